Background: an optimization exercise with open tools, aiming at a short achievable clock period and few clock cycles. Do not read the settings as production practice. The RTL was checked by simulation tests, not by an equivalence proof against the original design. The runs stand in the order in which they began. Some may have run side by side, so a run need not build on the results above it, and the first need not be the original design. Some runs may be left out. An edit can pass the tests and still lose a function that they never use. Power and IR drop assume default switching activity.

==> design.v <==
`timescale 1ns / 1ps
module SignZeroExtend(
        input wire [15:0] immediate,     
        input ExtSel,                    
        output [31:0] extendImmediate
    );
    assign extendImmediate[15:0] = immediate;
    assign extendImmediate[31:16] = ExtSel ? (immediate[15] ? 16'hffff : 16'h0000) : 16'h0000;
endmodule
`timescale 1ns / 1ps
module RegisterFile(
       input CLK,                
       input RegWre,
       input [4:0] rs,
       input [4:0] rt,
       input [4:0] rd,
       input [1:0] RegDst,
       input [31:0] WriteData, 
       output reg[31:0] ReadData1,
       output reg[31:0] ReadData2
    );
    reg [31:0] regFile[0:31];
    always@(*)  begin
        ReadData1 = (rs == 0) ? 32'h0 : regFile[rs];
        ReadData2 = (rt == 0) ? 32'h0 : regFile[rt];
    end
    reg [4:0] WriteReg; 
    always@(RegDst or rt or rd) begin
        case (RegDst)
            2'b00: WriteReg = 31;
            2'b01: WriteReg = rt;
            default: WriteReg = rd;
        endcase
    end
    always@(posedge CLK) begin
        if(RegWre && WriteReg)begin
                regFile[WriteReg] <= WriteData;
            end
    end
endmodule
`timescale 1ns / 1ps
module PC(
       input CLK,                
       input Reset,             
       input PCWre,             
       input [1:0] PCSrc,            
       input [31:0] immediate,  
       input [25:0] addr,
       input [31:0] rs_val,
       output reg [31:0] curPC,  
       output reg [31:0] PC4,
       output reg [31:0] nextPC
    );
    always@(Reset or curPC or PCSrc or immediate or addr or rs_val)
    begin
        PC4 = curPC + 4;
        if(!Reset) begin
            nextPC = 0;
        end
        else begin
            case(PCSrc)
                2'b00: nextPC = curPC + 4;
                2'b01: nextPC = curPC + 4 + immediate * 4;
                2'b10: nextPC = rs_val;
                2'b11: nextPC = {PC4[31:28],addr,2'b00};
            endcase
        end
    end
    always@(posedge CLK or negedge Reset)
    begin
        if(!Reset)  
            begin
                curPC <= 0;
            end
        else 
            begin
                if(PCWre)  
                    begin 
                        curPC <= nextPC;
                    end
                else     
                    begin
                        curPC <= curPC;
                    end
            end
    end
endmodule
`timescale 1ns / 1ps
module IR(
        input CLK,
        input RST,
        input IRWre,
        input [31:0] instruction,
        output reg[31:0] out
    );
    always@(posedge CLK or negedge RST) begin
        if (RST == 0) begin
            out <= 0;
        end
        else if (IRWre) begin
            out <= instruction;
        end
        else begin
            out <= out;
        end
    end
endmodule
`timescale 1ns / 1ps
module DR(
    input CLK,
    input [31:0] data,
    output reg[31:0] out
    );
    always@(negedge CLK) begin
        out <= data;
    end
endmodule
`timescale 1ns / 1ps
module ALU(
    input [2:0] ALUOp,
    input [31:0] A,
    input [31:0] B,
    output reg [31:0] result,
    output zero,
    output sign
    );
    assign zero = (result==0)?1:0;
    assign sign = result[31] == 0 ? 0 : 1;
    always @( ALUOp or A or B ) begin
        case (ALUOp)
          3'b000 : result = A + B;
          3'b001 : result = A - B;
          3'b101 : result = (A < B) ? 1 : 0; 
          3'b110 : result = (A < B && A[31] == B[31] || 
                                          A[31] == 1 && B[31] == 0) ? 1:0;
          3'b010 : result = B << A;
          3'b011 : result = A | B;
          3'b100 : result = A & B; 
          3'b111 : result = A ^ B;
         default : result = 32'h00000000;
         endcase
     end
endmodule
`timescale 1ns / 1ps
module ControlUnit(
        input zero,
        input sign,
        input CLK,
        input RST,         
        input [5:0] op,     
        output reg PCWre, 
        output reg ALUSrcA,     
        output reg ALUSrcB,      
        output reg DBDataSrc, 
        output reg RegWre, 
        output reg WrRegDSrc,  
        output reg InsMemRW, 
        output reg mRD,         
        output reg mWR, 
        output reg IRWre,   
        output reg ExtSel,   
        output reg [1:0] PCSrc,  
        output reg [1:0] RegDst,   
        output reg [2:0] ALUOp,     
        output reg [2:0] status  
    );
	parameter ADD  = 6'b000000;  
	parameter ADDIU  = 6'b000010;  
	parameter SUB  = 6'b000001; 
	parameter ORI  = 6'b010010; 
	parameter XORI  = 6'b010011; 
	parameter AND  = 6'b010000; 
	parameter ANDI  = 6'b010001; 
	parameter SLL  = 6'b011000; 
	parameter SLT  = 6'b100111; 
	parameter SLTI  = 6'b100110; 
	parameter BEQ  = 6'b110100; 
	parameter BNE  = 6'b110101; 
	parameter BLTZ  = 6'b110110; 
	parameter JAL  = 6'b111010; 
	parameter J  = 6'b111000; 
	parameter JR  = 6'b111001; 
	parameter SW  = 6'b110000; 
	parameter LW  = 6'b110001; 
	parameter HALT  = 6'b111111; 
    parameter sIF = 3'b000;
    parameter sID = 3'b001;
    parameter sEXE= 3'b010;
    parameter sMEM= 3'b100;
    parameter sWB = 3'b011;
    always@(negedge CLK or negedge RST) begin
        if (RST == 0) begin
            status <= 3'b000;
        end
        else begin
            case (status) 
                sIF: status <= sID;
                sID: begin
                        case (op)
                            J, JR, HALT: status <= sIF;
                            JAL: status <= sWB;
                            default: status <= sEXE;
                        endcase
                end
                sEXE: begin
                        case (op)
                            BEQ, BLTZ: status <= sIF;
                            SW, LW: status <= sMEM;
                            default: status <= sWB;
                        endcase
                end
                sMEM: begin
                        case (op)
                            SW: status <= sIF;
                            default: status <= sWB;
                        endcase
                end
                sWB: status <= sIF;
                default: status <= sIF;           
            endcase
        end
    end
    always@(op or zero or sign or status) 
    begin
        InsMemRW = 1;  
        PCWre = (op != HALT && status == sIF) ? 1 : 0;    
        ALUSrcA = (op == SLL) ? 1 : 0;
        ALUSrcB = (op == ADDIU || op == ANDI || op == ORI || op == XORI || op == SLTI || op == LW || op == SW) ? 1 : 0;
        DBDataSrc = (op == LW) ? 1 : 0;
        RegWre = (status != sWB || op == BEQ || op == BNE || op == BLTZ || op == J || op == SW || op == JR || op == HALT) ? 0 : 1;
        WrRegDSrc = (op == JAL) ? 0 : 1;
        mRD = (status == sMEM && op == LW) ? 1 : 0;
        mWR = (status == sMEM && op == SW) ? 1 : 0;      
        IRWre = (status == sID) ? 1 : 0;
        ExtSel = (op == ORI || op == XORI || op == ANDI) ? 0 : 1;
        case (op) 
            J, JAL: PCSrc = 2'b11;
            JR: PCSrc = 2'b10;
            BEQ: PCSrc = (zero == 1) ? 2'b01 : 2'b00;
			BNE: PCSrc = (zero == 0) ? 2'b01 : 2'b00;
            BLTZ: PCSrc = (sign == 1 && zero == 0) ? 2'b01: 2'b00;
            default: PCSrc = 2'b00;
        endcase
        case (op)
            JAL: RegDst = 2'b00;
            ADDIU, ANDI, ORI, XORI, SLTI, LW: RegDst = 2'b01;
            default: RegDst = 2'b10;
        endcase
        case (op) 
            ADD, ADDIU, SW, LW: 
                    ALUOp = 3'b000;
            SUB, BEQ, BNE, BLTZ: 
                    ALUOp = 3'b001;
            SLT, SLTI:
                    ALUOp = 3'b110;
            SLL:
                    ALUOp = 3'b010;
            ORI:
                    ALUOp = 3'b011;
            AND, ANDI:
                    ALUOp = 3'b100;
			XORI:
					ALUOp = 3'b111;
            default:
                    ALUOp = 3'b000;         
        endcase
    end
endmodule
`timescale 1ns / 1ps
module MultipleCycleCPU(
        input CLK,
        input RST,
        output [31:0] imem_addr,
        input  [31:0] imem_rdata,
        output [31:0] dmem_addr,
        output [31:0] dmem_wdata,
        output dmem_we,
        input  [31:0] dmem_rdata,
        output halted
    );
    wire [31:0] curPC, nextPC, instruction, DB, ALUResult, ADR_out, BDR_out;
    wire zero, sign, PCWre, ALUSrcA, ALUSrcB, DBDataSrc, RegWre, WrRegDSrc;
    wire InsMemRW, mRD, mWR, IRWre, ExtSel;
    wire [1:0] PCSrc;
    wire [1:0] RegDst;
    wire [2:0] ALUOp;
    wire [2:0] status;
    wire [5:0] op;
    wire [4:0] rs, rt, rd, sa;
    wire [15:0] immediate;
    wire [31:0] extendImmediate;
    wire [25:0] addr;
    assign op = instruction[31:26];
    assign rs = instruction[25:21];
    assign rt = instruction[20:16];
    assign rd = instruction[15:11];
    assign sa = instruction[5:0];
    assign immediate = instruction[15:0];
    assign addr = instruction[25:0];
    SignZeroExtend SignZeroExtend(.immediate(immediate),
                                  .ExtSel(ExtSel),
                                  .extendImmediate(extendImmediate));
    wire [31:0] ReadData1, ReadData2, PC4, IDataOut,ALUoutDR_out, DataOut;
    RegisterFile RegisterFile(.CLK(CLK),
                        .RegWre(RegWre),
                        .rs(rs),
                        .rt(rt),
                        .rd(rd),
                        .RegDst(RegDst),
                        .WriteData(WrRegDSrc ? DB : PC4),
                        .ReadData1(ReadData1),
                        .ReadData2(ReadData2));
    PC PC(.CLK(CLK),
          .Reset(RST),
          .PCWre(PCWre),
          .PCSrc(PCSrc),
          .immediate(extendImmediate),
          .addr(addr),
          .curPC(curPC),
          .PC4(PC4),
          .nextPC(nextPC),
          .rs_val(ReadData1));     
    assign imem_addr = curPC;
    assign IDataOut = imem_rdata;
    IR IR(.CLK(CLK),
          .RST(RST),
          .IRWre(IRWre),
          .instruction(IDataOut),
          .out(instruction));
    DR ADR(.CLK(CLK), 
           .data(ReadData1),
           .out(ADR_out));
    DR BDR(.CLK(CLK), 
                  .data(ReadData2),
                  .out(BDR_out));
    ALU ALU(.ALUOp(ALUOp),
            .A(ALUSrcA ? {27'b0, sa} : ADR_out),
            .B(ALUSrcB ? extendImmediate: BDR_out),
            .result(ALUResult),
            .zero(zero),
            .sign(sign));
    DR ALUoutDR(.CLK(CLK),
        .data(ALUResult),
        .out(ALUoutDR_out));
    ControlUnit ControlUnit(.zero(zero),
                            .sign(sign),
                            .CLK(CLK),
                            .RST(RST),
                            .op(op),
                            .PCWre(PCWre),
                            .ALUSrcA(ALUSrcA),
                            .ALUSrcB(ALUSrcB),   
                            .DBDataSrc(DBDataSrc),
                            .RegWre(RegWre),
                            .WrRegDSrc(WrRegDSrc),
                            .InsMemRW(InsMemRW),        
                            .mRD(mRD),
                            .mWR(mWR),
                            .IRWre(IRWre),
                            .ExtSel(ExtSel),
                            .PCSrc(PCSrc),
                            .RegDst(RegDst),
                            .ALUOp(ALUOp),
                            .status(status)
                            );
    assign dmem_addr = ALUoutDR_out;
    assign dmem_wdata = BDR_out;
    assign dmem_we = mWR;
    assign DataOut = dmem_rdata;
    DR DBDR(.CLK(CLK),
            .data(DBDataSrc ? DataOut : ALUResult),
            .out(DB));
    assign halted = (op == 6'b111111);
endmodule
==> run.sh <==
#!/bin/bash
# synth_recipe.tcl (not shown) runs the flow's synth.tcl, then flattens the netlist and writes it again
# the make line also repeats each setting of config.mk as NAME=value (left out here)
make -C /OpenROAD-flow-scripts/flow DESIGN_CONFIG=/design/flow/config.mk WORK_HOME=/design/flow/orfs CLKGATE_MAP_FILE= SYNTH_SCRIPT=/design/flow/synth_recipe.tcl finish
==> config.mk <==
export PLATFORM = sky130hd
export DESIGN_NAME = MultipleCycleCPU
export DESIGN_NICKNAME = MultipleCycleCPU
export VERILOG_FILES = /design/flow/design.v
export SDC_FILE = /design/flow/constraint.sdc
export NUM_CORES = 4
export LEC_CHECK = 0
export CAP_MARGIN = 20
export CORE_MARGIN = 2
export CORE_UTILIZATION = 40
export SETUP_SLACK_MARGIN = 0.5
export SLEW_MARGIN = 20
==> constraint.sdc <==
create_clock -name core_clock -period 12.5 [get_ports {CLK}]
set_input_delay 2.5000 -clock core_clock [delete_from_list [all_inputs] [get_ports {CLK}]]
set_output_delay 2.5000 -clock core_clock [all_outputs]
set_load 0.01 [all_outputs]
==> flow_metrics.py, run 1 <==
metrics = {
    "clock_network": {
        "clkSinkCount": 1219,
        "htree_levels": 3,
        "clkTransAtPathRegs_ns": 0.06,
        "cts-root-buf": "clkbuf_16",
        "clock_path_buffers": 3,
        "clk_latency_ns": 0.77,
        "cts_made_buffers": 121,
        "hold_buffers": 0,
        "cts_tree": "done",
    },
    "placed_design": {
        "place_ws_ns": 0.253,
        "gp_congestion": 1.07,
        "port_buffers": 163,
        "dp_hpwl_um": 153000,
    },
    "synthesis": {
        "syn_area_per_cell_um2": 14.9,
        "syn-cell-area_um2": 64400,
        "synth_cell_type_count": 109,
        "yosysSeqAreaShare_pct": 54.3,
        "synthCells": 4327,
        "synth_top_family_by_area": "multiplexers",
        "synth-xor-area-share_pct": 1.01,
        "synth_mux_area_share_pct": 24.9,
        "ys_warn_count": 6,
        "synth.most_common_cell": "edfxtp_1",
        "synth_edf_count": 1024,
        "ys_seq_elements": 1219,
        "yosysTopAreaCell": "edfxtp_1",
        "synth-simple-area-share_pct": 6.68,
        "ys_top_cells_by_area": "edfxtp_1 48%, mux4_2 22%, dfxtp_1 4.0%",
        "yosysTopAreaCellShare_pct": 47.7,
        "synth-compound-area-share_pct": 7.87,
        "ys_top_cells_by_count": "1,024 x edfxtp_1, 642 x mux4_2, 307 x nand2_1, 296 x nor2_1, 197 x clkbuf_1",
        "ys.flop_type": "edfxtp_1",
        "async_reset_ff_share_pct": 5.50,
        "synth-adder-area-share_pct": 2.50,
    },
    "global_route": {
        "grt_util_all_layers_pct": 27.7,
        "grt_pass1_vias": 43700,
        "antenna_found_initial": 7,
        "grt_max_degree": 122,
        "grt-ovfl-total": 0,
        "grt_pass1_wl_um": 323000,
    },
    "final_layout": {
        "fill_cells": 13800,
        "syn_to_final_growth_pct": 15.6,
        "nets": 4856,
        "seq_area_um2": 35000,
        "finalCoreUtilization_pct": 46.5,
        "multi_input_area_um2": 28500,
        "layout-drive-gt1-share_pct": 25.8,
    },
    "worst_setup_path": {
        "reg2regPathDepth": 24,
        "r2r-end": "PC.curPC[8]",
        "worstSetupEndpoint": "PC.curPC[8]",
        "cp-end-kind": "flip-flop",
        "worstSetupStartpoint": "ADR.out[0]",
        "critPathMaxFanout": 5,
        "cp-start-kind": "flip-flop",
        "r2r_start": "ADR.out[0]",
        "r2r_slack_ns": 0.64,
        "critical_path_class": "flip-flop to flip-flop",
        "crit_arrival_ns": 12.50,
        "crit_required_ns": 13.14,
    },
    "die": {
        "start_util_pct": 40.2,
        "rows": 147,
        "die_area_um2": 164000,
        "coreArea_um2": 160000,
        "fp.dieH_um": 405,
        "io_pins": 164,
        "chipWidth_um": 405,
    },
    "worst_hold_path": {
        "min_path_cells": 1,
        "hp-class": "flip-flop to flip-flop",
    },
    "status": {
        "outcome": "timing/DRC/antenna clean",
    },
    "detailed_routing": {
        "drtIter0Drc": 5751,
        "drc": 0,
        "viasPerCell": 6.39,
        "ant_nets": 0,
        "first_pass_iters": 9,
        "wire_per_inst_um": 33.0,
        "num_vias": 44300,
        "wirelength_um": 229000,
    },
    "run": {
        "cap_violations": 0,
    },
    "sta": {
        "slew_headroom_pct": 10.8,
        "rsz0062_at_grt": "no",
        "fin_worst_hold_slack_ns": 0.530,
        "fin_worst_skew_ns": 0.0887,
        "finalHoldViolCount": 0,
        "setup_ws_ns": 0.640,
        "slew_viol_final": 0,
        "finalSetupTns_ns": 0,
        "finalSetupViolCount": 0,
        "worst_pin_slew_ns": 1.32,
    },
}
[through the flow]
stage / area [um2] / cells
2_1_floorplan: 64600 / 4358
3_3_place_gp: 69400 / 6547
3_5_place_dp: 69600 / 6553
4_1_cts: 74100 / 6912
5_1_grt: 74500 / 6927
6_report: 74500 / 6929
[kinds of logic (layout without fill, tap and decap cells)]
| family | count (synthesis) | count (layout) |
|---|---|---|
| mux | 792 | 792 |
| xor+xnor | 74 | 74 |
| flops | 1219 | 1219 |
| buf+inv | 438 | 847 |
| fa+ha+maj | 127 | 127 |
| simple gates | 930 | 930 |
| other cells | 1 | 34 |
| compound gates | 746 | 746 |
[routing by layer]
metal	routed length, um	vias to the layer above	GRT usage, %
met5	18	-	0
met4	12800	2	13.6
met3	21500	580	5.15
met2	109000	2557	45.0
met1	85400	23000	35.7
li1	-	18100	-
[critical path, cell delays in order, from the launching register on]
cell and delay (ns):
dfxtp_1 0.31, a21boi_4 0.15, nor2_4 0.20, inv_1 0.09, ha_2 0.23, fa_2 0.45, a211oi_4 0.29, o21bai_2 0.12
a2111oi_2 0.40, buf_4 0.19, o41ai_1 0.12, a221oi_1 0.34, xnor2_1 0.11, nand2_1 0.08, nand4b_1 0.16, nor4_2 0.30
nand4_1 0.29, and4b_4 0.52, buf_4 0.15, a21oi_2 0.08, a221oi_4 0.32, buf_4 0.18, o21a_1 0.11, a2111oi_0 0.05
a221oi_1 0.28
[registers in the layout (all words and copies together) (netlist names)]
signal	count
PC.curPC	32
IR.out	32
DBDR.out	32
ADR.out	32
BDR.out	32
ControlUnit.status	3
RegisterFile.regFile	1024
ALUoutDR.out	32
[cell type report]
cell class / count / area share (%)
Clock buffer: 152 / 4.40
Sequential cell: 1219 / 47.0
Multi-Input combinational cell: 2701 / 38.2
Timing Repair Buffer: 352 / 4.47
Tap cell: 2160 / 3.63
Clock inverter: 203 / 1.59
Inverter: 140 / 0.705
Antenna cell: 2 / 0.00672
[how the worst min path moves through the flow]
| stage | from | endpoint | slack (ns) |
|---|---|---|---|
| 2_1_floorplan | ControlUnit.status[1] | ControlUnit.status[0] | 0.47 |
| 3_3_place_gp | ControlUnit.status[1] | ControlUnit.status[0] | 0.52 |
| 3_5_place_dp | ControlUnit.status[1] | ControlUnit.status[0] | 0.53 |
| 4_1_cts | ControlUnit.status[1] | ControlUnit.status[0] | 0.53 |
| 5_1_grt | ControlUnit.status[1] | ControlUnit.status[0] | 0.56 |
| 6_report | ControlUnit.status[1] | ControlUnit.status[0] | 0.53 |
[cells in the final DEF (no fill, tap or decap), drive strengths merged, types with 19 or more instances in the layout]
| cell type | Yosys | final |
|---|---|---|
| dfrtp | 64 | 64 |
| o21ai | 192 | 192 |
| clkbuf | 197 | 153 |
| conb | 1 | 32 |
| and2 | 39 | 39 |
| mux2 | 41 | 41 |
| a21oi | 144 | 144 |
| nand2b | 20 | 20 |
| o21a | 22 | 22 |
| clkdlybuf4s50 | 0 | 162 |
| nand3 | 78 | 78 |
| inv | 140 | 278 |
| nor2 | 299 | 299 |
| and3 | 25 | 25 |
| mux4 | 642 | 642 |
| clkinv | 1 | 45 |
| nor4 | 20 | 20 |
| o22ai | 24 | 24 |
| xnor2 | 55 | 55 |
| buf | 100 | 189 |
| ha | 124 | 124 |
| xor2 | 19 | 19 |
| a211oi | 27 | 27 |
| a221oi | 23 | 23 |
| o211ai | 42 | 42 |
| edfxtp | 1024 | 1024 |
| a31oi | 29 | 29 |
| nand2 | 309 | 309 |
| nor3 | 45 | 45 |
| o21bai | 19 | 19 |
| mux2i | 109 | 109 |
| dfxtp | 128 | 128 |
| a21o | 30 | 30 |
[repair_timing]
action | 4_1_cts | 5_1_grt
setup buffers | 5 | 12
gates resized for setup | 8 | 47
pin swaps | 4 | 14
gates cloned | 0 | 1
endpoints found under the setup margin | 29 | 35
Testbench counts, summed over its fixed seeds: cycles 583,124.
Power of run 1 is not shown: the default activity estimate is doubtful for this run.
==> run 2, diff against run 1 <==
==> design.v (replaced) <==
module RegisterFile(
    input         CLK,
    input         we,
    input  [4:0]  wa,
    input  [31:0] wd,
    input  [4:0]  ra1,
    input  [4:0]  ra2,
    output [31:0] rd1,
    output [31:0] rd2
    );
    reg [31:0] regs [1:31];
    always @(posedge CLK) begin
        if (we && wa != 5'd0)
            regs[wa] <= wd;
    end
    assign rd1 = (ra1 == 5'd0) ? 32'h0 : regs[ra1];
    assign rd2 = (ra2 == 5'd0) ? 32'h0 : regs[ra2];
endmodule
module MultipleCycleCPU(
        input CLK,
        input RST,
        output [31:0] imem_addr,
        input  [31:0] imem_rdata,
        output [31:0] dmem_addr,
        output [31:0] dmem_wdata,
        output dmem_we,
        input  [31:0] dmem_rdata,
        output halted
    );
    localparam [5:0] OP_ADD = 6'b000000, OP_SUB = 6'b000001, OP_ADDIU = 6'b000010,
                     OP_AND = 6'b010000, OP_ANDI = 6'b010001, OP_ORI = 6'b010010,
                     OP_XORI = 6'b010011, OP_SLL = 6'b011000, OP_SLTI = 6'b100110,
                     OP_SLT = 6'b100111, OP_SW = 6'b110000, OP_LW = 6'b110001,
                     OP_BEQ = 6'b110100, OP_BNE = 6'b110101, OP_BLTZ = 6'b110110,
                     OP_J = 6'b111000, OP_JR = 6'b111001, OP_JAL = 6'b111010,
                     OP_HALT = 6'b111111;
    reg [31:0] eA;         
    reg [31:0] eT;         
    reg [31:0] eB;         
    reg [4:0]  eSa;        
    reg [31:0] ePc4;       
    reg [31:0] eTarget;    
    reg [4:0]  eDst;       
    reg        eWe;        
    reg eSelAdd, eSelSub, eSelAnd, eSelOr, eSelXor, eSelSlt, eSelSll, eSelPc4, eSelLoad;
    reg eJmp, eJr, eBeq, eBne, eBltz, eSw, eHalt;
    wire [31:0] sum  = eA + eB;
    wire [31:0] diff = eA - eB;
    wire        lt   = (eA[31] != eB[31]) ? eA[31] : diff[31];
    wire [31:0] sll  = eT << eSa;
    wire        eq   = (eA == eT);
    wire [31:0] result =
          ({32{eSelAdd}}  & sum)
        | ({32{eSelSub}}  & diff)
        | ({32{eSelAnd}}  & (eA & eB))
        | ({32{eSelOr}}   & (eA | eB))
        | ({32{eSelXor}}  & (eA ^ eB))
        | ({32{eSelSlt}}  & {31'b0, lt})
        | ({32{eSelSll}}  & sll)
        | ({32{eSelPc4}}  & ePc4)
        | ({32{eSelLoad}} & dmem_rdata);
    wire take = eJmp | (eBeq & eq) | (eBne & ~eq) | (eBltz & diff[31]);
    wire [31:0] nextPC = eJr ? eA : (take ? eTarget : ePc4);
    assign imem_addr  = nextPC;
    assign dmem_addr  = sum;
    assign dmem_wdata = eT;
    assign dmem_we    = eSw;
    assign halted     = eHalt;
    wire [31:0] ins = imem_rdata;
    wire [5:0]  op  = ins[31:26];
    wire [4:0]  rs  = ins[25:21];
    wire [4:0]  rt  = ins[20:16];
    wire [4:0]  rd  = ins[15:11];
    wire [15:0] imm = ins[15:0];
    wire [31:0] rf1, rf2;
    RegisterFile RegisterFile(.CLK(CLK), .we(eWe), .wa(eDst), .wd(result),
                              .ra1(rs), .ra2(rt), .rd1(rf1), .rd2(rf2));
    wire [31:0] rsVal = (eWe && eDst == rs) ? result : rf1;
    wire [31:0] rtVal = (eWe && eDst == rt) ? result : rf2;
    wire dAdd  = op == OP_ADD,  dSub  = op == OP_SUB,  dAddiu = op == OP_ADDIU;
    wire dAnd  = op == OP_AND,  dAndi = op == OP_ANDI, dOri   = op == OP_ORI;
    wire dXori = op == OP_XORI, dSll  = op == OP_SLL,  dSlti  = op == OP_SLTI;
    wire dSlt  = op == OP_SLT,  dSw   = op == OP_SW,   dLw    = op == OP_LW;
    wire dBeq  = op == OP_BEQ,  dBne  = op == OP_BNE,  dBltz  = op == OP_BLTZ;
    wire dJ    = op == OP_J,    dJr   = op == OP_JR,   dJal   = op == OP_JAL;
    wire dHalt = op == OP_HALT;
    wire zext   = dAndi | dOri | dXori;
    wire useImm = dAddiu | dAndi | dOri | dXori | dSlti | dLw | dSw;
    wire [31:0] extImm = {{16{imm[15] & ~zext}}, imm};
    wire wrRd = dAdd | dSub | dAnd | dSll | dSlt;
    wire wrRt = dAddiu | dAndi | dOri | dXori | dSlti | dLw;
    wire [4:0] dst = dJal ? 5'd31 : (wrRt ? rt : rd);
    wire writes = (wrRd | wrRt | dJal) && dst != 5'd0;
    wire [31:0] fPc4 = {nextPC[31:2] + 30'd1, nextPC[1:0]};
    wire [31:0] fBr  = {nextPC[31:2] + {{14{imm[15]}}, imm} + 30'd1, nextPC[1:0]};
    wire [31:0] fTarget = dHalt ? nextPC :
                          (dJ | dJal) ? {fPc4[31:28], ins[25:0], 2'b00} : fBr;
    always @(posedge CLK or negedge RST) begin
        if (!RST) begin
            eA <= 32'h0; eT <= 32'h0; eB <= 32'h0; eSa <= 5'h0;
            ePc4 <= 32'h0; eTarget <= 32'h0; eDst <= 5'h0; eWe <= 1'b0;
            eSelAdd <= 1'b0; eSelSub <= 1'b0; eSelAnd <= 1'b0; eSelOr <= 1'b0;
            eSelXor <= 1'b0; eSelSlt <= 1'b0; eSelSll <= 1'b0; eSelPc4 <= 1'b0;
            eSelLoad <= 1'b0;
            eJmp <= 1'b0; eJr <= 1'b0; eBeq <= 1'b0; eBne <= 1'b0; eBltz <= 1'b0;
            eSw <= 1'b0; eHalt <= 1'b0;
        end else begin
            eA <= rsVal;
            eT <= rtVal;
            eB <= useImm ? extImm : rtVal;
            eSa <= ins[4:0];
            ePc4 <= fPc4;
            eTarget <= fTarget;
            eDst <= dst;
            eWe <= writes;
            eSelAdd <= dAdd | dAddiu;
            eSelSub <= dSub;
            eSelAnd <= dAnd | dAndi;
            eSelOr <= dOri;
            eSelXor <= dXori;
            eSelSlt <= dSlt | dSlti;
            eSelSll <= dSll;
            eSelPc4 <= dJal;
            eSelLoad <= dLw;
            eJmp <= dJ | dJal | dHalt;
            eJr <= dJr;
            eBeq <= dBeq;
            eBne <= dBne;
            eBltz <= dBltz;
            eSw <= dSw;
            eHalt <= dHalt;
        end
    end
endmodule
--- a/config.mk
+++ b/config.mk
@@ -6,7 +6,8 @@
 export NUM_CORES = 4
 export LEC_CHECK = 0
+export ABC_CLOCK_PERIOD_IN_PS = 4000
 export CAP_MARGIN = 20
 export CORE_MARGIN = 2
 export CORE_UTILIZATION = 40
-export SETUP_SLACK_MARGIN = 0.5
+export SETUP_SLACK_MARGIN = 5
 export SLEW_MARGIN = 20
==> flow_metrics.py, run 2 <==
metrics = {
    "synthesis": {
        "synth_edf_count": 992,
        "ys_seq_elements": 1179,
        "async_reset_ff_share_pct": 15.9,
        "yosysTopAreaCellShare_pct": 47.7,
        "ys_warn_count": 2,
        "yosysTopAreaCell": "edfxtp_1",
        "syn_area_per_cell_um2": 14.7,
        "syn-cell-area_um2": 62400,
        "synth_cell_type_count": 90,
        "yosysSeqAreaShare_pct": 55.2,
        "synth.most_common_cell": "edfxtp_1",
        "synthCells": 4258,
        "ys.flop_type": "edfxtp_1",
        "ys_top_cells_by_count": "992 x edfxtp_1, 515 x mux4_2, 251 x mux2i_1, 249 x nand2_1, 240 x nor2_1",
        "ys_top_cells_by_area": "edfxtp_1 48%, mux4_2 19%, dfrtp_1 7.5%",
    },
    "detailed_routing": {
        "viasPerCell": 6.46,
        "ant_nets": 0,
        "wire_per_inst_um": 34.3,
        "drc": 0,
        "drtIter0Drc": 5417,
        "num_vias": 43300,
        "first_pass_iters": 9,
        "wirelength_um": 230000,
    },
    "die": {
        "coreArea_um2": 155000,
        "fp.dieH_um": 399,
        "rows": 144,
        "io_pins": 164,
        "start_util_pct": 40.4,
        "chipWidth_um": 399,
        "die_area_um2": 159000,
    },
    "sta": {
        "slew_headroom_pct": 21.5,
        "fin_crit_sh_pct": 64.8,
        "finalSetupTns_ns": 0,
        "worst_pin_slew_ns": 1.18,
        "slew_viol_final": 0,
        "fmax_mhz": 123,
        "finalSetupViolCount": 0,
        "finalCriticalPeriod_ns": 8.11,
        "fin_worst_skew_ns": 0.0238,
        "finalHoldViolCount": 0,
        "rsz0062_at_grt": "yes",
    },
    "final_layout": {
        "nets": 4752,
        "layout.cells.non_filler": 6706,
        "layout-drive-gt1-share_pct": 28.3,
        "largest-register": "RegisterFile.regs",
        "layout_common_cells": "992 x edfxtp_1, 515 x mux4_2, 246 x nand2_1, 240 x buf_4, 234 x mux2i_1",
        "syn_to_final_growth_pct": 17.6,
        "layout_commonest_cell": "edfxtp_1",
        "largest_reg_flops": 992,
    },
    "worst_setup_path": {
        "critPathMaxFanout": 11,
        "crit_family": "simple AND/OR/NAND/NOR gates",
        "crit_path_max_incr_delay_ns": 0.67,
        "critPathBufInv": 4,
        "path_cells": "inv_1 > ha_2 > nor3_4 > nand3_2 > o211a_4 > a21oi_4 > a311oi_4 > nor2b_2 > o21ai_1 > a211oi_2 > nor3_2 > fa_1 > inv_4 > a21o_4 > or4_4 > nand2_8 > buf_8 > mux2i_4 > o21ai_2 > buf_2",
        "crit_required_ns": 10.00,
        "crit_arrival_ns": 5.61,
        "cp-end-kind": "primary output",
        "critical_path_class": "flip-flop to primary output",
        "cp-start-kind": "flip-flop",
        "slowest_stage": "or4_4",
    },
    "global_route": {
        "grt_pass1_wl_um": 321000,
        "grt_util_all_layers_pct": 28.6,
        "grt-ovfl-total": 0,
        "grt_pass1_vias": 42200,
        "antenna_found_initial": 6,
        "grt_max_degree": 99,
    },
    "clock_network": {
        "cts_made_buffers": 130,
        "cts_tree": "done",
        "clock_path_buffers": 3,
        "hold_buffers": 0,
        "cts-root-buf": "clkbuf_16",
        "clkSinkCount": 1179,
        "clk_latency_ns": 0.79,
        "clkTransAtPathRegs_ns": 0.06,
        "htree_levels": 4,
    },
    "placed_design": {
        "gp_congestion": 1.00,
        "port_buffers": 163,
        "dpl.cell_count": 6282,
        "dp_hpwl_um": 144000,
    },
    "pwr": {
        "p_leak_nw": 25.8,
        "ir_drop_mv": 0.142,
        "p_per_area_nw_per_um2": 163,
    },
    "worst_hold_path": {
        "hp-class": "flip-flop to flip-flop",
    },
    "run": {
        "cap_violations": 0,
    },
    "status": {
        "outcome": "timing/DRC/antenna clean",
    },
}
-- run 2: timing repair --
action,CTS,global route
buffers inserted,142,38
setup endpoints to repair,77,121
gates resized for setup,304,117
cloned,3,2
pin swaps,58,45
-- run 2: final timing paths --
kind	startpoint	end	slack (ns)	cells past startpoint
max	eA[10]	imem_addr[29]	4.39	20
min	eTarget[1]	ePc4[1]	0.62	2
max reg2reg	eA[1]	eB[27]	5.03	50
min reg2reg	eTarget[1]	ePc4[1]	0.62	2
max in group asynchronous	RST	eA[24]	9.36	2
min in group asynchronous	RST	ePc4[23]	1.71	1
-- run 2: through the flow --
stage	util (%)	area (um2)	worst slack [ns]	hold slack [ns]	total power, mW
floorplan	-	62400	5.14	0.572	6.54
global route	47.5	73400	4.26	0.662	12.3
detailed placement	43.2	66700	3.14	0.677	7.76
finish	47.5	73400	4.39	0.622	11.9
CTS	47.0	72600	4.34	0.615	11.7
global placement	43.1	66700	3.37	0.631	7.74
-- run 2: cell families (layout without fill, tap and decap cells) --
group | count (synthesis) | in the layout | share of synthesized area (%)
muxes | 804 | 804 | 23.3
adders and majority gates | 131 | 131 | 2.67
buffers and inverters | 447 | 843 | 2.75
xor gates and xnor gates | 124 | 124 | 1.74
and+or+nand+nor | 737 | 740 | 5.40
DFF | 1179 | 1179 | 55.2
AOI/OAI and AO/OA | 836 | 837 | 8.93
other | 0 | 4 | 0
-- run 2: layout make-up --
class / instances / area, um2
fill: 13200 / 81200
sequential: 1179 / 34500
multi-input combinational: 2636 / 27600
timing repair buffer: 460 / 4110
clock buffer: 160 / 3450
tap: 2044 / 2560
clock inverter: 75 / 628
inverter: 147 / 566
antenna: 4 / 10.0
timing repair inverter: 1 / 7.51
-- run 2: worst reg2reg max path, delay by kind of cell, from the launching register on --
family	cells	cell delay, ns
simple gates	1	0.10
flops	1	0.42
buf+inv	38	4.29
fa+ha+maj	1	0.14
compound gates	10	2.38
-- run 2: metal layers --
| metal | vias to the layer above | global-route usage, % | share of wire [%] |
|---|---|---|---|
| met1 | 22700 | 38.5 | 39 |
| met3 | 468 | 5.64 | 9.7 |
| met5 | - | 0 | 0.030 |
| li1 | 17700 | - | - |
| met2 | 2457 | 44.7 | 46 |
| met4 | 10 | 13.4 | 5.2 |
-- run 2: power breakdown --
part / internal (mW) / switching, mW / leakage (nW) / total [mW]
sequential: 4.62 / 0.251 / 11.3 / 4.87
clock: 2.07 / 1.66 / 1.98 / 3.73
combinational: 1.39 / 1.95 / 12.5 / 3.35
Testbench counts for the RTL of run 2, summed over its fixed seeds: cycles 150,538.
==> run 3, diff against run 2 <==
--- a/design.v
+++ b/design.v
@@ -35,4 +35,5 @@
                      OP_J = 6'b111000, OP_JR = 6'b111001, OP_JAL = 6'b111010,
                      OP_HALT = 6'b111111;
+    reg [31:0] fPC;        
     reg [31:0] eA;         
     reg [31:0] eT;         
@@ -43,6 +44,15 @@
     reg [4:0]  eDst;       
     reg        eWe;        
-    reg eSelAdd, eSelSub, eSelAnd, eSelOr, eSelXor, eSelSlt, eSelSll, eSelPc4, eSelLoad;
-    reg eJmp, eJr, eBeq, eBne, eBltz, eSw, eHalt;
+    reg eSelAdd, eSelSub, eSelAnd, eSelOr, eSelXor, eSelSlt, eSelSll, eSelPc4;
+    reg eLw, eSw, eHalt;
+    reg eBeq, eBne, eBltz, ePred;
+    reg [31:0] mAddr, mData, mResult;
+    reg [4:0]  mDst;
+    reg        mWe, mLw, mSw, mHalt;
+    assign dmem_addr  = mAddr;
+    assign dmem_wdata = mData;
+    assign dmem_we    = mSw;
+    assign halted     = mHalt;
+    wire [31:0] mRes = mLw ? dmem_rdata : mResult;
     wire [31:0] sum  = eA + eB;
     wire [31:0] diff = eA - eB;
@@ -50,5 +60,5 @@
     wire [31:0] sll  = eT << eSa;
     wire        eq   = (eA == eT);
-    wire [31:0] result =
+    wire [31:0] eResult =
           ({32{eSelAdd}}  & sum)
         | ({32{eSelSub}}  & diff)
@@ -58,13 +68,9 @@
         | ({32{eSelSlt}}  & {31'b0, lt})
         | ({32{eSelSll}}  & sll)
-        | ({32{eSelPc4}}  & ePc4)
-        | ({32{eSelLoad}} & dmem_rdata);
-    wire take = eJmp | (eBeq & eq) | (eBne & ~eq) | (eBltz & diff[31]);
-    wire [31:0] nextPC = eJr ? eA : (take ? eTarget : ePc4);
-    assign imem_addr  = nextPC;
-    assign dmem_addr  = sum;
-    assign dmem_wdata = eT;
-    assign dmem_we    = eSw;
-    assign halted     = eHalt;
+        | ({32{eSelPc4}}  & ePc4);
+    wire taken   = (eBeq & eq) | (eBne & ~eq) | (eBltz & diff[31]);
+    wire mispred = (eBeq | eBne | eBltz) & (taken != ePred);
+    wire [31:0] fixPC = ePred ? ePc4 : eTarget;
+    assign imem_addr = fPC;
     wire [31:0] ins = imem_rdata;
     wire [5:0]  op  = ins[31:26];
@@ -74,8 +80,10 @@
     wire [15:0] imm = ins[15:0];
     wire [31:0] rf1, rf2;
-    RegisterFile RegisterFile(.CLK(CLK), .we(eWe), .wa(eDst), .wd(result),
+    RegisterFile RegisterFile(.CLK(CLK), .we(mWe), .wa(mDst), .wd(mRes),
                               .ra1(rs), .ra2(rt), .rd1(rf1), .rd2(rf2));
-    wire [31:0] rsVal = (eWe && eDst == rs) ? result : rf1;
-    wire [31:0] rtVal = (eWe && eDst == rt) ? result : rf2;
+    wire [31:0] rsVal = (eWe && eDst == rs) ? eResult :
+                        (mWe && mDst == rs) ? mRes : rf1;
+    wire [31:0] rtVal = (eWe && eDst == rt) ? eResult :
+                        (mWe && mDst == rt) ? mRes : rf2;
     wire dAdd  = op == OP_ADD,  dSub  = op == OP_SUB,  dAddiu = op == OP_ADDIU;
     wire dAnd  = op == OP_AND,  dAndi = op == OP_ANDI, dOri   = op == OP_ORI;
@@ -92,18 +100,32 @@
     wire [4:0] dst = dJal ? 5'd31 : (wrRt ? rt : rd);
     wire writes = (wrRd | wrRt | dJal) && dst != 5'd0;
-    wire [31:0] fPc4 = {nextPC[31:2] + 30'd1, nextPC[1:0]};
-    wire [31:0] fBr  = {nextPC[31:2] + {{14{imm[15]}}, imm} + 30'd1, nextPC[1:0]};
-    wire [31:0] fTarget = dHalt ? nextPC :
-                          (dJ | dJal) ? {fPc4[31:28], ins[25:0], 2'b00} : fBr;
+    wire readsRs = ~(dSll | dJ | dJal | dHalt);
+    wire readsRt = dAdd | dSub | dAnd | dSll | dSlt | dSw | dBeq | dBne | dBltz;
+    wire loadUse = eLw & eWe & ((readsRs & (eDst == rs)) | (readsRt & (eDst == rt)));
+    wire sameReg = (rs == rt);
+    wire pred = dBeq ? (sameReg | imm[15]) :
+                dBne ? (~sameReg) :
+                       (~sameReg & imm[15]);
+    wire [31:0] fPc4 = {fPC[31:2] + 30'd1, fPC[1:0]};
+    wire [31:0] fBr  = {fPC[31:2] + {{14{imm[15]}}, imm} + 30'd1, fPC[1:0]};
+    wire [31:0] fJmp = {fPc4[31:28], ins[25:0], 2'b00};
+    wire [31:0] fNext = dHalt ? fPC :
+                        (dJ | dJal) ? fJmp :
+                        dJr ? rsVal :
+                        ((dBeq | dBne | dBltz) & pred) ? fBr : fPc4;
+    wire bubble = mispred | loadUse;
     always @(posedge CLK or negedge RST) begin
         if (!RST) begin
+            fPC <= 32'h0;
             eA <= 32'h0; eT <= 32'h0; eB <= 32'h0; eSa <= 5'h0;
             ePc4 <= 32'h0; eTarget <= 32'h0; eDst <= 5'h0; eWe <= 1'b0;
             eSelAdd <= 1'b0; eSelSub <= 1'b0; eSelAnd <= 1'b0; eSelOr <= 1'b0;
             eSelXor <= 1'b0; eSelSlt <= 1'b0; eSelSll <= 1'b0; eSelPc4 <= 1'b0;
-            eSelLoad <= 1'b0;
-            eJmp <= 1'b0; eJr <= 1'b0; eBeq <= 1'b0; eBne <= 1'b0; eBltz <= 1'b0;
-            eSw <= 1'b0; eHalt <= 1'b0;
+            eLw <= 1'b0; eSw <= 1'b0; eHalt <= 1'b0;
+            eBeq <= 1'b0; eBne <= 1'b0; eBltz <= 1'b0; ePred <= 1'b0;
+            mAddr <= 32'h0; mData <= 32'h0; mResult <= 32'h0; mDst <= 5'h0;
+            mWe <= 1'b0; mLw <= 1'b0; mSw <= 1'b0; mHalt <= 1'b0;
         end else begin
+            fPC <= mispred ? fixPC : (loadUse ? fPC : fNext);
             eA <= rsVal;
             eT <= rtVal;
@@ -111,8 +133,8 @@
             eSa <= ins[4:0];
             ePc4 <= fPc4;
-            eTarget <= fTarget;
+            eTarget <= fBr;
             eDst <= dst;
-            eWe <= writes;
-            eSelAdd <= dAdd | dAddiu;
+            eWe <= writes & ~bubble;
+            eSelAdd <= dAdd | dAddiu | dLw | dSw;
             eSelSub <= dSub;
             eSelAnd <= dAnd | dAndi;
@@ -122,12 +144,19 @@
             eSelSll <= dSll;
             eSelPc4 <= dJal;
-            eSelLoad <= dLw;
-            eJmp <= dJ | dJal | dHalt;
-            eJr <= dJr;
-            eBeq <= dBeq;
-            eBne <= dBne;
-            eBltz <= dBltz;
-            eSw <= dSw;
-            eHalt <= dHalt;
+            eLw <= dLw & ~bubble;
+            eSw <= dSw & ~bubble;
+            eHalt <= dHalt & ~bubble;
+            eBeq <= dBeq & ~bubble;
+            eBne <= dBne & ~bubble;
+            eBltz <= dBltz & ~bubble;
+            ePred <= pred;
+            mAddr <= sum;
+            mData <= eT;
+            mResult <= eResult;
+            mDst <= eDst;
+            mWe <= eWe;
+            mLw <= eLw;
+            mSw <= eSw;
+            mHalt <= eHalt;
         end
     end
==> flow/run.sh (new file) <==
#!/bin/bash
set -o pipefail
MARGIN=${MARGIN:-8.5}
cp standard.sh standard_sh.log
cp config.mk config_mk_orig.log
sed -i '/SETUP_SLACK_MARGIN/d' config.mk
echo "export SETUP_SLACK_MARGIN = $MARGIN" >> config.mk
bash standard.sh > standard.log 2>&1
==> standard.sh (new file) <==
#!/bin/bash
# synth_recipe.tcl (not shown) runs the flow's synth.tcl, then flattens the netlist and writes it again
# the make line also repeats each setting of config.mk as NAME=value (left out here)
make -C /OpenROAD-flow-scripts/flow DESIGN_CONFIG=/design/flow/config.mk WORK_HOME=/design/flow/orfs CLKGATE_MAP_FILE= SYNTH_SCRIPT=/design/flow/synth_recipe.tcl "${@:-finish}"
--- a/config.mk
+++ b/config.mk
@@ -6,8 +6,7 @@
 export NUM_CORES = 4
 export LEC_CHECK = 0
-export ABC_CLOCK_PERIOD_IN_PS = 4000
 export CAP_MARGIN = 20
 export CORE_MARGIN = 2
 export CORE_UTILIZATION = 40
-export SETUP_SLACK_MARGIN = 5
 export SLEW_MARGIN = 20
+export SETUP_SLACK_MARGIN = 8.5
removed: run.sh
==> flow_metrics.py, run 3 <==
metrics = {
    "sta": {
        "finalHoldViolCount": 0,
        "fmax_mhz": 216,
        "finalCriticalPeriod_ns": 4.64,
        "fin_worst_skew_ns": 0.0284,
        "finalSetupViolCount": 0,
        "fin_worst_hold_slack_ns": 0.350,
        "finalSetupTns_ns": 0,
        "rsz0062_at_grt": "yes",
        "fin_crit_sh_pct": 37.1,
        "slew_headroom_pct": 19.5,
        "worst_pin_slew_ns": 1.20,
        "slew_viol_final": 0,
    },
    "detailed_routing": {
        "wirelength_um": 284000,
        "wire_per_inst_um": 36.8,
        "viasPerCell": 6.67,
        "first_pass_iters": 6,
        "drc": 0,
        "num_vias": 51500,
        "ant_nets": 0,
        "drtIter0Drc": 6952,
    },
    "worst_setup_path": {
        "cp-start-kind": "flip-flop",
        "crit_required_ns": 13.19,
        "cp-end-kind": "flip-flop",
        "worstSetupStartpoint": "eA[17]",
        "r2r_start": "eA[17]",
        "crit_arrival_ns": 5.33,
        "critPathMaxFanout": 14,
        "critical_path_class": "flip-flop to flip-flop",
    },
    "final_layout": {
        "fill_cells": 14100,
        "layout_common_cells": "992 x edfxtp_1, 420 x mux4_2, 328 x mux2i_1, 289 x buf_4, 273 x dfrtp_1",
        "syn_to_final_growth_pct": 26.6,
        "largest-register": "RegisterFile.regs",
        "layout-drive-gt1-share_pct": 35.1,
        "nets": 5567,
        "layout_commonest_cell": "edfxtp_1",
        "largest_reg_flops": 992,
    },
    "die": {
        "fp.dieH_um": 419,
        "start_util_pct": 40.2,
        "chipWidth_um": 419,
        "rows": 152,
        "coreArea_um2": 171000,
        "die_area_um2": 175000,
        "io_pins": 164,
    },
    "clock_network": {
        "clkTransAtPathRegs_ns": 0.06,
        "clock_path_buffers": 3,
        "htree_levels": 4,
        "clkSinkCount": 1313,
        "clk_latency_ns": 0.82,
        "cts_tree": "done",
        "cts_made_buffers": 145,
        "cts-root-buf": "clkbuf_16",
    },
    "synthesis": {
        "async_reset_ff_share_pct": 24.4,
        "syn_area_per_cell_um2": 14.0,
        "syn-cell-area_um2": 68800,
        "synth.most_common_cell": "edfxtp_1",
        "ys.flop_type": "edfxtp_1",
        "ys_top_cells_by_area": "edfxtp_1 43%, mux4_2 14%, dfrtp_1 12%",
        "yosysSeqAreaShare_pct": 55.0,
        "synth_cell_type_count": 103,
        "synth_edf_count": 992,
        "yosysTopAreaCellShare_pct": 43.3,
        "ys_seq_elements": 1313,
        "synthCells": 4903,
        "ys_warn_count": 2,
        "ys_top_cells_by_count": "992 x edfxtp_1, 420 x mux4_2, 356 x mux2i_1, 321 x dfrtp_1",
        "yosysTopAreaCell": "edfxtp_1",
    },
    "worst_hold_path": {
        "hp-class": "flip-flop to flip-flop",
        "hp-start": "eSw",
    },
    "pwr": {
        "p_leak_nw": 31.6,
        "p_per_area_nw_per_um2": 157,
        "total_power_mw": 13.7,
        "ir_drop_mv": 0.164,
    },
    "run": {
        "cap_violations": 0,
    },
    "global_route": {
        "grt_pass1_vias": 49500,
        "grt_pass1_wl_um": 389000,
        "grt_max_degree": 80,
        "antenna_found_initial": 7,
        "grt_util_all_layers_pct": 31.7,
        "grt-ovfl-total": 0,
    },
    "status": {
        "outcome": "timing/DRC/antenna clean",
    },
    "placed_design": {
        "dp_hpwl_um": 160000,
        "port_buffers": 163,
        "gp_congestion": 0.979,
    },
}
run 3: cell types whose count changed after synthesis, moves of 31 or more:
cell	change
a221oi_1	+108
buf_4	+43
buf_2	+54
dfrtp_1	+134
buf_1	-35
a211oi_1	+54
nor3_1	+31
mux2i_1	+105
a21oi_1	+36
mux2_2	+51
mux4_2	-95
run 3: cells by family (layout without fill, tap and decap cells):
group	Yosys count	count (layout)	synth area share, %
and+or+nand+nor	830	832	5.64
muxes	872	872	20.5
buffers and inverters	510	1087	3.42
DFF	1313	1313	55.0
AOI/OAI and AO/OA	1096	1096	11.1
adders and majority gates	129	129	2.39
other	0	4	0
xor gates and xnor gates	153	153	1.95
run 3: layout make-up:
type                            instances  area, um2  share of cell area [%]
Antenna cell                            4       10.0                  0.0115
Clock buffer                          183       3960                    4.55
Clock inverter                         74        703                   0.808
Inverter                              144        604                   0.694
Multi-Input combinational cell       3082      32400                    37.2
Sequential cell                      1313      37900                    43.5
Tap cell                             2233       2790                    3.21
Timing Repair Buffer                  684       8690                    9.98
Timing Repair inverter                  2       12.5                  0.0144
run 3: layer usage:
metal	vias to the layer above	wire [um]	global-route usage [%]
met5	-	41	0
met4	6	25400	22.9
met3	997	28400	6.80
met2	3491	131000	50.1
met1	26500	99600	38.6
li1	20500	-	-
run 3: path summary, 6_finish.rpt:
kind,to,slack [ns],depth (start not counted)
worst max-delay path,fPC[11],7.86,22
worst min-delay path,mSw,0.35,0
worst max register to register,fPC[11],7.86,22
worst min register to register,mSw,0.35,0
max in group asynchronous,fPC[13],8.87,3
min in group asynchronous,mAddr[31],1.62,1
run 3: power by group:
part | total [mW] | internal [mW] | leakage (nW) | switching, mW
sequential | 5.47 | 5.17 | 12.9 | 0.302
combinational | 3.93 | 1.60 | 16.4 | 2.33
clock | 4.30 | 2.44 | 2.26 | 1.86
run 3: timing repair:
action                     4_1_cts  5_1_grt
pin swaps                      116      149
setup endpoints to repair      328      201
gates resized for setup        864      321
cloned                          70        8
hold buffers                     0        0
buffers inserted               218      103
run 3: per-stage QoR:
stage	std cells	setup WS (ns)	utilization [%]	cell area [um2]
floorplan	4903	7.69	-	70400
global placement	7058	5.43	42.9	73300
detailed placement	7059	5.47	42.9	73400
CTS	7604	7.92	49.5	84700
global route	7715	7.78	50.8	87000
finish	7719	7.86	50.9	87000
run 3: critical path, stage by stage (launching register included):
cell	delay, ns
dfrtp_2	0.45
inv_1	0.06
ha_1	0.29
buf_4	0.21
nor2b_1	0.14
o21ai_0	0.20
nand3_1	0.19
a31oi_4	0.20
nand2b_4	0.17
nand2_4	0.05
a21oi_4	0.18
o21ai_2	0.07
nor2b_4	0.14
fa_2	0.56
buf_12	0.14
nor2b_4	0.05
o31a_1	0.27
nor3_4	0.26
buf_12	0.17
nand2b_4	0.24
buf_4	0.16
a221oi_2	0.03
a221oi_1	0.28
Testbench counts for the RTL of run 3, summed over its fixed seeds: cycles 154,628.
==> run 4, diff against run 3 <==
--- a/design.v
+++ b/design.v
@@ -16,4 +16,24 @@
     assign rd1 = (ra1 == 5'd0) ? 32'h0 : regs[ra1];
     assign rd2 = (ra2 == 5'd0) ? 32'h0 : regs[ra2];
+endmodule
+module CmpTree #(parameter W = 32) (
+    input  [W-1:0] a,
+    input  [W-1:0] b,
+    output         lt,
+    output         eq
+    );
+    generate
+        if (W == 1) begin : leaf
+            assign lt = ~a[0] & b[0];
+            assign eq = ~(a[0] ^ b[0]);
+        end else begin : node
+            localparam H = W / 2;
+            wire ltH, eqH, ltL, eqL;
+            CmpTree #(W - H) hi (.a(a[W-1:H]), .b(b[W-1:H]), .lt(ltH), .eq(eqH));
+            CmpTree #(H)     lo (.a(a[H-1:0]), .b(b[H-1:0]), .lt(ltL), .eq(eqL));
+            assign lt = ltH | (eqH & ltL);
+            assign eq = eqH & eqL;
+        end
+    endgenerate
 endmodule
 module MultipleCycleCPU(
@@ -59,5 +79,4 @@
     wire        lt   = (eA[31] != eB[31]) ? eA[31] : diff[31];
     wire [31:0] sll  = eT << eSa;
-    wire        eq   = (eA == eT);
     wire [31:0] eResult =
           ({32{eSelAdd}}  & sum)
@@ -69,5 +88,9 @@
         | ({32{eSelSll}}  & sll)
         | ({32{eSelPc4}}  & ePc4);
-    wire taken   = (eBeq & eq) | (eBne & ~eq) | (eBltz & diff[31]);
+    wire ltLow, eqLow;
+    CmpTree #(31) cmpE (.a(eA[30:0]), .b(eT[30:0]), .lt(ltLow), .eq(eqLow));
+    wire brEq   = eqLow & (eA[31] == eT[31]);
+    wire brSign = eA[31] ^ eT[31] ^ ltLow;
+    wire taken   = (eBeq & brEq) | (eBne & ~brEq) | (eBltz & brSign);
     wire mispred = (eBeq | eBne | eBltz) & (taken != ePred);
     wire [31:0] fixPC = ePred ? ePc4 : eTarget;
--- a/flow/run.sh
+++ b/flow/run.sh
@@ -6,3 +6,4 @@
 sed -i '/SETUP_SLACK_MARGIN/d' config.mk
 echo "export SETUP_SLACK_MARGIN = $MARGIN" >> config.mk
+echo "export BUFFER_PORTS_ARGS = -buffer_cell sky130_fd_sc_hd__buf_4" >> config.mk
 bash standard.sh > standard.log 2>&1
--- a/config.mk
+++ b/config.mk
@@ -11,2 +11,3 @@
 export SLEW_MARGIN = 20
 export SETUP_SLACK_MARGIN = 8.5
+export BUFFER_PORTS_ARGS = -buffer_cell sky130_fd_sc_hd__buf_4
==> flow_metrics.py, run 4 <==
metrics = {
    "status": {
        "outcome": "timing/DRC/antenna clean",
    },
    "detailed_routing": {
        "wirelength_um": 282000,
        "drc": 0,
        "wire_per_inst_um": 36.1,
        "first_pass_iters": 9,
        "ant_nets": 0,
        "viasPerCell": 6.61,
        "drtIter0Drc": 7192,
        "num_vias": 51600,
    },
    "sta": {
        "finalSetupTns_ns": 0,
        "finalSetupViolCount": 0,
        "fin_worst_skew_ns": 0.0478,
        "fin_crit_sh_pct": 40.2,
        "finalHoldViolCount": 0,
        "fmax_mhz": 199,
        "rsz0062_at_grt": "yes",
        "setup_ws_ns": 7.48,
        "slew_headroom_pct": 15.3,
        "fin_worst_hold_slack_ns": 0.352,
        "slew_viol_final": 0,
        "worst_pin_slew_ns": 1.24,
        "finalCriticalPeriod_ns": 5.02,
    },
    "final_layout": {
        "syn_to_final_growth_pct": 25.7,
        "fill_cells": 14200,
        "nets": 5609,
        "largest-register": "RegisterFile.regs",
        "finalCoreUtilization_pct": 50.6,
        "largest_reg_flops": 992,
        "layout_common_cells": "992 x edfxtp_1, 454 x mux4_2, 383 x buf_4, 306 x mux2i_1, 285 x dfrtp_1",
        "layout-drive-gt1-share_pct": 34.9,
        "layout_commonest_cell": "edfxtp_1",
    },
    "worst_setup_path": {
        "cp-end-kind": "flip-flop",
        "slowest_stage": "fa_1",
        "path_cells": "inv_2 > ha_4 > o21ba_1 > or4_4 > a21oi_4 > nand2_2 > a211oi_4 > a2111oi_4 > nor3_1 > nor2_1 > o21bai_1 > a221oi_2 > fa_1 > a22oi_1 > o2111ai_2 > a21oi_4 > mux2i_4 > a221oi_1 > nor2_1",
        "r2r_slack_ns": 7.48,
        "critical_path_class": "flip-flop to flip-flop",
        "crit_arrival_ns": 5.70,
        "r2r_start": "eB[1]",
        "reg2regPathDepth": 19,
        "worstSetupEndpoint": "fPC[0]",
        "cp-start-kind": "flip-flop",
        "r2r-end": "fPC[0]",
        "worstSetupStartpoint": "eB[1]",
        "critPathMaxFanout": 5,
        "crit_required_ns": 13.18,
        "crit_path_max_incr_delay_ns": 0.57,
    },
    "synthesis": {
        "synthCells": 4927,
        "yosysTopAreaCellShare_pct": 43.1,
        "async_reset_ff_share_pct": 24.4,
        "synth-simple-area-share_pct": 5.90,
        "synth-adder-area-share_pct": 2.94,
        "ys.flop_type": "edfxtp_1",
        "yosysSeqAreaShare_pct": 54.8,
        "ys_warn_count": 2,
        "ys_top_cells_by_count": "992 x edfxtp_1, 454 x mux4_2, 348 x mux2i_1, 321 x dfrtp_1, 293 x nor2_1",
        "ys_top_cells_by_area": "edfxtp_1 43%, mux4_2 15%, dfrtp_1 12%",
        "ys_seq_elements": 1313,
        "synth_top_family_by_area": "multiplexers",
        "synth_edf_count": 992,
        "synth-xor-area-share_pct": 1.54,
        "syn-cell-area_um2": 69000,
        "synth-compound-area-share_pct": 10.6,
        "yosysTopAreaCell": "edfxtp_1",
        "synth_mux_area_share_pct": 20.9,
        "synth_cell_type_count": 96,
        "synth.most_common_cell": "edfxtp_1",
        "syn_area_per_cell_um2": 14.0,
    },
    "pwr": {
        "p_per_area_nw_per_um2": 157,
        "ir_drop_mv": 0.138,
        "total_power_mw": 13.7,
        "p_leak_nw": 31.8,
    },
    "clock_network": {
        "cts-root-buf": "clkbuf_16",
        "hold_buffers": 0,
        "clkTransAtPathRegs_ns": 0.06,
        "cts_made_buffers": 144,
        "clock_path_buffers": 3,
        "clkSinkCount": 1313,
        "htree_levels": 4,
        "cts_tree": "done",
        "clk_latency_ns": 0.81,
    },
    "worst_hold_path": {
        "hp-class": "flip-flop to flip-flop",
    },
    "die": {
        "io_pins": 164,
        "rows": 152,
        "fp.dieH_um": 419,
        "chipWidth_um": 419,
        "start_util_pct": 40.2,
        "die_area_um2": 176000,
        "coreArea_um2": 172000,
    },
    "global_route": {
        "grt_util_all_layers_pct": 31.4,
        "grt_pass1_wl_um": 386000,
        "grt_pass1_vias": 49700,
        "antenna_found_initial": 6,
        "grt_util_met3_pct": 6.37,
        "grt_max_degree": 83,
        "grt.busiest_layer": "met2",
        "grt-ovfl-total": 0,
        "met2_usage_pct": 49.6,
        "grtUsageMet1_pct": 38.5,
    },
    "placed_design": {
        "place_ws_ns": 5.42,
        "dp_hpwl_um": 162000,
        "gp_congestion": 0.961,
        "port_buffers": 163,
    },
    "run": {
        "cap_violations": 0,
    },
}
[run 4: timing repair]
| item | in CTS | in global routing |
|---|---|---|
| setup endpoints to repair | 189 | 140 |
| setup buffers | 206 | 94 |
| cloned | 74 | 16 |
| pin swaps | 118 | 167 |
| resized for setup | 578 | 293 |
[run 4: worst min path at each step]
stage	start	endpoint	slack, ns	cells past startpoint
2_1_floorplan	eHalt	mHalt	0.33	0
3_3_place_gp	eSw	mSw	0.33	0
3_5_place_dp	eHalt	mHalt	0.34	0
4_1_cts	eHalt	mHalt	0.36	0
5_1_grt	eHalt	mHalt	0.36	0
6_report	eHalt	mHalt	0.35	0
[run 4: cells by family after synthesis]
logic type / count (synthesis)
AOI/OAI and AO/OA: 1071
xor gates and xnor gates: 121
adders and majority gates: 160
buffers and inverters: 499
DFF: 1313
muxes: 868
and+or+nand+nor: 895
[run 4: per-stage QoR]
step / instances / cell area, um2
2_1_floorplan: 4927 / 70200
3_3_place_gp: 7155 / 72900
3_5_place_dp: 7156 / 73000
4_1_cts: 7689 / 84300
5_1_grt: 7800 / 86800
6_report: 7803 / 86800
[run 4: metal layers]
layer,vias to the layer above,wire (um)
met5,-,23
met2,3522,131000
met4,4,24100
li1,20600,-
met1,26600,99500
met3,944,27700
[run 4: area by class of cell]
class | count | area [um2] | area share [%]
Antenna cell | 3 | 7.51 | 0.00865
Timing Repair Buffer | 664 | 8620 | 9.93
Inverter | 144 | 572 | 0.659
Sequential cell | 1313 | 37900 | 43.6
Clock buffer | 183 | 3830 | 4.42
Tap cell | 2310 | 2890 | 3.33
Clock inverter | 70 | 843 | 0.972
Multi-Input combinational cell | 3116 | 32200 | 37.1
[run 4: critical path: cells and delay by family (launching register included)]
family                     cells  cell delay, ns
adders and majority gates      2            0.79
DFF                            1            0.41
AOI/OAI and AO/OA             10            2.44
buffers and inverters          1            0.12
muxes                          1            0.17
and+or+nand+nor                5            0.93
[run 4: power by group]
group          internal (mW)  switching, mW
combinational           1.60           2.25
clock                   2.46           1.85
sequential              5.13          0.361
Testbench counts for the RTL of run 4, summed over its fixed seeds: cycles 154,628.
==> run 5, diff against run 4 <==
--- a/design.v
+++ b/design.v
@@ -66,5 +66,6 @@
     reg eSelAdd, eSelSub, eSelAnd, eSelOr, eSelXor, eSelSlt, eSelSll, eSelPc4;
     reg eLw, eSw, eHalt;
-    reg eBeq, eBne, eBltz, ePred;
+    reg eBeq, eBne, eBltz, ePred, eJr;
+    reg [31:0] ras;        
     reg [31:0] mAddr, mData, mResult;
     reg [4:0]  mDst;
@@ -77,5 +78,7 @@
     wire [31:0] sum  = eA + eB;
     wire [31:0] diff = eA - eB;
-    wire        lt   = (eA[31] != eB[31]) ? eA[31] : diff[31];
+    wire ltuLow, equLow;
+    CmpTree #(31) cmpSlt (.a(eA[30:0]), .b(eB[30:0]), .lt(ltuLow), .eq(equLow));
+    wire        lt   = (eA[31] != eB[31]) ? eA[31] : ltuLow;
     wire [31:0] sll  = eT << eSa;
     wire [31:0] eResult =
@@ -93,6 +96,7 @@
     wire brSign = eA[31] ^ eT[31] ^ ltLow;
     wire taken   = (eBeq & brEq) | (eBne & ~brEq) | (eBltz & brSign);
-    wire mispred = (eBeq | eBne | eBltz) & (taken != ePred);
-    wire [31:0] fixPC = ePred ? ePc4 : eTarget;
+    wire jrOk    = (eA == eTarget);
+    wire mispred = ((eBeq | eBne | eBltz) & (taken != ePred)) | (eJr & ~jrOk);
+    wire [31:0] fixPC = eJr ? eA : (ePred ? ePc4 : eTarget);
     assign imem_addr = fPC;
     wire [31:0] ins = imem_rdata;
@@ -131,10 +135,33 @@
                        (~sameReg & imm[15]);
     wire [31:0] fPc4 = {fPC[31:2] + 30'd1, fPC[1:0]};
-    wire [31:0] fBr  = {fPC[31:2] + {{14{imm[15]}}, imm} + 30'd1, fPC[1:0]};
+    wire [16:0] brLo = {1'b0, fPC[17:2]} + {1'b0, imm} + 17'd1;
+    wire [13:0] hi0  = fPC[31:18];
+    wire [13:0] hiP, hiM;
+    genvar k;
+    generate
+        for (k = 0; k < 14; k = k + 1) begin : incdec
+            if (k == 0) begin : b0
+                assign hiP[k] = ~hi0[k];
+                assign hiM[k] = ~hi0[k];
+            end else begin : bk
+                assign hiP[k] = hi0[k] ^ (&hi0[k-1:0]);
+                assign hiM[k] = hi0[k] ^ ~(|hi0[k-1:0]);
+            end
+        end
+    endgenerate
+    wire [13:0] brHi = (brLo[16] == imm[15]) ? hi0 : (brLo[16] ? hiP : hiM);
+    wire [31:0] fBr  = {brHi, brLo[15:0], fPC[1:0]};
     wire [31:0] fJmp = {fPc4[31:28], ins[25:0], 2'b00};
-    wire [31:0] fNext = dHalt ? fPC :
-                        (dJ | dJal) ? fJmp :
-                        dJr ? rsVal :
-                        ((dBeq | dBne | dBltz) & pred) ? fBr : fPc4;
+    wire isBr  = dBeq | dBne | dBltz;
+    wire sSelf = dHalt;
+    wire sJmp  = dJ | dJal;
+    wire sJr   = dJr;
+    wire sBr   = isBr & pred;
+    wire sSeq  = ~(sSelf | sJmp | sJr | sBr);
+    wire [31:0] fNext = ({32{sSelf}} & fPC)
+                      | ({32{sJmp}}  & fJmp)
+                      | ({32{sJr}}   & ras)
+                      | ({32{sBr}}   & fBr)
+                      | ({32{sSeq}}  & fPc4);
     wire bubble = mispred | loadUse;
     always @(posedge CLK or negedge RST) begin
@@ -147,4 +174,5 @@
             eLw <= 1'b0; eSw <= 1'b0; eHalt <= 1'b0;
             eBeq <= 1'b0; eBne <= 1'b0; eBltz <= 1'b0; ePred <= 1'b0;
+            eJr <= 1'b0; ras <= 32'h0;
             mAddr <= 32'h0; mData <= 32'h0; mResult <= 32'h0; mDst <= 5'h0;
             mWe <= 1'b0; mLw <= 1'b0; mSw <= 1'b0; mHalt <= 1'b0;
@@ -156,5 +184,7 @@
             eSa <= ins[4:0];
             ePc4 <= fPc4;
-            eTarget <= fBr;
+            eTarget <= dJr ? ras : fBr;
+            eJr <= dJr & ~bubble;
+            if (dJal) ras <= fPc4;
             eDst <= dst;
             eWe <= writes & ~bubble;
==> flow_metrics.py, run 5 <==
metrics = {
    "detailed_routing": {
        "wirelength_um": 297000,
        "drtIter0Drc": 8357,
        "ant_nets": 0,
        "wire_per_inst_um": 36.8,
        "viasPerCell": 6.70,
        "first_pass_iters": 7,
        "num_vias": 54200,
        "drc": 0,
    },
    "worst_setup_path": {
        "crit_arrival_ns": 4.95,
        "cp-start-kind": "primary input",
        "critPathMaxFanout": 16,
        "crit_path_max_incr_delay_ns": 0.28,
        "slowest_stage": "ha_4",
        "cpMostUsedCell": "buf_6",
        "path_cells": "buf_12 > ha_4 > nor2_1 > a211o_1 > nand3b_1 > o22a_4 > buf_6 > buf_6 > or2_4 > o22a_1 > o31ai_2 > a22oi_1 > mux2i_1",
        "critPathBufInv": 3,
        "cp-end-kind": "flip-flop",
        "critical_path_class": "primary input to flip-flop",
        "crit_required_ns": 13.23,
        "crit_family": "compound AO/OA/AOI/OAI gates",
    },
    "pwr": {
        "p_per_area_nw_per_um2": 160,
        "p_leak_nw": 32.6,
        "total_power_mw": 14.0,
        "ir_drop_mv": 0.154,
    },
    "sta": {
        "fin_worst_skew_ns": 0.0542,
        "slew_viol_final": 0,
        "worst_pin_slew_ns": 1.10,
        "fin_crit_sh_pct": 33.8,
        "finalSetupTns_ns": 0,
        "finalSetupViolCount": 0,
        "finalHoldViolCount": 0,
        "fmax_mhz": 237,
        "finalCriticalPeriod_ns": 4.22,
        "rsz0062_at_grt": "yes",
        "slew_headroom_pct": 26.8,
    },
    "final_layout": {
        "syn_to_final_growth_pct": 22.4,
        "layout_commonest_cell": "edfxtp_1",
        "nets": 5845,
        "layout_common_cells": "992 x edfxtp_1, 439 x mux4_2, 365 x buf_4, 327 x mux2i_1, 317 x nand2_1",
        "largest_reg_flops": 992,
        "layout-drive-gt1-share_pct": 31.1,
        "largest-register": "RegisterFile.regs",
    },
    "synthesis": {
        "synthCells": 5273,
        "syn_area_per_cell_um2": 13.6,
        "synth_cell_type_count": 95,
        "async_reset_ff_share_pct": 26.4,
        "synth.most_common_cell": "edfxtp_1",
        "syn-cell-area_um2": 71600,
        "synth_edf_count": 992,
        "ys_top_cells_by_count": "992 x edfxtp_1, 439 x mux4_2, 356 x dfrtp_1, 340 x mux2i_1, 337 x a21oi_1",
        "ys_warn_count": 2,
        "ys_seq_elements": 1348,
        "yosysTopAreaCell": "edfxtp_1",
        "ys.flop_type": "edfxtp_1",
        "yosysSeqAreaShare_pct": 54.1,
        "yosysTopAreaCellShare_pct": 41.6,
        "ys_top_cells_by_area": "edfxtp_1 42%, mux4_2 14%, dfrtp_1 12%",
    },
    "global_route": {
        "grt_util_all_layers_pct": 31.7,
        "grt_pass1_vias": 51200,
        "grt_pass1_wl_um": 405000,
        "met2_usage_pct": 48.5,
        "antenna_found_initial": 15,
        "grt.busiest_layer": "met2",
        "grt-ovfl-total": 0,
        "grtUsageMet1_pct": 40.8,
        "grt_max_degree": 134,
        "grt_util_met3_pct": 6.83,
    },
    "run": {
        "cap_violations": 0,
    },
    "die": {
        "rows": 155,
        "start_util_pct": 40.2,
        "fp.dieH_um": 427,
        "io_pins": 164,
        "die_area_um2": 182000,
        "chipWidth_um": 427,
        "coreArea_um2": 178000,
    },
    "placed_design": {
        "gp_congestion": 0.981,
        "port_buffers": 163,
        "dp_hpwl_um": 173000,
    },
    "clock_network": {
        "clkSinkCount": 1348,
        "cts_made_buffers": 147,
        "cts-root-buf": "clkbuf_16",
        "htree_levels": 4,
        "clk_latency_ns": 0.82,
        "clkTransAtPathRegs_ns": 0.06,
        "hold_buffers": 0,
        "cts_tree": "done",
        "clock_path_buffers": 3,
    },
    "status": {
        "outcome": "timing/DRC/antenna clean",
    },
    "worst_hold_path": {
        "hp-class": "flip-flop to flip-flop",
    },
}
-- run 5: cell count changes in the layout (fill, tap and decap cells not counted), sizes merged, moves of 35 or more --
cell   change
nand2     +48
o21ai     +41
a21oi     +64
buf      -123
mux2      +41
dfrtp     +35
xor2      +40
-- run 5: metrics by stage --
| stage | instances | setup WS (ns) | instance area, um2 | hold WS, ns | utilization [%] |
|---|---|---|---|---|---|
| 2_1_floorplan | 5273 | 7.84 | 73200 | 0.331 | - |
| 3_3_place_gp | 7525 | 5.32 | 76100 | 0.337 | 42.7 |
| 3_5_place_dp | 7526 | 5.53 | 76100 | 0.346 | 42.8 |
| 4_1_cts | 7973 | 8.29 | 85600 | 0.358 | 48.1 |
| 5_1_grt | 8081 | 8.19 | 87600 | 0.361 | 49.2 |
| 6_report | 8089 | 8.28 | 87600 | 0.347 | 49.2 |
-- run 5: area by class of cell --
| class | instances | area [um2] |
|---|---|---|
| fillers | 15000 | 90400 |
| flip-flops and latches | 1348 | 38800 |
| multi-input cells | 3383 | 33100 |
| repair buffers | 559 | 7190 |
| clock buffers | 199 | 4080 |
| well taps | 2355 | 2950 |
| clock inverters | 68 | 848 |
| inverters | 157 | 617 |
| diodes | 20 | 50.0 |
-- run 5: kinds of logic after synthesis --
family,after synthesis,share of synthesized area (%)
flops,1348,54.1
compound gates,1189,11.2
simple gates,977,6.23
mux,886,20.3
buf+inv,543,3.18
fa+ha+maj,183,3.23
xor+xnor,147,1.80
-- run 5: repair_timing --
action | 4_1_cts | 5_1_grt
buffers inserted | 124 | 83
pin swaps | 64 | 96
setup endpoints to repair | 191 | 129
resized for setup | 387 | 205
cloned | 56 | 13
-- run 5: worst paths after layout --
path,startpoint,endpoint,slack [ns],depth (start not counted)
setup / recovery,imem_rdata[15],fPC[20],8.28,13
hold / removal,eSw,mSw,0.35,0
setup reg to reg,eA[30],eSw,8.51,14
hold reg to reg,eSw,mSw,0.35,0
max in group asynchronous,RST,fPC[26],8.83,3
min in group asynchronous,RST,mAddr[22],1.72,1
-- run 5: report_power, final --
group / internal [mW] / leakage, nW / switching (mW) / total [mW]
Combinational: 1.51 / 16.7 / 2.25 / 3.76
Clock: 2.55 / 2.42 / 1.93 / 4.48
Sequential: 5.34 / 13.4 / 0.444 / 5.79
-- run 5: routing by layer --
layer  vias up  wire length, um
met5         -              126
met4         4            24200
met3       943            33900
met2      4056           133000
met1     27700           106000
li1      21500                -
Testbench counts for the RTL of run 5, summed over its fixed seeds: cycles 154,628.
==> run 6, diff against run 5 <==
--- a/design.v
+++ b/design.v
@@ -56,4 +56,10 @@
                      OP_HALT = 6'b111111;
     reg [31:0] fPC;        
+    reg [31:0] ras;        
+    reg        dValid;     
+    reg [31:0] dIR;        
+    reg [31:0] dPc4;       
+    reg [31:0] dTarget;    
+    reg        dPred;      
     reg [31:0] eA;         
     reg [31:0] eT;         
@@ -67,5 +73,4 @@
     reg eLw, eSw, eHalt;
     reg eBeq, eBne, eBltz, ePred, eJr;
-    reg [31:0] ras;        
     reg [31:0] mAddr, mData, mResult;
     reg [4:0]  mDst;
@@ -99,11 +104,9 @@
     wire mispred = ((eBeq | eBne | eBltz) & (taken != ePred)) | (eJr & ~jrOk);
     wire [31:0] fixPC = eJr ? eA : (ePred ? ePc4 : eTarget);
-    assign imem_addr = fPC;
-    wire [31:0] ins = imem_rdata;
-    wire [5:0]  op  = ins[31:26];
-    wire [4:0]  rs  = ins[25:21];
-    wire [4:0]  rt  = ins[20:16];
-    wire [4:0]  rd  = ins[15:11];
-    wire [15:0] imm = ins[15:0];
+    wire [5:0]  op  = dIR[31:26];
+    wire [4:0]  rs  = dIR[25:21];
+    wire [4:0]  rt  = dIR[20:16];
+    wire [4:0]  rd  = dIR[15:11];
+    wire [15:0] imm = dIR[15:0];
     wire [31:0] rf1, rf2;
     RegisterFile RegisterFile(.CLK(CLK), .we(mWe), .wa(mDst), .wd(mRes),
@@ -118,5 +121,5 @@
     wire dSlt  = op == OP_SLT,  dSw   = op == OP_SW,   dLw    = op == OP_LW;
     wire dBeq  = op == OP_BEQ,  dBne  = op == OP_BNE,  dBltz  = op == OP_BLTZ;
-    wire dJ    = op == OP_J,    dJr   = op == OP_JR,   dJal   = op == OP_JAL;
+    wire dJr   = op == OP_JR,   dJal  = op == OP_JAL,  dJ     = op == OP_J;
     wire dHalt = op == OP_HALT;
     wire zext   = dAndi | dOri | dXori;
@@ -129,11 +132,19 @@
     wire readsRs = ~(dSll | dJ | dJal | dHalt);
     wire readsRt = dAdd | dSub | dAnd | dSll | dSlt | dSw | dBeq | dBne | dBltz;
-    wire loadUse = eLw & eWe & ((readsRs & (eDst == rs)) | (readsRt & (eDst == rt)));
-    wire sameReg = (rs == rt);
-    wire pred = dBeq ? (sameReg | imm[15]) :
-                dBne ? (~sameReg) :
-                       (~sameReg & imm[15]);
+    wire loadUse = dValid & eLw & eWe &
+                   ((readsRs & (eDst == rs)) | (readsRt & (eDst == rt)));
+    assign imem_addr = fPC;
+    wire [31:0] ins  = imem_rdata;
+    wire [5:0]  fOp  = ins[31:26];
+    wire [15:0] fImm = ins[15:0];
+    wire fBeq  = fOp == OP_BEQ,  fBne = fOp == OP_BNE, fBltz = fOp == OP_BLTZ;
+    wire fJ    = fOp == OP_J,    fJr  = fOp == OP_JR,  fJal  = fOp == OP_JAL;
+    wire fHalt = fOp == OP_HALT;
+    wire sameReg = (ins[25:21] == ins[20:16]);
+    wire pred = fBeq ? (sameReg | fImm[15]) :
+                fBne ? (~sameReg) :
+                       (~sameReg & fImm[15]);
     wire [31:0] fPc4 = {fPC[31:2] + 30'd1, fPC[1:0]};
-    wire [16:0] brLo = {1'b0, fPC[17:2]} + {1'b0, imm} + 17'd1;
+    wire [16:0] brLo = {1'b0, fPC[17:2]} + {1'b0, fImm} + 17'd1;
     wire [13:0] hi0  = fPC[31:18];
     wire [13:0] hiP, hiM;
@@ -150,12 +161,11 @@
         end
     endgenerate
-    wire [13:0] brHi = (brLo[16] == imm[15]) ? hi0 : (brLo[16] ? hiP : hiM);
+    wire [13:0] brHi = (brLo[16] == fImm[15]) ? hi0 : (brLo[16] ? hiP : hiM);
     wire [31:0] fBr  = {brHi, brLo[15:0], fPC[1:0]};
     wire [31:0] fJmp = {fPc4[31:28], ins[25:0], 2'b00};
-    wire isBr  = dBeq | dBne | dBltz;
-    wire sSelf = dHalt;
-    wire sJmp  = dJ | dJal;
-    wire sJr   = dJr;
-    wire sBr   = isBr & pred;
+    wire sSelf = fHalt;
+    wire sJmp  = fJ | fJal;
+    wire sJr   = fJr;
+    wire sBr   = (fBeq | fBne | fBltz) & pred;
     wire sSeq  = ~(sSelf | sJmp | sJr | sBr);
     wire [31:0] fNext = ({32{sSelf}} & fPC)
@@ -164,8 +174,9 @@
                       | ({32{sBr}}   & fBr)
                       | ({32{sSeq}}  & fPc4);
-    wire bubble = mispred | loadUse;
+    wire eBubble = mispred | loadUse | ~dValid;
     always @(posedge CLK or negedge RST) begin
         if (!RST) begin
-            fPC <= 32'h0;
+            fPC <= 32'h0; ras <= 32'h0;
+            dValid <= 1'b0; dIR <= 32'h0; dPc4 <= 32'h0; dTarget <= 32'h0; dPred <= 1'b0;
             eA <= 32'h0; eT <= 32'h0; eB <= 32'h0; eSa <= 5'h0;
             ePc4 <= 32'h0; eTarget <= 32'h0; eDst <= 5'h0; eWe <= 1'b0;
@@ -173,20 +184,29 @@
             eSelXor <= 1'b0; eSelSlt <= 1'b0; eSelSll <= 1'b0; eSelPc4 <= 1'b0;
             eLw <= 1'b0; eSw <= 1'b0; eHalt <= 1'b0;
-            eBeq <= 1'b0; eBne <= 1'b0; eBltz <= 1'b0; ePred <= 1'b0;
-            eJr <= 1'b0; ras <= 32'h0;
+            eBeq <= 1'b0; eBne <= 1'b0; eBltz <= 1'b0; ePred <= 1'b0; eJr <= 1'b0;
             mAddr <= 32'h0; mData <= 32'h0; mResult <= 32'h0; mDst <= 5'h0;
             mWe <= 1'b0; mLw <= 1'b0; mSw <= 1'b0; mHalt <= 1'b0;
         end else begin
-            fPC <= mispred ? fixPC : (loadUse ? fPC : fNext);
+            if (mispred) begin
+                fPC <= fixPC;
+                dValid <= 1'b0;
+            end else if (!loadUse) begin
+                fPC <= fNext;
+                dValid <= 1'b1;
+                dIR <= ins;
+                dPc4 <= fPc4;
+                dTarget <= fJr ? ras : fBr;
+                dPred <= pred;
+                if (fJal) ras <= fPc4;
+            end
             eA <= rsVal;
             eT <= rtVal;
             eB <= useImm ? extImm : rtVal;
-            eSa <= ins[4:0];
-            ePc4 <= fPc4;
-            eTarget <= dJr ? ras : fBr;
-            eJr <= dJr & ~bubble;
-            if (dJal) ras <= fPc4;
+            eSa <= dIR[4:0];
+            ePc4 <= dPc4;
+            eTarget <= dTarget;
+            ePred <= dPred;
             eDst <= dst;
-            eWe <= writes & ~bubble;
+            eWe <= writes & ~eBubble;
             eSelAdd <= dAdd | dAddiu | dLw | dSw;
             eSelSub <= dSub;
@@ -197,11 +217,11 @@
             eSelSll <= dSll;
             eSelPc4 <= dJal;
-            eLw <= dLw & ~bubble;
-            eSw <= dSw & ~bubble;
-            eHalt <= dHalt & ~bubble;
-            eBeq <= dBeq & ~bubble;
-            eBne <= dBne & ~bubble;
-            eBltz <= dBltz & ~bubble;
-            ePred <= pred;
+            eLw <= dLw & ~eBubble;
+            eSw <= dSw & ~eBubble;
+            eHalt <= dHalt & ~eBubble;
+            eBeq <= dBeq & ~eBubble;
+            eBne <= dBne & ~eBubble;
+            eBltz <= dBltz & ~eBubble;
+            eJr <= dJr & ~eBubble;
             mAddr <= sum;
             mData <= eT;
==> flow_metrics.py, run 6 <==
metrics = {
    "die": {
        "die_area_um2": 192000,
        "coreArea_um2": 187000,
        "start_util_pct": 40.1,
        "io_pins": 164,
        "chipWidth_um": 438,
        "fp.dieH_um": 438,
        "rows": 159,
    },
    "sta": {
        "finalSetupViolCount": 0,
        "worst_pin_slew_ns": 1.19,
        "fin_worst_hold_slack_ns": 0.361,
        "fin_crit_sh_pct": 36.0,
        "slew_headroom_pct": 20.6,
        "slew_viol_final": 0,
        "finalHoldViolCount": 0,
        "finalSetupTns_ns": 0,
        "fin_worst_skew_ns": 0.0531,
        "fmax_mhz": 222,
        "finalCriticalPeriod_ns": 4.51,
        "rsz0062_at_grt": "yes",
    },
    "global_route": {
        "grt_pass1_vias": 50800,
        "grt_util_all_layers_pct": 28.3,
        "grt_max_degree": 172,
        "grt_pass1_wl_um": 387000,
        "grt-ovfl-total": 0,
        "antenna_found_initial": 13,
    },
    "final_layout": {
        "nets": 5782,
        "fill_cells": 16300,
        "layout_common_cells": "992 x edfxtp_1, 496 x mux4_2, 390 x dfrtp_1, 338 x buf_4, 293 x mux2i_1",
        "layout_commonest_cell": "edfxtp_1",
        "syn_to_final_growth_pct": 15.4,
        "layout-drive-gt1-share_pct": 27.5,
        "largest-register": "RegisterFile.regs",
        "largest_reg_flops": 992,
    },
    "clock_network": {
        "cts_made_buffers": 156,
        "clock_path_buffers": 3,
        "htree_levels": 4,
        "clk_latency_ns": 0.83,
        "cts-root-buf": "clkbuf_16",
        "hold_buffers": 0,
        "cts_tree": "done",
        "clkTransAtPathRegs_ns": 0.06,
        "clkSinkCount": 1446,
    },
    "synthesis": {
        "syn-cell-area_um2": 75200,
        "ys.flop_type": "edfxtp_1",
        "ys_top_cells_by_count": "992 x edfxtp_1, 496 x mux4_2, 454 x dfrtp_1, 306 x nor2_1, 301 x a21oi_1",
        "synth_edf_count": 992,
        "yosysTopAreaCell": "edfxtp_1",
        "ys_top_cells_by_area": "edfxtp_1 40%, dfrtp_1 15%, mux4_2 15%",
        "synth.most_common_cell": "edfxtp_1",
        "yosysSeqAreaShare_pct": 54.7,
        "synth_cell_type_count": 90,
        "yosysTopAreaCellShare_pct": 39.6,
        "ys_warn_count": 2,
        "ys_seq_elements": 1446,
        "syn_area_per_cell_um2": 14.0,
        "async_reset_ff_share_pct": 31.4,
        "synthCells": 5362,
    },
    "pwr": {
        "total_power_mw": 16.3,
        "p_per_area_nw_per_um2": 187,
        "ir_drop_mv": 0.151,
        "p_leak_nw": 31.4,
    },
    "worst_hold_path": {
        "hp-class": "flip-flop to flip-flop",
        "holdPathEnd": "ePc4[27]",
        "hp-start": "dPc4[27]",
        "min_path_cells": 0,
    },
    "detailed_routing": {
        "viasPerCell": 6.46,
        "drtIter0Drc": 6572,
        "ant_nets": 0,
        "first_pass_iters": 8,
        "num_vias": 52700,
        "drc": 0,
        "wirelength_um": 276000,
        "wire_per_inst_um": 33.8,
    },
    "worst_setup_path": {
        "crit_required_ns": 13.14,
        "r2r_start": "eA[12]",
        "cp-start-kind": "primary input",
        "cp-end-kind": "flip-flop",
        "critical_path_class": "primary input to flip-flop",
        "reg2regPathDepth": 13,
        "critPathMaxFanout": 5,
        "crit_arrival_ns": 5.15,
        "r2r_slack_ns": 8.44,
        "r2r-end": "eJr",
    },
    "run": {
        "cap_violations": 0,
    },
    "placed_design": {
        "port_buffers": 163,
        "dp_hpwl_um": 174000,
        "gp_congestion": 0.999,
    },
    "status": {
        "outcome": "timing/DRC/antenna clean",
    },
}
==> run 6: changes by cell type after synthesis, moves of 26 or more <==
cell | before | now
a211oi_1 | 69 | 142
a21oi_1 | 337 | 301
buf_2 | 77 | 51
dfrtp_1 | 356 | 454
mux2_2 | 107 | 168
mux2i_1 | 340 | 299
mux4_2 | 439 | 496
nand2_1 | 325 | 274
nor3_1 | 71 | 43
xnor2_1 | 69 | 109
xor2_1 | 78 | 39
==> run 6: metal layers <==
metal	vias to the layer above	global-route usage (%)	part of all wire (%)	wire, um
met3	657	4.41	8.6	23700
li1	21500	-	-	-
met1	27600	37.1	38	105000
met4	4	16.5	6.9	19000
met5	-	0	0.0087	24
met2	2980	44.7	46	128000
==> run 6: cells by family after synthesis <==
kind of cell,share of synthesized area [%]
adders and majority gates,3.07
muxes,21.5
and+or+nand+nor,5.63
DFF,54.7
buffers and inverters,3.15
xor gates and xnor gates,1.72
AOI/OAI and AO/OA,10.2
==> run 6: area by class of cell <==
class	instances	area [um2]	share of cell area [%]
clock buffer	204	4220	4.86
sequential	1446	41200	47.5
timing repair buffer	403	3680	4.24
antenna	5	12.5	0.0144
multi-input combinational	3365	33100	38.1
inverter	161	629	0.725
clock inverter	79	816	0.940
tap	2495	3120	3.60
==> run 6: power by group <==
group          switching, mW  total (mW)  leakage, nW  internal [mW]
Clock                   2.03        4.62         2.43           2.59
Sequential             0.667        6.59         14.5           5.93
Combinational           3.08        5.05         14.5           1.96
Total                   5.78        16.3         31.4           10.5
==> run 6: worst max path at each step <==
| stage | cells after the start | slack (ns) | from | to |
|---|---|---|---|---|
| after floorplan | 12 | 7.53 | imem_rdata[0] | fPC[30] |
| after global placement | 13 | 6.81 | imem_rdata[0] | fPC[30] |
| after detailed placement | 13 | 6.77 | imem_rdata[0] | fPC[30] |
| after CTS | 14 | 8.00 | imem_rdata[0] | fPC[30] |
| after global routing | 14 | 7.92 | imem_rdata[0] | fPC[30] |
| final | 12 | 7.99 | imem_rdata[8] | fPC[30] |
==> run 6: critical path, stage by stage <==
cell and delay, ns:
buf_4 0.14, ha_4 0.24, a21oi_1 0.19, o21ai_2 0.13, a2111oi_4 0.41, a21oi_4 0.10
buf_12 0.14, or4_4 0.45, o21ba_4 0.22, mux2_4 0.30, a221oi_2 0.22, a21oi_1 0.09
==> run 6: what timing repair did <==
action / 4_1_cts / 5_1_grt
setup buffers: 62 / 35
pin swaps: 34 / 26
cloned: 9 / 3
resized for setup: 177 / 110
setup endpoints to repair: 313 / 317
==> run 6: metrics by stage <==
step	setup WS, ns	cell area, um2	utilization (%)	std cells
global route	7.92	86800	46.3	8153
CTS	8.00	86000	45.9	8114
global placement	6.81	79500	42.4	7760
finish	7.99	86800	46.3	8158
detailed placement	6.77	79500	42.4	7760
floorplan	7.53	75500	-	5362
Testbench counts for the RTL of run 6, summed over its fixed seeds: cycles 158,421.
==> run 7, diff against run 6 <==
--- a/design.v
+++ b/design.v
@@ -56,10 +56,4 @@
                      OP_HALT = 6'b111111;
     reg [31:0] fPC;        
-    reg [31:0] ras;        
-    reg        dValid;     
-    reg [31:0] dIR;        
-    reg [31:0] dPc4;       
-    reg [31:0] dTarget;    
-    reg        dPred;      
     reg [31:0] eA;         
     reg [31:0] eT;         
@@ -73,4 +67,5 @@
     reg eLw, eSw, eHalt;
     reg eBeq, eBne, eBltz, ePred, eJr;
+    reg [31:0] ras;        
     reg [31:0] mAddr, mData, mResult;
     reg [4:0]  mDst;
@@ -104,9 +99,11 @@
     wire mispred = ((eBeq | eBne | eBltz) & (taken != ePred)) | (eJr & ~jrOk);
     wire [31:0] fixPC = eJr ? eA : (ePred ? ePc4 : eTarget);
-    wire [5:0]  op  = dIR[31:26];
-    wire [4:0]  rs  = dIR[25:21];
-    wire [4:0]  rt  = dIR[20:16];
-    wire [4:0]  rd  = dIR[15:11];
-    wire [15:0] imm = dIR[15:0];
+    assign imem_addr = fPC;
+    wire [31:0] ins = imem_rdata;
+    wire [5:0]  op  = ins[31:26];
+    wire [4:0]  rs  = ins[25:21];
+    wire [4:0]  rt  = ins[20:16];
+    wire [4:0]  rd  = ins[15:11];
+    wire [15:0] imm = ins[15:0];
     wire [31:0] rf1, rf2;
     RegisterFile RegisterFile(.CLK(CLK), .we(mWe), .wa(mDst), .wd(mRes),
@@ -121,5 +118,5 @@
     wire dSlt  = op == OP_SLT,  dSw   = op == OP_SW,   dLw    = op == OP_LW;
     wire dBeq  = op == OP_BEQ,  dBne  = op == OP_BNE,  dBltz  = op == OP_BLTZ;
-    wire dJr   = op == OP_JR,   dJal  = op == OP_JAL,  dJ     = op == OP_J;
+    wire dJ    = op == OP_J,    dJr   = op == OP_JR,   dJal   = op == OP_JAL;
     wire dHalt = op == OP_HALT;
     wire zext   = dAndi | dOri | dXori;
@@ -132,19 +129,11 @@
     wire readsRs = ~(dSll | dJ | dJal | dHalt);
     wire readsRt = dAdd | dSub | dAnd | dSll | dSlt | dSw | dBeq | dBne | dBltz;
-    wire loadUse = dValid & eLw & eWe &
-                   ((readsRs & (eDst == rs)) | (readsRt & (eDst == rt)));
-    assign imem_addr = fPC;
-    wire [31:0] ins  = imem_rdata;
-    wire [5:0]  fOp  = ins[31:26];
-    wire [15:0] fImm = ins[15:0];
-    wire fBeq  = fOp == OP_BEQ,  fBne = fOp == OP_BNE, fBltz = fOp == OP_BLTZ;
-    wire fJ    = fOp == OP_J,    fJr  = fOp == OP_JR,  fJal  = fOp == OP_JAL;
-    wire fHalt = fOp == OP_HALT;
-    wire sameReg = (ins[25:21] == ins[20:16]);
-    wire pred = fBeq ? (sameReg | fImm[15]) :
-                fBne ? (~sameReg) :
-                       (~sameReg & fImm[15]);
+    wire loadUse = eLw & eWe & ((readsRs & (eDst == rs)) | (readsRt & (eDst == rt)));
+    wire sameReg = (rs == rt);
+    wire pred = dBeq ? (sameReg | imm[15]) :
+                dBne ? (~sameReg) :
+                       (~sameReg & imm[15]);
     wire [31:0] fPc4 = {fPC[31:2] + 30'd1, fPC[1:0]};
-    wire [16:0] brLo = {1'b0, fPC[17:2]} + {1'b0, fImm} + 17'd1;
+    wire [16:0] brLo = {1'b0, fPC[17:2]} + {1'b0, imm} + 17'd1;
     wire [13:0] hi0  = fPC[31:18];
     wire [13:0] hiP, hiM;
@@ -161,22 +150,26 @@
         end
     endgenerate
-    wire [13:0] brHi = (brLo[16] == fImm[15]) ? hi0 : (brLo[16] ? hiP : hiM);
+    wire [13:0] hiC0 = imm[15] ? hiM : hi0;
+    wire [13:0] hiC1 = imm[15] ? hi0 : hiP;
+    wire [13:0] brHi = brLo[16] ? hiC1 : hiC0;
     wire [31:0] fBr  = {brHi, brLo[15:0], fPC[1:0]};
     wire [31:0] fJmp = {fPc4[31:28], ins[25:0], 2'b00};
-    wire sSelf = fHalt;
-    wire sJmp  = fJ | fJal;
-    wire sJr   = fJr;
-    wire sBr   = (fBeq | fBne | fBltz) & pred;
+    wire isBr  = dBeq | dBne | dBltz;
+    wire sSelf = dHalt;
+    wire sJmp  = dJ | dJal;
+    wire sJr   = dJr;
+    wire sBr   = isBr & pred;
     wire sSeq  = ~(sSelf | sJmp | sJr | sBr);
-    wire [31:0] fNext = ({32{sSelf}} & fPC)
-                      | ({32{sJmp}}  & fJmp)
-                      | ({32{sJr}}   & ras)
-                      | ({32{sBr}}   & fBr)
-                      | ({32{sSeq}}  & fPc4);
-    wire eBubble = mispred | loadUse | ~dValid;
+    wire [31:0] fNextNoBr = ({32{sSelf}} & fPC)
+                          | ({32{sJmp}}  & fJmp)
+                          | ({32{sJr}}   & ras)
+                          | ({32{sSeq}}  & fPc4);
+    wire [31:0] fOther = mispred ? fixPC : (loadUse ? fPC : fNextNoBr);
+    wire        fTakeBr = sBr & ~mispred & ~loadUse;
+    wire [31:0] fPCnext = fTakeBr ? fBr : fOther;
+    wire bubble = mispred | loadUse;
     always @(posedge CLK or negedge RST) begin
         if (!RST) begin
-            fPC <= 32'h0; ras <= 32'h0;
-            dValid <= 1'b0; dIR <= 32'h0; dPc4 <= 32'h0; dTarget <= 32'h0; dPred <= 1'b0;
+            fPC <= 32'h0;
             eA <= 32'h0; eT <= 32'h0; eB <= 32'h0; eSa <= 5'h0;
             ePc4 <= 32'h0; eTarget <= 32'h0; eDst <= 5'h0; eWe <= 1'b0;
@@ -184,29 +177,20 @@
             eSelXor <= 1'b0; eSelSlt <= 1'b0; eSelSll <= 1'b0; eSelPc4 <= 1'b0;
             eLw <= 1'b0; eSw <= 1'b0; eHalt <= 1'b0;
-            eBeq <= 1'b0; eBne <= 1'b0; eBltz <= 1'b0; ePred <= 1'b0; eJr <= 1'b0;
+            eBeq <= 1'b0; eBne <= 1'b0; eBltz <= 1'b0; ePred <= 1'b0;
+            eJr <= 1'b0; ras <= 32'h0;
             mAddr <= 32'h0; mData <= 32'h0; mResult <= 32'h0; mDst <= 5'h0;
             mWe <= 1'b0; mLw <= 1'b0; mSw <= 1'b0; mHalt <= 1'b0;
         end else begin
-            if (mispred) begin
-                fPC <= fixPC;
-                dValid <= 1'b0;
-            end else if (!loadUse) begin
-                fPC <= fNext;
-                dValid <= 1'b1;
-                dIR <= ins;
-                dPc4 <= fPc4;
-                dTarget <= fJr ? ras : fBr;
-                dPred <= pred;
-                if (fJal) ras <= fPc4;
-            end
+            fPC <= fPCnext;
             eA <= rsVal;
             eT <= rtVal;
             eB <= useImm ? extImm : rtVal;
-            eSa <= dIR[4:0];
-            ePc4 <= dPc4;
-            eTarget <= dTarget;
-            ePred <= dPred;
+            eSa <= ins[4:0];
+            ePc4 <= fPc4;
+            eTarget <= dJr ? ras : fBr;
+            eJr <= dJr & ~bubble;
+            if (dJal) ras <= fPc4;
             eDst <= dst;
-            eWe <= writes & ~eBubble;
+            eWe <= writes & ~bubble;
             eSelAdd <= dAdd | dAddiu | dLw | dSw;
             eSelSub <= dSub;
@@ -217,11 +201,11 @@
             eSelSll <= dSll;
             eSelPc4 <= dJal;
-            eLw <= dLw & ~eBubble;
-            eSw <= dSw & ~eBubble;
-            eHalt <= dHalt & ~eBubble;
-            eBeq <= dBeq & ~eBubble;
-            eBne <= dBne & ~eBubble;
-            eBltz <= dBltz & ~eBubble;
-            eJr <= dJr & ~eBubble;
+            eLw <= dLw & ~bubble;
+            eSw <= dSw & ~bubble;
+            eHalt <= dHalt & ~bubble;
+            eBeq <= dBeq & ~bubble;
+            eBne <= dBne & ~bubble;
+            eBltz <= dBltz & ~bubble;
+            ePred <= pred;
             mAddr <= sum;
             mData <= eT;
--- a/flow/run.sh
+++ b/flow/run.sh
@@ -1,5 +1,5 @@
 #!/bin/bash
 set -o pipefail
-MARGIN=${MARGIN:-8.5}
+MARGIN=${MARGIN:-9}
 cp standard.sh standard_sh.log
 cp config.mk config_mk_orig.log
--- a/config.mk
+++ b/config.mk
@@ -10,4 +10,4 @@
 export CORE_UTILIZATION = 40
 export SLEW_MARGIN = 20
-export SETUP_SLACK_MARGIN = 8.5
+export SETUP_SLACK_MARGIN = 9
 export BUFFER_PORTS_ARGS = -buffer_cell sky130_fd_sc_hd__buf_4
==> flow_metrics.py, run 7 <==
metrics = {
    "status": {
        "outcome": "timing/DRC/antenna clean",
    },
    "synthesis": {
        "ys_top_cells_by_count": "992 x edfxtp_1, 426 x mux4_2, 386 x nand2_1, 356 x dfrtp_1, 318 x a21oi_1",
        "yosysSeqAreaShare_pct": 53.7,
        "ys_top_cells_by_area": "edfxtp_1 41%, mux4_2 13%, dfrtp_1 12%",
        "ys.flop_type": "edfxtp_1",
        "syn-cell-area_um2": 72100,
        "syn_area_per_cell_um2": 13.4,
        "yosysTopAreaCellShare_pct": 41.3,
        "synth_cell_type_count": 98,
        "yosysTopAreaCell": "edfxtp_1",
        "synth_edf_count": 992,
        "synthCells": 5378,
        "async_reset_ff_share_pct": 26.4,
        "ys_seq_elements": 1348,
        "ys_warn_count": 2,
        "synth.most_common_cell": "edfxtp_1",
    },
    "pwr": {
        "comb_power_share_pct": 29.6,
        "total_power_mw": 14.5,
        "p_seq_share_pct": 39.7,
        "ir_drop_mv": 0.137,
        "p_leak_nw": 34.4,
        "p_per_area_nw_per_um2": 156,
        "p_sw_share_pct": 33.7,
        "p_clk_share_pct": 30.7,
        "power.internal_mw": 9.61,
        "p_sw_mw": 4.89,
    },
    "worst_setup_path": {
        "cp-start-kind": "primary input",
        "cp-end-kind": "flip-flop",
        "crit_arrival_ns": 5.06,
        "crit_required_ns": 13.22,
        "critical_path_class": "primary input to flip-flop",
        "critPathMaxFanout": 5,
        "reg2regPathDepth": 11,
    },
    "detailed_routing": {
        "drc": 0,
        "drtIter0Drc": 8646,
        "wire_per_inst_um": 37.9,
        "wirelength_um": 318000,
        "num_vias": 56700,
        "viasPerCell": 6.76,
        "ant_nets": 0,
        "first_pass_iters": 7,
    },
    "global_route": {
        "grt-ovfl-total": 0,
        "antenna_found_initial": 17,
        "grt_pass1_vias": 54600,
        "grt_util_all_layers_pct": 33.7,
        "grt_pass1_wl_um": 434000,
        "grt_max_degree": 86,
    },
    "final_layout": {
        "layout_commonest_cell": "edfxtp_1",
        "layout_common_cells": "992 x edfxtp_1, 426 x mux4_2, 370 x nand2_1, 347 x buf_4, 293 x dfrtp_1",
        "largest-register": "RegisterFile.regs",
        "finalCoreUtilization_pct": 52.0,
        "layout.cells.non_filler": 8385,
        "layout-drive-gt1-share_pct": 36.6,
        "nets": 6155,
        "syn_to_final_growth_pct": 29.0,
        "fill_cells": 14600,
        "largest_reg_flops": 992,
    },
    "die": {
        "fp.dieH_um": 428,
        "coreArea_um2": 179000,
        "rows": 155,
        "io_pins": 164,
        "chipWidth_um": 428,
        "start_util_pct": 40.3,
        "die_area_um2": 184000,
    },
    "sta": {
        "rsz0062_at_grt": "yes",
        "finalCriticalPeriod_ns": 4.35,
        "fin_worst_skew_ns": 0.0297,
        "finalSetupViolCount": 0,
        "fmax_mhz": 230,
        "slew_headroom_pct": 27.4,
        "slew_viol_final": 0,
        "finalSetupTns_ns": 0,
        "finalHoldViolCount": 0,
        "worst_pin_slew_ns": 1.08,
        "fin_crit_sh_pct": 34.8,
    },
    "clock_network": {
        "clock_path_buffers": 3,
        "htree_levels": 4,
        "clkSinkCount": 1348,
        "clkTransAtPathRegs_ns": 0.06,
        "clk_latency_ns": 0.82,
        "hold_buffers": 0,
        "cts_made_buffers": 147,
        "cts_tree": "done",
        "cts-root-buf": "clkbuf_16",
    },
    "placed_design": {
        "dp_hpwl_um": 176000,
        "port_buffers": 163,
        "gp_congestion": 0.983,
        "dpl.cell_count": 7618,
    },
    "worst_hold_path": {
        "hp-class": "flip-flop to flip-flop",
        "min_path_cells": 0,
    },
    "run": {
        "cap_violations": 0,
    },
}
==> run 7: changes by cell type in the layout (fill, tap and decap cells not counted), sizes merged, moves of 62 or more <==
cell	change
buf	+329
nand2	+113
dfrtp	-98
mux2	-82
o21ai	+75
mux4	-62
==> run 7: logic make-up after synthesis <==
logic type,share of synthesized area (%)
buf+inv,3.55
fa+ha+maj,3.35
simple gates,6.60
compound gates,11.6
flops,53.7
mux,19.5
xor+xnor,1.69
==> run 7: repair_timing <==
action                                  CTS  global route
hold endpoints to repair                  0             0
setup buffers                           254           126
gates cloned                             99             7
resized for setup                       893           343
endpoints found under the setup margin  439           310
pin swaps                               202           207
==> run 7: critical path, cell delays in order <==
cell,delay [ns]
buf_12,0.11
inv_12,0.04
ha_4,0.12
inv_2,0.03
fa_2,0.35
a211oi_2,0.28
o21ai_2,0.13
a41oi_4,0.18
buf_12,0.15
o21ai_4,0.08
a31o_4,0.26
buf_6,0.13
mux2i_4,0.18
xnor2_2,0.21
o21ai_1,0.12
o21a_1,0.17
==> run 7: area by class of cell <==
cell class / count / area (um2) / area share, %
clock inverter: 65 / 693 / 0.746
clock buffer: 207 / 4180 / 4.50
timing repair buffer: 761 / 10400 / 11.2
tap: 2355 / 2950 / 3.17
inverter: 168 / 679 / 0.731
sequential: 1348 / 38800 / 41.7
antenna: 9 / 22.5 / 0.0242
multi-input combinational: 3471 / 35200 / 37.9
timing repair inverter: 1 / 7.51 / 0.00808
==> run 7: worst paths after layout <==
check,to,from,slack [ns]
min in group asynchronous,mData[26],RST,1.68
min reg2reg,mLw,eLw,0.39
max reg2reg,eB[10],eA[0],8.59
min,mLw,eLw,0.39
max in group asynchronous,eB[1],RST,9.31
max,fPC[21],imem_rdata[0],8.15
==> run 7: per-layer routing <==
metal	vias to the layer above	global-route usage [%]	wire, um
met5	-	0	39
met4	4	25.5	30500
met2	4352	50.9	140000
met1	28900	41.1	108000
met3	1218	9.30	39400
li1	22200	-	-
==> run 7: power by group through the flow <==
| stage | clock, mW | sequential, mW | combinational, mW |
|---|---|---|---|
| 2_1_floorplan | 0 | 5.60 | 2.00 |
| 5_1_grt | 4.63 | 5.76 | 4.51 |
| 4_1_cts | 4.46 | 5.73 | 3.85 |
| 6_report | 4.45 | 5.75 | 4.30 |
| 3_3_place_gp | 0 | 5.87 | 2.99 |
| 3_5_place_dp | 0 | 5.88 | 3.02 |
==> run 7: per-stage QoR <==
stage | area [um2] | hold WS [ns] | setup WS, ns
6_report | 92900 | 0.390 | 8.15
5_1_grt | 92900 | 0.405 | 8.07
4_1_cts | 89900 | 0.392 | 8.12
3_5_place_dp | 76300 | 0.377 | 5.50
3_3_place_gp | 76300 | 0.396 | 5.61
2_1_floorplan | 73700 | 0.331 | 7.65
Testbench counts for the RTL of run 7, summed over its fixed seeds: cycles 154,628.
==> run 8, diff against run 7 <==
--- a/design.v
+++ b/design.v
@@ -56,4 +56,10 @@
                      OP_HALT = 6'b111111;
     reg [31:0] fPC;        
+    reg [31:0] ras;        
+    reg        dValid;     
+    reg [31:0] dIR;        
+    reg [31:0] dPc4;       
+    reg [31:0] dTarget;    
+    reg        dPred;      
     reg [31:0] eA;         
     reg [31:0] eT;         
@@ -67,5 +73,4 @@
     reg eLw, eSw, eHalt;
     reg eBeq, eBne, eBltz, ePred, eJr;
-    reg [31:0] ras;        
     reg [31:0] mAddr, mData, mResult;
     reg [4:0]  mDst;
@@ -99,11 +104,9 @@
     wire mispred = ((eBeq | eBne | eBltz) & (taken != ePred)) | (eJr & ~jrOk);
     wire [31:0] fixPC = eJr ? eA : (ePred ? ePc4 : eTarget);
-    assign imem_addr = fPC;
-    wire [31:0] ins = imem_rdata;
-    wire [5:0]  op  = ins[31:26];
-    wire [4:0]  rs  = ins[25:21];
-    wire [4:0]  rt  = ins[20:16];
-    wire [4:0]  rd  = ins[15:11];
-    wire [15:0] imm = ins[15:0];
+    wire [5:0]  op  = dIR[31:26];
+    wire [4:0]  rs  = dIR[25:21];
+    wire [4:0]  rt  = dIR[20:16];
+    wire [4:0]  rd  = dIR[15:11];
+    wire [15:0] imm = dIR[15:0];
     wire [31:0] rf1, rf2;
     RegisterFile RegisterFile(.CLK(CLK), .we(mWe), .wa(mDst), .wd(mRes),
@@ -118,5 +121,5 @@
     wire dSlt  = op == OP_SLT,  dSw   = op == OP_SW,   dLw    = op == OP_LW;
     wire dBeq  = op == OP_BEQ,  dBne  = op == OP_BNE,  dBltz  = op == OP_BLTZ;
-    wire dJ    = op == OP_J,    dJr   = op == OP_JR,   dJal   = op == OP_JAL;
+    wire dJr   = op == OP_JR,   dJal  = op == OP_JAL,  dJ     = op == OP_J;
     wire dHalt = op == OP_HALT;
     wire zext   = dAndi | dOri | dXori;
@@ -129,11 +132,19 @@
     wire readsRs = ~(dSll | dJ | dJal | dHalt);
     wire readsRt = dAdd | dSub | dAnd | dSll | dSlt | dSw | dBeq | dBne | dBltz;
-    wire loadUse = eLw & eWe & ((readsRs & (eDst == rs)) | (readsRt & (eDst == rt)));
-    wire sameReg = (rs == rt);
-    wire pred = dBeq ? (sameReg | imm[15]) :
-                dBne ? (~sameReg) :
-                       (~sameReg & imm[15]);
+    wire loadUse = dValid & eLw & eWe &
+                   ((readsRs & (eDst == rs)) | (readsRt & (eDst == rt)));
+    assign imem_addr = fPC;
+    wire [31:0] ins  = imem_rdata;
+    wire [5:0]  fOp  = ins[31:26];
+    wire [15:0] fImm = ins[15:0];
+    wire fBeq  = fOp == OP_BEQ,  fBne = fOp == OP_BNE, fBltz = fOp == OP_BLTZ;
+    wire fJ    = fOp == OP_J,    fJr  = fOp == OP_JR,  fJal  = fOp == OP_JAL;
+    wire fHalt = fOp == OP_HALT;
+    wire sameReg = (ins[25:21] == ins[20:16]);
+    wire pred = fBeq ? (sameReg | fImm[15]) :
+                fBne ? (~sameReg) :
+                       (~sameReg & fImm[15]);
     wire [31:0] fPc4 = {fPC[31:2] + 30'd1, fPC[1:0]};
-    wire [16:0] brLo = {1'b0, fPC[17:2]} + {1'b0, imm} + 17'd1;
+    wire [16:0] brLo = {1'b0, fPC[17:2]} + {1'b0, fImm} + 17'd1;
     wire [13:0] hi0  = fPC[31:18];
     wire [13:0] hiP, hiM;
@@ -150,14 +161,13 @@
         end
     endgenerate
-    wire [13:0] hiC0 = imm[15] ? hiM : hi0;
-    wire [13:0] hiC1 = imm[15] ? hi0 : hiP;
+    wire [13:0] hiC0 = fImm[15] ? hiM : hi0;
+    wire [13:0] hiC1 = fImm[15] ? hi0 : hiP;
     wire [13:0] brHi = brLo[16] ? hiC1 : hiC0;
     wire [31:0] fBr  = {brHi, brLo[15:0], fPC[1:0]};
     wire [31:0] fJmp = {fPc4[31:28], ins[25:0], 2'b00};
-    wire isBr  = dBeq | dBne | dBltz;
-    wire sSelf = dHalt;
-    wire sJmp  = dJ | dJal;
-    wire sJr   = dJr;
-    wire sBr   = isBr & pred;
+    wire sSelf = fHalt;
+    wire sJmp  = fJ | fJal;
+    wire sJr   = fJr;
+    wire sBr   = (fBeq | fBne | fBltz) & pred;
     wire sSeq  = ~(sSelf | sJmp | sJr | sBr);
     wire [31:0] fNextNoBr = ({32{sSelf}} & fPC)
@@ -168,8 +178,9 @@
     wire        fTakeBr = sBr & ~mispred & ~loadUse;
     wire [31:0] fPCnext = fTakeBr ? fBr : fOther;
-    wire bubble = mispred | loadUse;
+    wire eBubble = mispred | loadUse | ~dValid;
     always @(posedge CLK or negedge RST) begin
         if (!RST) begin
-            fPC <= 32'h0;
+            fPC <= 32'h0; ras <= 32'h0;
+            dValid <= 1'b0; dIR <= 32'h0; dPc4 <= 32'h0; dTarget <= 32'h0; dPred <= 1'b0;
             eA <= 32'h0; eT <= 32'h0; eB <= 32'h0; eSa <= 5'h0;
             ePc4 <= 32'h0; eTarget <= 32'h0; eDst <= 5'h0; eWe <= 1'b0;
@@ -177,20 +188,28 @@
             eSelXor <= 1'b0; eSelSlt <= 1'b0; eSelSll <= 1'b0; eSelPc4 <= 1'b0;
             eLw <= 1'b0; eSw <= 1'b0; eHalt <= 1'b0;
-            eBeq <= 1'b0; eBne <= 1'b0; eBltz <= 1'b0; ePred <= 1'b0;
-            eJr <= 1'b0; ras <= 32'h0;
+            eBeq <= 1'b0; eBne <= 1'b0; eBltz <= 1'b0; ePred <= 1'b0; eJr <= 1'b0;
             mAddr <= 32'h0; mData <= 32'h0; mResult <= 32'h0; mDst <= 5'h0;
             mWe <= 1'b0; mLw <= 1'b0; mSw <= 1'b0; mHalt <= 1'b0;
         end else begin
             fPC <= fPCnext;
+            if (mispred) begin
+                dValid <= 1'b0;
+            end else if (!loadUse) begin
+                dValid <= 1'b1;
+                dIR <= ins;
+                dPc4 <= fPc4;
+                dTarget <= fJr ? ras : fBr;
+                dPred <= pred;
+                if (fJal) ras <= fPc4;
+            end
             eA <= rsVal;
             eT <= rtVal;
             eB <= useImm ? extImm : rtVal;
-            eSa <= ins[4:0];
-            ePc4 <= fPc4;
-            eTarget <= dJr ? ras : fBr;
-            eJr <= dJr & ~bubble;
-            if (dJal) ras <= fPc4;
+            eSa <= dIR[4:0];
+            ePc4 <= dPc4;
+            eTarget <= dTarget;
+            ePred <= dPred;
             eDst <= dst;
-            eWe <= writes & ~bubble;
+            eWe <= writes & ~eBubble;
             eSelAdd <= dAdd | dAddiu | dLw | dSw;
             eSelSub <= dSub;
@@ -201,11 +220,11 @@
             eSelSll <= dSll;
             eSelPc4 <= dJal;
-            eLw <= dLw & ~bubble;
-            eSw <= dSw & ~bubble;
-            eHalt <= dHalt & ~bubble;
-            eBeq <= dBeq & ~bubble;
-            eBne <= dBne & ~bubble;
-            eBltz <= dBltz & ~bubble;
-            ePred <= pred;
+            eLw <= dLw & ~eBubble;
+            eSw <= dSw & ~eBubble;
+            eHalt <= dHalt & ~eBubble;
+            eBeq <= dBeq & ~eBubble;
+            eBne <= dBne & ~eBubble;
+            eBltz <= dBltz & ~eBubble;
+            eJr <= dJr & ~eBubble;
             mAddr <= sum;
             mData <= eT;
==> flow_metrics.py, run 8 <==
metrics = {
    "final_layout": {
        "largest-register": "RegisterFile.regs",
        "nets": 6081,
        "largest_reg_flops": 992,
        "fill_cells": 15700,
        "layout_common_cells": "992 x edfxtp_1, 459 x mux4_2, 382 x dfrtp_1, 328 x buf_4, 308 x nand2_1",
        "layout-drive-gt1-share_pct": 34.9,
        "layout_commonest_cell": "edfxtp_1",
        "syn_to_final_growth_pct": 22.9,
        "finalCoreUtilization_pct": 49.4,
    },
    "clock_network": {
        "clk_latency_ns": 0.83,
        "cts_tree": "done",
        "hold_buffers": 0,
        "cts-root-buf": "clkbuf_16",
        "htree_levels": 4,
        "clkSinkCount": 1446,
        "clkTransAtPathRegs_ns": 0.07,
        "cts_made_buffers": 156,
        "clock_path_buffers": 3,
    },
    "sta": {
        "slew_viol_final": 0,
        "slew_headroom_pct": 29.0,
        "finalSetupTns_ns": 0,
        "finalSetupViolCount": 0,
        "worst_pin_slew_ns": 1.06,
        "finalCriticalPeriod_ns": 4.51,
        "fin_crit_sh_pct": 36.1,
        "rsz0062_at_grt": "yes",
        "fmax_mhz": 222,
        "fin_worst_skew_ns": 0.0393,
        "finalHoldViolCount": 0,
    },
    "synthesis": {
        "synth-simple-area-share_pct": 6.20,
        "ys_warn_count": 2,
        "syn-cell-area_um2": 74400,
        "syn_area_per_cell_um2": 13.7,
        "synth_mux_area_share_pct": 19.8,
        "synth_edf_count": 992,
        "yosysSeqAreaShare_pct": 55.3,
        "ys_top_cells_by_count": "992 x edfxtp_1, 459 x mux4_2, 454 x dfrtp_1, 429 x nand2_1, 330 x a21oi_1",
        "async_reset_ff_share_pct": 31.4,
        "ys_seq_elements": 1446,
        "synth_cell_type_count": 96,
        "synth-adder-area-share_pct": 3.24,
        "yosysTopAreaCellShare_pct": 40.1,
        "synth-xor-area-share_pct": 1.71,
        "ys_top_cells_by_area": "edfxtp_1 40%, dfrtp_1 15%, mux4_2 14%",
        "synth_top_family_by_area": "multiplexers",
        "synth.most_common_cell": "edfxtp_1",
        "synthCells": 5437,
        "synth-compound-area-share_pct": 10.6,
        "yosysTopAreaCell": "edfxtp_1",
        "ys.flop_type": "edfxtp_1",
    },
    "worst_setup_path": {
        "cp-end-kind": "flip-flop",
        "cp-start-kind": "primary input",
        "crit_required_ns": 13.26,
        "critical_path_class": "primary input to flip-flop",
        "critPathMaxFanout": 4,
        "crit_path_max_incr_delay_ns": 0.38,
        "path_cells": "buf_12 > inv_12 > ha_4 > inv_2 > fa_2 > a211oi_4 > o21ai_2 > nand3_4 > o21ai_4 > a221oi_4 > buf_6 > buf_8 > buf_4 > nor3_1 > a31oi_1 > o21ai_1 > o211ai_1 > o21a_1",
        "crit_arrival_ns": 5.27,
        "slowest_stage": "fa_2",
    },
    "detailed_routing": {
        "wire_per_inst_um": 34.7,
        "wirelength_um": 293000,
        "num_vias": 55000,
        "first_pass_iters": 12,
        "drtIter0Drc": 7174,
        "drc": 0,
        "viasPerCell": 6.53,
        "ant_nets": 0,
    },
    "global_route": {
        "grt_pass1_wl_um": 408000,
        "antenna_found_initial": 7,
        "grt_max_degree": 83,
        "grt_util_all_layers_pct": 30.1,
        "grt_pass1_vias": 53600,
        "grt-ovfl-total": 0,
    },
    "die": {
        "fp.dieH_um": 435,
        "coreArea_um2": 185000,
        "start_util_pct": 40.2,
        "chipWidth_um": 435,
        "die_area_um2": 189000,
        "rows": 158,
        "io_pins": 164,
    },
    "worst_hold_path": {
        "hp-class": "flip-flop to flip-flop",
    },
    "status": {
        "outcome": "timing/DRC/antenna clean",
    },
    "run": {
        "cap_violations": 0,
    },
    "placed_design": {
        "port_buffers": 163,
        "dp_hpwl_um": 176000,
        "gp_congestion": 0.983,
    },
}
==> run 8: changes by cell type after synthesis, sizes merged, moves of 25 or more <==
cell,before,now
xnor2,61,114
mux2i,312,281
a211oi,94,40
mux4,434,459
dfrtp,356,454
xor2,78,31
nand2,386,429
mux2,98,138
o221ai,35,61
a22oi,61,31
==> run 8: cell type report <==
class | instances | area [um2] | share of cell area, %
well taps | 2480 | 3100 | 3.40
repair buffers | 622 | 7150 | 7.83
clock buffers | 209 | 4290 | 4.70
clock inverters | 72 | 563 | 0.616
repair inverters | 3 | 15.0 | 0.0164
multi-input cells | 3423 | 34300 | 37.5
flip-flops and latches | 1446 | 41300 | 45.2
diodes | 2 | 5.00 | 0.00548
inverters | 172 | 704 | 0.771
==> run 8: final timing paths <==
path / startpoint / end / slack [ns] / depth (start not counted)
max in group asynchronous: RST / fPC[30] / 9.21 / 3
hold reg to reg: dTarget[29] / eTarget[29] / 0.38 / 0
min in group asynchronous: RST / mAddr[29] / 1.61 / 1
hold / removal: dTarget[29] / eTarget[29] / 0.38 / 0
setup / recovery: imem_rdata[0] / dTarget[26] / 7.99 / 18
setup reg to reg: eA[28] / ras[18] / 8.59 / 17
==> run 8: kinds of logic (layout without fill, tap and decap cells) <==
kind of cell	count (synthesis)	count (layout)
buffers and inverters	569	1078
DFF	1446	1446
xor gates and xnor gates	145	145
adders and majority gates	191	191
AOI/OAI and AO/OA	1195	1195
other	0	2
and+or+nand+nor	1013	1014
muxes	878	878
==> run 8: through the flow <==
step / area (um2) / hold slack [ns] / std cells / setup slack (ns)
2_1_floorplan: 74900 / 0.331 / 5437 / 7.55
3_3_place_gp: 78900 / 0.356 / 7818 / 6.75
3_5_place_dp: 78900 / 0.359 / 7819 / 6.81
4_1_cts: 89300 / 0.370 / 8349 / 8.13
5_1_grt: 91400 / 0.384 / 8427 / 7.85
6_report: 91400 / 0.380 / 8429 / 7.99
==> run 8: worst max-delay path, delay by kind of cell <==
family / cells / cell delay (ns)
fa+ha+maj: 2 / 0.50
buf+inv: 6 / 0.60
simple gates: 2 / 0.19
compound gates: 8 / 1.46
==> run 8: what timing repair did <==
item | 4_1_cts | 5_1_grt
setup endpoints to repair | 459 | 355
pin swaps | 130 | 150
gates cloned | 41 | 9
buffers inserted | 208 | 69
hold endpoints to repair | 0 | 0
gates resized for setup | 665 | 325
==> run 8: layer usage <==
| metal | GRT usage (%) | vias to the layer above | part of all wire [%] |
|---|---|---|---|
| met3 | 6.24 | 938 | 10 |
| met4 | 18.1 | 6 | 7.4 |
| met5 | 0 | - | 0.014 |
| met2 | 46.5 | 3702 | 45 |
| li1 | - | 22100 | - |
| met1 | 39.1 | 28300 | 37 |
Testbench counts for the RTL of run 8, summed over its fixed seeds: cycles 158,421.
Power of run 8 is not shown: the default activity estimate is doubtful for this run.
==> run 9, diff against run 8 <==
==> design.v: back to that of run 5 <==
--- a/config.mk
+++ b/config.mk
@@ -8,5 +8,5 @@
 export CAP_MARGIN = 20
 export CORE_MARGIN = 2
-export CORE_UTILIZATION = 40
+export CORE_UTILIZATION = 60
 export SLEW_MARGIN = 20
 export SETUP_SLACK_MARGIN = 9
==> flow_metrics.py, run 9 <==
metrics = {
    "clock_network": {
        "clock_path_buffers": 3,
        "hold_buffers": 0,
        "clkTransAtPathRegs_ns": 0.06,
        "clkSinkCount": 1348,
        "cts_made_buffers": 144,
        "htree_levels": 4,
        "clk_latency_ns": 0.81,
        "cts_tree": "done",
        "cts-root-buf": "clkbuf_16",
    },
    "pwr": {
        "p_clk_share_pct": 29.5,
        "p_leak_nw": 34.5,
        "ir_drop_mv": 0.136,
        "comb_power_share_pct": 30.6,
        "p_sw_share_pct": 33.9,
        "power.internal_mw": 9.57,
        "p_sw_mw": 4.90,
        "p_seq_share_pct": 39.9,
        "p_per_area_nw_per_um2": 158,
    },
    "synthesis": {
        "ys_warn_count": 2,
        "yosysTopAreaCell": "edfxtp_1",
        "synth_top_family_by_area": "multiplexers",
        "synth-compound-area-share_pct": 11.2,
        "async_reset_ff_share_pct": 26.4,
        "syn-cell-area_um2": 71600,
        "synth_cell_type_count": 95,
        "synth-adder-area-share_pct": 3.23,
        "ys_top_cells_by_count": "992 x edfxtp_1, 439 x mux4_2, 356 x dfrtp_1, 340 x mux2i_1, 337 x a21oi_1",
        "synth-xor-area-share_pct": 1.80,
        "synth_edf_count": 992,
        "ys_top_cells_by_area": "edfxtp_1 42%, mux4_2 14%, dfrtp_1 12%",
        "ys_seq_elements": 1348,
        "synth-simple-area-share_pct": 6.23,
        "ys.flop_type": "edfxtp_1",
        "synth.most_common_cell": "edfxtp_1",
        "yosysSeqAreaShare_pct": 54.1,
        "syn_area_per_cell_um2": 13.6,
        "yosysTopAreaCellShare_pct": 41.6,
        "synthCells": 5273,
        "synth_mux_area_share_pct": 20.3,
    },
    "sta": {
        "finalCriticalPeriod_ns": 4.49,
        "worst_pin_slew_ns": 1.32,
        "fin_crit_sh_pct": 35.9,
        "rsz0062_at_grt": "yes",
        "fmax_mhz": 223,
        "slew_headroom_pct": 11.8,
        "finalHoldViolCount": 0,
        "slew_viol_final": 0,
        "finalSetupViolCount": 0,
        "fin_worst_skew_ns": 0.0524,
        "finalSetupTns_ns": 0,
    },
    "die": {
        "fp.dieH_um": 349,
        "start_util_pct": 60.5,
        "coreArea_um2": 118000,
        "chipWidth_um": 349,
        "die_area_um2": 122000,
        "io_pins": 164,
        "rows": 126,
    },
    "placed_design": {
        "gp_congestion": 1.03,
        "dp_hpwl_um": 167000,
        "port_buffers": 163,
        "post_dp_cell_area_um2": 75100,
    },
    "worst_setup_path": {
        "cp-end-kind": "flip-flop",
        "cp-start-kind": "primary input",
        "critical_path_class": "primary input to flip-flop",
        "critPathMaxFanout": 5,
        "crit_arrival_ns": 5.15,
        "crit_required_ns": 13.16,
    },
    "status": {
        "outcome": "timing/DRC/antenna clean",
    },
    "detailed_routing": {
        "route.top_layer_used": "met5",
        "wire_per_inst_um": 41.3,
        "viasPerCell": 7.72,
        "wirelength_um": 308000,
        "ant_nets": 0,
        "met2_length_um": 130000,
        "drc": 0,
        "first_pass_iters": 7,
        "wl_met1_um": 98800,
        "drtIter0Drc": 9566,
        "dr_wl_met3_um": 47600,
        "num_vias": 57600,
    },
    "run": {
        "cap_violations": 0,
    },
    "global_route": {
        "grt_max_degree": 83,
        "antenna_found_initial": 13,
        "grt_pass1_wl_um": 417000,
        "grt_util_all_layers_pct": 49.1,
        "grt-ovfl-total": 0,
        "grt_pass1_vias": 55300,
    },
    "final_layout": {
        "largest_reg_flops": 992,
        "nets": 6063,
        "layout_common_cells": "992 x edfxtp_1, 439 x mux4_2, 356 x buf_4, 318 x mux2i_1, 310 x nand2_1",
        "fill_cells": 6659,
        "largest-register": "RegisterFile.regs",
        "final_area_um2": 91700,
        "layout_commonest_cell": "edfxtp_1",
        "syn_to_final_growth_pct": 28.2,
        "layout-drive-gt1-share_pct": 37.3,
    },
    "worst_hold_path": {
        "hp-class": "flip-flop to flip-flop",
    },
}
run 9: cell count changes after synthesis, sizes merged, moves of 21 or more:
cell | before | now
a211oi | 40 | 74
a221oi | 119 | 98
a22oi | 31 | 70
dfrtp | 454 | 356
mux2 | 138 | 107
mux2i | 281 | 340
nand2 | 429 | 325
nor2 | 240 | 308
o21ai | 297 | 226
o221ai | 61 | 27
xnor2 | 114 | 69
xor2 | 31 | 78
run 9: area by class of cell:
class	count	area, um2	area share [%]
sequential	1348	38800	42.3
clock inverter	69	598	0.652
clock buffer	195	3960	4.32
timing repair buffer	772	10400	11.4
inverter	157	649	0.708
tap	1536	1920	2.10
timing repair inverter	3	22.5	0.0246
antenna	2	5.00	0.00546
multi-input combinational	3388	35400	38.6
run 9: critical path, stage by stage:
cell and delay, ns:
buf_16 0.12, buf_16 0.13, mux4_2 0.53, mux4_2 0.52, o211ai_1 0.64, o21ai_1 0.22, nand2_1 0.13, o21ai_2 0.06
mux2_4 0.28
run 9: cells by family after synthesis:
family                   after synthesis
flip-flops                          1348
AND/OR/NAND/NOR                      977
adder cells (fa/ha/maj)              183
buffers and inverters                543
AO/OA/AOI/OAI                       1189
XOR/XNOR                             147
multiplexers                         886
run 9: timing repair:
| action | in CTS | in global routing |
|---|---|---|
| pin swaps | 173 | 179 |
| resized for setup | 939 | 363 |
| setup endpoints to repair | 438 | 474 |
| hold endpoints to repair | 0 | 0 |
| gates cloned | 93 | 17 |
| setup buffers | 276 | 112 |
run 9: metal layers:
metal	global-route usage, %	vias up
met5	0.549	-
met4	39.2	16
met3	16.5	1634
met2	69.8	5580
met1	61.7	28500
li1	-	22000
run 9: power by group through the flow:
stage	registers [mW]	logic [mW]	clock network, mW
global placement	5.87	3.07	0
CTS	5.74	3.95	4.20
finish	5.78	4.43	4.26
floorplan	5.67	2.04	0
global route	5.77	4.61	4.41
detailed placement	5.88	3.10	0
run 9: metrics by stage:
step / power [mW] / hold WS [ns] / utilization (%) / cells / setup WS, ns
after CTS: 13.9 / 0.354 / 75.1 / 7339 / 8.25
after global routing: 14.8 / 0.364 / 77.6 / 7468 / 8.10
after floorplan: 7.72 / 0.331 / - / 5273 / 7.84
final: 14.5 / 0.349 / 77.6 / 7470 / 8.01
after detailed placement: 8.98 / 0.341 / 63.5 / 6706 / 5.79
after global placement: 8.94 / 0.334 / 63.5 / 6705 / 5.37
run 9: final timing paths:
check                                from         to  slack, ns  depth (start not counted)
min                                   eSw        mSw       0.35                          0
max                        imem_rdata[16]      eB[7]       8.01                          9
max reg2reg                        eSa[0]      eB[6]       8.60                          7
min reg2reg                           eSw        mSw       0.35                          0
max in group asynchronous             RST      eT[4]       9.23                          2
min in group asynchronous             RST  mData[11]       1.65                          1
Testbench counts for the RTL of run 9, summed over its fixed seeds: cycles 154,628.
==> run 10, diff against run 9 <==
--- a/flow/run.sh
+++ b/flow/run.sh
@@ -7,3 +7,4 @@
 echo "export SETUP_SLACK_MARGIN = $MARGIN" >> config.mk
 echo "export BUFFER_PORTS_ARGS = -buffer_cell sky130_fd_sc_hd__buf_4" >> config.mk
+echo "export ADDER_MAP_FILE =" >> config.mk
 bash standard.sh > standard.log 2>&1
--- a/config.mk
+++ b/config.mk
@@ -12,2 +12,3 @@
 export SETUP_SLACK_MARGIN = 9
 export BUFFER_PORTS_ARGS = -buffer_cell sky130_fd_sc_hd__buf_4
+export ADDER_MAP_FILE =
==> flow_metrics.py, run 10 <==
metrics = {
    "status": {
        "outcome": "timing/DRC/antenna clean",
    },
    "sta": {
        "slew_headroom_pct": 22.7,
        "slew_viol_final": 0,
        "worst_pin_slew_ns": 1.16,
        "finalHoldViolCount": 0,
        "rsz0062_at_grt": "yes",
        "finalSetupViolCount": 0,
        "finalSetupTns_ns": 0,
        "setup_ws_ns": 8.22,
        "fin_worst_skew_ns": 0.0703,
        "fin_crit_sh_pct": 34.2,
        "finalCriticalPeriod_ns": 4.28,
        "fmax_mhz": 234,
    },
    "clock_network": {
        "clock_path_buffers": 3,
        "clk_latency_ns": 0.83,
        "clkTransAtPathRegs_ns": 0.06,
        "htree_levels": 4,
        "cts-root-buf": "clkbuf_16",
        "cts_tree": "done",
        "cts_made_buffers": 141,
        "clkSinkCount": 1348,
    },
    "pwr": {
        "comb_power_share_pct": 28.4,
        "ir_drop_mv": 0.160,
        "total_power_mw": 14.3,
        "p_sw_share_pct": 33.1,
        "p_sw_mw": 4.72,
        "p_seq_share_pct": 40.8,
        "power.internal_mw": 9.55,
        "p_per_area_nw_per_um2": 159,
        "p_leak_nw": 32.7,
        "p_clk_share_pct": 30.8,
    },
    "final_layout": {
        "largest_reg_flops": 992,
        "largest-register": "RegisterFile.regs",
        "layout-drive-gt1-share_pct": 36.3,
        "fill_cells": 6608,
        "layout_common_cells": "992 x edfxtp_1, 456 x mux4_2, 363 x nand2_1, 340 x buf_4, 297 x dfrtp_1",
        "layout_commonest_cell": "edfxtp_1",
        "layout.cells.non_filler": 7374,
        "nets": 5796,
        "finalCoreUtilization_pct": 77.0,
        "syn_to_final_growth_pct": 27.0,
    },
    "placed_design": {
        "gp_congestion": 1.03,
        "port_buffers": 163,
        "dpl.cell_count": 6657,
        "dp_hpwl_um": 161000,
        "place_ws_ns": 5.71,
    },
    "die": {
        "start_util_pct": 60.6,
        "coreArea_um2": 117000,
        "chipWidth_um": 347,
        "io_pins": 164,
        "rows": 125,
        "fp.dieH_um": 347,
        "die_area_um2": 121000,
    },
    "worst_hold_path": {
        "hp-class": "flip-flop to flip-flop",
        "min_path_cells": 0,
    },
    "worst_setup_path": {
        "critPathBufInv": 2,
        "crit_family": "compound AO/OA/AOI/OAI gates",
        "cpMostUsedCell": "o21ai_2",
        "critical_path_class": "primary input to flip-flop",
        "crit_cells": 11,
        "cp-start-kind": "primary input",
        "crit_path_max_incr_delay_ns": 0.73,
        "crit_required_ns": 13.25,
        "crit_arrival_ns": 5.02,
        "slowest_stage": "o211ai_1",
        "cp-end-kind": "flip-flop",
        "path_cells": "buf_16 > nor2b_4 > buf_12 > a221oi_4 > nor2_2 > o211ai_1 > nand3_1 > o21ai_2 > nand2_2 > o21ai_2 > mux2_4",
        "critPathMaxFanout": 37,
        "reg2regPathDepth": 11,
    },
    "run": {
        "cap_violations": 0,
    },
    "synthesis": {
        "syn-cell-area_um2": 70700,
        "synth_edf_count": 992,
        "ys_top_cells_by_area": "edfxtp_1 42%, mux4_2 15%, dfrtp_1 13%",
        "ys_seq_elements": 1348,
        "synth.most_common_cell": "edfxtp_1",
        "syn_area_per_cell_um2": 13.4,
        "ys_warn_count": 2,
        "ys_top_cells_by_count": "992 x edfxtp_1, 456 x mux4_2, 381 x nand2_1, 356 x dfrtp_1, 344 x a21oi_1",
        "yosysSeqAreaShare_pct": 54.8,
        "yosysTopAreaCellShare_pct": 42.2,
        "yosysTopAreaCell": "edfxtp_1",
        "ys.flop_type": "edfxtp_1",
        "async_reset_ff_share_pct": 26.4,
        "synth_cell_type_count": 97,
        "synthCells": 5280,
    },
    "detailed_routing": {
        "wire_per_inst_um": 41.4,
        "first_pass_iters": 7,
        "drc": 0,
        "viasPerCell": 7.70,
        "drtIter0Drc": 9716,
        "ant_nets": 0,
        "num_vias": 56800,
        "wirelength_um": 305000,
    },
    "global_route": {
        "grt_pass1_vias": 54100,
        "grt_max_degree": 106,
        "grt_util_all_layers_pct": 48.9,
        "grt_pass1_wl_um": 411000,
        "antenna_found_initial": 21,
        "grt-ovfl-total": 0,
    },
}
run 10: changes by cell type in the layout (fill, tap and decap cells not counted), sizes merged, moves of 46 or more:
cell / before / now
ha: 180 / 0
nand2: 325 / 382
maj3: 0 / 59
xnor2: 69 / 186
nor2: 308 / 262
mux2i: 340 / 287
run 10: cells by family after synthesis:
group	Yosys count	share of synthesized area [%]
muxes	828	20.0
AOI/OAI and AO/OA	1179	11.0
DFF	1348	54.8
and+or+nand+nor	1043	6.87
xor gates and xnor gates	260	3.24
adders and majority gates	59	0.841
buffers and inverters	563	3.30
run 10: timing repair:
| item | in CTS | in global routing |
|---|---|---|
| resized for setup | 849 | 304 |
| hold buffers | 0 | 0 |
| cloned | 87 | 6 |
| endpoints found under the setup margin | 474 | 532 |
| pin swaps | 192 | 172 |
| setup buffers | 240 | 121 |
run 10: routing by layer:
metal | wire, um | vias up | global-route usage (%) | part of all wire (%)
li1 | - | 21600 | - | -
met1 | 96000 | 27800 | 61.6 | 31
met2 | 129000 | 5674 | 70.1 | 42
met3 | 49000 | 1605 | 17.1 | 16
met4 | 30800 | 22 | 36.8 | 10
met5 | 363 | - | 0 | 0.12
run 10: area by class of cell:
cell class	count	area, um2	share of cell area (%)
sequential	1348	38800	43.2
clock buffer	177	3790	4.22
clock inverter	77	892	0.994
antenna	9	22.5	0.0251
tap	1524	1910	2.13
timing repair buffer	758	10400	11.5
timing repair inverter	2	12.5	0.0139
inverter	109	453	0.505
multi-input combinational	3370	33500	37.4
run 10: worst paths after layout:
kind	startpoint	to	slack [ns]
worst min register to register	eSw	mSw	0.36
worst min-delay path	eSw	mSw	0.36
max in group asynchronous	RST	eB[6]	9.22
worst max-delay path	imem_rdata[17]	eB[0]	8.22
min in group asynchronous	RST	mData[29]	1.62
worst max register to register	eA[15]	eB[0]	8.73
run 10: worst register-to-register path, cell delays in order, from the launching register on:
cell,delay [ns]
dfrtp_1,0.37
buf_4,0.38
nor2b_1,0.11
maj3_1,0.39
o2111ai_1,0.31
a2111oi_1,0.18
nor4_2,0.48
o211ai_1,0.28
buf_4,0.23
a311oi_4,0.51
o21ai_2,0.13
mux2_4,0.27
run 10: per-stage QoR:
step | hold slack (ns) | cell area, um2
5_1_grt | 0.373 | 89700
3_5_place_dp | 0.340 | 74000
3_3_place_gp | 0.335 | 74000
2_1_floorplan | 0.331 | 72600
4_1_cts | 0.365 | 87000
6_report | 0.365 | 89700
run 10: power groups by stage:
stage          Combinational (mW)  Clock, mW  Sequential, mW
6_report                     4.05       4.40            5.82
5_1_grt                      4.21       4.54            5.83
4_1_cts                      3.65       4.33            5.79
3_5_place_dp                 2.92          0            5.95
3_3_place_gp                 2.89          0            5.95
2_1_floorplan                2.06          0            5.63
==> run 11, diff against run 10 <==
--- a/design.v
+++ b/design.v
@@ -61,5 +61,7 @@
     reg [4:0]  eSa;        
     reg [31:0] ePc4;       
-    reg [31:0] eTarget;    
+    reg [15:0] eImm;       
+    reg [31:0] eJrPred;    
+    reg        eReplay;    
     reg [4:0]  eDst;       
     reg        eWe;        
@@ -96,7 +98,9 @@
     wire brSign = eA[31] ^ eT[31] ^ ltLow;
     wire taken   = (eBeq & brEq) | (eBne & ~brEq) | (eBltz & brSign);
-    wire jrOk    = (eA == eTarget);
-    wire mispred = ((eBeq | eBne | eBltz) & (taken != ePred)) | (eJr & ~jrOk);
-    wire [31:0] fixPC = eJr ? eA : (ePred ? ePc4 : eTarget);
+    wire [31:0] brTarget = {ePc4[31:2] + {{14{eImm[15]}}, eImm}, ePc4[1:0]};
+    wire jrOk    = (eA == eJrPred);
+    wire mispred = eReplay | ((eBeq | eBne | eBltz) & (taken != ePred)) | (eJr & ~jrOk);
+    wire [31:0] ePc  = {ePc4[31:2] - 30'd1, ePc4[1:0]};
+    wire [31:0] fixPC = eReplay ? ePc : (eJr ? eA : (ePred ? ePc4 : brTarget));
     assign imem_addr = fPC;
     wire [31:0] ins = imem_rdata;
@@ -164,10 +168,10 @@
                       | ({32{sBr}}   & fBr)
                       | ({32{sSeq}}  & fPc4);
-    wire bubble = mispred | loadUse;
+    wire bubble = mispred;
     always @(posedge CLK or negedge RST) begin
         if (!RST) begin
             fPC <= 32'h0;
             eA <= 32'h0; eT <= 32'h0; eB <= 32'h0; eSa <= 5'h0;
-            ePc4 <= 32'h0; eTarget <= 32'h0; eDst <= 5'h0; eWe <= 1'b0;
+            ePc4 <= 32'h0; eImm <= 16'h0; eJrPred <= 32'h0; eReplay <= 1'b0; eDst <= 5'h0; eWe <= 1'b0;
             eSelAdd <= 1'b0; eSelSub <= 1'b0; eSelAnd <= 1'b0; eSelOr <= 1'b0;
             eSelXor <= 1'b0; eSelSlt <= 1'b0; eSelSll <= 1'b0; eSelPc4 <= 1'b0;
@@ -178,5 +182,5 @@
             mWe <= 1'b0; mLw <= 1'b0; mSw <= 1'b0; mHalt <= 1'b0;
         end else begin
-            fPC <= mispred ? fixPC : (loadUse ? fPC : fNext);
+            fPC <= mispred ? fixPC : fNext;
             eA <= rsVal;
             eT <= rtVal;
@@ -184,5 +188,7 @@
             eSa <= ins[4:0];
             ePc4 <= fPc4;
-            eTarget <= dJr ? ras : fBr;
+            eImm <= imm;
+            eJrPred <= ras;
+            eReplay <= loadUse & ~bubble;
             eJr <= dJr & ~bubble;
             if (dJal) ras <= fPc4;
@@ -208,8 +214,8 @@
             mResult <= eResult;
             mDst <= eDst;
-            mWe <= eWe;
-            mLw <= eLw;
-            mSw <= eSw;
-            mHalt <= eHalt;
+            mWe <= eWe & ~eReplay;
+            mLw <= eLw & ~eReplay;
+            mSw <= eSw & ~eReplay;
+            mHalt <= eHalt & ~eReplay;
         end
     end
==> flow/run.sh (replaced) <==
#!/bin/bash
set -o pipefail
MARGIN=${MARGIN:-8.5}
cp standard.sh standard_sh.log
cp config.mk config_mk_orig.log
sed -i '/SETUP_SLACK_MARGIN/d' config.mk
echo "export SETUP_SLACK_MARGIN = $MARGIN" >> config.mk
echo "export BUFFER_PORTS_ARGS = -buffer_cell sky130_fd_sc_hd__buf_4" >> config.mk
bash standard.sh > standard.log 2>&1
--- a/config.mk
+++ b/config.mk
@@ -8,7 +8,6 @@
 export CAP_MARGIN = 20
 export CORE_MARGIN = 2
-export CORE_UTILIZATION = 60
+export CORE_UTILIZATION = 40
 export SLEW_MARGIN = 20
-export SETUP_SLACK_MARGIN = 9
+export SETUP_SLACK_MARGIN = 8.5
 export BUFFER_PORTS_ARGS = -buffer_cell sky130_fd_sc_hd__buf_4
-export ADDER_MAP_FILE =
==> flow_metrics.py, run 11 <==
metrics = {
    "status": {
        "outcome": "timing/DRC/antenna clean",
    },
    "sta": {
        "finalSetupTns_ns": 0,
        "slew_headroom_pct": 19.7,
        "finalHoldViolCount": 0,
        "worst_pin_slew_ns": 1.20,
        "finalCriticalPeriod_ns": 4.33,
        "rsz0062_at_grt": "yes",
        "fin_worst_skew_ns": 0.0656,
        "fmax_mhz": 231,
        "fin_crit_sh_pct": 34.6,
        "finalSetupViolCount": 0,
        "slew_viol_final": 0,
    },
    "pwr": {
        "ir_drop_mv": 0.128,
        "p_per_area_nw_per_um2": 159,
        "p_leak_nw": 32.7,
    },
    "final_layout": {
        "multi_input_area_um2": 34100,
        "fill_cells": 15300,
        "largest_reg_flops": 992,
        "layout_commonest_cell": "edfxtp_1",
        "layout_common_cells": "992 x edfxtp_1, 458 x mux4_2, 364 x buf_4, 325 x nand2_1, 313 x dfrtp_1",
        "nets": 5982,
        "layout-drive-gt1-share_pct": 31.1,
        "largest-register": "RegisterFile.regs",
        "seq_area_um2": 39100,
        "syn_to_final_growth_pct": 21.9,
        "final_area_um2": 88600,
    },
    "synthesis": {
        "synth_cell_type_count": 94,
        "ys_top_cells_by_count": "992 x edfxtp_1, 458 x mux4_2, 368 x dfrtp_1, 340 x a21oi_1, 340 x nand2_1",
        "async_reset_ff_share_pct": 27.1,
        "ys_warn_count": 2,
        "ys_seq_elements": 1360,
        "syn-cell-area_um2": 72700,
        "syn_area_per_cell_um2": 13.5,
        "synth_edf_count": 992,
        "yosysSeqAreaShare_pct": 53.6,
        "yosysTopAreaCellShare_pct": 41.0,
        "ys_top_cells_by_area": "edfxtp_1 41%, mux4_2 14%, dfrtp_1 13%",
        "ys.flop_type": "edfxtp_1",
        "synth.most_common_cell": "edfxtp_1",
        "synthCells": 5376,
        "yosysTopAreaCell": "edfxtp_1",
    },
    "clock_network": {
        "clk_latency_ns": 0.85,
        "cts_tree": "done",
        "cts-root-buf": "clkbuf_16",
        "cts_made_buffers": 145,
        "clkTransAtPathRegs_ns": 0.06,
        "clkSinkCount": 1360,
        "htree_levels": 4,
        "clock_path_buffers": 3,
    },
    "worst_setup_path": {
        "critPathBufInv": 2,
        "slowest_stage": "ha_1",
        "crit_family": "compound AO/OA/AOI/OAI gates",
        "critical_path_class": "primary input to flip-flop",
        "reg2regPathDepth": 8,
        "crit_path_max_incr_delay_ns": 0.36,
        "crit_cells": 12,
        "crit_arrival_ns": 5.06,
        "path_cells": "buf_4 > ha_1 > a21oi_1 > nand2_1 > a31oi_2 > a31oi_4 > buf_6 > o21ai_4 > nor3_2 > o21a_1 > o311a_1 > a31oi_1",
        "cp-end-kind": "flip-flop",
        "crit_required_ns": 13.23,
        "critPathMaxFanout": 5,
        "cp-start-kind": "primary input",
    },
    "placed_design": {
        "gp_congestion": 0.998,
        "dp_hpwl_um": 185000,
        "port_buffers": 163,
        "post_dp_cell_area_um2": 77500,
    },
    "global_route": {
        "grt_pass1_vias": 53000,
        "grt_max_degree": 168,
        "antenna_found_initial": 20,
        "grt_util_all_layers_pct": 32.5,
        "grt_pass1_wl_um": 422000,
        "grt-ovfl-total": 0,
    },
    "run": {
        "cap_violations": 0,
    },
    "die": {
        "coreArea_um2": 181000,
        "rows": 156,
        "chipWidth_um": 430,
        "die_area_um2": 185000,
        "fp.dieH_um": 430,
        "start_util_pct": 40.2,
        "io_pins": 164,
    },
    "detailed_routing": {
        "ant_nets": 0,
        "drtIter0Drc": 8783,
        "num_vias": 55500,
        "first_pass_iters": 8,
        "viasPerCell": 6.76,
        "wire_per_inst_um": 38.0,
        "wirelength_um": 312000,
        "drc": 0,
    },
    "worst_hold_path": {
        "hp-class": "flip-flop to flip-flop",
        "min_path_cells": 0,
    },
}
run 11: cell types whose count changed after synthesis, sizes merged, moves of 29 or more:
cell,previous run,this run
a31oi,51,22
clkbuf,288,259
maj3,59,0
o22ai,43,13
o21ai,237,274
mux2i,287,233
ha,0,210
buf,166,118
inv,106,199
xnor2,186,105
nand2,381,340
mux2,85,140
run 11: metal layers:
metal  vias to the layer above  wire [um]  global-route usage, %
li1                      21900          -                      -
met1                     28400     109000                   39.8
met2                      4175     140000                   49.7
met3                       973      37600                   9.03
met4                         4      26000                   23.2
met5                         -         22                      0
run 11: final timing paths:
path | end | slack (ns) | from
max in group asynchronous | eA[0] | 8.97 | RST
min in group asynchronous | mData[23] | 1.71 | RST
setup / recovery | fPC[31] | 8.17 | imem_rdata[9]
setup reg to reg | eB[0] | 8.43 | eA[26]
hold / removal | eJrPred[20] | 0.39 | ras[20]
hold reg to reg | eJrPred[20] | 0.39 | ras[20]
run 11: repair_timing:
| item | in CTS | in global routing |
|---|---|---|
| pin swaps | 47 | 71 |
| setup buffers | 99 | 110 |
| hold buffers | 0 | 0 |
| cloned | 46 | 19 |
| gates resized for setup | 327 | 242 |
| endpoints found under the setup margin | 212 | 283 |
run 11: cell families (layout without fill, tap and decap cells):
logic type	after synthesis	in the layout	share of synthesized area, %
DFF	1360	1360	53.6
AOI/OAI and AO/OA	1219	1220	11.2
and+or+nand+nor	1000	1001	6.59
muxes	831	831	19.6
buffers and inverters	579	1025	3.20
adders and majority gates	214	214	3.72
xor gates and xnor gates	173	173	2.08
other	0	12	0
run 11: worst register-to-register path: stages, from the launching register on:
cell and delay [ns]:
dfrtp_4 0.60, inv_1 0.17, ha_1 0.57, nor4_1 0.61, nand4_1 0.30, a211oi_1 0.71, or4_1 0.56, a2bb2oi_4 0.29
mux2_4 0.19
run 11: per-stage QoR:
step / std cells / worst slack [ns] / hold WS (ns) / power [mW] / util [%]
2_1_floorplan: 5376 / 7.66 / 0.373 / 7.84 / -
3_3_place_gp: 7649 / 5.59 / 0.387 / 9.19 / 42.9
3_5_place_dp: 7650 / 5.56 / 0.387 / 9.22 / 42.9
4_1_cts: 8064 / 8.23 / 0.388 / 13.9 / 47.6
5_1_grt: 8198 / 8.09 / 0.411 / 14.5 / 49.0
6_report: 8206 / 8.17 / 0.394 / 14.1 / 49.0
run 11: layout make-up:
cell class	instances	share of cell area (%)
multi-input combinational	3439	38.5
antenna	12	0.0339
timing repair buffer	555	7.72
tap	2370	3.35
sequential	1360	44.1
inverter	201	0.891
clock inverter	69	0.898
clock buffer	200	4.55
run 11: where the power goes:
part           switching (mW)  leakage (nW)  internal, mW
logic                    2.26          16.8          1.52
registers               0.605          13.6          5.30
clock network            1.95          2.33          2.46
total                    4.82          32.7          9.28
Testbench counts for the RTL of run 11, summed over its fixed seeds: cycles 154,925.

-- what the ideal ports hide --
How much do the figures lean on ideal ports? The routed layouts below were timed once more, with nothing changed but the port constraints. Step 1, drivers: a clkbuf_16 drives CLK and a buf_2 each remaining input, both assumed. Step 2 also shifts input and output timing later by t, the mid clock arrival at the registers, as if the neighbouring blocks saw the same clock. Slacks: ideal ports / drivers / drivers and shift; pairs: ideal ports / drivers.
run	t, ns	slack for setup (ns)	slew at the worst register clock pin (ns)
run 2	0.859	4.395 / 4.310 / 5.031	0.07 / 0.07
run 3	0.886	7.861 / 7.709 / 6.823	0.07 / 0.07
run 4	0.869	7.479 / 7.479 / 6.852	0.07 / 0.07
run 5	0.882	8.279 / 8.019 / 7.137	0.07 / 0.07
run 6	0.887	7.994 / 8.053 / 7.165	0.07 / 0.07
run 7	0.894	8.155 / 7.886 / 6.992	0.07 / 0.07
run 8	0.898	7.989 / 8.032 / 7.134	0.07 / 0.07
run 9	0.869	8.010 / 7.667 / 6.799	0.07 / 0.07
run 10	0.878	8.225 / 7.952 / 7.074	0.07 / 0.07
run 11	0.897	8.173 / 7.958 / 7.061	0.07 / 0.07
After both steps every run listed still meets setup and hold. For run 9, which loses most, drivers alone change the setup slack by -0.343 ns; drivers and shift together by -1.211 ns.
